This is an optimization exercise on Yosys and OpenROAD, whose aim is a short achievable clock period and few clock cycles, not a production implementation. At most, simulation tests tie the RTL to the original design; equivalence was not proved. The runs stand in the order in which they began. Some may have run side by side, so a run need not build on the results above it, and the first need not be the original design. Not every run is shown, and edits may drop behaviour that the tests do not exercise. No functional check of the RTL was part of runs 2, 3 and 6. Power is estimated from default activity; no workload was simulated.

===== run.sh =====
#!/bin/bash
# synth_recipe.tcl (not shown) runs the flow's synth.tcl, then flattens the netlist and writes it again
# the make line also repeats each setting of config.mk as NAME=value (left out here)
make -C /OpenROAD-flow-scripts/flow DESIGN_CONFIG=/design/flow/config.mk WORK_HOME=/design/flow/orfs CLKGATE_MAP_FILE= SYNTH_SCRIPT=/design/flow/synth_recipe.tcl finish

===== config.mk =====
export PLATFORM = sky130hd
export DESIGN_NAME = cpu
export DESIGN_NICKNAME = cpu
export VERILOG_FILES = /design/flow/design.v
export SDC_FILE = /design/flow/constraint.sdc
export NUM_CORES = 4
export LEC_CHECK = 0
export CAP_MARGIN = 20
export CORE_MARGIN = 2
export CORE_UTILIZATION = 40
export SLEW_MARGIN = 20

===== constraint.sdc =====
create_clock -name core_clock -period 11.0 [get_ports {clock}]
set_input_delay 2.2000 -clock core_clock [delete_from_list [all_inputs] [get_ports {clock}]]
set_output_delay 2.2000 -clock core_clock [all_outputs]
set_load 0.01 [all_outputs]

===== design.v =====
module flopr(clock, reset, d, q);
    parameter WIDTH = 8;
    input clock; 
    input reset;
    input [WIDTH-1:0] d; 
    output reg [WIDTH-1:0] q;   
    always @(posedge clock, posedge reset)
        if (reset)
            q <= 0;
        else 
            q <= d;
endmodule
module adder(a, b, sum);
    input [31:0] a;
    input [31:0] b;
    output [31:0] sum;
    assign sum = a + b;
endmodule
module mux2(d0, d1, s, y);
    parameter WIDTH = 8;
    input [WIDTH-1:0] d0; 
    input [WIDTH-1:0] d1;
    input s;
    output [WIDTH-1:0] y;
    assign y = s ? d1 : d0;
endmodule
module mux3(d0, d1, d2, s, y);
    parameter WIDTH = 8;
    input [WIDTH-1:0] d0; 
    input [WIDTH-1:0] d1;
    input [WIDTH-1:0] d2;
    input [1:0] s;
    output [WIDTH-1:0] y;
    assign y = s[1] ? d2 : (s[0] ? d1 : d0);
endmodule
module mux8(d0, d1, d2, d3, d4, d5, d6, d7, s, y);
    parameter WIDTH = 8;
    input [WIDTH-1:0] d0;
    input [WIDTH-1:0] d1;
    input [WIDTH-1:0] d2;
    input [WIDTH-1:0] d3;
    input [WIDTH-1:0] d4;
    input [WIDTH-1:0] d5;
    input [WIDTH-1:0] d6;
    input [WIDTH-1:0] d7;
    input [2:0] s;
    output reg [WIDTH-1:0] y;
    always @*
        begin
            case(s)
                3'b000: y = d0;
                3'b001: y = d1;
                3'b010: y = d2;
                3'b011: y = d3;
                3'b100: y = d4;
                3'b101: y = d5;
                3'b110: y = d6;
                3'b111: y = d7;
                default: y = d0;
            endcase
        end
endmodule
module regfile(clock, write_enable, address_read_1, address_read_2, address_write, write_data, read_data_1, read_data_2);
    input clock;
    input write_enable;
    input [4:0] address_read_1;
    input [4:0] address_read_2;
    input [4:0] address_write;
    input [31:0] write_data;
    output [31:0] read_data_1;
    output [31:0] read_data_2;
    reg [31:0] registers[31:0];
    always @(posedge clock)
        begin
            if (write_enable) 
                registers[address_write] <= write_data;
        end
    assign read_data_1 = (address_read_1 != 0) ? registers[address_read_1] : 0;  
    assign read_data_2 = (address_read_2 != 0) ? registers[address_read_2] : 0;  
endmodule
module generate_immediate(instruction, immediate);
    input [31:0] instruction;
    output reg [31:0] immediate;
    always @*
        begin
            case(instruction[6:0])
                7'b0000011,                                                                                                      
                7'b0010011,                                                                                                      
                7'b1100111: immediate = {{20{instruction[31]}}, instruction[31:20]};                                             
                7'b0100011: immediate = {{20{instruction[31]}}, instruction[31:25], instruction[11:7]};                          
                7'b1100011: immediate = {{20{instruction[31]}}, instruction[7], instruction[30:25],  instruction[11:8], 1'b0};   
                7'b1101111: immediate = {{12{instruction[31]}}, instruction[19:12], instruction[20], instruction[30:21], 1'b0};  
                7'b0110111,                                                                                                      
                7'b0010111: immediate = {instruction[31:12], 12'b0};                                                             
                default: immediate = 32'bx;  
            endcase
        end
endmodule
module alu(src_A, src_B, ALU_control, ALU_result, zero);
    input [31:0] src_A;
    input [31:0] src_B;
    input [3:0] ALU_control;
    output reg [31:0] ALU_result;
    output zero;
    always @*
        case(ALU_control)
            4'b0000: ALU_result <= src_A + src_B;  
            4'b0001: ALU_result <= src_A - src_B;  
            4'b0010: ALU_result <= src_A & src_B;  
            4'b0011: ALU_result <= src_A | src_B;  
            4'b0100: ALU_result <= src_A ^ src_B;  
            4'b0101: ALU_result <= ($signed(src_A) < $signed(src_B)) ? 1 : 0;  
            4'b0110: ALU_result <= ($unsigned(src_A) < $unsigned(src_B)) ? 1 : 0;  
            4'b0111: ALU_result <= $signed(src_A) >>> src_B[4:0];  
            4'b1000: ALU_result <= $signed(src_A) >> src_B[4:0];  
            4'b1001: ALU_result <= $signed(src_A) << src_B[4:0];  
            default: ALU_result <= 32'd0;  
        endcase
    assign zero = (ALU_result == 0) ? 1 : 0;  
endmodule
module select_read(funct3, read_data_in, read_data_out);
    input [2:0] funct3;
    input [31:0] read_data_in;
    output reg [31:0] read_data_out;
    always @*
        begin
            case(funct3)
                3'b000: read_data_out = {{24{read_data_in[7]}}, read_data_in[7:0]};      
                3'b001: read_data_out = {{16{read_data_in[15]}}, read_data_in[15:0]};    
                3'b010: read_data_out = read_data_in;                                    
                3'b100: read_data_out = {24'b0, read_data_in[7:0]};                      
                3'b101: read_data_out = {16'b0, read_data_in[15:0]};                     
                default: read_data_out = 32'bx;  
            endcase
        end
endmodule
module main_decoder(opcode, funct3, reg_write, ALU_select, memory_control, result_select, branch, ALU_op, jump);
    input [6:0] opcode;
    input [2:0] funct3;
    output reg_write;
    output ALU_select;
    output [3:0] memory_control;
    output [2:0] result_select;
    output branch;
    output [1:0] ALU_op;
    output jump;
    reg [12:0] controls;
    assign {reg_write, ALU_select, memory_control, result_select, branch, ALU_op, jump} = controls;   
    always @*
        case(opcode)      
            7'b0000011:                                          
                case(funct3)
                    3'b000: controls = 13'b1_1_0010_001_0_00_0;      
                    3'b001: controls = 13'b1_1_0100_001_0_00_0;      
                    3'b010: controls = 13'b1_1_0000_001_0_00_0;      
                    3'b100: controls = 13'b1_1_1010_001_0_00_0;      
                    3'b101: controls = 13'b1_1_1100_001_0_00_0;      
                    default: controls = 13'bx_x_x_xxxx_xxx_xx_x;     
                endcase
            7'b0100011:
                case(funct3)
                    3'b000: controls = 13'b0_1_0011_000_0_00_0;      
                    3'b001: controls = 13'b0_1_0101_000_0_00_0;      
                    3'b010: controls = 13'b0_1_0001_000_0_00_0;      
                    default: controls = 13'bx_x_x_xxxx_xxx_xx_x;     
                endcase
            7'b0110011: controls = 13'b1_0_0000_000_0_10_0;          
            7'b0010111: controls = 13'b1_0_0000_100_0_00_0;          
            7'b0110111: controls = 13'b1_0_0000_011_0_00_0;          
            7'b1100011: controls = 13'b0_0_0000_000_1_01_0;          
            7'b0010011: controls = 13'b1_1_0000_000_0_10_0;          
            7'b1100111: controls = 13'b1_1_0000_010_0_00_1;          
            7'b1101111: controls = 13'b1_0_0000_010_0_00_1;          
            default:    controls = 13'bx_x_xxxx_xxx_x_xx_x;          
        endcase
endmodule
module alu_decoder(opcode_b5, funct3, funct7b5, ALU_op, ALU_control);
    input opcode_b5;
    input [2:0] funct3;
    input funct7b5;
    input [1:0] ALU_op;
    output reg [3:0] ALU_control;
    wire R_type_subtract;
    wire shift_arithemetic;
    assign R_type_subtract = funct7b5 & opcode_b5;  
    assign shift_arithemetic = funct7b5;  
    always @*
        case(ALU_op)
            2'b00: ALU_control = 3'b000;  
            2'b01:
                case(funct3)
                    3'b000: ALU_control = 4'b0001;  
                    3'b001: ALU_control = 4'b0001;  
                    3'b100: ALU_control = 4'b0101;  
                    3'b101: ALU_control = 4'b0101;  
                    3'b110: ALU_control = 4'b0110;  
                    3'b111: ALU_control = 4'b0110;  
                    default: ALU_control = 4'bxxxx;  
                endcase
            default:
                case(funct3)  
                    3'b000: 
                        begin
                            if (R_type_subtract)
                                ALU_control = 3'b001;  
                            else
                                ALU_control = 3'b000;  
                        end
                    3'b001: ALU_control = 4'b1001;  
                    3'b010: ALU_control = 4'b0101;  
                    3'b011: ALU_control = 4'b0110;  
                    3'b100: ALU_control = 4'b0100;  
                    3'b101:
                        begin
                            if(shift_arithemetic)
                                ALU_control = 4'b0111;  
                            else
                                ALU_control = 4'b1000;  
                        end
                    3'b110: ALU_control = 4'b0011;  
                    3'b111: ALU_control = 4'b0010;  
                    default: ALU_control = 4'bxxxx;  
                endcase
        endcase
endmodule
module controller(opcode, funct3, funct7b5, zero, result_select, memory_control, PC_select, ALU_select, reg_write, jump, ALU_control);
    input [6:0] opcode;
    input [2:0] funct3;  
    input funct7b5;
    input zero;
    output [2:0] result_select;
    output [3:0] memory_control;
    output reg [1:0] PC_select;
    output ALU_select;
    output reg_write;
    output jump;
    output [3:0] ALU_control;
    wire [1:0] ALU_op;
    wire branch;
    main_decoder main_decoder
    (
        opcode,              
        funct3,              
        reg_write,           
        ALU_select,          
        memory_control,      
        result_select,       
        branch,              
        ALU_op,              
        jump                 
    );
    alu_decoder alu_decoder
    (
        opcode[5],       
        funct3,          
        funct7b5,        
        ALU_op,          
        ALU_control      
    );
    always @*
        if(jump)
            case(opcode[3])
                1'b0: PC_select = 2'b10;             
                1'b1: PC_select = 2'b01;             
                default: PC_select = 2'b01;
            endcase
        else
            case(funct3)
                3'b000: PC_select = branch & zero;    
                3'b001: PC_select = branch & ~zero;   
                3'b100: PC_select = branch & ~zero;   
                3'b101: PC_select = branch & zero;    
                3'b110: PC_select = branch & ~zero;   
                3'b111: PC_select = branch & zero;    
                default: PC_select = 2'b00;
            endcase           
endmodule
module datapath(clock, reset, result_select, PC_select, ALU_select, reg_write, ALU_control, instruction, read_data, zero, PC, ALU_result, write_data);
    input clock;
    input reset;
    input [2:0] result_select;
    input [1:0] PC_select;
    input ALU_select;
    input reg_write;
    input [3:0] ALU_control;
    input [31:0] instruction;
    input [31:0] read_data;
    output zero;
    output [31:0] PC;
    output [31:0] ALU_result;
    output [31:0] write_data;
    wire [31:0] PC_next;
    wire [31:0] PC_plus4;
    wire [31:0] PC_target;
    wire [31:0] immediate;
    wire [31:0] src_A;
    wire [31:0] src_B;
    wire [31:0] read_data_out;
    wire [31:0] result;
    flopr #(32) pc_reg(clock, reset, PC_next, PC);
    adder pc_add4(PC, 32'd4, PC_plus4);
    adder pc_addbranch(PC, immediate, PC_target);
    mux3 #(32) pc_mux(PC_plus4, PC_target, ALU_result, PC_select, PC_next);
    regfile regfile(clock, reg_write, instruction[19:15], instruction[24:20], instruction[11:7], result, src_A, write_data);
    generate_immediate generate_immediate(instruction, immediate);
    mux2 #(32) src_B_mux(write_data, immediate, ALU_select, src_B);
    alu alu(src_A, src_B, ALU_control, ALU_result, zero);
    select_read select_read(instruction[14:12], read_data, read_data_out);
    mux8 #(32) result_mux(ALU_result, read_data_out, PC_plus4, immediate, PC_target, 32'hxxxxxxxx, 32'hxxxxxxxx, 32'hxxxxxxxx, result_select, result);
endmodule
module cpu(clock, reset, instruction, read_data, memory_control, PC, ALU_result, write_data);
    input clock;
    input reset;
    input [31:0] instruction;
    input [31:0] read_data;
    output [3:0] memory_control;
    output [31:0] PC;
    output [31:0] ALU_result;
    output [31:0] write_data;
    wire [1:0] PC_select;
    wire ALU_select; 
    wire reg_write;
    wire jump;
    wire zero;
    wire [2:0] result_select;
    wire [3:0] ALU_control;
    controller controller
    (
        instruction[6:0],        
        instruction[14:12],      
        instruction[30],         
        zero,                    
        result_select,           
        memory_control,          
        PC_select,               
        ALU_select,              
        reg_write,               
        jump,                    
        ALU_control              
    );
    datapath datapath
    (
        clock,                   
        reset,                   
        result_select,           
        PC_select,               
        ALU_select,              
        reg_write,               
        ALU_control,             
        instruction,             
        read_data,               
        zero,                    
        PC,                      
        ALU_result,              
        write_data               
    );
endmodule

==> results of run 1 <==
-- flip-flops by register name (all words and copies together) (netlist names) --
signal	count
datapath.regfile.registers	1024
datapath.pc_reg.q	32
-- cell usage after synthesis, types with 14 or more instances --
cell type                  number  area share
sky130_fd_sc_hd__o22ai_1       54      0.0054
sky130_fd_sc_hd__nand2_1      230       0.014
sky130_fd_sc_hd__dfrtp_1       32       0.013
sky130_fd_sc_hd__clkbuf_1     181       0.011
sky130_fd_sc_hd__a21o_1        37      0.0044
sky130_fd_sc_hd__ha_1         132       0.026
sky130_fd_sc_hd__buf_4         19      0.0023
sky130_fd_sc_hd__o211ai_1      48      0.0057
sky130_fd_sc_hd__buf_1         59      0.0035
sky130_fd_sc_hd__a221oi_1      53      0.0074
sky130_fd_sc_hd__nand2b_1      24      0.0024
sky130_fd_sc_hd__a211o_1       32      0.0045
sky130_fd_sc_hd__inv_1        118      0.0070
sky130_fd_sc_hd__o21ai_0      137       0.011
sky130_fd_sc_hd__a221oi_2      18      0.0043
sky130_fd_sc_hd__xnor2_1       37      0.0052
sky130_fd_sc_hd__mux2i_1      179       0.028
sky130_fd_sc_hd__o21a_1        22      0.0026
sky130_fd_sc_hd__o221ai_1      62      0.0086
sky130_fd_sc_hd__and2_1        43      0.0043
sky130_fd_sc_hd__nor3_1        92      0.0073
sky130_fd_sc_hd__a31oi_1       61      0.0061
sky130_fd_sc_hd__or3_1         39      0.0039
sky130_fd_sc_hd__a211oi_1      45      0.0054
sky130_fd_sc_hd__mux2_2        48      0.0086
sky130_fd_sc_hd__nor2b_1       20      0.0020
sky130_fd_sc_hd__o31ai_1       14      0.0017
sky130_fd_sc_hd__xor2_1        29      0.0040
sky130_fd_sc_hd__nand3_1      103      0.0082
sky130_fd_sc_hd__mux4_2       534        0.19
sky130_fd_sc_hd__a21oi_1      241       0.019
sky130_fd_sc_hd__o21ai_1       22      0.0018
sky130_fd_sc_hd__buf_2         64      0.0051
sky130_fd_sc_hd__o21bai_1      25      0.0030
sky130_fd_sc_hd__and3_1        38      0.0038
sky130_fd_sc_hd__a22oi_1       22      0.0026
sky130_fd_sc_hd__edfxtp_1    1024        0.49
sky130_fd_sc_hd__buf_6         24      0.0043
sky130_fd_sc_hd__nor2_1       303       0.018
-- how the worst max path moves through the flow --
| stage | to | cells past startpoint | from | slack (ns) |
|---|---|---|---|---|
| after CTS | ALU_result[0] | 27 | instruction[20] | 0.08 |
| after detailed placement | ALU_result[0] | 27 | instruction[20] | -0.14 |
| after global routing | ALU_result[30] | 27 | instruction[20] | 0.01 |
| final | ALU_result[0] | 24 | instruction[21] | 0.22 |
| after floorplan | ALU_result[29] | 26 | instruction[20] | 0.52 |
| after global placement | ALU_result[0] | 27 | instruction[20] | -0.07 |
-- routing by layer --
layer  global-route usage  share of wire  up-vias
li1                     -              -    19490
met4               0.1385          0.049       12
met1               0.4461           0.39    25050
met5                    0        0.00029        -
met2               0.5065           0.45     3112
met3              0.06688           0.10      600
-- repair_timing --
action | in CTS | in global routing
pin swaps | 0 | 0
gates resized for setup | 1 | 15
endpoints found under the setup margin | 1 | 8
-- through the flow --
stage	total power, mW	hold WS, ns	setup slack, ns	util
final	12.11	0.6433	0.2196	0.4715
after global routing	12.47	0.6677	0.01325	0.4715
after CTS	12.05	0.6425	0.07916	0.4710
after detailed placement	8.270	0.6310	-0.1402	0.4476
after global placement	8.270	0.6305	-0.07295	0.4475
after floorplan	6.694	0.6379	0.5163	-
-- logic make-up (layout without fill, tap and decap cells) --
group	after synthesis	after routing
AO/OA/AOI/OAI	1059	1059
flip-flops	1056	1056
AND/OR/NAND/NOR	1003	1003
multiplexers	768	768
buffers and inverters	488	993
adder cells (fa/ha/maj)	135	135
XOR/XNOR	66	66
other	0	1
-- worst max-delay path, stage by stage --
cell and delay (ns):
sky130_fd_sc_hd__buf_8 0.30, sky130_fd_sc_hd__buf_4 0.60, sky130_fd_sc_hd__mux4_2 0.42, sky130_fd_sc_hd__mux4_2 0.50, sky130_fd_sc_hd__mux2i_1 0.35, sky130_fd_sc_hd__nor2_1 0.12, sky130_fd_sc_hd__nand2_1 0.16, sky130_fd_sc_hd__a21boi_0 0.29
sky130_fd_sc_hd__ha_1 0.27, sky130_fd_sc_hd__inv_1 0.07, sky130_fd_sc_hd__a2111oi_0 0.35, sky130_fd_sc_hd__buf_4 0.20, sky130_fd_sc_hd__nor3_1 0.06, sky130_fd_sc_hd__o221a_2 0.29, sky130_fd_sc_hd__o2bb2ai_4 0.25, sky130_fd_sc_hd__a31oi_1 0.20
sky130_fd_sc_hd__o31ai_1 0.23, sky130_fd_sc_hd__buf_4 0.16, sky130_fd_sc_hd__a21oi_1 0.08, sky130_fd_sc_hd__o31ai_1 0.37, sky130_fd_sc_hd__buf_4 0.20, sky130_fd_sc_hd__nand3b_1 0.17, sky130_fd_sc_hd__buf_4 0.20, sky130_fd_sc_hd__clkdlybuf4s50_1 0.47
-- power groups by stage --
stage / Combinational (mW) / Clock [mW] / Sequential (mW)
2_1_floorplan: 1.89 / 0 / 4.81
3_3_place_gp: 3.44 / 0 / 4.83
3_5_place_dp: 3.44 / 0 / 4.83
4_1_cts: 3.46 / 3.85 / 4.74
5_1_grt: 3.71 / 4.00 / 4.76
6_report: 3.54 / 3.82 / 4.75
-- area by class of cell --
class,count,area share
clock inverter,78,0.01218
tap,2058,0.03496
timing repair buffer,661,0.07733
multi-input combinational,3031,0.4029
clock buffer,122,0.03741
sequential,1056,0.4284
antenna,1,0.00003398
inverter,132,0.006829
-- placed cells by master (no fill, tap or decap), drive strengths merged, types with 132 or more instances in the layout --
master         count
edfxtp          1024
a21oi            246
clkdlybuf4s50    155
o21ai            163
buf              506
inv              137
ha               132
mux4             534
nand2            234
nor2             307
mux2i            181
==> impl_metrics.xml, run 1 <==
<?xml version="1.0" encoding="UTF-8"?>
<metrics>
  <group name="outcome">
    <metric name="run_status" unit="">no timing/DRC/antenna violations</metric>
  </group>
  <group name="route">
    <metric name="wire_per_inst" unit="microns">37.27</metric>
    <metric name="detail_route.first_pass.iterations" unit="">6</metric>
    <metric name="ant_nets" unit="">0</metric>
    <metric name="drt_wl_total" unit="mm">266.1</metric>
    <metric name="route.detailed.vias_per_inst" unit="">6.761</metric>
    <metric name="drc_violation_count_after_routing" unit="">0</metric>
    <metric name="detailroute.via_count" unit="">48270</metric>
    <metric name="first_iter_violations" unit="">6848</metric>
  </group>
  <group name="critical_path">
    <metric name="timing.critical_path.arrival" unit="ns">8.58</metric>
    <metric name="capture_instance_of_the_worst_register_to_register_path" unit="">datapath.pc_reg.q[30]</metric>
    <metric name="timing.critical_path.to_type" unit="">output port</metric>
    <metric name="worst-endpoint-required" unit="ns">8.80</metric>
    <metric name="startpoint_type" unit="">primary input</metric>
    <metric name="worstSetupPathType" unit="">primary input to output port</metric>
    <metric name="worst-r2r-setup-slack" unit="ns">2.38</metric>
    <metric name="worst-path-max-fanout" unit="">39</metric>
    <metric name="rr_worst_depth" unit="">27</metric>
    <metric name="worstReg2RegStart" unit="">datapath.regfile.registers[19][6]</metric>
  </group>
  <group name="cts">
    <metric name="clk_path_buf_depth" unit="">3</metric>
    <metric name="clkLatencyLatePin" unit="ns">0.77</metric>
    <metric name="cts.clk_slew.worst_paths" unit="ns">0.06</metric>
    <metric name="clock-sinks" unit="">1056</metric>
    <metric name="cts_tree" unit="">yes</metric>
    <metric name="cts_hold_repair.buffers" unit="">0</metric>
    <metric name="post_cts_buffers" unit="">0</metric>
    <metric name="cts_root_buf" unit="">sky130_fd_sc_hd__clkbuf_16</metric>
    <metric name="htree_num_levels" unit="">3</metric>
    <metric name="numCtsBuffers" unit="">108</metric>
  </group>
  <group name="floorplan">
    <metric name="dieWidth" unit="microns">400.6</metric>
    <metric name="dieHeight" unit="microns">400.6</metric>
    <metric name="initial_core_util" unit="">0.4028</metric>
    <metric name="fp.coreArea" unit="sq mm">0.1562</metric>
    <metric name="ios" unit="">166</metric>
    <metric name="floorplan.die_area" unit="sq mm">0.1605</metric>
    <metric name="row_count" unit="">145</metric>
  </group>
  <group name="final_layout">
    <metric name="area_growth" unit="%">17.06</metric>
    <metric name="nFillCells" unit="">13600</metric>
    <metric name="final_design_area_no_fill" unit="sq mm">0.07365</metric>
    <metric name="post_layout_nonfiller_instances" unit="">7139</metric>
    <metric name="layout.area.seq" unit="sq mm">0.03155</metric>
    <metric name="multi_input_area" unit="sq mm">0.02967</metric>
    <metric name="layout-drive-gt1-share" unit="">0.2858</metric>
    <metric name="final_net_count" unit="">5191</metric>
  </group>
  <group name="hold_path">
    <metric name="hold_end" unit="">datapath.pc_reg.q[0]</metric>
    <metric name="hold_path_class" unit="">register to register</metric>
    <metric name="hold_path_depth" unit="">1</metric>
    <metric name="hold_path_startpoint" unit="">datapath.pc_reg.q[0]</metric>
  </group>
  <group name="pwr">
    <metric name="p_seq_frac" unit="">0.392</metric>
    <metric name="p_leak" unit="nW">25.42</metric>
    <metric name="power_frac_comb" unit="">0.293</metric>
    <metric name="power_per_cell_area" unit="mW/mm^2">164.5</metric>
    <metric name="switchingPower" unit="mW">3.928</metric>
    <metric name="peakVddDrop" unit="uV">113.0</metric>
    <metric name="clock_share_of_power" unit="">0.315</metric>
    <metric name="internal_power" unit="mW">8.186</metric>
    <metric name="power_switching_share" unit="">0.3243</metric>
  </group>
  <group name="timing">
    <metric name="hold_violations" unit="">0</metric>
    <metric name="finalSetupTns" unit="ns">0</metric>
    <metric name="maxSlewHeadroom" unit="">0.1676</metric>
    <metric name="layout_min_cycle_time" unit="ns">10.78</metric>
    <metric name="skew" unit="ns">0.05876</metric>
    <metric name="grt_setup_unrepaired" unit="">false</metric>
    <metric name="report.final.slew_viol_count" unit="">0</metric>
    <metric name="final_period_util" unit="">0.9800</metric>
    <metric name="clock.fmax" unit="MHz">92.76</metric>
    <metric name="report.final.setup_viol" unit="">0</metric>
    <metric name="worst_margin_pin_slew" unit="ns">1.238</metric>
  </group>
  <group name="grt">
    <metric name="first_global_vias" unit="">47130</metric>
    <metric name="grt.overflow.total" unit="">0</metric>
    <metric name="gr-usage-all-layers" unit="">0.3262</metric>
    <metric name="grt_first_pass_wirelength" unit="mm">371.0</metric>
    <metric name="antenna_found_initial" unit="">16</metric>
    <metric name="grt_max_degree" unit="">103</metric>
  </group>
  <group name="synth">
    <metric name="post_synth_xor_area_fraction" unit="">0.009187</metric>
    <metric name="synth.distinct_cells" unit="">119</metric>
    <metric name="yosys_reg_bits" unit="">1056</metric>
    <metric name="synth_cells" unit="">4575</metric>
    <metric name="ys.flop_type" unit="">sky130_fd_sc_hd__edfxtp_1</metric>
    <metric name="synth_compound_area_frac" unit="">0.1188</metric>
    <metric name="synth_enable_flop_cells" unit="">1024</metric>
    <metric name="mux_contribution_to_synthesized_area" unit="">0.2298</metric>
    <metric name="synth_fa_ha_area_frac" unit="">0.02720</metric>
    <metric name="ys_async_sr_fraction" unit="">0.03030</metric>
    <metric name="area_fraction_in_and_or_nand_and_nor_cells_after_synthesis" unit="">0.07742</metric>
    <metric name="syn_avg_cell_area" unit="sq um">13.75</metric>
    <metric name="area_of_the_mapped_netlist" unit="sq mm">0.06292</metric>
    <metric name="synth-seq-area-share" unit="">0.5015</metric>
    <metric name="synth.yosys.warnings" unit="">9</metric>
    <metric name="synth_top_family_by_area" unit="">multiplexers</metric>
  </group>
  <group name="placed_design">
    <metric name="place_area" unit="sq mm">0.06992</metric>
    <metric name="port_buffers" unit="">165</metric>
    <metric name="routability_cong" unit="">1.043</metric>
    <metric name="placed_cells_incl_taps" unit="">6939</metric>
    <metric name="detailed_place_hpwl" unit="mm">182.1</metric>
  </group>
  <group name="flow_run">
    <metric name="max_cap_viol_count" unit="">0</metric>
  </group>
</metrics>
Testbench counts, summed over its fixed seeds: cycles 117,387.
==> run 2: changes to the inputs <==
--- a/design.v
+++ b/design.v
@@ -317,41 +317,230 @@
     output [31:0] PC;
     output [31:0] ALU_result;
     output [31:0] write_data;
-    wire [1:0] PC_select;
-    wire ALU_select; 
-    wire reg_write;
-    wire jump;
-    wire zero;
-    wire [2:0] result_select;
-    wire [3:0] ALU_control;
-    controller controller
-    (
-        instruction[6:0],        
-        instruction[14:12],      
-        instruction[30],         
-        zero,                    
-        result_select,           
-        memory_control,          
-        PC_select,               
-        ALU_select,              
-        reg_write,               
-        jump,                    
-        ALU_control              
-    );
-    datapath datapath
-    (
-        clock,                   
-        reset,                   
-        result_select,           
-        PC_select,               
-        ALU_select,              
-        reg_write,               
-        ALU_control,             
-        instruction,             
-        read_data,               
-        zero,                    
-        PC,                      
-        ALU_result,              
-        write_data               
-    );
+    reg [31:0] pc_f;
+    reg        btb_v;
+    reg [31:0] btb_pc;
+    reg [31:0] btb_tgt;
+    reg        valid_d;
+    reg [31:0] ir_d;
+    reg [31:0] pc_d;
+    reg        pred_d;
+    reg        valid_x;
+    reg [31:0] a_x, b_x, sd_x, c_x;
+    reg        fa_x, fb_x, fs_x;
+    reg        s_add_x, s_sub_x, s_and_x, s_or_x, s_xor_x, s_slt_x, s_sltu_x;
+    reg        s_sll_x, s_srl_x, s_sra_x, s_c_x;
+    reg        br_x, jal_x, jalr_x, ld_x, st_x, wen_x;
+    reg [2:0]  f3_x;
+    reg [4:0]  rd_x;
+    reg        pred_x;
+    reg [31:0] tgt_x, pcp4_x;
+    reg        valid_m;
+    reg [31:0] res_m, sd_m, tgt_m;
+    reg        st_m, ld_m, wen_m, jalr_m;
+    reg [2:0]  f3_m;
+    reg [4:0]  rd_m;
+    reg        valid_w;
+    reg [31:0] res_w;
+    reg        wen_w;
+    reg [4:0]  rd_w;
+    reg [31:0] rf [1:31];
+    wire        mem_redir;
+    wire        ex_redir;
+    wire        id_redir;
+    wire        stall;
+    wire [31:0] ex_tgt;
+    wire [31:0] id_tgt;
+    wire btb_hit = btb_v & (btb_pc == pc_f);
+    wire [31:0] pc_next =
+        mem_redir ? tgt_m :
+        ex_redir  ? ex_tgt :
+        stall     ? pc_f :
+        id_redir  ? id_tgt :
+        btb_hit   ? btb_tgt :
+                    pc_f + 32'd4;
+    always @(posedge clock, posedge reset)
+        if (reset)
+            pc_f <= 32'd0;
+        else
+            pc_f <= pc_next;
+    wire [6:0] op  = ir_d[6:0];
+    wire [4:0] rd  = ir_d[11:7];
+    wire [2:0] f3  = ir_d[14:12];
+    wire [4:0] rs1 = ir_d[19:15];
+    wire [4:0] rs2 = ir_d[24:20];
+    wire       f7b5 = ir_d[30];
+    wire is_lui   = (op == 7'b0110111);
+    wire is_auipc = (op == 7'b0010111);
+    wire is_jal   = (op == 7'b1101111);
+    wire is_jalr  = (op == 7'b1100111);
+    wire is_br    = (op == 7'b1100011);
+    wire is_ld    = (op == 7'b0000011);
+    wire is_st    = (op == 7'b0100011);
+    wire is_opi   = (op == 7'b0010011);
+    wire is_op    = (op == 7'b0110011);
+    wire writes   = is_lui | is_auipc | is_jal | is_jalr | is_ld | is_opi | is_op;
+    wire wen_d    = writes & (rd != 5'd0);
+    wire use_rs1  = is_jalr | is_br | is_ld | is_st | is_opi | is_op;
+    wire use_rs2  = is_br | is_st | is_op;
+    wire [31:0] imm_i = {{20{ir_d[31]}}, ir_d[31:20]};
+    wire [31:0] imm_s = {{20{ir_d[31]}}, ir_d[31:25], ir_d[11:7]};
+    wire [31:0] imm_b = {{20{ir_d[31]}}, ir_d[7], ir_d[30:25], ir_d[11:8], 1'b0};
+    wire [31:0] imm_j = {{12{ir_d[31]}}, ir_d[19:12], ir_d[20], ir_d[30:21], 1'b0};
+    wire [31:0] imm_u = {ir_d[31:12], 12'b0};
+    wire [31:0] tgt_b = pc_d + imm_b;
+    wire [31:0] tgt_j = pc_d + imm_j;
+    wire [31:0] pcp4_d = pc_d + 32'd4;
+    assign id_tgt = is_jal ? tgt_j : tgt_b;
+    wire [31:0] rf1 = (rs1 == 5'd0) ? 32'd0 : rf[rs1];
+    wire [31:0] rf2 = (rs2 == 5'd0) ? 32'd0 : rf[rs2];
+    wire m1 = valid_m & wen_m & (rd_m == rs1);
+    wire m2 = valid_m & wen_m & (rd_m == rs2);
+    wire w1 = valid_w & wen_w & (rd_w == rs1);
+    wire w2 = valid_w & wen_w & (rd_w == rs2);
+    wire [31:0] rv1 = m1 ? res_m : w1 ? res_w : rf1;
+    wire [31:0] rv2 = m2 ? res_m : w2 ? res_w : rf2;
+    wire x1 = valid_x & wen_x & (rd_x == rs1);
+    wire x2 = valid_x & wen_x & (rd_x == rs2);
+    assign stall = valid_d & (
+        (use_rs1 & ((x1 & ld_x) | (m1 & ld_m))) |
+        (use_rs2 & ((x2 & ld_x) | (m2 & ld_m))));
+    wire pred_taken_d = pred_d | is_jal | (is_br & ir_d[31]);
+    assign id_redir = valid_d & ~stall & ~pred_d & (is_jal | (is_br & ir_d[31]));
+    always @(posedge clock, posedge reset)
+        if (reset)
+            btb_v <= 1'b0;
+        else if (id_redir & is_br & ~ex_redir & ~mem_redir)
+            btb_v <= 1'b1;
+    always @(posedge clock)
+        if (id_redir & is_br & ~ex_redir & ~mem_redir) begin
+            btb_pc <= pc_d;
+            btb_tgt <= tgt_b;
+        end
+    always @(posedge clock, posedge reset)
+        if (reset)
+            valid_d <= 1'b0;
+        else if (ex_redir | mem_redir)
+            valid_d <= 1'b0;
+        else if (~stall)
+            valid_d <= ~id_redir;
+    always @(posedge clock)
+        if (~stall | ex_redir | mem_redir) begin
+            ir_d <= instruction;
+            pc_d <= pc_f;
+            pred_d <= btb_hit;
+        end
+    always @(posedge clock, posedge reset)
+        if (reset)
+            valid_x <= 1'b0;
+        else
+            valid_x <= valid_d & ~stall & ~ex_redir & ~mem_redir;
+    always @(posedge clock) begin
+        a_x   <= is_auipc ? pc_d : is_lui ? 32'd0 : rv1;
+        b_x   <= (is_op | is_br) ? rv2 : is_st ? imm_s : (is_lui | is_auipc) ? imm_u : imm_i;
+        sd_x  <= rv2;
+        c_x   <= is_lui ? imm_u : pcp4_d;
+        fa_x  <= x1 & use_rs1;
+        fb_x  <= x2 & (is_op | is_br);
+        fs_x  <= x2;
+        s_add_x  <= is_ld | is_st | is_auipc | ((is_opi | is_op) & (f3 == 3'b000) & ~(is_op & f7b5));
+        s_sub_x  <= is_op & (f3 == 3'b000) & f7b5;
+        s_sll_x  <= (is_opi | is_op) & (f3 == 3'b001);
+        s_slt_x  <= (is_opi | is_op) & (f3 == 3'b010);
+        s_sltu_x <= (is_opi | is_op) & (f3 == 3'b011);
+        s_xor_x  <= (is_opi | is_op) & (f3 == 3'b100);
+        s_srl_x  <= (is_opi | is_op) & (f3 == 3'b101) & ~f7b5;
+        s_sra_x  <= (is_opi | is_op) & (f3 == 3'b101) & f7b5;
+        s_or_x   <= (is_opi | is_op) & (f3 == 3'b110);
+        s_and_x  <= (is_opi | is_op) & (f3 == 3'b111);
+        s_c_x    <= is_lui | is_jal | is_jalr;
+        br_x  <= is_br;
+        jal_x <= is_jal;
+        jalr_x <= is_jalr;
+        ld_x  <= is_ld;
+        st_x  <= is_st;
+        wen_x <= wen_d;
+        f3_x  <= f3;
+        rd_x  <= rd;
+        pred_x <= pred_taken_d;
+        tgt_x <= id_tgt;
+        pcp4_x <= pcp4_d;
+    end
+    wire [31:0] A  = fa_x ? res_m : a_x;
+    wire [31:0] B  = fb_x ? res_m : b_x;
+    wire [31:0] SD = fs_x ? res_m : sd_x;
+    wire [31:0] sum = A + B;
+    wire [31:0] dif = A - B;
+    wire ltu = A < B;
+    wire lts = $signed(A) < $signed(B);
+    wire eq  = (A == B);
+    wire [31:0] sll = A << B[4:0];
+    wire [31:0] srl = A >> B[4:0];
+    wire [31:0] sra = $signed(A) >>> B[4:0];
+    wire [31:0] res_x =
+        ({32{s_add_x}}  & sum) |
+        ({32{s_sub_x}}  & dif) |
+        ({32{s_and_x}}  & (A & B)) |
+        ({32{s_or_x}}   & (A | B)) |
+        ({32{s_xor_x}}  & (A ^ B)) |
+        ({32{s_slt_x}}  & {31'd0, lts}) |
+        ({32{s_sltu_x}} & {31'd0, ltu}) |
+        ({32{s_sll_x}}  & sll) |
+        ({32{s_srl_x}}  & srl) |
+        ({32{s_sra_x}}  & sra) |
+        ({32{s_c_x}}    & c_x);
+    reg cond;
+    always @*
+        case (f3_x)
+            3'b000: cond = eq;
+            3'b001: cond = ~eq;
+            3'b100: cond = lts;
+            3'b101: cond = ~lts;
+            3'b110: cond = ltu;
+            3'b111: cond = ~ltu;
+            default: cond = 1'b0;
+        endcase
+    wire taken = (br_x & cond) | jal_x;
+    assign ex_redir = valid_x & (taken != pred_x);
+    assign ex_tgt = taken ? tgt_x : pcp4_x;
+    always @(posedge clock, posedge reset)
+        if (reset) begin
+            valid_m <= 1'b0;
+            st_m <= 1'b0;
+        end else begin
+            valid_m <= valid_x & ~mem_redir;
+            st_m <= valid_x & st_x & ~mem_redir;
+        end
+    always @(posedge clock) begin
+        res_m  <= res_x;
+        sd_m   <= SD;
+        tgt_m  <= sum;
+        ld_m   <= ld_x;
+        wen_m  <= wen_x;
+        jalr_m <= jalr_x;
+        f3_m   <= f3_x;
+        rd_m   <= rd_x;
+    end
+    assign mem_redir = valid_m & jalr_m;
+    assign PC = pc_f;
+    assign ALU_result = res_m;
+    assign write_data = sd_m;
+    assign memory_control = {f3_m[2], f3_m[1:0] == 2'b01, f3_m[1:0] == 2'b00, st_m};
+    wire [31:0] ld_val =
+        (f3_m == 3'b000) ? {{24{read_data[7]}}, read_data[7:0]} :
+        (f3_m == 3'b001) ? {{16{read_data[15]}}, read_data[15:0]} :
+                           read_data;
+    always @(posedge clock, posedge reset)
+        if (reset)
+            valid_w <= 1'b0;
+        else
+            valid_w <= valid_m;
+    always @(posedge clock) begin
+        res_w <= ld_m ? ld_val : res_m;
+        wen_w <= wen_m;
+        rd_w  <= rd_m;
+    end
+    always @(posedge clock)
+        if (valid_w & wen_w)
+            rf[rd_w] <= res_w;
 endmodule
--- a/config.mk
+++ b/config.mk
@@ -5,7 +5,9 @@
 export SDC_FILE = /design/flow/constraint.sdc
 export NUM_CORES = 4
 export LEC_CHECK = 0
+export ABC_CLOCK_PERIOD_IN_PS = 3000
 export CAP_MARGIN = 20
 export CORE_MARGIN = 2
 export CORE_UTILIZATION = 40
+export SETUP_SLACK_MARGIN = 5
 export SLEW_MARGIN = 20
==> impl_metrics.xml, run 2 <==
<?xml version="1.0" encoding="UTF-8"?>
<metrics>
  <group name="outcome">
    <metric name="run_status" unit="">no timing/DRC/antenna violations</metric>
  </group>
  <group name="placed_design">
    <metric name="routability_cong" unit="">0.9882</metric>
    <metric name="placed_cells_incl_taps" unit="">8177</metric>
    <metric name="detailed_place_hpwl" unit="mm">189.8</metric>
    <metric name="port_buffers" unit="">165</metric>
    <metric name="place_area" unit="sq mm">0.08232</metric>
  </group>
  <group name="route">
    <metric name="wire_per_inst" unit="microns">34.25</metric>
    <metric name="ant_nets" unit="">0</metric>
    <metric name="drt_wl_total" unit="mm">290.3</metric>
    <metric name="detailroute.via_count" unit="">53740</metric>
    <metric name="first_iter_violations" unit="">6442</metric>
    <metric name="detail_route.first_pass.iterations" unit="">6</metric>
    <metric name="drc_violation_count_after_routing" unit="">0</metric>
    <metric name="route.detailed.vias_per_inst" unit="">6.340</metric>
  </group>
  <group name="final_layout">
    <metric name="area_growth" unit="%">13.10</metric>
    <metric name="post_layout_nonfiller_instances" unit="">8477</metric>
    <metric name="largest_register_ffs" unit="">992</metric>
    <metric name="final_net_count" unit="">6031</metric>
    <metric name="nFillCells" unit="">17130</metric>
    <metric name="multi_input_area" unit="sq mm">0.03376</metric>
    <metric name="final_core_util" unit="">0.4554</metric>
    <metric name="layout.area.seq" unit="sq mm">0.04216</metric>
    <metric name="final_common_cell" unit="">sky130_fd_sc_hd__edfxtp_1</metric>
    <metric name="final_design_area_no_fill" unit="sq mm">0.08770</metric>
    <metric name="largest-register" unit="">rf</metric>
    <metric name="layout-drive-gt1-share" unit="">0.1955</metric>
    <metric name="most-common-layout-cells" unit="">1,120 x sky130_fd_sc_hd__edfxtp_1, 553 x sky130_fd_sc_hd__mux4_2, 457 x sky130_fd_sc_hd__nor2_1</metric>
  </group>
  <group name="synth">
    <metric name="post_synth_most_frequent_cells" unit="">1,120 x sky130_fd_sc_hd__edfxtp_1, 553 x sky130_fd_sc_hd__mux4_2, 489 x sky130_fd_sc_hd__nor2_1</metric>
    <metric name="area_of_the_mapped_netlist" unit="sq mm">0.07754</metric>
    <metric name="syn_avg_cell_area" unit="sq um">13.43</metric>
    <metric name="synth.top_cell.area_share" unit="">0.4337</metric>
    <metric name="yosys-top-cells-area" unit="">sky130_fd_sc_hd__edfxtp_1 43%, sky130_fd_sc_hd__mux4_2 16%, sky130_fd_sc_hd__dfxtp_1 9.7%</metric>
    <metric name="synth-seq-area-share" unit="">0.5428</metric>
    <metric name="ys_async_sr_fraction" unit="">0.02479</metric>
    <metric name="synth.distinct_cells" unit="">96</metric>
    <metric name="yosys_reg_bits" unit="">1533</metric>
    <metric name="synth.yosys.warnings" unit="">1</metric>
    <metric name="post-synth-top-count-cell" unit="">sky130_fd_sc_hd__edfxtp_1</metric>
    <metric name="synth_enable_flop_cells" unit="">1120</metric>
    <metric name="cell_type_with_the_highest_aggregate_area_in_the_netlist" unit="">sky130_fd_sc_hd__edfxtp_1</metric>
    <metric name="synth_cells" unit="">5776</metric>
    <metric name="ys.flop_type" unit="">sky130_fd_sc_hd__edfxtp_1</metric>
  </group>
  <group name="timing">
    <metric name="report.final.setup_viol" unit="">0</metric>
    <metric name="hold_violations" unit="">0</metric>
    <metric name="maxSlewHeadroom" unit="">0.1700</metric>
    <metric name="worst_margin_pin_slew" unit="ns">1.229</metric>
    <metric name="skew" unit="ns">0.06414</metric>
    <metric name="finalSetupTns" unit="ns">0</metric>
    <metric name="report.final.slew_viol_count" unit="">0</metric>
    <metric name="clock.fmax" unit="MHz">168.3</metric>
    <metric name="final_period_util" unit="">0.5400</metric>
    <metric name="grt_setup_unrepaired" unit="">true</metric>
    <metric name="layout_min_cycle_time" unit="ns">5.940</metric>
  </group>
  <group name="cts">
    <metric name="cts.clk_slew.worst_paths" unit="ns">0.06</metric>
    <metric name="cts_root_buf" unit="">sky130_fd_sc_hd__clkbuf_16</metric>
    <metric name="cts_tree" unit="">yes</metric>
    <metric name="htree_num_levels" unit="">4</metric>
    <metric name="numCtsBuffers" unit="">164</metric>
    <metric name="cts_hold_repair.buffers" unit="">0</metric>
    <metric name="post_cts_buffers" unit="">0</metric>
    <metric name="clock-sinks" unit="">1533</metric>
    <metric name="clk_path_buf_depth" unit="">3</metric>
    <metric name="clkLatencyLatePin" unit="ns">0.85</metric>
  </group>
  <group name="floorplan">
    <metric name="floorplan.die_area" unit="sq mm">0.1974</metric>
    <metric name="dieHeight" unit="microns">444.3</metric>
    <metric name="dieWidth" unit="microns">444.3</metric>
    <metric name="row_count" unit="">161</metric>
    <metric name="ios" unit="">166</metric>
    <metric name="fp.coreArea" unit="sq mm">0.1926</metric>
    <metric name="initial_core_util" unit="">0.4027</metric>
  </group>
  <group name="grt">
    <metric name="grt_first_pass_wirelength" unit="mm">403.7</metric>
    <metric name="gr-usage-all-layers" unit="">0.2895</metric>
    <metric name="first_global_vias" unit="">52370</metric>
    <metric name="antenna_found_initial" unit="">9</metric>
    <metric name="grt_max_degree" unit="">125</metric>
    <metric name="grt.overflow.total" unit="">0</metric>
  </group>
  <group name="flow_run">
    <metric name="max_cap_viol_count" unit="">0</metric>
  </group>
  <group name="critical_path">
    <metric name="startpoint_type" unit="">register</metric>
    <metric name="worstSetupStartpoint" unit="">fb_x</metric>
    <metric name="worstSetupPathType" unit="">register to register</metric>
    <metric name="timing.critical_path.arrival" unit="ns">6.66</metric>
    <metric name="capture_instance_of_the_worst_register_to_register_path" unit="">pc_f[25]</metric>
    <metric name="endpoint" unit="">pc_f[25]</metric>
    <metric name="timing.critical_path.to_type" unit="">register</metric>
    <metric name="rr_worst_depth" unit="">15</metric>
    <metric name="worst-r2r-setup-slack" unit="ns">5.06</metric>
    <metric name="worstReg2RegStart" unit="">fb_x</metric>
    <metric name="worst-endpoint-required" unit="ns">11.72</metric>
    <metric name="worst-path-max-fanout" unit="">68</metric>
  </group>
  <group name="pwr">
    <metric name="p_leak" unit="nW">30.47</metric>
    <metric name="power_per_cell_area" unit="mW/mm^2">189.0</metric>
    <metric name="peakVddDrop" unit="uV">179.0</metric>
    <metric name="design_power_total" unit="mW">16.58</metric>
  </group>
  <group name="hold_path">
    <metric name="hold_path_class" unit="">register to register</metric>
  </group>
</metrics>
## run 2: layer usage
metal	global-route usage	wire length [microns]
met4	0.1809	21010
met1	0.3676	108700
met3	0.05800	25620
met5	0	0
met2	0.4557	135000
## run 2: power by group
| group | leakage (nW) | internal (mW) | switching [mW] |
|---|---|---|---|
| registers | 14.0 | 6.74 | 0.789 |
| logic | 13.9 | 1.41 | 2.20 |
| clock network | 2.55 | 3.03 | 2.40 |
## run 2: area by class of cell
class	count	share of cell area
antenna	6	0.0001712
sequential	1533	0.4807
clock buffer	206	0.05037
tap	2526	0.03604
clock inverter	86	0.009587
inverter	164	0.007033
multi-input combinational	3661	0.3849
timing repair buffer	295	0.03116
## run 2: logic make-up (layout without fill, tap and decap cells)
family / Yosys count / in the layout / share of synthesized area
buffers and inverters: 583 / 751 / 0.02953
AOI/OAI and AO/OA: 1197 / 1197 / 0.1009
other: 0 / 6 / 0
and+or+nand+nor: 1188 / 1189 / 0.06992
xor gates and xnor gates: 214 / 214 / 0.02417
DFF: 1533 / 1533 / 0.5428
muxes: 915 / 915 / 0.2088
adders and majority gates: 146 / 146 / 0.02395
## run 2: repair_timing
action	4_1_cts	5_1_grt
endpoints found under the setup margin	177	47
resized for setup	9	4
pin swaps	1	0
gates cloned	1	0
## run 2: critical path, cell delays in order, from the launching register on
cell	delay (ns)
sky130_fd_sc_hd__dfxtp_4	0.63
sky130_fd_sc_hd__buf_6	0.36
sky130_fd_sc_hd__mux2i_4	0.30
sky130_fd_sc_hd__buf_8	0.38
sky130_fd_sc_hd__ha_4	0.30
sky130_fd_sc_hd__or4_1	0.50
sky130_fd_sc_hd__nor2_1	0.36
sky130_fd_sc_hd__nand4_1	0.31
sky130_fd_sc_hd__xor2_1	0.24
sky130_fd_sc_hd__nor2_1	0.08
sky130_fd_sc_hd__a31o_2	0.30
sky130_fd_sc_hd__o41ai_4	0.58
sky130_fd_sc_hd__o21a_1	0.62
sky130_fd_sc_hd__buf_4	0.47
sky130_fd_sc_hd__a2111oi_2	0.06
sky130_fd_sc_hd__a21o_1	0.21
## run 2: metrics by stage
step           setup slack [ns]  hold slack [ns]
2_1_floorplan             4.244           0.3096
3_3_place_gp              4.012           0.3551
3_5_place_dp              3.941           0.3582
6_report                  5.060           0.3651
5_1_grt                   4.946           0.3704
4_1_cts                   5.015           0.3581
## run 2: worst min-delay path by stage
stage	start	end	slack, ns	cells after the start
4_1_cts	jalr_x	jalr_m	0.36	0
3_3_place_gp	ld_x	ld_m	0.36	0
5_1_grt	jalr_x	jalr_m	0.37	0
2_1_floorplan	jalr_x	jalr_m	0.31	0
3_5_place_dp	ld_x	ld_m	0.36	0
6_report	jalr_x	jalr_m	0.37	0
==> run 3: changes to the inputs <==
--- a/design.v
+++ b/design.v
@@ -330,14 +330,14 @@
     reg        fa_x, fb_x, fs_x;
     reg        s_add_x, s_sub_x, s_and_x, s_or_x, s_xor_x, s_slt_x, s_sltu_x;
     reg        s_sll_x, s_srl_x, s_sra_x, s_c_x;
-    reg        br_x, jal_x, jalr_x, ld_x, st_x, wen_x;
+    reg        jalr_x, ld_x, st_x, wen_x;
     reg [2:0]  f3_x;
     reg [4:0]  rd_x;
-    reg        pred_x;
-    reg [31:0] tgt_x, pcp4_x;
+    reg        r_eq_x, r_ne_x, r_lt_x, r_ge_x, r_ltu_x, r_geu_x, r_all_x;
+    reg [31:0] alt_x;
     reg        valid_m;
-    reg [31:0] res_m, sd_m, tgt_m;
-    reg        st_m, ld_m, wen_m, jalr_m;
+    reg [31:0] res_m, sd_m;
+    reg        st_m, ld_m, wen_m;
     reg [2:0]  f3_m;
     reg [4:0]  rd_m;
     reg        valid_w;
@@ -345,7 +345,6 @@
     reg        wen_w;
     reg [4:0]  rd_w;
     reg [31:0] rf [1:31];
-    wire        mem_redir;
     wire        ex_redir;
     wire        id_redir;
     wire        stall;
@@ -353,7 +352,6 @@
     wire [31:0] id_tgt;
     wire btb_hit = btb_v & (btb_pc == pc_f);
     wire [31:0] pc_next =
-        mem_redir ? tgt_m :
         ex_redir  ? ex_tgt :
         stall     ? pc_f :
         id_redir  ? id_tgt :
@@ -410,22 +408,22 @@
     always @(posedge clock, posedge reset)
         if (reset)
             btb_v <= 1'b0;
-        else if (id_redir & is_br & ~ex_redir & ~mem_redir)
+        else if (id_redir & is_br)
             btb_v <= 1'b1;
     always @(posedge clock)
-        if (id_redir & is_br & ~ex_redir & ~mem_redir) begin
+        if (id_redir & is_br) begin
             btb_pc <= pc_d;
             btb_tgt <= tgt_b;
         end
     always @(posedge clock, posedge reset)
         if (reset)
             valid_d <= 1'b0;
-        else if (ex_redir | mem_redir)
+        else if (ex_redir)
             valid_d <= 1'b0;
         else if (~stall)
             valid_d <= ~id_redir;
     always @(posedge clock)
-        if (~stall | ex_redir | mem_redir) begin
+        if (~stall) begin
             ir_d <= instruction;
             pc_d <= pc_f;
             pred_d <= btb_hit;
@@ -434,7 +432,7 @@
         if (reset)
             valid_x <= 1'b0;
         else
-            valid_x <= valid_d & ~stall & ~ex_redir & ~mem_redir;
+            valid_x <= valid_d & ~stall & ~ex_redir;
     always @(posedge clock) begin
         a_x   <= is_auipc ? pc_d : is_lui ? 32'd0 : rv1;
         b_x   <= (is_op | is_br) ? rv2 : is_st ? imm_s : (is_lui | is_auipc) ? imm_u : imm_i;
@@ -454,17 +452,20 @@
         s_or_x   <= (is_opi | is_op) & (f3 == 3'b110);
         s_and_x  <= (is_opi | is_op) & (f3 == 3'b111);
         s_c_x    <= is_lui | is_jal | is_jalr;
-        br_x  <= is_br;
-        jal_x <= is_jal;
         jalr_x <= is_jalr;
         ld_x  <= is_ld;
         st_x  <= is_st;
         wen_x <= wen_d;
         f3_x  <= f3;
         rd_x  <= rd;
-        pred_x <= pred_taken_d;
-        tgt_x <= id_tgt;
-        pcp4_x <= pcp4_d;
+        r_eq_x  <= is_br & ((f3 == 3'b000) & ~pred_taken_d | (f3 == 3'b001) & pred_taken_d);
+        r_ne_x  <= is_br & ((f3 == 3'b001) & ~pred_taken_d | (f3 == 3'b000) & pred_taken_d);
+        r_lt_x  <= is_br & ((f3 == 3'b100) & ~pred_taken_d | (f3 == 3'b101) & pred_taken_d);
+        r_ge_x  <= is_br & ((f3 == 3'b101) & ~pred_taken_d | (f3 == 3'b100) & pred_taken_d);
+        r_ltu_x <= is_br & ((f3 == 3'b110) & ~pred_taken_d | (f3 == 3'b111) & pred_taken_d);
+        r_geu_x <= is_br & ((f3 == 3'b111) & ~pred_taken_d | (f3 == 3'b110) & pred_taken_d);
+        r_all_x <= pred_taken_d & ~is_br & ~is_jal;
+        alt_x <= pred_taken_d ? pcp4_d : id_tgt;
     end
     wire [31:0] A  = fa_x ? res_m : a_x;
     wire [31:0] B  = fb_x ? res_m : b_x;
@@ -489,39 +490,26 @@
         ({32{s_srl_x}}  & srl) |
         ({32{s_sra_x}}  & sra) |
         ({32{s_c_x}}    & c_x);
-    reg cond;
-    always @*
-        case (f3_x)
-            3'b000: cond = eq;
-            3'b001: cond = ~eq;
-            3'b100: cond = lts;
-            3'b101: cond = ~lts;
-            3'b110: cond = ltu;
-            3'b111: cond = ~ltu;
-            default: cond = 1'b0;
-        endcase
-    wire taken = (br_x & cond) | jal_x;
-    assign ex_redir = valid_x & (taken != pred_x);
-    assign ex_tgt = taken ? tgt_x : pcp4_x;
+    wire mispredict = (r_eq_x & eq) | (r_ne_x & ~eq) | (r_lt_x & lts) | (r_ge_x & ~lts) |
+                      (r_ltu_x & ltu) | (r_geu_x & ~ltu) | r_all_x;
+    assign ex_redir = valid_x & (jalr_x | mispredict);
+    assign ex_tgt = jalr_x ? sum : alt_x;
     always @(posedge clock, posedge reset)
         if (reset) begin
             valid_m <= 1'b0;
             st_m <= 1'b0;
         end else begin
-            valid_m <= valid_x & ~mem_redir;
-            st_m <= valid_x & st_x & ~mem_redir;
+            valid_m <= valid_x;
+            st_m <= valid_x & st_x;
         end
     always @(posedge clock) begin
         res_m  <= res_x;
         sd_m   <= SD;
-        tgt_m  <= sum;
         ld_m   <= ld_x;
         wen_m  <= wen_x;
-        jalr_m <= jalr_x;
         f3_m   <= f3_x;
         rd_m   <= rd_x;
     end
-    assign mem_redir = valid_m & jalr_m;
     assign PC = pc_f;
     assign ALU_result = res_m;
     assign write_data = sd_m;
==> flow/run.sh (new file) <==
#!/bin/bash
# Standard ORFS layout (standard.sh) with a larger setup repair margin, so that
# repair_timing keeps improving paths well past the 11 ns clock.
set -euo pipefail
bash standard.sh SETUP_SLACK_MARGIN=7.5 finish > standard.log 2>&1
==> standard.sh (new file) <==
#!/bin/bash
# synth_recipe.tcl (not shown) runs the flow's synth.tcl, then flattens the netlist and writes it again
# the make line also repeats each setting of config.mk as NAME=value (left out here)
make -C /OpenROAD-flow-scripts/flow DESIGN_CONFIG=/design/flow/config.mk WORK_HOME=/design/flow/orfs CLKGATE_MAP_FILE= SYNTH_SCRIPT=/design/flow/synth_recipe.tcl "${@:-finish}"
--- a/config.mk
+++ b/config.mk
@@ -9,5 +9,4 @@
 export CAP_MARGIN = 20
 export CORE_MARGIN = 2
 export CORE_UTILIZATION = 40
-export SETUP_SLACK_MARGIN = 5
 export SLEW_MARGIN = 20
removed: run.sh
==> impl_metrics.xml, run 3 <==
<?xml version="1.0" encoding="UTF-8"?>
<metrics>
  <group name="outcome">
    <metric name="run_status" unit="">no timing/DRC/antenna violations</metric>
  </group>
  <group name="critical_path">
    <metric name="startpoint_type" unit="">register</metric>
    <metric name="capture_instance_of_the_worst_register_to_register_path" unit="">res_m[18]</metric>
    <metric name="cp_num_buf_inv" unit="">4</metric>
    <metric name="timing.critical_path.to_type" unit="">register</metric>
    <metric name="worst-r2r-setup-slack" unit="ns">6.83</metric>
    <metric name="worst-endpoint-required" unit="ns">11.66</metric>
    <metric name="critical_path.slowest_cell" unit="">sky130_fd_sc_hd__a222oi_1</metric>
    <metric name="path_depth" unit="">16</metric>
    <metric name="worstSetupPathType" unit="">register to register</metric>
    <metric name="worstSetupStartpoint" unit="">fa_x</metric>
    <metric name="critical_path.cell_chain" unit="">buf_12 &gt; mux2i_4 &gt; ha_4 &gt; inv_2 &gt; fa_2 &gt; nor2b_4 &gt; o311a_1 &gt; o31a_1 &gt; buf_4 &gt; buf_4 &gt; nor3_4 &gt; o21ai_1 &gt; a21oi_2 &gt; xnor2_2 &gt; a222oi_1 &gt; nand4_1</metric>
    <metric name="worstReg2RegStart" unit="">fa_x</metric>
    <metric name="endpoint" unit="">res_m[18]</metric>
    <metric name="rr_worst_depth" unit="">16</metric>
    <metric name="worst_path_dominant_cell_family" unit="">compound AO/OA/AOI/OAI gates</metric>
    <metric name="worst-path-max-fanout" unit="">8</metric>
    <metric name="timing.critical_path.arrival" unit="ns">4.83</metric>
    <metric name="cell_occurring_most_often_along_the_worst_timing_path" unit="">sky130_fd_sc_hd__buf_4</metric>
    <metric name="crit_path_max_incr_delay" unit="ns">0.57</metric>
  </group>
  <group name="route">
    <metric name="drt_wl_total" unit="mm">306.5</metric>
    <metric name="first_iter_violations" unit="">7117</metric>
    <metric name="detailroute.via_count" unit="">56750</metric>
    <metric name="detail_route.first_pass.iterations" unit="">9</metric>
    <metric name="wire_per_inst" unit="microns">35.03</metric>
    <metric name="drc_violation_count_after_routing" unit="">0</metric>
    <metric name="route.detailed.vias_per_inst" unit="">6.485</metric>
    <metric name="ant_nets" unit="">0</metric>
  </group>
  <group name="timing">
    <metric name="layout_min_cycle_time" unit="ns">4.169</metric>
    <metric name="hold_violations" unit="">0</metric>
    <metric name="grt_setup_unrepaired" unit="">true</metric>
    <metric name="worst_margin_pin_slew" unit="ns">1.227</metric>
    <metric name="report.final.slew_viol_count" unit="">0</metric>
    <metric name="report.final.setup_viol" unit="">0</metric>
    <metric name="final_period_util" unit="">0.3790</metric>
    <metric name="skew" unit="ns">0.03885</metric>
    <metric name="clock.fmax" unit="MHz">239.9</metric>
    <metric name="maxSlewHeadroom" unit="">0.1820</metric>
    <metric name="finalSetupTns" unit="ns">0</metric>
  </group>
  <group name="grt">
    <metric name="gr-usage-all-layers" unit="">0.3099</metric>
    <metric name="antenna_found_initial" unit="">23</metric>
    <metric name="first_global_vias" unit="">54920</metric>
    <metric name="grt_first_pass_wirelength" unit="mm">423.8</metric>
    <metric name="grt.overflow.total" unit="">0</metric>
    <metric name="grt_max_degree" unit="">83</metric>
  </group>
  <group name="floorplan">
    <metric name="initial_core_util" unit="">0.4024</metric>
    <metric name="dieWidth" unit="microns">441.4</metric>
    <metric name="dieHeight" unit="microns">441.4</metric>
    <metric name="ios" unit="">166</metric>
    <metric name="row_count" unit="">160</metric>
    <metric name="floorplan.die_area" unit="sq mm">0.1949</metric>
    <metric name="fp.coreArea" unit="sq mm">0.1902</metric>
  </group>
  <group name="pwr">
    <metric name="peakVddDrop" unit="uV">167.6</metric>
    <metric name="power_switching_share" unit="">0.3323</metric>
    <metric name="clock_share_of_power" unit="">0.312</metric>
    <metric name="power_frac_comb" unit="">0.283</metric>
    <metric name="p_leak" unit="nW">32.17</metric>
    <metric name="design_power_total" unit="mW">17.29</metric>
    <metric name="switchingPower" unit="mW">5.744</metric>
    <metric name="internal_power" unit="mW">11.54</metric>
    <metric name="power_per_cell_area" unit="mW/mm^2">187.1</metric>
    <metric name="p_seq_frac" unit="">0.405</metric>
  </group>
  <group name="cts">
    <metric name="cts_tree" unit="">yes</metric>
    <metric name="numCtsBuffers" unit="">158</metric>
    <metric name="clk_path_buf_depth" unit="">3</metric>
    <metric name="cts.clk_slew.worst_paths" unit="ns">0.06</metric>
    <metric name="htree_num_levels" unit="">4</metric>
    <metric name="cts_root_buf" unit="">sky130_fd_sc_hd__clkbuf_16</metric>
    <metric name="clock-sinks" unit="">1473</metric>
    <metric name="clkLatencyLatePin" unit="ns">0.83</metric>
  </group>
  <group name="placed_design">
    <metric name="detailed_place_hpwl" unit="mm">185.8</metric>
    <metric name="port_buffers" unit="">165</metric>
    <metric name="place_area" unit="sq mm">0.08133</metric>
    <metric name="routability_cong" unit="">0.9960</metric>
  </group>
  <group name="final_layout">
    <metric name="largest-register" unit="">rf</metric>
    <metric name="most-common-layout-cells" unit="">1,120 x sky130_fd_sc_hd__edfxtp_1, 549 x sky130_fd_sc_hd__mux4_2, 454 x sky130_fd_sc_hd__nor2_1</metric>
    <metric name="largest_register_ffs" unit="">992</metric>
    <metric name="final_common_cell" unit="">sky130_fd_sc_hd__edfxtp_1</metric>
    <metric name="nFillCells" unit="">16400</metric>
    <metric name="final_core_util" unit="">0.4857</metric>
    <metric name="layout-drive-gt1-share" unit="">0.2977</metric>
    <metric name="area_growth" unit="%">20.68</metric>
    <metric name="final_design_area_no_fill" unit="sq mm">0.09237</metric>
    <metric name="final_net_count" unit="">6314</metric>
  </group>
  <group name="synth">
    <metric name="area_of_the_mapped_netlist" unit="sq mm">0.07654</metric>
    <metric name="synth_enable_flop_cells" unit="">1120</metric>
    <metric name="synth.yosys.warnings" unit="">1</metric>
    <metric name="yosys_reg_bits" unit="">1473</metric>
    <metric name="ys.flop_type" unit="">sky130_fd_sc_hd__edfxtp_1</metric>
    <metric name="ys_async_sr_fraction" unit="">0.02580</metric>
    <metric name="post-synth-top-count-cell" unit="">sky130_fd_sc_hd__edfxtp_1</metric>
    <metric name="synth.top_cell.area_share" unit="">0.4394</metric>
    <metric name="post_synth_most_frequent_cells" unit="">1,120 x sky130_fd_sc_hd__edfxtp_1, 549 x sky130_fd_sc_hd__mux4_2, 494 x sky130_fd_sc_hd__nor2_1</metric>
    <metric name="yosys-top-cells-area" unit="">sky130_fd_sc_hd__edfxtp_1 44%, sky130_fd_sc_hd__mux4_2 16%, sky130_fd_sc_hd__dfxtp_1 8.2%</metric>
    <metric name="synth.distinct_cells" unit="">97</metric>
    <metric name="syn_avg_cell_area" unit="sq um">13.31</metric>
    <metric name="cell_type_with_the_highest_aggregate_area_in_the_netlist" unit="">sky130_fd_sc_hd__edfxtp_1</metric>
    <metric name="synth_cells" unit="">5749</metric>
    <metric name="synth-seq-area-share" unit="">0.5342</metric>
  </group>
  <group name="hold_path">
    <metric name="hold_path_class" unit="">register to register</metric>
  </group>
  <group name="flow_run">
    <metric name="max_cap_viol_count" unit="">0</metric>
  </group>
</metrics>
==> run 3: changes by cell type in the layout (fill, tap and decap cells not counted), moves of 24 or more <==
cell and change:
sky130_fd_sc_hd__buf_4 +190, sky130_fd_sc_hd__buf_6 +105, sky130_fd_sc_hd__clkdlybuf4s50_1 -100, sky130_fd_sc_hd__dfxtp_1 -99, sky130_fd_sc_hd__o21ai_0 -43, sky130_fd_sc_hd__buf_12 +42
sky130_fd_sc_hd__a22oi_1 -40, sky130_fd_sc_hd__ha_1 -36, sky130_fd_sc_hd__o211ai_1 +31, sky130_fd_sc_hd__dfrtp_1 -29, sky130_fd_sc_hd__dfrtp_2 +29, sky130_fd_sc_hd__buf_2 +27
sky130_fd_sc_hd__mux2i_2 +25, sky130_fd_sc_hd__a21o_1 -24
==> run 3: worst min path at each step <==
stage	from	end	slack [ns]	cells after the start
global placement	f3_x[2]	f3_m[2]	0.31	0
detailed placement	f3_x[0]	f3_m[0]	0.31	0
global route	f3_x[0]	f3_m[0]	0.33	0
finish	f3_x[1]	f3_m[1]	0.33	0
CTS	f3_x[0]	f3_m[0]	0.33	0
floorplan	f3_x[0]	f3_m[0]	0.31	0
==> run 3: layer usage <==
metal	share of wire	wire, microns	up-vias	global-route usage
met1	0.36	110000	29090	0.3797
li1	-	-	23280	-
met4	0.086	26220	26	0.2173
met5	0.00049	150	-	0
met3	0.092	28130	911	0.06225
met2	0.46	142100	3442	0.4929
==> run 3: kinds of logic after synthesis <==
family | share of synthesized area
flip-flops | 0.5342
AO/OA/AOI/OAI | 0.1015
AND/OR/NAND/NOR | 0.07067
multiplexers | 0.2150
buffers and inverters | 0.03039
XOR/XNOR | 0.02392
adder cells (fa/ha/maj) | 0.02426
==> run 3: power groups by stage <==
stage          Sequential, mW  Clock, mW  Combinational, mW
6_report                 7.00       5.39               4.90
5_1_grt                  6.99       5.64               5.11
4_1_cts                  6.98       5.44               4.53
3_5_place_dp             7.26          0               3.70
3_3_place_gp             7.26          0               3.71
2_1_floorplan            6.87          0               2.42
==> run 3: worst register-to-register path, cell delays in order (launching register included) <==
cell	delay, ns
sky130_fd_sc_hd__dfxtp_4	0.43
sky130_fd_sc_hd__buf_12	0.18
sky130_fd_sc_hd__mux2i_4	0.35
sky130_fd_sc_hd__ha_4	0.19
sky130_fd_sc_hd__inv_2	0.04
sky130_fd_sc_hd__fa_2	0.33
sky130_fd_sc_hd__nor2b_4	0.13
sky130_fd_sc_hd__o311a_1	0.31
sky130_fd_sc_hd__o31a_1	0.34
sky130_fd_sc_hd__buf_4	0.15
sky130_fd_sc_hd__buf_4	0.13
sky130_fd_sc_hd__nor3_4	0.23
sky130_fd_sc_hd__o21ai_1	0.12
sky130_fd_sc_hd__a21oi_2	0.19
sky130_fd_sc_hd__xnor2_2	0.14
sky130_fd_sc_hd__a222oi_1	0.58
sky130_fd_sc_hd__nand4_1	0.17
==> run 3: final cells by class <==
cell class	instances	area, sq um	area share
Timing Repair inverter	2	17.52	0.0001896
Clock inverter	101	987.2	0.01069
Timing Repair Buffer	610	6610	0.07156
Antenna cell	7	17.52	0.0001896
Sequential cell	1473	41100	0.4450
Multi-Input combinational cell	3702	35710	0.3866
Tap cell	2511	3142	0.03401
Clock buffer	189	4175	0.04520
Inverter	155	605.6	0.006556
==> run 3: what timing repair did <==
action / in CTS / in global routing
setup buffers: 227 / 50
endpoints found under the setup margin: 355 / 217
pin swaps: 65 / 54
gates cloned: 30 / 2
gates resized for setup: 951 / 134
hold buffers: 0 / 0
==> run 3: stage by stage <==
stage	hold WS [ns]	worst slack, ns	std cells
2_1_floorplan	0.3096	7.096	5749
3_3_place_gp	0.3145	5.756	8142
3_5_place_dp	0.3138	5.690	8143
4_1_cts	0.3272	6.977	8690
5_1_grt	0.3281	6.840	8745
6_report	0.3254	6.831	8750
==> run 4: changes to the inputs <==
--- a/design.v
+++ b/design.v
@@ -327,7 +327,6 @@
     reg        pred_d;
     reg        valid_x;
     reg [31:0] a_x, b_x, sd_x, c_x;
-    reg        fa_x, fb_x, fs_x;
     reg        s_add_x, s_sub_x, s_and_x, s_or_x, s_xor_x, s_slt_x, s_sltu_x;
     reg        s_sll_x, s_srl_x, s_sra_x, s_c_x;
     reg        jalr_x, ld_x, st_x, wen_x;
@@ -433,14 +432,15 @@
             valid_x <= 1'b0;
         else
             valid_x <= valid_d & ~stall & ~ex_redir;
+    wire fa = x1 & use_rs1;
+    wire fb = x2 & (is_op | is_br);
+    wire fs = x2;
+    wire [31:0] res_x;
     always @(posedge clock) begin
-        a_x   <= is_auipc ? pc_d : is_lui ? 32'd0 : rv1;
-        b_x   <= (is_op | is_br) ? rv2 : is_st ? imm_s : (is_lui | is_auipc) ? imm_u : imm_i;
-        sd_x  <= rv2;
+        a_x   <= fa ? res_x : is_auipc ? pc_d : is_lui ? 32'd0 : rv1;
+        b_x   <= fb ? res_x : (is_op | is_br) ? rv2 : is_st ? imm_s : (is_lui | is_auipc) ? imm_u : imm_i;
+        sd_x  <= fs ? res_x : rv2;
         c_x   <= is_lui ? imm_u : pcp4_d;
-        fa_x  <= x1 & use_rs1;
-        fb_x  <= x2 & (is_op | is_br);
-        fs_x  <= x2;
         s_add_x  <= is_ld | is_st | is_auipc | ((is_opi | is_op) & (f3 == 3'b000) & ~(is_op & f7b5));
         s_sub_x  <= is_op & (f3 == 3'b000) & f7b5;
         s_sll_x  <= (is_opi | is_op) & (f3 == 3'b001);
@@ -467,9 +467,9 @@
         r_all_x <= pred_taken_d & ~is_br & ~is_jal;
         alt_x <= pred_taken_d ? pcp4_d : id_tgt;
     end
-    wire [31:0] A  = fa_x ? res_m : a_x;
-    wire [31:0] B  = fb_x ? res_m : b_x;
-    wire [31:0] SD = fs_x ? res_m : sd_x;
+    wire [31:0] A  = a_x;
+    wire [31:0] B  = b_x;
+    wire [31:0] SD = sd_x;
     wire [31:0] sum = A + B;
     wire [31:0] dif = A - B;
     wire ltu = A < B;
@@ -478,7 +478,7 @@
     wire [31:0] sll = A << B[4:0];
     wire [31:0] srl = A >> B[4:0];
     wire [31:0] sra = $signed(A) >>> B[4:0];
-    wire [31:0] res_x =
+    assign res_x =
         ({32{s_add_x}}  & sum) |
         ({32{s_sub_x}}  & dif) |
         ({32{s_and_x}}  & (A & B)) |
==> impl_metrics.xml, run 4 <==
<?xml version="1.0" encoding="UTF-8"?>
<metrics>
  <group name="critical_path">
    <metric name="startpoint_type" unit="">register</metric>
    <metric name="endpoint" unit="">pc_f[12]</metric>
    <metric name="critical_path.slowest_cell" unit="">sky130_fd_sc_hd__dfxtp_4</metric>
    <metric name="worstSetupPathType" unit="">register to register</metric>
    <metric name="worstReg2RegStart" unit="">a_x[0]</metric>
    <metric name="cp_num_buf_inv" unit="">7</metric>
    <metric name="worst-r2r-setup-slack" unit="ns">7.29</metric>
    <metric name="path_depth" unit="">19</metric>
    <metric name="crit_path_max_incr_delay" unit="ns">0.36</metric>
    <metric name="worstSetupStartpoint" unit="">a_x[0]</metric>
    <metric name="timing.critical_path.to_type" unit="">register</metric>
    <metric name="capture_instance_of_the_worst_register_to_register_path" unit="">pc_f[12]</metric>
    <metric name="critical_path.cell_chain" unit="">inv_4 &gt; ha_4 &gt; inv_2 &gt; fa_2 &gt; nor2b_4 &gt; o311ai_4 &gt; a311oi_2 &gt; buf_4 &gt; or3_4 &gt; a211oi_4 &gt; buf_6 &gt; mux2i_1 &gt; o22ai_2 &gt; o31ai_4 &gt; buf_6 &gt; buf_12 &gt; buf_16 &gt; a211oi_2 &gt; a21oi_1</metric>
    <metric name="worst_path_dominant_cell_family" unit="">compound AO/OA/AOI/OAI gates</metric>
    <metric name="timing.critical_path.arrival" unit="ns">4.43</metric>
    <metric name="worst-path-max-fanout" unit="">8</metric>
    <metric name="rr_worst_depth" unit="">19</metric>
    <metric name="cell_occurring_most_often_along_the_worst_timing_path" unit="">sky130_fd_sc_hd__buf_6</metric>
    <metric name="worst-endpoint-required" unit="ns">11.72</metric>
  </group>
  <group name="grt">
    <metric name="grt_max_degree" unit="">65</metric>
    <metric name="gr-usage-all-layers" unit="">0.3148</metric>
    <metric name="grt_first_pass_wirelength" unit="mm">428.4</metric>
    <metric name="antenna_found_initial" unit="">22</metric>
    <metric name="first_global_vias" unit="">55100</metric>
    <metric name="grt.overflow.total" unit="">0</metric>
  </group>
  <group name="synth">
    <metric name="synth-seq-area-share" unit="">0.5364</metric>
    <metric name="post-synth-top-count-cell" unit="">sky130_fd_sc_hd__edfxtp_1</metric>
    <metric name="synth.yosys.warnings" unit="">1</metric>
    <metric name="synth.distinct_cells" unit="">90</metric>
    <metric name="post_synth_most_frequent_cells" unit="">1,120 x sky130_fd_sc_hd__edfxtp_1, 575 x sky130_fd_sc_hd__mux4_2, 477 x sky130_fd_sc_hd__nor2_1</metric>
    <metric name="ys.flop_type" unit="">sky130_fd_sc_hd__edfxtp_1</metric>
    <metric name="cell_type_with_the_highest_aggregate_area_in_the_netlist" unit="">sky130_fd_sc_hd__edfxtp_1</metric>
    <metric name="ys_async_sr_fraction" unit="">0.02585</metric>
    <metric name="synth.top_cell.area_share" unit="">0.4419</metric>
    <metric name="yosys-top-cells-area" unit="">sky130_fd_sc_hd__edfxtp_1 44%, sky130_fd_sc_hd__mux4_2 17%, sky130_fd_sc_hd__dfxtp_1 8.2%</metric>
    <metric name="synth_cells" unit="">5686</metric>
    <metric name="yosys_reg_bits" unit="">1470</metric>
    <metric name="synth_enable_flop_cells" unit="">1120</metric>
    <metric name="area_of_the_mapped_netlist" unit="sq mm">0.07611</metric>
    <metric name="syn_avg_cell_area" unit="sq um">13.39</metric>
  </group>
  <group name="pwr">
    <metric name="clock_share_of_power" unit="">0.315</metric>
    <metric name="switchingPower" unit="mW">5.670</metric>
    <metric name="power_per_cell_area" unit="mW/mm^2">186.0</metric>
    <metric name="power_frac_comb" unit="">0.266</metric>
    <metric name="peakVddDrop" unit="uV">164.9</metric>
    <metric name="power_switching_share" unit="">0.3361</metric>
    <metric name="p_leak" unit="nW">31.57</metric>
    <metric name="internal_power" unit="mW">11.20</metric>
    <metric name="p_seq_frac" unit="">0.420</metric>
  </group>
  <group name="final_layout">
    <metric name="final_common_cell" unit="">sky130_fd_sc_hd__edfxtp_1</metric>
    <metric name="final_design_area_no_fill" unit="sq mm">0.09072</metric>
    <metric name="layout.area.seq" unit="sq mm">0.04118</metric>
    <metric name="multi_input_area" unit="sq mm">0.03492</metric>
    <metric name="nFillCells" unit="">16420</metric>
    <metric name="layout-drive-gt1-share" unit="">0.2918</metric>
    <metric name="area_growth" unit="%">19.20</metric>
    <metric name="final_net_count" unit="">6167</metric>
    <metric name="most-common-layout-cells" unit="">1,120 x sky130_fd_sc_hd__edfxtp_1, 575 x sky130_fd_sc_hd__mux4_2, 438 x sky130_fd_sc_hd__nor2_1</metric>
    <metric name="largest-register" unit="">rf</metric>
    <metric name="largest_register_ffs" unit="">992</metric>
  </group>
  <group name="placed_design">
    <metric name="routability_cong" unit="">0.9948</metric>
    <metric name="place_area" unit="sq mm">0.08063</metric>
    <metric name="port_buffers" unit="">165</metric>
    <metric name="detailed_place_hpwl" unit="mm">188.0</metric>
  </group>
  <group name="route">
    <metric name="drc_violation_count_after_routing" unit="">0</metric>
    <metric name="route.detailed.vias_per_inst" unit="">6.593</metric>
    <metric name="ant_nets" unit="">0</metric>
    <metric name="detailroute.via_count" unit="">56750</metric>
    <metric name="drt_wl_total" unit="mm">310.2</metric>
    <metric name="first_iter_violations" unit="">7552</metric>
    <metric name="wire_per_inst" unit="microns">36.04</metric>
    <metric name="detail_route.first_pass.iterations" unit="">7</metric>
  </group>
  <group name="timing">
    <metric name="final_period_util" unit="">0.3371</metric>
    <metric name="report.final.slew_viol_count" unit="">0</metric>
    <metric name="maxSlewHeadroom" unit="">0.2721</metric>
    <metric name="worst_margin_pin_slew" unit="ns">1.092</metric>
    <metric name="finalSetupTns" unit="ns">0</metric>
    <metric name="clock.fmax" unit="MHz">269.7</metric>
    <metric name="hold_violations" unit="">0</metric>
    <metric name="skew" unit="ns">0.04030</metric>
    <metric name="report.final.setup_viol" unit="">0</metric>
    <metric name="grt_setup_unrepaired" unit="">true</metric>
    <metric name="layout_min_cycle_time" unit="ns">3.708</metric>
  </group>
  <group name="hold_path">
    <metric name="hold_path_depth" unit="">0</metric>
    <metric name="hold_path_class" unit="">register to register</metric>
  </group>
  <group name="floorplan">
    <metric name="row_count" unit="">160</metric>
    <metric name="dieHeight" unit="microns">440.2</metric>
    <metric name="ios" unit="">166</metric>
    <metric name="initial_core_util" unit="">0.4015</metric>
    <metric name="floorplan.die_area" unit="sq mm">0.1938</metric>
    <metric name="dieWidth" unit="microns">440.2</metric>
    <metric name="fp.coreArea" unit="sq mm">0.1896</metric>
  </group>
  <group name="cts">
    <metric name="cts_tree" unit="">yes</metric>
    <metric name="clk_path_buf_depth" unit="">3</metric>
    <metric name="clock-sinks" unit="">1470</metric>
    <metric name="cts_hold_repair.buffers" unit="">0</metric>
    <metric name="clkLatencyLatePin" unit="ns">0.83</metric>
    <metric name="numCtsBuffers" unit="">158</metric>
    <metric name="cts.clk_slew.worst_paths" unit="ns">0.06</metric>
    <metric name="cts_root_buf" unit="">sky130_fd_sc_hd__clkbuf_16</metric>
    <metric name="htree_num_levels" unit="">4</metric>
  </group>
  <group name="outcome">
    <metric name="run_status" unit="">no timing/DRC/antenna violations</metric>
  </group>
  <group name="flow_run">
    <metric name="max_cap_viol_count" unit="">0</metric>
  </group>
</metrics>
[run 4: changes by cell type in the layout (fill, tap and decap cells not counted), sizes merged, moves of 26 or more]
cell	previous run	this run
buf	529	447
mux4	549	575
mux2	71	23
mux2i	328	242
a211oi	133	187
[run 4: cell type report]
class,count,area share
clock buffers,199,0.04733
repair buffers,531,0.06312
well taps,2511,0.03463
repair inverters,1,0.00009654
diodes,16,0.0004413
multi-input cells,3637,0.3849
inverters,156,0.007006
flip-flops and latches,1470,0.4539
clock inverters,86,0.008537
[run 4: per-stage QoR]
stage / total power, mW / util / hold WS (ns) / std cells / worst slack (ns)
floorplan: 9.128 / - / 0.3096 / 5686 / 7.507
global placement: 10.75 / 0.4252 / 0.3107 / 8071 / 5.774
detailed placement: 10.77 / 0.4253 / 0.3143 / 8073 / 5.735
CTS: 16.57 / 0.4709 / 0.3265 / 8533 / 7.312
global route: 17.32 / 0.4784 / 0.3282 / 8596 / 7.201
finish: 16.87 / 0.4785 / 0.3243 / 8607 / 7.292
[run 4: cell families after synthesis]
kind of cell | synth area share
AOI/OAI and AO/OA | 0.1127
xor gates and xnor gates | 0.02451
adders and majority gates | 0.02440
buffers and inverters | 0.03099
DFF | 0.5364
muxes | 0.2054
and+or+nand+nor | 0.06556
[run 4: power by group through the flow]
stage          clock network, mW  registers [mW]  logic [mW]
2_1_floorplan                  0            6.84        2.29
3_3_place_gp                   0            7.28        3.47
3_5_place_dp                   0            7.28        3.49
4_1_cts                     5.35            7.04        4.18
5_1_grt                     5.56            7.07        4.69
6_report                    5.31            7.08        4.48
[run 4: per-layer routing]
metal | routed length [microns] | vias up | part of all wire | track usage
li1 | - | 22990 | - | -
met1 | 108600 | 28930 | 0.35 | 0.3815
met2 | 142500 | 3800 | 0.46 | 0.4909
met3 | 30860 | 1013 | 0.099 | 0.06956
met4 | 28050 | 16 | 0.090 | 0.2407
met5 | 115 | - | 0.00037 | 0
[run 4: worst reg2reg max path, stage by stage (launching register included)]
cell                       delay (ns)
sky130_fd_sc_hd__dfxtp_4         0.36
sky130_fd_sc_hd__inv_4           0.06
sky130_fd_sc_hd__ha_4            0.13
sky130_fd_sc_hd__inv_2           0.04
sky130_fd_sc_hd__fa_2            0.36
sky130_fd_sc_hd__nor2b_4         0.15
sky130_fd_sc_hd__o311ai_4        0.25
sky130_fd_sc_hd__a311oi_2        0.15
sky130_fd_sc_hd__buf_4           0.15
sky130_fd_sc_hd__or3_4           0.33
sky130_fd_sc_hd__a211oi_4        0.24
sky130_fd_sc_hd__buf_6           0.16
sky130_fd_sc_hd__mux2i_1         0.23
sky130_fd_sc_hd__o22ai_2         0.11
sky130_fd_sc_hd__o31ai_4         0.24
sky130_fd_sc_hd__buf_6           0.17
sky130_fd_sc_hd__buf_12          0.13
sky130_fd_sc_hd__buf_16          0.14
sky130_fd_sc_hd__a211oi_2        0.04
sky130_fd_sc_hd__a21oi_1         0.18
[run 4: what timing repair did]
item	CTS	global route
gates cloned	26	4
setup endpoints to repair	418	290
resized for setup	952	175
pin swaps	43	43
buffers inserted	149	54
[run 4: worst min path at each step]
stage | end | slack, ns | start
2_1_floorplan | f3_m[0] | 0.31 | f3_x[0]
3_3_place_gp | f3_m[2] | 0.31 | f3_x[2]
3_5_place_dp | sd_m[12] | 0.31 | sd_x[12]
4_1_cts | sd_m[3] | 0.33 | sd_x[3]
5_1_grt | sd_m[6] | 0.33 | sd_x[6]
6_report | sd_m[3] | 0.32 | sd_x[3]
Testbench counts for the RTL of run 4, summed over its fixed seeds: cycles 132,933.
==> run 5: changes to the inputs <==
--- a/design.v
+++ b/design.v
@@ -317,7 +317,9 @@
     output [31:0] PC;
     output [31:0] ALU_result;
     output [31:0] write_data;
-    reg [31:0] pc_f;
+    reg [31:0] pc_o;
+    reg [31:0] pc_n;
+    wire [31:0] pc_f = ~pc_n;
     reg        btb_v;
     reg [31:0] btb_pc;
     reg [31:0] btb_tgt;
@@ -335,8 +337,8 @@
     reg        r_eq_x, r_ne_x, r_lt_x, r_ge_x, r_ltu_x, r_geu_x, r_all_x;
     reg [31:0] alt_x;
     reg        valid_m;
-    reg [31:0] res_m, sd_m;
-    reg        st_m, ld_m, wen_m;
+    reg [31:0] res_m, sd_m, addr_m;
+    reg        st_m, ld_m, wen_m, mcb_m, mch_m, mcu_m;
     reg [2:0]  f3_m;
     reg [4:0]  rd_m;
     reg        valid_w;
@@ -358,9 +360,14 @@
                     pc_f + 32'd4;
     always @(posedge clock, posedge reset)
         if (reset)
-            pc_f <= 32'd0;
+            pc_o <= 32'd0;
         else
-            pc_f <= pc_next;
+            pc_o <= pc_next;
+    always @(posedge clock, posedge reset)
+        if (reset)
+            pc_n <= 32'hFFFFFFFF;
+        else
+            pc_n <= ~pc_next;
     wire [6:0] op  = ir_d[6:0];
     wire [4:0] rd  = ir_d[11:7];
     wire [2:0] f3  = ir_d[14:12];
@@ -472,9 +479,29 @@
     wire [31:0] SD = sd_x;
     wire [31:0] sum = A + B;
     wire [31:0] dif = A - B;
-    wire ltu = A < B;
-    wire lts = $signed(A) < $signed(B);
-    wire eq  = (A == B);
+    wire [30:0] lt0 = ~A[30:0] & B[30:0];
+    wire [30:0] eq0 = ~(A[30:0] ^ B[30:0]);
+    wire [31:0] ltt [0:5];
+    wire [31:0] eqt [0:5];
+    assign ltt[0] = {1'b0, lt0};
+    assign eqt[0] = {1'b1, eq0};
+    genvar gl, gi;
+    generate
+        for (gl = 1; gl <= 5; gl = gl + 1) begin : cmp_level
+            for (gi = 0; gi < (32 >> gl); gi = gi + 1) begin : cmp_node
+                assign ltt[gl][gi] = ltt[gl-1][2*gi+1] | (eqt[gl-1][2*gi+1] & ltt[gl-1][2*gi]);
+                assign eqt[gl][gi] = eqt[gl-1][2*gi+1] & eqt[gl-1][2*gi];
+            end
+            assign ltt[gl][31:(32 >> gl)] = 0;
+            assign eqt[gl][31:(32 >> gl)] = 0;
+        end
+    endgenerate
+    wire lt_lo = ltt[5][0];
+    wire eq_lo = eqt[5][0];
+    wire eq31 = ~(A[31] ^ B[31]);
+    wire eq  = eq31 & eq_lo;
+    wire ltu = (~A[31] & B[31]) | (eq31 & lt_lo);
+    wire lts = (A[31] & ~B[31]) | (eq31 & lt_lo);
     wire [31:0] sll = A << B[4:0];
     wire [31:0] srl = A >> B[4:0];
     wire [31:0] sra = $signed(A) >>> B[4:0];
@@ -504,16 +531,20 @@
         end
     always @(posedge clock) begin
         res_m  <= res_x;
+        addr_m <= sum;
         sd_m   <= SD;
         ld_m   <= ld_x;
         wen_m  <= wen_x;
         f3_m   <= f3_x;
+        mcb_m  <= (f3_x[1:0] == 2'b00);
+        mch_m  <= (f3_x[1:0] == 2'b01);
+        mcu_m  <= f3_x[2] & (ld_x | st_x);
         rd_m   <= rd_x;
     end
-    assign PC = pc_f;
-    assign ALU_result = res_m;
+    assign PC = pc_o;
+    assign ALU_result = addr_m;
     assign write_data = sd_m;
-    assign memory_control = {f3_m[2], f3_m[1:0] == 2'b01, f3_m[1:0] == 2'b00, st_m};
+    assign memory_control = {mcu_m, mch_m, mcb_m, st_m};
     wire [31:0] ld_val =
         (f3_m == 3'b000) ? {{24{read_data[7]}}, read_data[7:0]} :
         (f3_m == 3'b001) ? {{16{read_data[15]}}, read_data[15:0]} :
==> impl_metrics.xml, run 5 <==
<?xml version="1.0" encoding="UTF-8"?>
<metrics>
  <group name="outcome">
    <metric name="run_status" unit="">no timing/DRC/antenna violations</metric>
  </group>
  <group name="critical_path">
    <metric name="worstReg2RegStart" unit="">a_x[22]</metric>
    <metric name="worst-path-max-fanout" unit="">11</metric>
    <metric name="worstSetupStartpoint" unit="">a_x[22]</metric>
    <metric name="worstSetupPathType" unit="">register to register</metric>
    <metric name="critical_path.slowest_cell" unit="">sky130_fd_sc_hd__o31a_4</metric>
    <metric name="crit_path_max_incr_delay" unit="ns">0.35</metric>
    <metric name="startpoint_type" unit="">register</metric>
    <metric name="critical_path.cell_chain" unit="">buf_6 &gt; inv_1 &gt; ha_4 &gt; nor4_4 &gt; nand4_1 &gt; nor4_4 &gt; o221ai_2 &gt; a31oi_4 &gt; buf_6 &gt; nor2_2 &gt; mux2_4 &gt; o31a_4 &gt; buf_12 &gt; buf_16 &gt; mux2_4</metric>
    <metric name="cp_num_buf_inv" unit="">5</metric>
    <metric name="worst-endpoint-required" unit="ns">11.76</metric>
    <metric name="timing.critical_path.to_type" unit="">register</metric>
    <metric name="timing.critical_path.arrival" unit="ns">4.42</metric>
    <metric name="worst_path_dominant_cell_family" unit="">compound AO/OA/AOI/OAI gates</metric>
  </group>
  <group name="synth">
    <metric name="yosys-top-cells-area" unit="">sky130_fd_sc_hd__edfxtp_1 42%, sky130_fd_sc_hd__mux4_2 17%, sky130_fd_sc_hd__dfxtp_1 8.7%</metric>
    <metric name="area_fraction_in_and_or_nand_and_nor_cells_after_synthesis" unit="">0.06438</metric>
    <metric name="ys.flop_type" unit="">sky130_fd_sc_hd__edfxtp_1</metric>
    <metric name="cell_type_with_the_highest_aggregate_area_in_the_netlist" unit="">sky130_fd_sc_hd__edfxtp_1</metric>
    <metric name="synth_enable_flop_cells" unit="">1120</metric>
    <metric name="synth.yosys.warnings" unit="">1</metric>
    <metric name="synth_compound_area_frac" unit="">0.1108</metric>
    <metric name="synth_fa_ha_area_frac" unit="">0.03010</metric>
    <metric name="synth.top_cell.area_share" unit="">0.4227</metric>
    <metric name="synth_cells" unit="">5926</metric>
    <metric name="mux_contribution_to_synthesized_area" unit="">0.2080</metric>
    <metric name="yosys_reg_bits" unit="">1537</metric>
    <metric name="post_synth_most_frequent_cells" unit="">1,120 x sky130_fd_sc_hd__edfxtp_1, 593 x sky130_fd_sc_hd__mux4_2, 433 x sky130_fd_sc_hd__nor2_1</metric>
    <metric name="synth_top_family_by_area" unit="">multiplexers</metric>
    <metric name="post-synth-top-count-cell" unit="">sky130_fd_sc_hd__edfxtp_1</metric>
    <metric name="synth.distinct_cells" unit="">100</metric>
    <metric name="syn_avg_cell_area" unit="sq um">13.43</metric>
    <metric name="post_synth_xor_area_fraction" unit="">0.02257</metric>
    <metric name="synth-seq-area-share" unit="">0.5325</metric>
    <metric name="area_of_the_mapped_netlist" unit="sq mm">0.07956</metric>
    <metric name="ys_async_sr_fraction" unit="">0.04554</metric>
  </group>
  <group name="floorplan">
    <metric name="floorplan.die_area" unit="sq mm">0.2025</metric>
    <metric name="initial_core_util" unit="">0.4030</metric>
    <metric name="dieWidth" unit="microns">450.0</metric>
    <metric name="fp.coreArea" unit="sq mm">0.1974</metric>
    <metric name="dieHeight" unit="microns">450.0</metric>
    <metric name="ios" unit="">166</metric>
    <metric name="row_count" unit="">163</metric>
  </group>
  <group name="cts">
    <metric name="numCtsBuffers" unit="">166</metric>
    <metric name="clock-sinks" unit="">1537</metric>
    <metric name="cts_root_buf" unit="">sky130_fd_sc_hd__clkbuf_16</metric>
    <metric name="cts_hold_repair.buffers" unit="">0</metric>
    <metric name="clk_path_buf_depth" unit="">3</metric>
    <metric name="cts_tree" unit="">yes</metric>
    <metric name="htree_num_levels" unit="">4</metric>
    <metric name="cts.clk_slew.worst_paths" unit="ns">0.06</metric>
    <metric name="clkLatencyLatePin" unit="ns">0.84</metric>
  </group>
  <group name="route">
    <metric name="drt_wl_total" unit="mm">311.5</metric>
    <metric name="wire_per_inst" unit="microns">34.35</metric>
    <metric name="ant_nets" unit="">0</metric>
    <metric name="detailroute.via_count" unit="">58270</metric>
    <metric name="detail_route.first_pass.iterations" unit="">6</metric>
    <metric name="first_iter_violations" unit="">7756</metric>
    <metric name="route.detailed.vias_per_inst" unit="">6.426</metric>
    <metric name="drc_violation_count_after_routing" unit="">0</metric>
  </group>
  <group name="grt">
    <metric name="antenna_found_initial" unit="">11</metric>
    <metric name="grt_max_degree" unit="">105</metric>
    <metric name="gr-usage-all-layers" unit="">0.2983</metric>
    <metric name="first_global_vias" unit="">56510</metric>
    <metric name="grt_first_pass_wirelength" unit="mm">430.3</metric>
    <metric name="grt.overflow.total" unit="">0</metric>
  </group>
  <group name="final_layout">
    <metric name="most-common-layout-cells" unit="">1,120 x sky130_fd_sc_hd__edfxtp_1, 593 x sky130_fd_sc_hd__mux4_2, 388 x sky130_fd_sc_hd__nor2_1</metric>
    <metric name="final_net_count" unit="">6535</metric>
    <metric name="final_common_cell" unit="">sky130_fd_sc_hd__edfxtp_1</metric>
    <metric name="area_growth" unit="%">20.16</metric>
    <metric name="final_design_area_no_fill" unit="sq mm">0.09560</metric>
    <metric name="largest-register" unit="">rf</metric>
    <metric name="layout-drive-gt1-share" unit="">0.3132</metric>
    <metric name="largest_register_ffs" unit="">992</metric>
  </group>
  <group name="timing">
    <metric name="layout_min_cycle_time" unit="ns">3.659</metric>
    <metric name="report.final.slew_viol_count" unit="">0</metric>
    <metric name="worst_margin_pin_slew" unit="ns">1.200</metric>
    <metric name="finalSetupTns" unit="ns">0</metric>
    <metric name="maxSlewHeadroom" unit="">0.1980</metric>
    <metric name="clock.fmax" unit="MHz">273.3</metric>
    <metric name="final_period_util" unit="">0.3326</metric>
    <metric name="hold_violations" unit="">0</metric>
    <metric name="skew" unit="ns">0.03441</metric>
    <metric name="grt_setup_unrepaired" unit="">true</metric>
    <metric name="report.final.setup_viol" unit="">0</metric>
  </group>
  <group name="hold_path">
    <metric name="hold_path_class" unit="">register to register</metric>
    <metric name="hold_path_startpoint" unit="">sd_x[28]</metric>
  </group>
  <group name="placed_design">
    <metric name="place_area" unit="sq mm">0.08437</metric>
    <metric name="detailed_place_hpwl" unit="mm">194.3</metric>
    <metric name="port_buffers" unit="">165</metric>
    <metric name="routability_cong" unit="">0.9889</metric>
  </group>
  <group name="pwr">
    <metric name="peakVddDrop" unit="uV">188.7</metric>
    <metric name="power_per_cell_area" unit="mW/mm^2">195.1</metric>
    <metric name="p_leak" unit="nW">33.74</metric>
  </group>
  <group name="flow_run">
    <metric name="max_cap_viol_count" unit="">0</metric>
  </group>
</metrics>
run 5: cell count changes after synthesis, moves of 26 or more:
cell and change:
sky130_fd_sc_hd__dfxtp_1 +35, sky130_fd_sc_hd__a2bb2oi_1 +30, sky130_fd_sc_hd__a31oi_1 -26, sky130_fd_sc_hd__inv_1 +30, sky130_fd_sc_hd__o211ai_1 -44, sky130_fd_sc_hd__ha_1 +43, sky130_fd_sc_hd__o21ai_0 +36, sky130_fd_sc_hd__mux2_2 +46
sky130_fd_sc_hd__dfstp_2 +32, sky130_fd_sc_hd__nor2_1 -44
run 5: path summary, 6_finish.rpt:
path,endpoint,slack [ns],depth (start not counted)
setup / recovery,pc_n[18],7.34,15
hold reg to reg,sd_m[28],0.32,0
setup reg to reg,pc_n[18],7.34,15
hold / removal,sd_m[28],0.32,0
max in group asynchronous,pc_o[31],8.52,3
min in group asynchronous,pc_o[19],1.94,3
run 5: logic make-up after synthesis:
logic type | Yosys count
xor gates and xnor gates | 205
DFF | 1537
adders and majority gates | 189
and+or+nand+nor | 1103
buffers and inverters | 629
muxes | 903
AOI/OAI and AO/OA | 1360
run 5: routing by layer:
layer / vias to the layer above / part of all wire / global-route usage
met3: 807 / 0.096 / 0.05785
li1: 24030 / - / -
met4: 10 / 0.078 / 0.1999
met1: 29760 / 0.37 / 0.3835
met5: - / 0.00022 / 0
met2: 3674 / 0.46 / 0.4593
run 5: cell type report:
cell class                      count  area (sq um)
Fill cell                       17150        101800
Sequential cell                  1537         42630
Multi-Input combinational cell   3761         37130
Timing Repair Buffer              628          6206
Clock buffer                      217          4592
Tap cell                         2640          3303
Clock inverter                     91         980.9
Inverter                          186         742.0
Antenna cell                        8         20.02
run 5: repair_timing:
action | in CTS | in global routing
setup buffers | 199 | 83
endpoints found under the setup margin | 436 | 236
gates cloned | 16 | 9
pin swaps | 80 | 56
resized for setup | 899 | 192
run 5: stage by stage:
step | hold WS (ns) | instances | setup slack (ns) | util | total power, mW
floorplan | 0.3096 | 5926 | 7.505 | - | 9.934
global placement | 0.3137 | 8445 | 5.451 | 0.4273 | 12.09
detailed placement | 0.3121 | 8445 | 5.806 | 0.4274 | 12.09
CTS | 0.3207 | 8968 | 7.301 | 0.4755 | 18.23
global route | 0.3290 | 9062 | 7.221 | 0.4842 | 19.17
finish | 0.3153 | 9068 | 7.341 | 0.4843 | 18.65
run 5: power breakdown:
part           leakage, nW  internal, mW  switching [mW]  total (mW)
registers             14.1          6.93           0.707        7.63
clock network         2.73          3.28            2.43        5.72
logic                 16.9          2.05            3.26        5.30
Testbench counts for the RTL of run 5, summed over its fixed seeds: cycles 132,933.
==> run 6: changes to the inputs <==
--- a/design.v
+++ b/design.v
@@ -320,9 +320,6 @@
     reg [31:0] pc_o;
     reg [31:0] pc_n;
     wire [31:0] pc_f = ~pc_n;
-    reg        btb_v;
-    reg [31:0] btb_pc;
-    reg [31:0] btb_tgt;
     reg        valid_d;
     reg [31:0] ir_d;
     reg [31:0] pc_d;
@@ -334,7 +331,7 @@
     reg        jalr_x, ld_x, st_x, wen_x;
     reg [2:0]  f3_x;
     reg [4:0]  rd_x;
-    reg        r_eq_x, r_ne_x, r_lt_x, r_ge_x, r_ltu_x, r_geu_x, r_all_x;
+    reg        r_eq_x, r_ne_x, r_lt_x, r_ge_x, r_ltu_x, r_geu_x, r_jal_x;
     reg [31:0] alt_x;
     reg        valid_m;
     reg [31:0] res_m, sd_m, addr_m;
@@ -351,13 +348,25 @@
     wire        stall;
     wire [31:0] ex_tgt;
     wire [31:0] id_tgt;
-    wire btb_hit = btb_v & (btb_pc == pc_f);
-    wire [31:0] pc_next =
-        ex_redir  ? ex_tgt :
-        stall     ? pc_f :
-        id_redir  ? id_tgt :
-        btb_hit   ? btb_tgt :
-                    pc_f + 32'd4;
+    wire [20:0] f_imm_j = {instruction[31], instruction[19:12], instruction[20], instruction[30:21], 1'b0};
+    wire [12:0] f_imm_b = {instruction[31], instruction[7], instruction[30:25], instruction[11:8], 1'b0};
+    wire [13:0] f_lo_j;
+    wire [13:0] f_lo_b;
+    add13 add_j(pc_f[12:0], f_imm_j[12:0], f_lo_j);
+    add13 add_b(pc_f[12:0], f_imm_b, f_lo_b);
+    wire [18:0] f_hi   = pc_f[31:13];
+    wire [18:0] f_hi_p = pc_f[31:13] + 19'd1;
+    wire [18:0] f_hi_m = pc_f[31:13] - 19'd1;
+    wire [31:0] pc_other = stall ? pc_f : pc_f + 32'd4;
+    wire        f_pred, f_jal, sel_j, sel_b;
+    wire [18:0] up1, up0;
+    fetch_select fetch_select(instruction, stall, f_hi, f_hi_p, f_hi_m, pc_other[31:13],
+                              f_pred, f_jal, sel_j, sel_b, up1, up0);
+    wire [31:0] pc_next;
+    wire [31:0] pc_next_n;
+    pc_final pc_final(ex_redir, ex_tgt, id_redir, id_tgt, f_jal, f_lo_j[13], f_lo_b[13], up1, up0,
+                      sel_j, sel_b, f_lo_j[12:0], f_lo_b[12:0], pc_other[12:0],
+                      pc_next, pc_next_n);
     always @(posedge clock, posedge reset)
         if (reset)
             pc_o <= 32'd0;
@@ -367,7 +376,7 @@
         if (reset)
             pc_n <= 32'hFFFFFFFF;
         else
-            pc_n <= ~pc_next;
+            pc_n <= pc_next_n;
     wire [6:0] op  = ir_d[6:0];
     wire [4:0] rd  = ir_d[11:7];
     wire [2:0] f3  = ir_d[14:12];
@@ -390,12 +399,12 @@
     wire [31:0] imm_i = {{20{ir_d[31]}}, ir_d[31:20]};
     wire [31:0] imm_s = {{20{ir_d[31]}}, ir_d[31:25], ir_d[11:7]};
     wire [31:0] imm_b = {{20{ir_d[31]}}, ir_d[7], ir_d[30:25], ir_d[11:8], 1'b0};
-    wire [31:0] imm_j = {{12{ir_d[31]}}, ir_d[19:12], ir_d[20], ir_d[30:21], 1'b0};
     wire [31:0] imm_u = {ir_d[31:12], 12'b0};
+    wire [31:0] imm_j = {{12{ir_d[31]}}, ir_d[19:12], ir_d[20], ir_d[30:21], 1'b0};
     wire [31:0] tgt_b = pc_d + imm_b;
     wire [31:0] tgt_j = pc_d + imm_j;
     wire [31:0] pcp4_d = pc_d + 32'd4;
-    assign id_tgt = is_jal ? tgt_j : tgt_b;
+    wire [31:0] auipc_d = pc_d + imm_u;
     wire [31:0] rf1 = (rs1 == 5'd0) ? 32'd0 : rf[rs1];
     wire [31:0] rf2 = (rs2 == 5'd0) ? 32'd0 : rf[rs2];
     wire m1 = valid_m & wen_m & (rd_m == rs1);
@@ -409,18 +418,12 @@
     assign stall = valid_d & (
         (use_rs1 & ((x1 & ld_x) | (m1 & ld_m))) |
         (use_rs2 & ((x2 & ld_x) | (m2 & ld_m))));
-    wire pred_taken_d = pred_d | is_jal | (is_br & ir_d[31]);
-    assign id_redir = valid_d & ~stall & ~pred_d & (is_jal | (is_br & ir_d[31]));
-    always @(posedge clock, posedge reset)
-        if (reset)
-            btb_v <= 1'b0;
-        else if (id_redir & is_br)
-            btb_v <= 1'b1;
-    always @(posedge clock)
-        if (id_redir & is_br) begin
-            btb_pc <= pc_d;
-            btb_tgt <= tgt_b;
-        end
+    wire jalr_c = x1 & s_c_x;
+    wire jalr_z = (rs1 == 5'd0);
+    wire jalr_fast = is_jalr & (jalr_c | jalr_z);
+    assign id_redir = valid_d & ~stall & jalr_fast;
+    wire [31:0] id_tgt_c = c_x + imm_i;
+    assign id_tgt = jalr_c ? id_tgt_c : imm_i;
     always @(posedge clock, posedge reset)
         if (reset)
             valid_d <= 1'b0;
@@ -432,7 +435,7 @@
         if (~stall) begin
             ir_d <= instruction;
             pc_d <= pc_f;
-            pred_d <= btb_hit;
+            pred_d <= f_pred;
         end
     always @(posedge clock, posedge reset)
         if (reset)
@@ -444,11 +447,11 @@
     wire fs = x2;
     wire [31:0] res_x;
     always @(posedge clock) begin
-        a_x   <= fa ? res_x : is_auipc ? pc_d : is_lui ? 32'd0 : rv1;
-        b_x   <= fb ? res_x : (is_op | is_br) ? rv2 : is_st ? imm_s : (is_lui | is_auipc) ? imm_u : imm_i;
+        a_x   <= fa ? res_x : rv1;
+        b_x   <= fb ? res_x : (is_op | is_br) ? rv2 : is_st ? imm_s : imm_i;
         sd_x  <= fs ? res_x : rv2;
-        c_x   <= is_lui ? imm_u : pcp4_d;
-        s_add_x  <= is_ld | is_st | is_auipc | ((is_opi | is_op) & (f3 == 3'b000) & ~(is_op & f7b5));
+        c_x   <= is_lui ? imm_u : is_auipc ? auipc_d : pcp4_d;
+        s_add_x  <= is_ld | is_st | ((is_opi | is_op) & (f3 == 3'b000) & ~(is_op & f7b5));
         s_sub_x  <= is_op & (f3 == 3'b000) & f7b5;
         s_sll_x  <= (is_opi | is_op) & (f3 == 3'b001);
         s_slt_x  <= (is_opi | is_op) & (f3 == 3'b010);
@@ -458,21 +461,22 @@
         s_sra_x  <= (is_opi | is_op) & (f3 == 3'b101) & f7b5;
         s_or_x   <= (is_opi | is_op) & (f3 == 3'b110);
         s_and_x  <= (is_opi | is_op) & (f3 == 3'b111);
-        s_c_x    <= is_lui | is_jal | is_jalr;
-        jalr_x <= is_jalr;
+        s_c_x    <= is_lui | is_auipc | is_jal | is_jalr;
+        jalr_x <= is_jalr & ~jalr_fast;
         ld_x  <= is_ld;
         st_x  <= is_st;
         wen_x <= wen_d;
         f3_x  <= f3;
         rd_x  <= rd;
-        r_eq_x  <= is_br & ((f3 == 3'b000) & ~pred_taken_d | (f3 == 3'b001) & pred_taken_d);
-        r_ne_x  <= is_br & ((f3 == 3'b001) & ~pred_taken_d | (f3 == 3'b000) & pred_taken_d);
-        r_lt_x  <= is_br & ((f3 == 3'b100) & ~pred_taken_d | (f3 == 3'b101) & pred_taken_d);
-        r_ge_x  <= is_br & ((f3 == 3'b101) & ~pred_taken_d | (f3 == 3'b100) & pred_taken_d);
-        r_ltu_x <= is_br & ((f3 == 3'b110) & ~pred_taken_d | (f3 == 3'b111) & pred_taken_d);
-        r_geu_x <= is_br & ((f3 == 3'b111) & ~pred_taken_d | (f3 == 3'b110) & pred_taken_d);
-        r_all_x <= pred_taken_d & ~is_br & ~is_jal;
-        alt_x <= pred_taken_d ? pcp4_d : id_tgt;
+        r_eq_x  <= is_br & ((f3 == 3'b000) & ~pred_d | (f3 == 3'b001) & pred_d);
+        r_ne_x  <= is_br & ((f3 == 3'b001) & ~pred_d | (f3 == 3'b000) & pred_d);
+        r_lt_x  <= is_br & ((f3 == 3'b100) & ~pred_d | (f3 == 3'b101) & pred_d);
+        r_ge_x  <= is_br & ((f3 == 3'b101) & ~pred_d | (f3 == 3'b100) & pred_d);
+        r_ltu_x <= is_br & ((f3 == 3'b110) & ~pred_d | (f3 == 3'b111) & pred_d);
+        r_geu_x <= is_br & ((f3 == 3'b111) & ~pred_d | (f3 == 3'b110) & pred_d);
+        r_jal_x <= is_jal & ~pred_d;
+        alt_x <= ({32{pred_d}} & pcp4_d) | ({32{~pred_d & is_jal}} & tgt_j) |
+                 ({32{~pred_d & ~is_jal}} & tgt_b);
     end
     wire [31:0] A  = a_x;
     wire [31:0] B  = b_x;
@@ -518,7 +522,7 @@
         ({32{s_sra_x}}  & sra) |
         ({32{s_c_x}}    & c_x);
     wire mispredict = (r_eq_x & eq) | (r_ne_x & ~eq) | (r_lt_x & lts) | (r_ge_x & ~lts) |
-                      (r_ltu_x & ltu) | (r_geu_x & ~ltu) | r_all_x;
+                      (r_ltu_x & ltu) | (r_geu_x & ~ltu) | r_jal_x;
     assign ex_redir = valid_x & (jalr_x | mispredict);
     assign ex_tgt = jalr_x ? sum : alt_x;
     always @(posedge clock, posedge reset)
@@ -563,3 +567,70 @@
         if (valid_w & wen_w)
             rf[rd_w] <= res_w;
 endmodule
+module add13(a, b, s);
+    input [12:0] a;
+    input [12:0] b;
+    output reg [13:0] s;
+    reg [12:0] g, p, p0;
+    integer d, i;
+    always @* begin
+        g = a & b;
+        p = a ^ b;
+        p0 = p;
+        for (d = 1; d < 13; d = d * 2)
+            for (i = 12; i >= d; i = i - 1) begin
+                g[i] = g[i] | (p[i] & g[i-d]);
+                p[i] = p[i] & p[i-d];
+            end
+        s = {g[12], p0 ^ {g[11:0], 1'b0}};
+    end
+endmodule
+module fetch_select(instruction, hold, hi, hi_p, hi_m, other, pred, jal, sel_j, sel_b, up1, up0);
+    input [31:0] instruction;
+    input hold;
+    input [18:0] hi;
+    input [18:0] hi_p;
+    input [18:0] hi_m;
+    input [18:0] other;
+    output pred;
+    output jal;
+    output sel_j;
+    output sel_b;
+    output [18:0] up1;
+    output [18:0] up0;
+    wire [20:0] imm_j = {instruction[31], instruction[19:12], instruction[20], instruction[30:21], 1'b0};
+    wire [12:0] imm_b = {instruction[31], instruction[7], instruction[30:25], instruction[11:8], 1'b0};
+    assign jal = (instruction[6:0] == 7'b1101111) &
+                 ((imm_j[20:12] == 9'h000) | (imm_j[20:12] == 9'h1FF));
+    wire bbr = (instruction[6:0] == 7'b1100011) & instruction[31];
+    assign pred = jal | bbr;
+    assign sel_j = jal & ~hold;
+    assign sel_b = bbr & ~hold;
+    wire s = jal ? imm_j[12] : imm_b[12];
+    assign up1 = (sel_j | sel_b) ? (s ? hi : hi_p) : other;
+    assign up0 = (sel_j | sel_b) ? (s ? hi_m : hi) : other;
+endmodule
+module pc_final(ex_redir, ex_tgt, id_redir, id_tgt, jal, cj, cb, up1, up0, sel_j, sel_b,
+                lo_j, lo_b, lo_other, pc_next, pc_next_n);
+    input ex_redir;
+    input [31:0] ex_tgt;
+    input id_redir;
+    input [31:0] id_tgt;
+    input jal;
+    input cj;
+    input cb;
+    input [18:0] up1;
+    input [18:0] up0;
+    input sel_j;
+    input sel_b;
+    input [12:0] lo_j;
+    input [12:0] lo_b;
+    input [12:0] lo_other;
+    output [31:0] pc_next;
+    output [31:0] pc_next_n;
+    wire c = jal ? cj : cb;
+    wire [18:0] up = c ? up1 : up0;
+    wire [12:0] lo = ({13{sel_j}} & lo_j) | ({13{sel_b}} & lo_b) | ({13{~sel_j & ~sel_b}} & lo_other);
+    assign pc_next = ex_redir ? ex_tgt : id_redir ? id_tgt : {up, lo};
+    assign pc_next_n = ~pc_next;
+endmodule
--- a/config.mk
+++ b/config.mk
@@ -10,3 +10,4 @@
 export CORE_MARGIN = 2
 export CORE_UTILIZATION = 40
 export SLEW_MARGIN = 20
+export SYNTH_HIERARCHICAL = 1
==> impl_metrics.xml, run 6 <==
<?xml version="1.0" encoding="UTF-8"?>
<metrics>
  <group name="final_layout">
    <metric name="largest_register_ffs" unit="">992</metric>
    <metric name="final_common_cell" unit="">sky130_fd_sc_hd__edfxtp_1</metric>
    <metric name="layout-drive-gt1-share" unit="">0.3419</metric>
    <metric name="largest-register" unit="">rf</metric>
    <metric name="most-common-layout-cells" unit="">1,057 x sky130_fd_sc_hd__edfxtp_1, 607 x sky130_fd_sc_hd__mux4_2, 389 x sky130_fd_sc_hd__nor2_1</metric>
    <metric name="area_growth" unit="%">21.71</metric>
    <metric name="final_net_count" unit="">6997</metric>
  </group>
  <group name="critical_path">
    <metric name="timing.critical_path.arrival" unit="ns">4.53</metric>
    <metric name="startpoint_type" unit="">primary input</metric>
    <metric name="worstSetupPathType" unit="">primary input to register</metric>
    <metric name="worst-path-max-fanout" unit="">6</metric>
    <metric name="worst-endpoint-required" unit="ns">11.74</metric>
    <metric name="timing.critical_path.to_type" unit="">register</metric>
  </group>
  <group name="route">
    <metric name="drt_wl_total" unit="mm">309.2</metric>
    <metric name="drc_violation_count_after_routing" unit="">0</metric>
    <metric name="detail_route.first_pass.iterations" unit="">8</metric>
    <metric name="met3RoutedLength" unit="mm">27.64</metric>
    <metric name="met2WireLength" unit="mm">144.4</metric>
    <metric name="ant_nets" unit="">0</metric>
    <metric name="first_iter_violations" unit="">7862</metric>
    <metric name="detailroute.via_count" unit="">60740</metric>
    <metric name="wire_per_inst" unit="microns">32.62</metric>
    <metric name="route.detailed.vias_per_inst" unit="">6.406</metric>
    <metric name="dr.max_layer_used" unit="">met5</metric>
    <metric name="met1_length" unit="mm">115.1</metric>
  </group>
  <group name="floorplan">
    <metric name="ios" unit="">166</metric>
    <metric name="dieHeight" unit="microns">455.6</metric>
    <metric name="initial_core_util" unit="">0.4027</metric>
    <metric name="dieWidth" unit="microns">455.6</metric>
    <metric name="floorplan.die_area" unit="sq mm">0.2075</metric>
    <metric name="fp.coreArea" unit="sq mm">0.2025</metric>
    <metric name="row_count" unit="">165</metric>
  </group>
  <group name="pwr">
    <metric name="peakVddDrop" unit="uV">130.1</metric>
    <metric name="p_leak" unit="nW">34.84</metric>
    <metric name="power_per_cell_area" unit="mW/mm^2">185.9</metric>
  </group>
  <group name="synth">
    <metric name="ys_async_sr_fraction" unit="">0.04684</metric>
    <metric name="yosys_reg_bits" unit="">1473</metric>
    <metric name="synth.distinct_cells" unit="">109</metric>
    <metric name="yosys-top-cells-area" unit="">sky130_fd_sc_hd__edfxtp_1 39%, sky130_fd_sc_hd__mux4_2 17%, sky130_fd_sc_hd__dfxtp_1 8.5%</metric>
    <metric name="area_of_the_mapped_netlist" unit="sq mm">0.08157</metric>
    <metric name="synth.top_cell.area_share" unit="">0.3891</metric>
    <metric name="syn_avg_cell_area" unit="sq um">12.98</metric>
    <metric name="ys.flop_type" unit="">sky130_fd_sc_hd__edfxtp_1</metric>
    <metric name="synth_cells" unit="">6286</metric>
    <metric name="cell_type_with_the_highest_aggregate_area_in_the_netlist" unit="">sky130_fd_sc_hd__edfxtp_1</metric>
    <metric name="post-synth-top-count-cell" unit="">sky130_fd_sc_hd__edfxtp_1</metric>
    <metric name="synth.yosys.warnings" unit="">8</metric>
    <metric name="synth_enable_flop_cells" unit="">1057</metric>
    <metric name="post_synth_most_frequent_cells" unit="">1,057 x sky130_fd_sc_hd__edfxtp_1, 607 x sky130_fd_sc_hd__mux4_2, 438 x sky130_fd_sc_hd__nor2_1</metric>
    <metric name="synth-seq-area-share" unit="">0.4960</metric>
  </group>
  <group name="cts">
    <metric name="clkLatencyLatePin" unit="ns">0.87</metric>
    <metric name="cts_root_buf" unit="">sky130_fd_sc_hd__clkbuf_16</metric>
    <metric name="clock-sinks" unit="">1473</metric>
    <metric name="cts.clk_slew.worst_paths" unit="ns">0.07</metric>
    <metric name="numCtsBuffers" unit="">159</metric>
    <metric name="htree_num_levels" unit="">4</metric>
    <metric name="cts_hold_repair.buffers" unit="">0</metric>
    <metric name="clk_path_buf_depth" unit="">3</metric>
    <metric name="cts_tree" unit="">yes</metric>
  </group>
  <group name="timing">
    <metric name="skew" unit="ns">0.07600</metric>
    <metric name="layout_min_cycle_time" unit="ns">3.787</metric>
    <metric name="report.final.slew_viol_count" unit="">0</metric>
    <metric name="finalSetupTns" unit="ns">0</metric>
    <metric name="clock.fmax" unit="MHz">264.1</metric>
    <metric name="worst_margin_pin_slew" unit="ns">1.127</metric>
    <metric name="whs" unit="ns">0.3262</metric>
    <metric name="final_period_util" unit="">0.3442</metric>
    <metric name="grt_setup_unrepaired" unit="">true</metric>
    <metric name="report.final.setup_viol" unit="">0</metric>
    <metric name="maxSlewHeadroom" unit="">0.2462</metric>
    <metric name="hold_violations" unit="">0</metric>
  </group>
  <group name="grt">
    <metric name="grt_first_pass_wirelength" unit="mm">432.4</metric>
    <metric name="grt.overflow.total" unit="">0</metric>
    <metric name="grt_max_degree" unit="">92</metric>
    <metric name="antenna_found_initial" unit="">13</metric>
    <metric name="first_global_vias" unit="">59610</metric>
    <metric name="gr-usage-all-layers" unit="">0.2866</metric>
  </group>
  <group name="placed_design">
    <metric name="detailed_place_hpwl" unit="mm">190.4</metric>
    <metric name="port_buffers" unit="">165</metric>
    <metric name="routability_cong" unit="">1.006</metric>
  </group>
  <group name="hold_path">
    <metric name="hold_path_class" unit="">register to register</metric>
  </group>
  <group name="flow_run">
    <metric name="max_cap_viol_count" unit="">0</metric>
  </group>
  <group name="outcome">
    <metric name="run_status" unit="">no timing/DRC/antenna violations</metric>
  </group>
</metrics>
-- run 6: changes by cell type after synthesis, moves of 31 or more --
cell                        delta
sky130_fd_sc_hd__a211oi_1     -41
sky130_fd_sc_hd__a21o_1       +31
sky130_fd_sc_hd__a21oi_1      -42
sky130_fd_sc_hd__a2bb2oi_1    -31
sky130_fd_sc_hd__buf_1        -35
sky130_fd_sc_hd__buf_4        +41
sky130_fd_sc_hd__edfxtp_1     -63
sky130_fd_sc_hd__ha_1         +70
sky130_fd_sc_hd__inv_1        +45
sky130_fd_sc_hd__mux2_2       +66
sky130_fd_sc_hd__mux2i_1      -74
sky130_fd_sc_hd__nand2_1      +90
sky130_fd_sc_hd__nor3_1       +35
sky130_fd_sc_hd__xnor2_1      +45
-- run 6: worst max-delay path: stages --
cell and delay (ns):
sky130_fd_sc_hd__buf_4 0.15, sky130_fd_sc_hd__ha_4 0.24, sky130_fd_sc_hd__a21oi_2 0.18, sky130_fd_sc_hd__nor3b_2 0.07
sky130_fd_sc_hd__a21oi_2 0.09, sky130_fd_sc_hd__nand3b_1 0.18, sky130_fd_sc_hd__o21ai_2 0.24, sky130_fd_sc_hd__a21oi_4 0.11
sky130_fd_sc_hd__buf_4 0.15, sky130_fd_sc_hd__mux2i_4 0.16, sky130_fd_sc_hd__buf_12 0.18, sky130_fd_sc_hd__buf_12 0.15
sky130_fd_sc_hd__buf_4 0.11, sky130_fd_sc_hd__nor3_2 0.04, sky130_fd_sc_hd__o31ai_1 0.26
-- run 6: cell type report --
class                           count  area, sq um
Tap cell                         2672         3343
Clock inverter                     83        833.3
Multi-Input combinational cell   4151        42150
Sequential cell                  1473        40700
Antenna cell                        6        15.01
Timing Repair Buffer              649         6900
Inverter                          234        947.2
Fill cell                       17170       103200
Clock buffer                      213         4390
-- run 6: through the flow --
stage                     worst slack (ns)  power (mW)  cell area [sq um]    util  instances
after floorplan                      6.903       10.13              81810       -       6287
after global routing                 7.186       19.10              99270  0.4902       9479
after detailed placement             5.022       11.79              86100  0.4251       8820
final                                7.213       18.46              99280  0.4902       9481
after CTS                            7.291       17.85              96690  0.4774       9365
after global placement               5.050       11.76              86100  0.4251       8820
-- run 6: final timing paths --
| check | slack, ns | endpoint | cells past startpoint | startpoint |
|---|---|---|---|---|
| max | 7.21 | pc_o[25] | 15 | instruction[26] |
| min | 0.33 | sd_m[27] | 0 | sd_x[27] |
| max reg2reg | 7.28 | pc_o[10] | 18 | ir_d[20] |
| min reg2reg | 0.33 | sd_m[27] | 0 | sd_x[27] |
| max in group asynchronous | 8.10 | pc_o[4] | 3 | reset |
| min in group asynchronous | 1.77 | pc_o[29] | 2 | reset |
-- run 6: where the power goes --
| part | total [mW] | switching [mW] | internal, mW |
|---|---|---|---|
| sequential | 7.06 | 0.579 | 6.48 |
| clock | 5.39 | 2.41 | 2.97 |
| combinational | 6.01 | 3.29 | 2.73 |
| total | 18.5 | 6.28 | 12.2 |
-- run 6: modules after synthesis, one instance, submodules excluded --
module        flops+latches  cell area (sq um)  cells
cpu                    1473              77920   5826
pc_final                  0               1346    204
fetch_select              0               1114    104
add13                     0              593.1     76
-- run 6: kinds of logic (layout without fill, tap and decap cells) --
group / Yosys count / count (layout) / synth area share
other cells: 1 / 8 / 0.00004598
xor+xnor: 253 / 253 / 0.02717
simple gates: 1266 / 1268 / 0.07147
compound gates: 1432 / 1435 / 0.1177
flops: 1473 / 1473 / 0.4960
fa+ha+maj: 263 / 263 / 0.04108
mux: 928 / 930 / 0.2104
buf+inv: 670 / 1179 / 0.03613
-- run 6: timing repair --
item,in CTS,in global routing
gates cloned,36,7
buffers inserted,213,102
endpoints found under the setup margin,334,252
resized for setup,1162,333
pin swaps,142,154
-- run 6: layer usage --
layer,vias up,track usage
li1,25390,-
met2,3442,0.4566
met5,-,0
met1,31040,0.3599
met3,860,0.05743
met4,12,0.1766
==> run 7: changes to the inputs <==
--- a/design.v
+++ b/design.v
@@ -328,7 +328,7 @@
     reg [31:0] a_x, b_x, sd_x, c_x;
     reg        s_add_x, s_sub_x, s_and_x, s_or_x, s_xor_x, s_slt_x, s_sltu_x;
     reg        s_sll_x, s_srl_x, s_sra_x, s_c_x;
-    reg        jalr_x, ld_x, st_x, wen_x;
+    reg        jalr_x, ld_x, st_x, wen_x, p_add_x;
     reg [2:0]  f3_x;
     reg [4:0]  rd_x;
     reg        r_eq_x, r_ne_x, r_lt_x, r_ge_x, r_ltu_x, r_geu_x, r_jal_x;
@@ -362,10 +362,13 @@
     wire [18:0] up1, up0;
     fetch_select fetch_select(instruction, stall, f_hi, f_hi_p, f_hi_m, pc_other[31:13],
                               f_pred, f_jal, sel_j, sel_b, up1, up0);
+    wire [18:0] p1 = id_redir ? id_tgt[31:13] : up1;
+    wire [18:0] p0 = id_redir ? id_tgt[31:13] : up0;
+    wire [12:0] q_lo = id_redir ? id_tgt[12:0] : pc_other[12:0];
     wire [31:0] pc_next;
     wire [31:0] pc_next_n;
-    pc_final pc_final(ex_redir, ex_tgt, id_redir, id_tgt, f_jal, f_lo_j[13], f_lo_b[13], up1, up0,
-                      sel_j, sel_b, f_lo_j[12:0], f_lo_b[12:0], pc_other[12:0],
+    pc_final pc_final(ex_redir, ex_tgt, f_jal, f_lo_j[13], f_lo_b[13], p1, p0,
+                      sel_j & ~id_redir, sel_b & ~id_redir, f_lo_j[12:0], f_lo_b[12:0], q_lo,
                       pc_next, pc_next_n);
     always @(posedge clock, posedge reset)
         if (reset)
@@ -421,9 +424,15 @@
     wire jalr_c = x1 & s_c_x;
     wire jalr_z = (rs1 == 5'd0);
     wire jalr_fast = is_jalr & (jalr_c | jalr_z);
-    assign id_redir = valid_d & ~stall & jalr_fast;
     wire [31:0] id_tgt_c = c_x + imm_i;
-    assign id_tgt = jalr_c ? id_tgt_c : imm_i;
+    wire [31:0] zx = (a_x ^ b_x) ^ {a_x[30:0] | b_x[30:0], 1'b0};
+    wire sum_zero = ~|zx;
+    wire br_on_sum = is_br & pred_d & (f3[2:1] == 2'b00) & valid_x & wen_x & p_add_x &
+                     (((rs2 == 5'd0) & (rd_x == rs1)) | ((rs1 == 5'd0) & (rd_x == rs2)));
+    wire br_fall = br_on_sum & (f3[0] ? sum_zero : ~sum_zero);
+    assign id_redir = valid_d & ~stall & (jalr_fast | br_fall);
+    assign id_tgt = jalr_fast ? (jalr_c ? id_tgt_c : imm_i) : pcp4_d;
+    wire pred_e = pred_d & ~br_fall;
     always @(posedge clock, posedge reset)
         if (reset)
             valid_d <= 1'b0;
@@ -452,6 +461,7 @@
         sd_x  <= fs ? res_x : rv2;
         c_x   <= is_lui ? imm_u : is_auipc ? auipc_d : pcp4_d;
         s_add_x  <= is_ld | is_st | ((is_opi | is_op) & (f3 == 3'b000) & ~(is_op & f7b5));
+        p_add_x  <= (is_opi | is_op) & (f3 == 3'b000) & ~(is_op & f7b5);
         s_sub_x  <= is_op & (f3 == 3'b000) & f7b5;
         s_sll_x  <= (is_opi | is_op) & (f3 == 3'b001);
         s_slt_x  <= (is_opi | is_op) & (f3 == 3'b010);
@@ -468,15 +478,15 @@
         wen_x <= wen_d;
         f3_x  <= f3;
         rd_x  <= rd;
-        r_eq_x  <= is_br & ((f3 == 3'b000) & ~pred_d | (f3 == 3'b001) & pred_d);
-        r_ne_x  <= is_br & ((f3 == 3'b001) & ~pred_d | (f3 == 3'b000) & pred_d);
-        r_lt_x  <= is_br & ((f3 == 3'b100) & ~pred_d | (f3 == 3'b101) & pred_d);
-        r_ge_x  <= is_br & ((f3 == 3'b101) & ~pred_d | (f3 == 3'b100) & pred_d);
-        r_ltu_x <= is_br & ((f3 == 3'b110) & ~pred_d | (f3 == 3'b111) & pred_d);
-        r_geu_x <= is_br & ((f3 == 3'b111) & ~pred_d | (f3 == 3'b110) & pred_d);
+        r_eq_x  <= is_br & ((f3 == 3'b000) & ~pred_e | (f3 == 3'b001) & pred_e);
+        r_ne_x  <= is_br & ((f3 == 3'b001) & ~pred_e | (f3 == 3'b000) & pred_e);
+        r_lt_x  <= is_br & ((f3 == 3'b100) & ~pred_e | (f3 == 3'b101) & pred_e);
+        r_ge_x  <= is_br & ((f3 == 3'b101) & ~pred_e | (f3 == 3'b100) & pred_e);
+        r_ltu_x <= is_br & ((f3 == 3'b110) & ~pred_e | (f3 == 3'b111) & pred_e);
+        r_geu_x <= is_br & ((f3 == 3'b111) & ~pred_e | (f3 == 3'b110) & pred_e);
         r_jal_x <= is_jal & ~pred_d;
-        alt_x <= ({32{pred_d}} & pcp4_d) | ({32{~pred_d & is_jal}} & tgt_j) |
-                 ({32{~pred_d & ~is_jal}} & tgt_b);
+        alt_x <= ({32{pred_e}} & pcp4_d) | ({32{~pred_d & is_jal}} & tgt_j) |
+                 ({32{~pred_e & ~is_jal}} & tgt_b);
     end
     wire [31:0] A  = a_x;
     wire [31:0] B  = b_x;
@@ -610,12 +620,10 @@
     assign up1 = (sel_j | sel_b) ? (s ? hi : hi_p) : other;
     assign up0 = (sel_j | sel_b) ? (s ? hi_m : hi) : other;
 endmodule
-module pc_final(ex_redir, ex_tgt, id_redir, id_tgt, jal, cj, cb, up1, up0, sel_j, sel_b,
+module pc_final(ex_redir, ex_tgt, jal, cj, cb, up1, up0, sel_j, sel_b,
                 lo_j, lo_b, lo_other, pc_next, pc_next_n);
     input ex_redir;
     input [31:0] ex_tgt;
-    input id_redir;
-    input [31:0] id_tgt;
     input jal;
     input cj;
     input cb;
@@ -631,6 +639,6 @@
     wire c = jal ? cj : cb;
     wire [18:0] up = c ? up1 : up0;
     wire [12:0] lo = ({13{sel_j}} & lo_j) | ({13{sel_b}} & lo_b) | ({13{~sel_j & ~sel_b}} & lo_other);
-    assign pc_next = ex_redir ? ex_tgt : id_redir ? id_tgt : {up, lo};
+    assign pc_next = ex_redir ? ex_tgt : {up, lo};
     assign pc_next_n = ~pc_next;
 endmodule
--- a/config.mk
+++ b/config.mk
@@ -9,5 +9,7 @@
 export CAP_MARGIN = 20
 export CORE_MARGIN = 2
 export CORE_UTILIZATION = 40
+export CTS_CLUSTER_DIAMETER = 90
+export CTS_CLUSTER_SIZE = 25
 export SLEW_MARGIN = 20
 export SYNTH_HIERARCHICAL = 1
==> impl_metrics.xml, run 7 <==
<?xml version="1.0" encoding="UTF-8"?>
<metrics>
  <group name="floorplan">
    <metric name="row_count" unit="">167</metric>
    <metric name="dieWidth" unit="microns">459.1</metric>
    <metric name="floorplan.die_area" unit="sq mm">0.2107</metric>
    <metric name="initial_core_util" unit="">0.4012</metric>
    <metric name="ios" unit="">166</metric>
    <metric name="dieHeight" unit="microns">459.1</metric>
    <metric name="fp.coreArea" unit="sq mm">0.2064</metric>
  </group>
  <group name="cts">
    <metric name="clk_path_buf_depth" unit="">3</metric>
    <metric name="cts.clk_slew.worst_paths" unit="ns">0.09</metric>
    <metric name="cts_root_buf" unit="">sky130_fd_sc_hd__clkbuf_16</metric>
    <metric name="clock-sinks" unit="">1474</metric>
    <metric name="cts_hold_repair.buffers" unit="">0</metric>
    <metric name="numCtsBuffers" unit="">84</metric>
    <metric name="htree_num_levels" unit="">3</metric>
    <metric name="cts_tree" unit="">yes</metric>
    <metric name="clkLatencyLatePin" unit="ns">0.80</metric>
  </group>
  <group name="synth">
    <metric name="ys_async_sr_fraction" unit="">0.04681</metric>
    <metric name="post_synth_most_frequent_cells" unit="">1,057 x sky130_fd_sc_hd__edfxtp_1, 608 x sky130_fd_sc_hd__mux4_2, 508 x sky130_fd_sc_hd__nor2_1</metric>
    <metric name="area_of_the_mapped_netlist" unit="sq mm">0.08283</metric>
    <metric name="syn_avg_cell_area" unit="sq um">12.67</metric>
    <metric name="yosys_reg_bits" unit="">1474</metric>
    <metric name="synth.top_cell.area_share" unit="">0.3832</metric>
    <metric name="synth-seq-area-share" unit="">0.4886</metric>
    <metric name="ys.flop_type" unit="">sky130_fd_sc_hd__edfxtp_1</metric>
    <metric name="cell_type_with_the_highest_aggregate_area_in_the_netlist" unit="">sky130_fd_sc_hd__edfxtp_1</metric>
    <metric name="synth_enable_flop_cells" unit="">1057</metric>
    <metric name="synth_cells" unit="">6535</metric>
    <metric name="synth.yosys.warnings" unit="">8</metric>
    <metric name="synth.distinct_cells" unit="">118</metric>
    <metric name="post-synth-top-count-cell" unit="">sky130_fd_sc_hd__edfxtp_1</metric>
    <metric name="yosys-top-cells-area" unit="">sky130_fd_sc_hd__edfxtp_1 38%, sky130_fd_sc_hd__mux4_2 17%, sky130_fd_sc_hd__dfxtp_1 8.4%</metric>
  </group>
  <group name="final_layout">
    <metric name="final_common_cell" unit="">sky130_fd_sc_hd__edfxtp_1</metric>
    <metric name="final_net_count" unit="">7235</metric>
    <metric name="largest-register" unit="">rf</metric>
    <metric name="largest_register_ffs" unit="">992</metric>
    <metric name="post_layout_nonfiller_instances" unit="">9684</metric>
    <metric name="layout-drive-gt1-share" unit="">0.3393</metric>
    <metric name="area_growth" unit="%">20.13</metric>
    <metric name="most-common-layout-cells" unit="">1,057 x sky130_fd_sc_hd__edfxtp_1, 608 x sky130_fd_sc_hd__mux4_2, 453 x sky130_fd_sc_hd__nor2_1</metric>
    <metric name="nFillCells" unit="">17990</metric>
  </group>
  <group name="critical_path">
    <metric name="timing.critical_path.arrival" unit="ns">4.39</metric>
    <metric name="worstSetupPathType" unit="">register to register</metric>
    <metric name="timing.critical_path.to_type" unit="">register</metric>
    <metric name="startpoint_type" unit="">register</metric>
    <metric name="worst-endpoint-required" unit="ns">11.60</metric>
    <metric name="worst-path-max-fanout" unit="">7</metric>
  </group>
  <group name="grt">
    <metric name="first_global_vias" unit="">60680</metric>
    <metric name="grt_max_degree" unit="">70</metric>
    <metric name="gr-usage-all-layers" unit="">0.3035</metric>
    <metric name="grt_first_pass_wirelength" unit="mm">458.1</metric>
    <metric name="antenna_found_initial" unit="">20</metric>
    <metric name="grt.overflow.total" unit="">0</metric>
  </group>
  <group name="pwr">
    <metric name="p_seq_frac" unit="">0.396</metric>
    <metric name="design_power_total" unit="mW">18.12</metric>
    <metric name="p_leak" unit="nW">35.12</metric>
    <metric name="peakVddDrop" unit="uV">144.1</metric>
    <metric name="power_switching_share" unit="">0.3715</metric>
    <metric name="power_frac_comb" unit="">0.394</metric>
    <metric name="switchingPower" unit="mW">6.730</metric>
    <metric name="power_per_cell_area" unit="mW/mm^2">182.1</metric>
    <metric name="internal_power" unit="mW">11.39</metric>
    <metric name="clock_share_of_power" unit="">0.210</metric>
  </group>
  <group name="placed_design">
    <metric name="detailed_place_hpwl" unit="mm">209.5</metric>
    <metric name="routability_cong" unit="">0.9974</metric>
    <metric name="port_buffers" unit="">165</metric>
    <metric name="placed_cells_incl_taps" unit="">9075</metric>
    <metric name="detailedPlace.worstSlack" unit="ns">5.237</metric>
  </group>
  <group name="timing">
    <metric name="grt_setup_unrepaired" unit="">true</metric>
    <metric name="hold_violations" unit="">0</metric>
    <metric name="report.final.slew_viol_count" unit="">0</metric>
    <metric name="skew" unit="ns">0.06935</metric>
    <metric name="whs" unit="ns">0.3227</metric>
    <metric name="clock.fmax" unit="MHz">263.3</metric>
    <metric name="final_period_util" unit="">0.3453</metric>
    <metric name="maxSlewHeadroom" unit="">0.2173</metric>
    <metric name="worst_margin_pin_slew" unit="ns">1.172</metric>
    <metric name="finalSetupTns" unit="ns">0</metric>
    <metric name="layout_min_cycle_time" unit="ns">3.798</metric>
    <metric name="setup_slack" unit="ns">7.202</metric>
    <metric name="report.final.setup_viol" unit="">0</metric>
  </group>
  <group name="route">
    <metric name="detail_route.first_pass.iterations" unit="">8</metric>
    <metric name="wire_per_inst" unit="microns">34.15</metric>
    <metric name="drt_wl_total" unit="mm">330.7</metric>
    <metric name="ant_nets" unit="">0</metric>
    <metric name="first_iter_violations" unit="">8566</metric>
    <metric name="route.detailed.vias_per_inst" unit="">6.532</metric>
    <metric name="detailroute.via_count" unit="">63260</metric>
    <metric name="drc_violation_count_after_routing" unit="">0</metric>
  </group>
  <group name="outcome">
    <metric name="run_status" unit="">no timing/DRC/antenna violations</metric>
  </group>
  <group name="flow_run">
    <metric name="max_cap_viol_count" unit="">0</metric>
  </group>
  <group name="hold_path">
    <metric name="hold_path_class" unit="">register to register</metric>
  </group>
</metrics>
[run 7: critical path, stage by stage, from the launching register on]
cell                       delay (ns)
sky130_fd_sc_hd__dfxtp_4         0.47
sky130_fd_sc_hd__buf_4           0.21
sky130_fd_sc_hd__mux2_2          0.37
sky130_fd_sc_hd__mux2i_4         0.22
sky130_fd_sc_hd__a211oi_1        0.13
sky130_fd_sc_hd__a31oi_2         0.28
sky130_fd_sc_hd__o21ai_2         0.13
sky130_fd_sc_hd__a221o_1         0.41
sky130_fd_sc_hd__a311oi_2        0.30
sky130_fd_sc_hd__o21ai_1         0.11
sky130_fd_sc_hd__a32o_2          0.38
sky130_fd_sc_hd__a22o_4          0.32
sky130_fd_sc_hd__o21a_2          0.29
[run 7: logic make-up after synthesis]
group	share of synthesized area
AO/OA/AOI/OAI	0.1241
XOR/XNOR	0.02887
adder cells (fa/ha/maj)	0.04045
buffers and inverters	0.03465
flip-flops	0.4886
multiplexers	0.2093
other	0.00004527
AND/OR/NAND/NOR	0.07391
[run 7: path summary, 6_finish.rpt]
path                            startpoint       end  slack (ns)  cells after the start
worst max-delay path                b_x[0]   b_x[26]        7.20                     12
min in group asynchronous            reset  pc_o[22]        2.02                      3
worst min-delay path              sd_x[27]  sd_m[27]        0.32                      0
worst min register to register    sd_x[27]  sd_m[27]        0.32                      0
worst max register to register      b_x[0]   b_x[26]        7.20                     12
max in group asynchronous            reset   pc_o[1]        8.40                      3
[run 7: per-layer routing]
layer  global-route usage  wire length [microns]  vias up
met3              0.05502                  30430      981
met1               0.3825                 120900    32260
met4               0.1994                  26020        8
li1                     -                      -    26120
met5                    0                     58        -
met2               0.4802                 153400     3888
[run 7: metrics by stage]
step	util	instance area [sq um]
2_1_floorplan	-	83150
3_3_place_gp	0.4236	87450
3_5_place_dp	0.4237	87470
4_1_cts	0.4664	96280
5_1_grt	0.4818	99470
6_report	0.4820	99500
[run 7: final cells by class]
| cell class | instances | area [sq um] | share of cell area |
|---|---|---|---|
| multi-input combinational | 4387 | 43800 | 0.4402 |
| clock buffer | 99 | 2265 | 0.02276 |
| timing repair inverter | 2 | 27.53 | 0.0002766 |
| timing repair buffer | 738 | 7597 | 0.07635 |
| clock inverter | 49 | 759.5 | 0.007633 |
| sequential | 1474 | 40690 | 0.4090 |
| inverter | 219 | 945.9 | 0.009507 |
| antenna | 12 | 30.03 | 0.0003018 |
| tap | 2704 | 3383 | 0.03400 |
[run 7: power by group through the flow]
| stage | registers [mW] | logic [mW] | clock network, mW |
|---|---|---|---|
| 2_1_floorplan | 7.00 | 3.74 | 0 |
| 3_3_place_gp | 7.30 | 5.50 | 0 |
| 3_5_place_dp | 7.31 | 5.51 | 0 |
| 4_1_cts | 7.15 | 6.34 | 3.86 |
| 5_1_grt | 7.21 | 7.47 | 4.05 |
| 6_report | 7.18 | 7.13 | 3.81 |
[run 7: repair_timing]
item	CTS	global route
pin swaps	146	192
buffers inserted	232	169
endpoints found under the setup margin	433	204
gates resized for setup	1199	375
cloned	40	8
[run 7: modules after synthesis, one instance, submodules excluded]
module	cell area (sq um)	copies in the design	flops+latches	cells inside
pc_final	992.2	1	0	146
fetch_select	1114	1	0	104
add13	593.1	2	0	76
cpu	79540	1	1474	6133
Testbench counts for the RTL of run 7, summed over its fixed seeds: cycles 126,911.
==> run 8: changes to the inputs <==
--- a/config.mk
+++ b/config.mk
@@ -9,7 +9,5 @@
 export CAP_MARGIN = 20
 export CORE_MARGIN = 2
 export CORE_UTILIZATION = 40
-export CTS_CLUSTER_DIAMETER = 90
-export CTS_CLUSTER_SIZE = 25
 export SLEW_MARGIN = 20
 export SYNTH_HIERARCHICAL = 1
==> impl_metrics.xml, run 8 <==
<?xml version="1.0" encoding="UTF-8"?>
<metrics>
  <group name="outcome">
    <metric name="run_status" unit="">no timing/DRC/antenna violations</metric>
  </group>
  <group name="route">
    <metric name="drc_violation_count_after_routing" unit="">0</metric>
    <metric name="wire_per_inst" unit="microns">34.04</metric>
    <metric name="detail_route.first_pass.iterations" unit="">8</metric>
    <metric name="detailroute.via_count" unit="">64200</metric>
    <metric name="route.detailed.vias_per_inst" unit="">6.531</metric>
    <metric name="ant_nets" unit="">0</metric>
    <metric name="drt_wl_total" unit="mm">334.6</metric>
    <metric name="first_iter_violations" unit="">8424</metric>
  </group>
  <group name="floorplan">
    <metric name="ios" unit="">166</metric>
    <metric name="floorplan.die_area" unit="sq mm">0.2107</metric>
    <metric name="dieWidth" unit="microns">459.1</metric>
    <metric name="row_count" unit="">167</metric>
    <metric name="dieHeight" unit="microns">459.1</metric>
    <metric name="initial_core_util" unit="">0.4012</metric>
    <metric name="fp.coreArea" unit="sq mm">0.2064</metric>
  </group>
  <group name="cts">
    <metric name="htree_num_levels" unit="">4</metric>
    <metric name="numCtsBuffers" unit="">163</metric>
    <metric name="cts.clk_slew.worst_paths" unit="ns">0.07</metric>
    <metric name="cts_root_buf" unit="">sky130_fd_sc_hd__clkbuf_16</metric>
    <metric name="clkLatencyLatePin" unit="ns">0.87</metric>
    <metric name="clk_path_buf_depth" unit="">3</metric>
    <metric name="clock-sinks" unit="">1474</metric>
    <metric name="cts_tree" unit="">yes</metric>
  </group>
  <group name="timing">
    <metric name="hold_violations" unit="">0</metric>
    <metric name="whs" unit="ns">0.2849</metric>
    <metric name="report.final.setup_viol" unit="">0</metric>
    <metric name="clock.fmax" unit="MHz">265.6</metric>
    <metric name="report.final.slew_viol_count" unit="">0</metric>
    <metric name="worst_margin_pin_slew" unit="ns">1.159</metric>
    <metric name="layout_min_cycle_time" unit="ns">3.765</metric>
    <metric name="maxSlewHeadroom" unit="">0.2220</metric>
    <metric name="setup_slack" unit="ns">7.235</metric>
    <metric name="grt_setup_unrepaired" unit="">true</metric>
    <metric name="finalSetupTns" unit="ns">0</metric>
    <metric name="final_period_util" unit="">0.3423</metric>
    <metric name="skew" unit="ns">0.07126</metric>
  </group>
  <group name="placed_design">
    <metric name="detailed_place_hpwl" unit="mm">209.5</metric>
    <metric name="placed_cells_incl_taps" unit="">9075</metric>
    <metric name="detailedPlace.worstSlack" unit="ns">5.237</metric>
    <metric name="routability_cong" unit="">0.9974</metric>
    <metric name="port_buffers" unit="">165</metric>
    <metric name="place_area" unit="sq mm">0.08747</metric>
  </group>
  <group name="critical_path">
    <metric name="crit_path_max_incr_delay" unit="ns">0.59</metric>
    <metric name="worstSetupPathType" unit="">register to register</metric>
    <metric name="worst-endpoint-required" unit="ns">11.70</metric>
    <metric name="worst_path_dominant_cell_family" unit="">compound AO/OA/AOI/OAI gates</metric>
    <metric name="cp_num_buf_inv" unit="">2</metric>
    <metric name="timing.critical_path.arrival" unit="ns">4.47</metric>
    <metric name="critical_path.slowest_cell" unit="">sky130_fd_sc_hd__or4_4</metric>
    <metric name="worst-path-max-fanout" unit="">8</metric>
    <metric name="critical_path.cell_chain" unit="">buf_16 &gt; buf_4 &gt; mux4_2 &gt; mux2i_1 &gt; a211oi_1 &gt; o21ai_0 &gt; nand2_1 &gt; or4_4 &gt; a211o_1 &gt; o2bb2ai_2 &gt; o21a_1</metric>
    <metric name="worst-r2r-setup-slack" unit="ns">7.24</metric>
    <metric name="timing.critical_path.to_type" unit="">register</metric>
    <metric name="startpoint_type" unit="">register</metric>
  </group>
  <group name="final_layout">
    <metric name="final_core_util" unit="">0.4966</metric>
    <metric name="largest_register_ffs" unit="">992</metric>
    <metric name="layout.area.seq" unit="sq mm">0.04069</metric>
    <metric name="final_common_cell" unit="">sky130_fd_sc_hd__edfxtp_1</metric>
    <metric name="most-common-layout-cells" unit="">1,057 x sky130_fd_sc_hd__edfxtp_1, 608 x sky130_fd_sc_hd__mux4_2, 443 x sky130_fd_sc_hd__nor2_1</metric>
    <metric name="layout-drive-gt1-share" unit="">0.3507</metric>
    <metric name="multi_input_area" unit="sq mm">0.04399</metric>
    <metric name="final_design_area_no_fill" unit="sq mm">0.1025</metric>
    <metric name="post_layout_nonfiller_instances" unit="">9829</metric>
    <metric name="nFillCells" unit="">17650</metric>
    <metric name="largest-register" unit="">rf</metric>
    <metric name="area_growth" unit="%">23.77</metric>
    <metric name="final_net_count" unit="">7308</metric>
  </group>
  <group name="synth">
    <metric name="cell_type_with_the_highest_aggregate_area_in_the_netlist" unit="">sky130_fd_sc_hd__edfxtp_1</metric>
    <metric name="synth.yosys.warnings" unit="">8</metric>
    <metric name="synth_enable_flop_cells" unit="">1057</metric>
    <metric name="post-synth-top-count-cell" unit="">sky130_fd_sc_hd__edfxtp_1</metric>
    <metric name="synth_cells" unit="">6535</metric>
    <metric name="yosys_reg_bits" unit="">1474</metric>
    <metric name="area_of_the_mapped_netlist" unit="sq mm">0.08283</metric>
    <metric name="synth-seq-area-share" unit="">0.4886</metric>
    <metric name="syn_avg_cell_area" unit="sq um">12.67</metric>
    <metric name="ys_async_sr_fraction" unit="">0.04681</metric>
    <metric name="yosys-top-cells-area" unit="">sky130_fd_sc_hd__edfxtp_1 38%, sky130_fd_sc_hd__mux4_2 17%, sky130_fd_sc_hd__dfxtp_1 8.4%</metric>
    <metric name="synth.top_cell.area_share" unit="">0.3832</metric>
    <metric name="post_synth_most_frequent_cells" unit="">1,057 x sky130_fd_sc_hd__edfxtp_1, 608 x sky130_fd_sc_hd__mux4_2, 508 x sky130_fd_sc_hd__nor2_1</metric>
    <metric name="synth.distinct_cells" unit="">118</metric>
    <metric name="ys.flop_type" unit="">sky130_fd_sc_hd__edfxtp_1</metric>
  </group>
  <group name="grt">
    <metric name="grt_max_degree" unit="">70</metric>
    <metric name="globalRoute.busiestLayer" unit="">met2</metric>
    <metric name="first_global_vias" unit="">61730</metric>
    <metric name="met1_grt_util" unit="">0.3833</metric>
    <metric name="grt.overflow.total" unit="">0</metric>
    <metric name="gr-usage-all-layers" unit="">0.3074</metric>
    <metric name="globalRouteMet3Util" unit="">0.06161</metric>
    <metric name="antenna_found_initial" unit="">21</metric>
    <metric name="grt_first_pass_wirelength" unit="mm">464.2</metric>
    <metric name="grt_util_met2" unit="">0.4848</metric>
  </group>
  <group name="pwr">
    <metric name="power_per_cell_area" unit="mW/mm^2">194.4</metric>
    <metric name="peakVddDrop" unit="uV">180.1</metric>
    <metric name="p_leak" unit="nW">36.51</metric>
    <metric name="design_power_total" unit="mW">19.93</metric>
  </group>
  <group name="hold_path">
    <metric name="hold_path_class" unit="">register to register</metric>
  </group>
  <group name="flow_run">
    <metric name="max_cap_viol_count" unit="">0</metric>
  </group>
</metrics>
[run 8: changes by cell type in the layout (fill, tap and decap cells not counted), moves of 8 or more]
cell / before / now
sky130_fd_sc_hd__dfxtp_2: 56 / 71
sky130_fd_sc_hd__dfxtp_1: 253 / 243
sky130_fd_sc_hd__buf_4: 425 / 390
sky130_fd_sc_hd__clkbuf_16: 96 / 172
sky130_fd_sc_hd__clkbuf_1: 10 / 43
sky130_fd_sc_hd__a21oi_2: 48 / 56
sky130_fd_sc_hd__buf_6: 81 / 123
sky130_fd_sc_hd__clkinv_2: 6 / 24
sky130_fd_sc_hd__buf_2: 76 / 51
sky130_fd_sc_hd__nor2_1: 453 / 443
sky130_fd_sc_hd__clkinv_1: 3 / 26
sky130_fd_sc_hd__buf_12: 38 / 49
[run 8: Yosys stat by module (local to each module, per instance)]
module	flip-flops and latches	times used	cell area, sq um	cells
pc_final	0	1	992.2	146
cpu	1474	1	79540	6133
add13	0	2	593.1	76
fetch_select	0	1	1114	104
[run 8: layout make-up]
class	instances	area share
multi-input cells	4388	0.4291
flip-flops and latches	1474	0.3969
repair buffers	731	0.07814
clock buffers	214	0.04254
well taps	2704	0.03300
clock inverters	89	0.01062
inverters	219	0.009239
repair inverters	2	0.0002685
diodes	8	0.0001953
[run 8: final timing paths]
path	startpoint	endpoint	cells after the start
min in group asynchronous	reset	st_m	3
worst min-delay path	sd_x[26]	sd_m[26]	0
worst max-delay path	b_x[1]	b_x[31]	11
worst min register to register	sd_x[26]	sd_m[26]	0
max in group asynchronous	reset	pc_o[1]	3
worst max register to register	b_x[1]	b_x[31]	11
[run 8: repair_timing]
| item | CTS | global route |
|---|---|---|
| resized for setup | 1294 | 385 |
| setup buffers | 261 | 127 |
| pin swaps | 158 | 181 |
| cloned | 43 | 11 |
| setup endpoints to repair | 433 | 219 |
| hold buffers | 0 | 0 |
[run 8: layer usage]
| metal | vias up | routed length, microns |
|---|---|---|
| li1 | 26370 | - |
| met1 | 32680 | 120500 |
| met2 | 4093 | 154600 |
| met3 | 1048 | 32470 |
| met4 | 8 | 26930 |
| met5 | - | 93 |
[run 8: where the power goes]
part	internal (mW)	switching, mW	leakage, nW
Sequential	6.55	0.663	13.4
Clock	3.12	2.45	2.61
Combinational	3.17	3.97	20.5
[run 8: cell families after synthesis]
logic type | synth area share
muxes | 0.2093
AOI/OAI and AO/OA | 0.1241
xor gates and xnor gates | 0.02887
other | 0.00004527
buffers and inverters | 0.03465
adders and majority gates | 0.04045
and+or+nand+nor | 0.07391
DFF | 0.4886
==> run 9: changes to the inputs <==
--- a/design.v
+++ b/design.v
@@ -414,13 +414,13 @@
     wire m2 = valid_m & wen_m & (rd_m == rs2);
     wire w1 = valid_w & wen_w & (rd_w == rs1);
     wire w2 = valid_w & wen_w & (rd_w == rs2);
-    wire [31:0] rv1 = m1 ? res_m : w1 ? res_w : rf1;
-    wire [31:0] rv2 = m2 ? res_m : w2 ? res_w : rf2;
+    wire [31:0] ld_val;
+    wire [31:0] mv = ld_m ? ld_val : res_m;
+    wire [31:0] rv1 = m1 ? mv : w1 ? res_w : rf1;
+    wire [31:0] rv2 = m2 ? mv : w2 ? res_w : rf2;
     wire x1 = valid_x & wen_x & (rd_x == rs1);
     wire x2 = valid_x & wen_x & (rd_x == rs2);
-    assign stall = valid_d & (
-        (use_rs1 & ((x1 & ld_x) | (m1 & ld_m))) |
-        (use_rs2 & ((x2 & ld_x) | (m2 & ld_m))));
+    assign stall = valid_d & ((use_rs1 & x1 & ld_x) | (use_rs2 & x2 & ld_x));
     wire jalr_c = x1 & s_c_x;
     wire jalr_z = (rs1 == 5'd0);
     wire jalr_fast = is_jalr & (jalr_c | jalr_z);
@@ -559,7 +559,7 @@
     assign ALU_result = addr_m;
     assign write_data = sd_m;
     assign memory_control = {mcu_m, mch_m, mcb_m, st_m};
-    wire [31:0] ld_val =
+    assign ld_val =
         (f3_m == 3'b000) ? {{24{read_data[7]}}, read_data[7:0]} :
         (f3_m == 3'b001) ? {{16{read_data[15]}}, read_data[15:0]} :
                            read_data;
==> impl_metrics.xml, run 9 <==
<?xml version="1.0" encoding="UTF-8"?>
<metrics>
  <group name="pwr">
    <metric name="design_power_total" unit="mW">19.62</metric>
    <metric name="switchingPower" unit="mW">6.895</metric>
    <metric name="power_switching_share" unit="">0.3515</metric>
    <metric name="p_seq_frac" unit="">0.366</metric>
    <metric name="peakVddDrop" unit="uV">171.6</metric>
    <metric name="power_per_cell_area" unit="mW/mm^2">191.8</metric>
    <metric name="clock_share_of_power" unit="">0.281</metric>
    <metric name="p_leak" unit="nW">36.69</metric>
    <metric name="internal_power" unit="mW">12.72</metric>
    <metric name="power_frac_comb" unit="">0.353</metric>
  </group>
  <group name="synth">
    <metric name="synth.distinct_cells" unit="">98</metric>
    <metric name="ys_async_sr_fraction" unit="">0.04681</metric>
    <metric name="yosys_reg_bits" unit="">1474</metric>
    <metric name="synth.yosys.warnings" unit="">8</metric>
    <metric name="ys.flop_type" unit="">sky130_fd_sc_hd__edfxtp_1</metric>
    <metric name="syn_avg_cell_area" unit="sq um">12.66</metric>
    <metric name="cell_type_with_the_highest_aggregate_area_in_the_netlist" unit="">sky130_fd_sc_hd__edfxtp_1</metric>
    <metric name="post_synth_most_frequent_cells" unit="">1,057 x sky130_fd_sc_hd__edfxtp_1, 610 x sky130_fd_sc_hd__mux4_2, 512 x sky130_fd_sc_hd__nor2_1</metric>
    <metric name="area_of_the_mapped_netlist" unit="sq mm">0.08217</metric>
    <metric name="yosys-top-cells-area" unit="">sky130_fd_sc_hd__edfxtp_1 39%, sky130_fd_sc_hd__mux4_2 17%, sky130_fd_sc_hd__dfxtp_1 8.5%</metric>
    <metric name="synth-seq-area-share" unit="">0.4926</metric>
    <metric name="synth_enable_flop_cells" unit="">1057</metric>
    <metric name="post-synth-top-count-cell" unit="">sky130_fd_sc_hd__edfxtp_1</metric>
    <metric name="synth_cells" unit="">6492</metric>
    <metric name="synth.top_cell.area_share" unit="">0.3863</metric>
  </group>
  <group name="cts">
    <metric name="clkLatencyLatePin" unit="ns">0.85</metric>
    <metric name="cts_tree" unit="">yes</metric>
    <metric name="cts.clk_slew.worst_paths" unit="ns">0.06</metric>
    <metric name="clock-sinks" unit="">1474</metric>
    <metric name="htree_num_levels" unit="">4</metric>
    <metric name="cts_root_buf" unit="">sky130_fd_sc_hd__clkbuf_16</metric>
    <metric name="clk_path_buf_depth" unit="">3</metric>
    <metric name="numCtsBuffers" unit="">160</metric>
  </group>
  <group name="floorplan">
    <metric name="fp.coreArea" unit="sq mm">0.2044</metric>
    <metric name="ios" unit="">166</metric>
    <metric name="dieWidth" unit="microns">457.2</metric>
    <metric name="floorplan.die_area" unit="sq mm">0.2091</metric>
    <metric name="dieHeight" unit="microns">457.2</metric>
    <metric name="initial_core_util" unit="">0.4020</metric>
    <metric name="row_count" unit="">166</metric>
  </group>
  <group name="final_layout">
    <metric name="area_growth" unit="%">24.50</metric>
    <metric name="most-common-layout-cells" unit="">1,057 x sky130_fd_sc_hd__edfxtp_1, 610 x sky130_fd_sc_hd__mux4_2, 445 x sky130_fd_sc_hd__buf_4</metric>
    <metric name="largest_register_ffs" unit="">992</metric>
    <metric name="largest-register" unit="">rf</metric>
    <metric name="final_net_count" unit="">7352</metric>
    <metric name="final_common_cell" unit="">sky130_fd_sc_hd__edfxtp_1</metric>
    <metric name="layout-drive-gt1-share" unit="">0.3546</metric>
    <metric name="post_layout_nonfiller_instances" unit="">9852</metric>
  </group>
  <group name="route">
    <metric name="drt_wl_total" unit="mm">329.6</metric>
    <metric name="first_iter_violations" unit="">8973</metric>
    <metric name="drc_violation_count_after_routing" unit="">0</metric>
    <metric name="detailroute.via_count" unit="">63870</metric>
    <metric name="wire_per_inst" unit="microns">33.46</metric>
    <metric name="route.detailed.vias_per_inst" unit="">6.482</metric>
    <metric name="ant_nets" unit="">0</metric>
    <metric name="detail_route.first_pass.iterations" unit="">9</metric>
  </group>
  <group name="grt">
    <metric name="grt_util_met2" unit="">0.4778</metric>
    <metric name="antenna_found_initial" unit="">22</metric>
    <metric name="first_global_vias" unit="">61110</metric>
    <metric name="grt_first_pass_wirelength" unit="mm">456.6</metric>
    <metric name="gr-usage-all-layers" unit="">0.3038</metric>
    <metric name="globalRouteMet3Util" unit="">0.06192</metric>
    <metric name="met1_grt_util" unit="">0.3873</metric>
    <metric name="globalRoute.busiestLayer" unit="">met2</metric>
    <metric name="grt_max_degree" unit="">71</metric>
    <metric name="grt.overflow.total" unit="">0</metric>
  </group>
  <group name="critical_path">
    <metric name="worst-endpoint-required" unit="ns">11.69</metric>
    <metric name="cell_occurring_most_often_along_the_worst_timing_path" unit="">sky130_fd_sc_hd__buf_6</metric>
    <metric name="startpoint_type" unit="">register</metric>
    <metric name="timing.critical_path.arrival" unit="ns">5.10</metric>
    <metric name="worst-path-max-fanout" unit="">2</metric>
    <metric name="worstSetupPathType" unit="">register to register</metric>
    <metric name="timing.critical_path.to_type" unit="">register</metric>
    <metric name="critical_path.slowest_cell" unit="">sky130_fd_sc_hd__dfstp_2</metric>
    <metric name="crit_path_max_incr_delay" unit="ns">0.38</metric>
  </group>
  <group name="placed_design">
    <metric name="placed_cells_incl_taps" unit="">9023</metric>
    <metric name="detailed_place_hpwl" unit="mm">205.0</metric>
    <metric name="port_buffers" unit="">165</metric>
    <metric name="routability_cong" unit="">1.014</metric>
  </group>
  <group name="timing">
    <metric name="grt_setup_unrepaired" unit="">true</metric>
    <metric name="worst_margin_pin_slew" unit="ns">1.124</metric>
    <metric name="skew" unit="ns">0.06273</metric>
    <metric name="layout_min_cycle_time" unit="ns">4.417</metric>
    <metric name="report.final.slew_viol_count" unit="">0</metric>
    <metric name="report.final.setup_viol" unit="">0</metric>
    <metric name="maxSlewHeadroom" unit="">0.2497</metric>
    <metric name="clock.fmax" unit="MHz">226.4</metric>
    <metric name="hold_violations" unit="">0</metric>
    <metric name="final_period_util" unit="">0.4015</metric>
    <metric name="finalSetupTns" unit="ns">0</metric>
  </group>
  <group name="flow_run">
    <metric name="max_cap_viol_count" unit="">0</metric>
  </group>
  <group name="outcome">
    <metric name="run_status" unit="">no timing/DRC/antenna violations</metric>
  </group>
  <group name="hold_path">
    <metric name="hold_path_class" unit="">register to register</metric>
  </group>
</metrics>
## run 9: critical path: cells and delay by family (launching register included)
kind	cells	cell delay, ns
adders and majority gates	1	0.14
and+or+nand+nor	2	0.21
xor gates and xnor gates	1	0.12
AOI/OAI and AO/OA	2	0.17
DFF	1	0.38
buffers and inverters	23	2.50
muxes	3	0.77
## run 9: kinds of logic after synthesis
kind of cell    count (synthesis)  share of synthesized area
xor+xnor                      287                    0.03059
flops                        1474                     0.4926
mux                           963                     0.2133
fa+ha+maj                     263                    0.04078
compound gates               1486                     0.1163
buf+inv                       684                    0.03254
simple gates                 1334                    0.07387
other cells                     1                 0.00004564
## run 9: power groups by stage
stage          Sequential (mW)  Clock, mW  Combinational [mW]
2_1_floorplan             6.99          0                3.72
3_3_place_gp              7.30          0                5.42
3_5_place_dp              7.30          0                5.44
4_1_cts                   7.15       5.57                6.31
5_1_grt                   7.19       5.78                7.29
6_report                  7.18       5.52                6.92
## run 9: per-stage QoR
step	worst slack, ns	hold WS, ns	cell area [sq um]	util
detailed placement	5.649	0.3132	87230	0.4268
CTS	6.653	0.3256	98850	0.4837
global route	6.478	0.3300	102300	0.5004
floorplan	6.674	0.3096	82740	-
global placement	5.647	0.3115	87210	0.4267
finish	6.583	0.3256	102300	0.5005
## run 9: per-layer routing
layer	part of all wire	vias to the layer above	wire length (microns)
li1	-	26280	-
met1	0.37	32500	121500
met2	0.46	4092	151500
met3	0.099	980	32470
met4	0.073	6	24160
met5	0.000079	-	26
## run 9: modules after synthesis, one instance, submodules excluded
module | cells | cell area, sq um | times used | flops+latches
cpu | 6090 | 78870 | 1 | 1474
add13 | 76 | 593.1 | 2 | 0
pc_final | 146 | 992.2 | 1 | 0
fetch_select | 104 | 1114 | 1 | 0
## run 9: worst paths after layout
kind / end / startpoint / slack (ns) / cells past startpoint
worst max-delay path: pc_o[19] / pc_n[13] / 6.58 / 32
worst min-delay path: sd_m[2] / sd_x[2] / 0.33 / 0
worst max register to register: pc_o[19] / pc_n[13] / 6.58 / 32
worst min register to register: sd_m[2] / sd_x[2] / 0.33 / 0
max in group asynchronous: pc_n[1] / reset / 8.53 / 4
min in group asynchronous: pc_o[28] / reset / 1.83 / 3
## run 9: cell type report
class | instances | area, sq um
diodes | 12 | 30.03
clock buffers | 205 | 4329
clock inverters | 86 | 1013
fillers | 17430 | 102100
inverters | 223 | 922.1
multi-input cells | 4343 | 43530
flip-flops and latches | 1474 | 40700
well taps | 2688 | 3363
repair buffers | 821 | 8407
## run 9: repair_timing
action / 4_1_cts / 5_1_grt
buffers inserted: 294 / 183
hold buffers: 0 / 0
endpoints found under the setup margin: 420 / 256
pin swaps: 137 / 190
resized for setup: 1289 / 363
gates cloned: 32 / 14
Testbench counts for the RTL of run 9, summed over its fixed seeds: cycles 126,431.
==> run 10: changes to the inputs <==
--- a/design.v
+++ b/design.v
@@ -455,10 +455,14 @@
     wire fb = x2 & (is_op | is_br);
     wire fs = x2;
     wire [31:0] res_x;
+    wire [31:0] a_d, b_d, sd_d;
+    late_mux late_a(fa, res_x, rv1, a_d);
+    late_mux late_b(fb, res_x, (is_op | is_br) ? rv2 : is_st ? imm_s : imm_i, b_d);
+    late_mux late_sd(fs, res_x, rv2, sd_d);
     always @(posedge clock) begin
-        a_x   <= fa ? res_x : rv1;
-        b_x   <= fb ? res_x : (is_op | is_br) ? rv2 : is_st ? imm_s : imm_i;
-        sd_x  <= fs ? res_x : rv2;
+        a_x   <= a_d;
+        b_x   <= b_d;
+        sd_x  <= sd_d;
         c_x   <= is_lui ? imm_u : is_auipc ? auipc_d : pcp4_d;
         s_add_x  <= is_ld | is_st | ((is_opi | is_op) & (f3 == 3'b000) & ~(is_op & f7b5));
         p_add_x  <= (is_opi | is_op) & (f3 == 3'b000) & ~(is_op & f7b5);
@@ -642,3 +646,10 @@
     assign pc_next = ex_redir ? ex_tgt : {up, lo};
     assign pc_next_n = ~pc_next;
 endmodule
+module late_mux(sel, late, early, out);
+    input sel;
+    input [31:0] late;
+    input [31:0] early;
+    output [31:0] out;
+    assign out = sel ? late : early;
+endmodule
==> impl_metrics.xml, run 10 <==
<?xml version="1.0" encoding="UTF-8"?>
<metrics>
  <group name="cts">
    <metric name="clkLatencyLatePin" unit="ns">0.86</metric>
    <metric name="cts_hold_repair.buffers" unit="">0</metric>
    <metric name="clock-sinks" unit="">1474</metric>
    <metric name="clk_path_buf_depth" unit="">3</metric>
    <metric name="numCtsBuffers" unit="">162</metric>
    <metric name="cts_tree" unit="">yes</metric>
    <metric name="cts.clk_slew.worst_paths" unit="ns">0.06</metric>
    <metric name="htree_num_levels" unit="">4</metric>
    <metric name="cts_root_buf" unit="">sky130_fd_sc_hd__clkbuf_16</metric>
  </group>
  <group name="grt">
    <metric name="grt_first_pass_wirelength" unit="mm">459.6</metric>
    <metric name="gr-usage-all-layers" unit="">0.3037</metric>
    <metric name="antenna_found_initial" unit="">16</metric>
    <metric name="grt_max_degree" unit="">70</metric>
    <metric name="grt.overflow.total" unit="">0</metric>
    <metric name="first_global_vias" unit="">61480</metric>
  </group>
  <group name="timing">
    <metric name="final_period_util" unit="">0.3935</metric>
    <metric name="skew" unit="ns">0.07715</metric>
    <metric name="layout_min_cycle_time" unit="ns">4.328</metric>
    <metric name="worst_margin_pin_slew" unit="ns">1.289</metric>
    <metric name="maxSlewHeadroom" unit="">0.1345</metric>
    <metric name="clock.fmax" unit="MHz">231.0</metric>
    <metric name="grt_setup_unrepaired" unit="">true</metric>
    <metric name="hold_violations" unit="">0</metric>
    <metric name="report.final.slew_viol_count" unit="">0</metric>
    <metric name="report.final.setup_viol" unit="">0</metric>
    <metric name="finalSetupTns" unit="ns">0</metric>
  </group>
  <group name="route">
    <metric name="ant_nets" unit="">0</metric>
    <metric name="drt_wl_total" unit="mm">330.2</metric>
    <metric name="drc_violation_count_after_routing" unit="">0</metric>
    <metric name="first_iter_violations" unit="">8219</metric>
    <metric name="detailroute.via_count" unit="">63420</metric>
    <metric name="wire_per_inst" unit="microns">33.50</metric>
    <metric name="detail_route.first_pass.iterations" unit="">6</metric>
    <metric name="route.detailed.vias_per_inst" unit="">6.433</metric>
  </group>
  <group name="placed_design">
    <metric name="detailed_place_hpwl" unit="mm">204.6</metric>
    <metric name="routability_cong" unit="">0.9796</metric>
    <metric name="port_buffers" unit="">165</metric>
    <metric name="place_area" unit="sq mm">0.08865</metric>
  </group>
  <group name="synth">
    <metric name="area_fraction_in_and_or_nand_and_nor_cells_after_synthesis" unit="">0.07342</metric>
    <metric name="syn_avg_cell_area" unit="sq um">12.81</metric>
    <metric name="mux_contribution_to_synthesized_area" unit="">0.2249</metric>
    <metric name="synth_fa_ha_area_frac" unit="">0.03912</metric>
    <metric name="post_synth_xor_area_fraction" unit="">0.02867</metric>
    <metric name="synth.top_cell.area_share" unit="">0.3806</metric>
    <metric name="synth_enable_flop_cells" unit="">1057</metric>
    <metric name="synth_cells" unit="">6510</metric>
    <metric name="yosys-top-cells-area" unit="">sky130_fd_sc_hd__edfxtp_1 38%, sky130_fd_sc_hd__mux4_2 16%, sky130_fd_sc_hd__dfxtp_1 8.4%</metric>
    <metric name="synth_top_family_by_area" unit="">multiplexers</metric>
    <metric name="area_of_the_mapped_netlist" unit="sq mm">0.08340</metric>
    <metric name="post_synth_most_frequent_cells" unit="">1,057 x sky130_fd_sc_hd__edfxtp_1, 603 x sky130_fd_sc_hd__mux4_2, 499 x sky130_fd_sc_hd__nor2_1</metric>
    <metric name="cell_type_with_the_highest_aggregate_area_in_the_netlist" unit="">sky130_fd_sc_hd__edfxtp_1</metric>
    <metric name="synth-seq-area-share" unit="">0.4853</metric>
    <metric name="yosys_reg_bits" unit="">1474</metric>
    <metric name="synth.distinct_cells" unit="">97</metric>
    <metric name="synth_compound_area_frac" unit="">0.1148</metric>
    <metric name="ys_async_sr_fraction" unit="">0.04681</metric>
    <metric name="post-synth-top-count-cell" unit="">sky130_fd_sc_hd__edfxtp_1</metric>
    <metric name="ys.flop_type" unit="">sky130_fd_sc_hd__edfxtp_1</metric>
    <metric name="synth.yosys.warnings" unit="">8</metric>
  </group>
  <group name="final_layout">
    <metric name="area_growth" unit="%">21.92</metric>
    <metric name="final_design_area_no_fill" unit="sq mm">0.1017</metric>
    <metric name="layout-drive-gt1-share" unit="">0.3412</metric>
    <metric name="most-common-layout-cells" unit="">1,057 x sky130_fd_sc_hd__edfxtp_1, 603 x sky130_fd_sc_hd__mux4_2, 436 x sky130_fd_sc_hd__nor2_1</metric>
    <metric name="largest_register_ffs" unit="">992</metric>
    <metric name="final_net_count" unit="">7248</metric>
    <metric name="largest-register" unit="">rf</metric>
    <metric name="final_common_cell" unit="">sky130_fd_sc_hd__edfxtp_1</metric>
  </group>
  <group name="critical_path">
    <metric name="startpoint_type" unit="">register</metric>
    <metric name="crit_path_max_incr_delay" unit="ns">0.54</metric>
    <metric name="cp_num_buf_inv" unit="">0</metric>
    <metric name="critical_path.slowest_cell" unit="">sky130_fd_sc_hd__or4_4</metric>
    <metric name="worstReg2RegStart" unit="">pc_n[13]</metric>
    <metric name="worst_path_dominant_cell_family" unit="">simple AND/OR/NAND/NOR gates</metric>
    <metric name="timing.critical_path.to_type" unit="">register</metric>
    <metric name="worst-path-max-fanout" unit="">2</metric>
    <metric name="worstSetupPathType" unit="">register to register</metric>
    <metric name="worstSetupStartpoint" unit="">pc_n[13]</metric>
    <metric name="cell_occurring_most_often_along_the_worst_timing_path" unit="">sky130_fd_sc_hd__or3_4</metric>
    <metric name="timing.critical_path.arrival" unit="ns">5.05</metric>
    <metric name="worst-endpoint-required" unit="ns">11.72</metric>
    <metric name="critical_path.cell_chain" unit="">or4_4 &gt; or4_4 &gt; or3_4 &gt; or3_4 &gt; or3_4 &gt; or3_4 &gt; or3_4 &gt; xnor2_2 &gt; mux2_2 &gt; mux2_4 &gt; nand2_2 &gt; nand2_2 &gt; mux2i_2 &gt; o21ai_1</metric>
  </group>
  <group name="pwr">
    <metric name="power_per_cell_area" unit="mW/mm^2">188.1</metric>
    <metric name="design_power_total" unit="mW">19.13</metric>
    <metric name="peakVddDrop" unit="uV">149.9</metric>
    <metric name="p_leak" unit="nW">36.51</metric>
  </group>
  <group name="floorplan">
    <metric name="initial_core_util" unit="">0.4024</metric>
    <metric name="floorplan.die_area" unit="sq mm">0.2122</metric>
    <metric name="dieHeight" unit="microns">460.6</metric>
    <metric name="fp.coreArea" unit="sq mm">0.2073</metric>
    <metric name="ios" unit="">166</metric>
    <metric name="row_count" unit="">167</metric>
    <metric name="dieWidth" unit="microns">460.6</metric>
  </group>
  <group name="flow_run">
    <metric name="max_cap_viol_count" unit="">0</metric>
  </group>
  <group name="hold_path">
    <metric name="hold_path_startpoint" unit="">sd_x[6]</metric>
    <metric name="hold_path_class" unit="">register to register</metric>
  </group>
  <group name="outcome">
    <metric name="run_status" unit="">no timing/DRC/antenna violations</metric>
  </group>
</metrics>
[run 10: cell types whose count changed after synthesis, moves of 13 or more]
cell	delta
sky130_fd_sc_hd__a21oi_1	-86
sky130_fd_sc_hd__mux2_2	+23
sky130_fd_sc_hd__buf_1	-14
sky130_fd_sc_hd__o21ai_0	-17
sky130_fd_sc_hd__a22oi_1	+35
sky130_fd_sc_hd__nor2_1	-13
sky130_fd_sc_hd__mux2_4	+90
sky130_fd_sc_hd__a221oi_1	+13
sky130_fd_sc_hd__a21o_1	+19
sky130_fd_sc_hd__xnor2_1	-13
sky130_fd_sc_hd__mux2i_1	-22
sky130_fd_sc_hd__nand3_1	-25
[run 10: power breakdown]
group	leakage, nW	switching, mW	internal [mW]
clock network	2.62	2.42	3.19
registers	13.4	0.650	6.55
logic	20.5	3.55	2.78
[run 10: path summary, 6_finish.rpt]
kind	end	slack (ns)	cells after the start
min	sd_m[6]	0.32	0
min reg2reg	sd_m[6]	0.32	0
max reg2reg	pc_o[30]	6.67	14
max in group asynchronous	pc_o[0]	8.44	3
max	pc_o[30]	6.67	14
min in group asynchronous	valid_w	1.92	3
[run 10: area by class of cell]
type | count | area (sq um)
timing repair inverter | 2 | 25.02
sequential | 1474 | 40690
tap | 2788 | 3488
antenna | 7 | 17.52
clock buffer | 215 | 4449
multi-input combinational | 4364 | 43670
clock inverter | 86 | 1013
inverter | 218 | 932.1
timing repair buffer | 704 | 7402
fill | 17800 | 105600
[run 10: worst register-to-register path, stage by stage (launching register included)]
cell and delay (ns):
sky130_fd_sc_hd__dfstp_2 0.39, sky130_fd_sc_hd__or4_4 0.54, sky130_fd_sc_hd__or4_4 0.44, sky130_fd_sc_hd__or3_4 0.35
sky130_fd_sc_hd__or3_4 0.37, sky130_fd_sc_hd__or3_4 0.35, sky130_fd_sc_hd__or3_4 0.34, sky130_fd_sc_hd__or3_4 0.36
sky130_fd_sc_hd__xnor2_2 0.14, sky130_fd_sc_hd__mux2_2 0.26, sky130_fd_sc_hd__mux2_4 0.27, sky130_fd_sc_hd__nand2_2 0.06
sky130_fd_sc_hd__nand2_2 0.06, sky130_fd_sc_hd__mux2i_2 0.18, sky130_fd_sc_hd__o21ai_1 0.10
[run 10: kinds of logic (layout without fill, tap and decap cells)]
group | Yosys count | after routing
buf+inv | 678 | 1225
compound gates | 1452 | 1454
simple gates | 1329 | 1332
xor+xnor | 273 | 273
mux | 1047 | 1047
other cells | 1 | 9
fa+ha+maj | 256 | 256
flops | 1474 | 1474
[run 10: stage by stage]
step | cells | worst slack [ns] | utilization | hold WS [ns]
finish | 9858 | 6.672 | 0.4906 | 0.3227
global route | 9852 | 6.603 | 0.4905 | 0.3218
CTS | 9733 | 6.679 | 0.4807 | 0.3238
detailed placement | 9151 | 5.232 | 0.4277 | 0.3121
global placement | 9151 | 5.274 | 0.4276 | 0.3129
floorplan | 6511 | 6.800 | - | 0.3096
[run 10: layer usage]
layer / up-vias / share of wire / GRT usage
met4: 2 / 0.075 / 0.1948
met2: 3822 / 0.46 / 0.4810
met3: 895 / 0.090 / 0.05528
met1: 32450 / 0.37 / 0.3835
li1: 26250 / - / -
met5: - / 0.000039 / 0
[run 10: Yosys stat by module, one instance, submodules excluded]
module,cells inside,area [sq um]
cpu,6000,78480
late_mux,36,544.3
fetch_select,104,1114
add13,76,593.1
pc_final,146,992.2
[run 10: repair_timing]
action | CTS | global route
buffers inserted | 238 | 114
endpoints found under the setup margin | 363 | 230
pin swaps | 127 | 118
gates resized for setup | 1094 | 238
gates cloned | 43 | 4
hold endpoints to repair | 0 | 0
Testbench counts for the RTL of run 10, summed over its fixed seeds: cycles 126,431.

==> re-timing with driven ports <==
The results above use ideal ports. As a check the final layouts listed here were re-extracted and re-timed, cells and wires unchanged. Step 1 assumes that a clkbuf_16 drives the clock port and a buf_2 every other input. Step 2 moves the port delays by t, midway between the first and last clock arrival at a register: inputs arrive t later, outputs are due t later. That takes back most of the time a late clock gives input paths. a / b / c = no drivers / after step 1 / after step 2; a / b = the first two.
run	t (ns)	setup WS [ns]	worst register clock-pin slew, ns	cell pins on the clock port's net
run 1	0.828	0.220 / 0.167 / 0.101	0.07 / 0.07	1
run 2	0.900	5.060 / 5.060 / 5.060	0.07 / 0.07	1
run 3	0.891	6.831 / 6.831 / 6.652	0.08 / 0.08	1
run 4	0.890	7.292 / 7.286 / 6.656	0.07 / 0.07	1
run 5	0.913	7.341 / 7.276 / 6.535	0.07 / 0.07	1
run 6	0.915	7.213 / 7.229 / 6.314	0.07 / 0.07	1
run 7	0.846	7.202 / 7.202 / 6.427	0.11 / 0.11	1
run 8	0.915	7.235 / 7.235 / 6.457	0.07 / 0.07	1
run 9	0.903	6.583 / 6.583 / 6.400	0.08 / 0.08	1
run 10	0.909	6.672 / 6.672 / 6.286	0.07 / 0.07	1
After both steps setup and hold are still met in every run listed. The setup slack of run 6, which loses most, moves by +0.016 ns with the drivers and by -0.899 ns with both steps.
